From an optimization exercise on the open Yosys and OpenROAD flow, aimed at small area; shortcuts taken in it are not production practice.
RTL that was checked went through simulation tests only; none was proved equivalent to the original.
The runs stand in the order in which they began. Some may have run side by side, so a run need not build on the results above it, and the first need not be the original design.
Some runs may be left out. An edit can pass the tests and still lose a function that they never use.
The RTL of runs 1 to 4 was laid out without a check of its function.
Power figures rest on the tool's default switching activity, not on a simulated workload.

File: flow/config.mk
export PLATFORM = sky130hd
export DESIGN_NAME = rxm_v23_sender
export DESIGN_NICKNAME = rxm_v23_sender
export VERILOG_FILES = /design/flow/design.v
export SDC_FILE = /design/flow/constraint.sdc
export NUM_CORES = 4
export LEC_CHECK = 0
export CAP_MARGIN = 20
export CORE_MARGIN = 2
export CORE_UTILIZATION = 40
export SLEW_MARGIN = 20
File: flow/constraint.sdc
create_clock -name core_clock -period 8.0 [get_ports {gmiiClk}]
set_input_delay 1.6000 -clock core_clock [delete_from_list [all_inputs] [get_ports {gmiiClk}]]
set_output_delay 1.6000 -clock core_clock [all_outputs]
set_load 0.01 [all_outputs]
File: flow/design.v
module CRC_gen (
input           Reset,
input           Clk,
input           Init,
input [7:0]     Frame_data,
input           Data_en,
input           CRC_rd,
output          CRC_end,
output reg [7:0] CRC_out
);
reg [31:0]  CRC_reg;
reg [31:0]  crc_next;
reg [3:0]   Counter;
integer     i;
always @(*) begin
    crc_next = CRC_reg;
    for (i = 0; i < 8; i = i + 1)
        crc_next = {crc_next[30:0], 1'b0} ^ ((crc_next[31] ^ Frame_data[i]) ? 32'h04c11db7 : 32'h0);
end
always @(posedge Clk or posedge Reset)
    if (Reset)          CRC_reg <= 32'hffffffff;
    else if (Init)      CRC_reg <= 32'hffffffff;
    else if (Data_en)   CRC_reg <= crc_next;
    else if (CRC_rd)    CRC_reg <= {CRC_reg[23:0], 8'hff};
always @(*)
    if (CRC_rd) CRC_out = ~{CRC_reg[24], CRC_reg[25], CRC_reg[26], CRC_reg[27],
                            CRC_reg[28], CRC_reg[29], CRC_reg[30], CRC_reg[31]};
    else        CRC_out = 8'h0;
always @(posedge Clk or posedge Reset)
    if (Reset)          Counter <= 4'h0;
    else if (!CRC_rd)   Counter <= 4'h0;
    else                Counter <= Counter + 1'b1;
assign CRC_end = (Counter == 4'd3);
endmodule
module CRC_chk (
input           Reset,
input           Clk,
input [7:0]     CRC_data,
input           CRC_init,
input           CRC_en,
input           CRC_chk_en,
output          CRC_err,
output reg      CRC_err_l
);
reg [31:0]  CRC_reg;
reg [31:0]  crc_next;
integer     i;
always @(*) begin
    crc_next = CRC_reg;
    for (i = 0; i < 8; i = i + 1)
        crc_next = {crc_next[30:0], 1'b0} ^ ((crc_next[31] ^ CRC_data[i]) ? 32'h04c11db7 : 32'h0);
end
always @(posedge Clk or posedge Reset)
    if (Reset)          CRC_reg <= 32'hffffffff;
    else if (CRC_init)  CRC_reg <= 32'hffffffff;
    else if (CRC_en)    CRC_reg <= crc_next;
assign CRC_err = CRC_chk_en & (CRC_reg != 32'hc704dd7b);
always @(posedge Clk or posedge Reset)
    if (Reset)  CRC_err_l <= 1'b0;
    else        CRC_err_l <= CRC_err;
endmodule
module rxm_v23_sender (
input           nrst,         
input           enLatch,		 
input			rst_latch,		 
input			rst_p,			 
input			one_second_l,	 
input			gmiiClk,
input           gmiiRxDv,                                       
input  [7:0]   	gmiiRxD,                                       
input           gmiiRxErr, 
output			gmiiTxEn,	 
output [7:0]	gmiiTxDa,	 
output [7:0]	rx_data,		 
output			rx_end,			 
output			rx_da_en,		 
output			rxCrcErr,		 
output          findReset_l,
output          findDevice_l,		 
output          findDeviceEnd_l,
output			findInit_l,			 
output			findActive_l,
output			findSync_l,			 
output          findCtrl_l,
output          findEctrl_l,
output          findEdata_l,
output          findData_l,
output          findStstus_l,
output			findUnknow_l,
output			chk_pkt_cnt_l,
output [15:0]	pkt_cnt,
output [15:0]	sv_cnt,
input [15:0]	dropDaAddr,			 
output			dropDaEn,			 
output [7:0]	dropDa,				 
input [15:0]	addDaAddr,			 
output			addDaEn,			 
input [7:0]		addDa,				 
input [15:0]	dropStAddr,		 
output			dropStEn,			 
output [7:0]	dropStDa,			 
input [15:0]	addStAddr,			 
output			addStEn,			 
input [7:0]		addStDa,			 
output [15:0]	rxHostMac,		 
output [7:0]	rxLocalMac,		 
output [23:0]	rxDelayTime,	 
output [31:0]	rxCfgValue,		 
output [7:0]	rxLastCmd,		 
output [1:0]	mfc,			 
output [39:0]	rxRev,			 
output [7:0]	star_chNo,		 
input [7:0]		localMac,		 
output [15:0]	rxPacketNum,
output [15:0]	rxPacketCrcErrNum,
output [7:0]	rxDnmNum,			 
output 			localIndexAviable,	 
output [1:0]	mib_da2,
output			led_crc,			 
output			rxSfd
, output		lts					 
);
parameter       State_idle          =4'd00;
parameter       State_preamble      =4'd01;
parameter       State_SFD           =4'd02;
parameter       State_data          =4'd03;
parameter       State_checkCRC      =4'd04;
parameter       State_OkEnd         =4'd05;
parameter       State_drop          =4'd06;
parameter       State_IFG           =4'd07;
reg [2:0]       Current_state  ;                                                   
reg [3:0]       ifgCnt;   
reg             RxDv_reg;      
reg [7:0]       RxD_reg;
reg             RxErr_reg;
reg             Too_short;
reg             rx_data_en;	 
reg [7:0]		local_mac_reg;
reg [23:0]		delay_reg;
reg [31:0]		conf_reg;
reg [39:0]		rev_reg;
reg [15:0]		host_mac_reg;
reg [7:0]		last_cmd_reg;
reg				rx_end_reg;
reg [7:0]		dly_reg3;
reg [7:0]		dly_reg2;
reg [7:0]		dly_reg1;
reg [7:0]		dly_reg0;
reg				dly_en_reg2;
reg				dly_en_reg1;
reg				dly_en_reg0;
reg				tx_en_reg3;
reg				tx_en_reg2;
reg				tx_en_reg1;
reg				tx_en_reg0;
reg				rx_sfd_reg;
wire [7:0]		crc_gen_daout;
wire			crc_gen_enable;
reg				crc_chk_err_level_reg;
reg 			crc_chk_eof;
reg [6:0]		genCnt;
reg				insert_device_cnt;		 
wire			crc_chk_err_l;
 assign rxCrcErr 	= crc_chk_err_level_reg;
 assign rxSfd		= rx_sfd_reg;
 wire   Clk			= gmiiClk;
always @ (negedge nrst or posedge Clk)                 
    if (~nrst) 
        begin  
            RxDv_reg      <=0;
            RxD_reg       <=0;                                                            
            RxErr_reg     <=0; 
        end
    else
        begin  
            RxDv_reg	<=gmiiRxDv;
            RxD_reg		<=gmiiRxD;                                                            
            RxErr_reg	<=gmiiRxErr; 
        end
always @ (negedge nrst or posedge Clk)                 
    if (~nrst) crc_chk_eof <= 0;
    else crc_chk_eof <= tx_en_reg0 & ~RxDv_reg; 
always @ (negedge nrst or posedge Clk)                 
    if (~nrst) Current_state   <=State_idle;                   
    else  begin              
        case (Current_state)                            
            State_idle:		if (RxDv_reg&&RxD_reg==8'h55)	Current_state <=State_preamble;  	 
            State_preamble:	if (!RxDv_reg | RxErr_reg)		Current_state <=State_drop;   	
							else if (RxD_reg==8'hd5)	Current_state <=State_SFD;                 
							else if (RxD_reg!=8'h55)	Current_state <=State_drop;   
            State_SFD:		if (!RxDv_reg | RxErr_reg)		Current_state <=State_drop;      
							else				Current_state <=State_data;    
            State_data:		if (!RxDv_reg&&!Too_short) 		Current_state <=State_checkCRC;   
							else if (!RxDv_reg&&Too_short || RxErr_reg)	Current_state <=State_drop;		 
            State_checkCRC:	if (crc_chk_err_level_reg)Current_state <=State_IFG;
							else         			Current_state <=State_OkEnd; 
            State_drop:		if (!RxDv_reg)  		Current_state <=State_IFG;     
            State_OkEnd:  	Current_state <=State_IFG;         						 
            State_IFG: 		if (ifgCnt==4'd8)	Current_state <=State_idle;   		 
            default:		Current_state <=State_idle;        
        endcase                                         
		end
always @ (negedge nrst or posedge Clk)                 
    if (~nrst)   						ifgCnt     <=0;   
    else if (Current_state==State_IFG) 	ifgCnt     <=ifgCnt + 1;                               
    else  								ifgCnt     <=0; 
always @ (posedge Clk or negedge nrst)
    if (~nrst)          					genCnt        <=0;   
    else if (Current_state==State_SFD ) 	genCnt        <=0;
    else if (Current_state==State_data && ~(&genCnt)) 	genCnt  <=genCnt+ 1'b1;
always @ (negedge nrst or posedge Clk)                 
    if (~nrst) rx_data_en <= 1'b0;   
    else if ((Current_state==State_data||Current_state==State_SFD ||rx_sfd_reg ) && gmiiRxDv ) 	rx_data_en <= 1'b1;                              
    else rx_data_en <= 1'b0;
always @ (negedge nrst or posedge Clk)                 
    if (~nrst) rx_sfd_reg <= 1'b0;   
    else if (Current_state==State_preamble && gmiiRxD==8'hd5 ) 	rx_sfd_reg <= 1'b1;                              
    else rx_sfd_reg <= 1'b0;
always @ (negedge nrst or posedge Clk)                 
    if (~nrst) Too_short <= 1'b0;   
    else if (genCnt < 7'd63)  Too_short   <=1'b1;                            
    else  Too_short   <=1'b0;
reg			posi_dmac_l;
reg			posi_type;
reg			posi_pkt_cnt;
reg			posi_sv_cnt;
reg [23:0]	gmacdata;
reg [7:0]	rx_tmp_da;
always @ (posedge Clk or negedge nrst)
    if (~nrst) 	begin 
    			posi_dmac_l <= 1'b0;
    			posi_type 	<= 1'b0;
    			posi_pkt_cnt<= 0;
    			posi_sv_cnt<= 0;
    			end
	else if(rx_data_en) begin
			posi_dmac_l 	<= (genCnt == 7'd4);		 
			posi_type 		<= (genCnt == 7'd12);		 
			posi_pkt_cnt 	<=  (genCnt == 7'd23);		 
			posi_sv_cnt 	<=  (genCnt == 7'd66);		 
			end
	else posi_dmac_l <= 1'b0;
always @ (posedge Clk or negedge nrst)
    if (~nrst) begin gmacdata <= 0;rx_tmp_da <= 0; end
	else begin 
			gmacdata[7:0] 	<= RxD_reg;
			gmacdata[15:8] 	<= gmacdata[7:0];
			gmacdata[23:16] <= gmacdata[15:8];
			rx_tmp_da		<= gmacdata[23:16];
		end
	reg		init_l_reg;
	reg		active_l_reg;
	reg		sync_l_reg;
	reg		reset_l_reg;
	reg		device_reg;
	reg		device_end_reg;
	reg		ctrl_l_reg;
	reg		ectrl_l_reg;
	reg		edata_l_reg;
	reg		data_l_reg;
	reg		status_l_reg;
	reg		unknow_l;
	wire [15:0]		source_da = {gmacdata[23:16],gmacdata[7:0]};
	always @ (posedge Clk or negedge nrst)
    if (~nrst) begin
				init_l_reg 		<= 1'b0;
				active_l_reg 	<= 1'b0;
				sync_l_reg 		<= 1'b0;
				reset_l_reg 	<= 1'b0;
				device_reg		<= 1'b0;
				device_end_reg	<= 1'b0;
				ctrl_l_reg 		<= 1'b0;
				ectrl_l_reg 	<= 1'b0;
				edata_l_reg 	<= 1'b0;
				data_l_reg 		<= 1'b0;
				status_l_reg 	<= 1'b0;
				unknow_l		<= 1'b0;
		end
	else if(~dly_en_reg2)begin
				init_l_reg 		<= 1'b0;
				active_l_reg 	<= 1'b0;
				sync_l_reg 		<= 1'b0;
				reset_l_reg 	<= 1'b0;
				device_reg		<= 1'b0;
				device_end_reg	<= 1'b0;			
				ctrl_l_reg 		<= 1'b0;
				ectrl_l_reg 	<= 1'b0;
				edata_l_reg 	<= 1'b0;
				data_l_reg 		<= 1'b0;
				status_l_reg 	<= 1'b0;
				unknow_l		<= 1'b0;
		end
	else if( posi_dmac_l) begin
				if(source_da == 16'h70_00) init_l_reg 		<= 1'b1;	
		   else if(source_da == 16'h70_01) device_reg 		<= 1'b1;
		   else if(source_da == 16'h70_02) device_end_reg	<= 1'b1;
		   else if(source_da == 16'h73_00) sync_l_reg 		<= 1'b1;
		   else if(source_da == 16'h72_00) reset_l_reg 		<= 1'b1;
		   else if(source_da == 16'h00_00) data_l_reg 		<= 1'b1;
		   else if(source_da == 16'h01_00) status_l_reg 	<= 1'b1;
		   else if(source_da == {8'h71,localMac}) 	active_l_reg 	<= 1'b1;
		   else if(source_da == {8'h61,localMac}) 	ctrl_l_reg 		<= 1'b1;
		   else if(source_da == {8'h62,localMac}) 	ectrl_l_reg 	<= 1'b1;
		   else if(source_da == {8'h63,localMac}) 	edata_l_reg 	<= 1'b1;
		   else   unknow_l <= 1'b1;
				end	
	assign findCtrl_l 	= ctrl_l_reg;
	assign findEctrl_l 	= ectrl_l_reg;
	assign findEdata_l 	= edata_l_reg;
	assign findData_l 	= data_l_reg;
	assign findStstus_l = status_l_reg;
	assign findUnknow_l	= unknow_l;
reg [2:0]	init_w1_reg;
reg [2:0]	active_w1_reg;
reg [2:0]	reset_w1_reg;
reg [2:0]	sync_w1_reg;
reg [2:0]	device_w1_reg;
reg [2:0]	device_end_w1_reg;
reg 		crc_err_reg;
always @ (posedge Clk or negedge nrst) 
    if (~nrst)  crc_err_reg <= 0; 
	else crc_err_reg 	<= rx_end_reg & ~crc_chk_err_level_reg;  
always @ (posedge Clk or negedge nrst)
    if (~nrst) begin
				init_w1_reg 	<= 0;
				active_w1_reg 	<= 0;
				reset_w1_reg 	<= 0;
				sync_w1_reg 	<= 0;
				device_w1_reg 	<= 0;
				device_end_w1_reg 	<= 0;
		end
	else begin
				init_w1_reg 	<= {init_w1_reg[1:0],	init_l_reg 		& crc_err_reg};
				active_w1_reg 	<= {active_w1_reg[1:0],	active_l_reg 	& crc_err_reg};
				reset_w1_reg 	<= {reset_w1_reg[1:0],	reset_l_reg 	& crc_err_reg};
				sync_w1_reg 	<= {sync_w1_reg[1:0],	sync_l_reg 		& crc_err_reg};
				device_w1_reg 	<= {device_w1_reg[1:0],	device_reg 		& crc_err_reg};
		device_end_w1_reg 	<= {device_end_w1_reg[1:0],device_end_reg 	& crc_err_reg};
		end
assign findInit_l 		= |init_w1_reg;
assign findActive_l 	= |active_w1_reg;
assign findDevice_l 	= |device_w1_reg;
assign findDeviceEnd_l 	= |device_end_w1_reg;
assign findSync_l 		= |sync_w1_reg;
assign findReset_l 		= |reset_w1_reg;
reg				type_reg;
reg [15:0]		pkt_cnt_reg;
reg [15:0]		pkt_sv_reg;
reg				chk_pkt_cnt;
always @ (posedge Clk or negedge nrst)
    if (~nrst) type_reg <= 0;
    else if(rx_sfd_reg) type_reg <= 0;
    else if(posi_type) type_reg <= gmacdata[15:0] == 16'hc000;		 
always @ (posedge Clk or negedge nrst)
    if (~nrst) pkt_cnt_reg <= 0;
    else if(rx_sfd_reg) pkt_cnt_reg <= 0;
    else if(posi_pkt_cnt) pkt_cnt_reg <= gmacdata[15:0] ;	
always @ (posedge Clk or negedge nrst)
    if (~nrst) pkt_sv_reg <= 0;
    else if(rx_sfd_reg) pkt_sv_reg <= 0;
    else if(posi_sv_cnt) pkt_sv_reg <= gmacdata[15:0] ;
always @ (posedge Clk or negedge nrst)
    if (~nrst) chk_pkt_cnt <= 0;
    else if (rx_sfd_reg) chk_pkt_cnt <= 0;
    else if (rx_end_reg) chk_pkt_cnt <= ~crc_chk_err_l & type_reg;		
assign chk_pkt_cnt_l 	= chk_pkt_cnt;
assign pkt_cnt			= pkt_cnt_reg;
assign sv_cnt			= pkt_sv_reg;
reg [5:0]   insert_cnt;			 
reg 		drop_status_en;
reg 		add_status_en;
reg 		drop_data_en;
reg 		add_data_en;
reg [7:0]	ch_cnt_64B;
reg [7:0]	ch_cnt_16B;
reg			rx_da_en_reg;
reg			avaib_status_drop;
reg			avaib_status_add;
reg			avaib_data_drop;
reg			avaib_data_add;
reg		dly_add_data_en;
reg		dly_add_status_en;
always @ (posedge Clk or negedge nrst)
    if (~nrst)          					insert_cnt        <= 0; 
    else if (Current_state==State_SFD ) 	insert_cnt        <= 0;
    else if (Current_state==State_data) 	insert_cnt        <= insert_cnt+ 1'b1;
always @ (posedge Clk or negedge nrst)
    if (~nrst)   ch_cnt_64B <= 0;
    else if(data_l_reg )   begin 
    			if (insert_cnt == 6'ha) ch_cnt_64B <= ch_cnt_64B + 1'b1;
    			end
    else ch_cnt_64B <= 0;
always @ (posedge Clk or negedge nrst)
    if (~nrst)   ch_cnt_16B <= 0;
    else if(status_l_reg)   begin 
    			if (insert_cnt[3:0] == 4'hb)ch_cnt_16B <= ch_cnt_16B + 1'b1;
    			end
    else ch_cnt_16B <= 0;
always @ (posedge Clk or negedge nrst)
    if (~nrst)    begin avaib_status_drop <= 0;avaib_status_add <= 0; avaib_data_drop <= 0;  avaib_data_add <= 0; end
    else begin 
    		avaib_status_drop 	<= (dropStAddr[15:8] != 0) && (dropStAddr[7:0]> dropStAddr[15:8]) && (dropStAddr[7:0] <= 8'd65);
    		avaib_status_add 	<= (addStAddr[15:8]  != 0) && (addStAddr[7:0] > addStAddr[15:8])  && (addStAddr[7:0] 	<= 8'd65);
    		avaib_data_drop 	<= (dropDaAddr[15:8] != 0) && (dropDaAddr[7:0]> dropDaAddr[15:8]) && (dropDaAddr[7:0] <= 8'd129);
    		avaib_data_add 		<= (addDaAddr[15:8]  != 0) && (addDaAddr[7:0] > addDaAddr[15:8])  && (addDaAddr[7:0]  <= 8'd129);
    	end	
always @ (posedge Clk or negedge nrst)
    if (~nrst)   drop_status_en <= 1'b0;
    else if((ch_cnt_16B == dropStAddr[15:8]) && avaib_status_drop && status_l_reg)   drop_status_en <= 1'b1;
		 else  if(ch_cnt_16B == dropStAddr[7:0])drop_status_en <= 1'b0;			 			 
always @ (posedge Clk or negedge nrst)
    if (~nrst)   add_status_en <= 1'b0;
    else if((ch_cnt_16B == addStAddr[15:8]) && avaib_status_add && status_l_reg)   add_status_en <= 1'b1;
		 else  if(ch_cnt_16B == addStAddr[7:0]) add_status_en <= 1'b0;
always @ (posedge Clk or negedge nrst)
    if (~nrst)   drop_data_en <= 1'b0;
    else if((ch_cnt_64B == dropDaAddr[15:8]) && avaib_data_drop && data_l_reg)   drop_data_en <= 1'b1;
		 else  if(ch_cnt_64B == dropDaAddr[7:0]) drop_data_en <= 1'b0;	
always @ (posedge Clk or negedge nrst)
    if (~nrst)   add_data_en <= 1'b0;
    else if((ch_cnt_64B == addDaAddr[15:8]) && avaib_data_add && data_l_reg)   add_data_en <= 1'b1;
		 else  if(ch_cnt_64B == addDaAddr[7:0]) add_data_en <= 1'b0;	
assign dropDaEn 	= drop_data_en;						 
assign dropDa	 	= gmiiRxD; 
assign addDaEn 		= add_data_en;						 
assign dropStEn		= drop_status_en;
assign dropStDa	 	= RxD_reg; 
assign addStEn		= add_status_en;
always @ (posedge Clk or negedge nrst)
    if (~nrst)    begin 
    				dly_add_data_en 	<= 1'b0; 
    				dly_add_status_en 	<= 1'b0; 
    				end
    else 		 begin 
    				dly_add_data_en 	<= add_data_en;
    				dly_add_status_en 	<= add_status_en;
    			end
always @ (posedge Clk or negedge nrst)
    if (~nrst) begin
				dly_reg0 	<= 8'h0;
				dly_reg1 	<= 8'h0;
				dly_reg2 	<= 8'h0;
				dly_reg3 	<= 8'h0;
				dly_en_reg0 <= 1'b0;
				dly_en_reg1 <= 1'b0;
				dly_en_reg2 <= 1'b0;
				tx_en_reg0	<= 1'b0;
				tx_en_reg1	<= 1'b0;
				tx_en_reg2	<= 1'b0;
				tx_en_reg3	<= 1'b0;	
		end
	else begin
				dly_reg0 	<= dly_add_data_en   ? addDa   : RxD_reg;
				dly_reg1 	<= dly_add_status_en ? addStDa : dly_reg0;			
				dly_reg2 	<= insert_device_cnt ? (rev_reg[7:0] + 1'b1) : dly_reg1;		 
				dly_reg3 	<= crc_gen_enable ? crc_gen_daout : dly_reg2;					 
				dly_en_reg0 <= rx_data_en;    
				dly_en_reg1 <= dly_en_reg0;
				dly_en_reg2 <= dly_en_reg1;
				tx_en_reg0	<= RxDv_reg;
				tx_en_reg1	<= tx_en_reg0;
				tx_en_reg2	<= tx_en_reg1;
				tx_en_reg3	<= tx_en_reg2;
		end
always @ (posedge Clk or negedge nrst)
    if (~nrst) rx_end_reg <= 1'b0;
	else  rx_end_reg <= crc_chk_eof;
always @ (posedge Clk or negedge nrst)
    if (~nrst) rx_da_en_reg <= 1'b0;
	else  if(genCnt == 7'h10) rx_da_en_reg <= 1'b1;
		  else if(Current_state==State_IFG) rx_da_en_reg <= 1'b0;
assign rx_data 	= rx_tmp_da; 
assign rx_da_en	= RxDv_reg & rx_da_en_reg;	 
assign rx_end	= rx_end_reg;
assign gmiiTxEn		= tx_en_reg3;
assign gmiiTxDa 	= dly_reg3;
always @ (posedge Clk or negedge nrst)
    if (~nrst)   begin local_mac_reg <=0; host_mac_reg <= 0; end
	else if(rst_p) begin local_mac_reg <=0; host_mac_reg <= 0; end
    else if(init_l_reg && rst_latch && genCnt == 7'hd)begin
			 local_mac_reg 	<= gmiiRxD;
			 host_mac_reg 	<= {rx_tmp_da,gmacdata[23:16]};
			end
always @ (posedge Clk or negedge nrst)
    if (~nrst)   last_cmd_reg <=0; 
    else if(rst_p) last_cmd_reg <=0;
    else if(ctrl_l_reg|ectrl_l_reg|edata_l_reg)begin
			 if(genCnt == 7'h6) last_cmd_reg <= rx_tmp_da;
			end
reg		lts_reg;
always @ (posedge Clk or negedge nrst)
    if (~nrst)  delay_reg <=0;
    else if(genCnt == 7'h10) delay_reg 		<= gmacdata[23:0];
always @ (posedge Clk or negedge nrst)
    if (~nrst)   lts_reg <= 0;
    else if(~RxDv_reg) lts_reg <= 0;
    else if (genCnt == 7'h12) lts_reg <= 1'b1;
reg [1:0]	conf_cnt_reg;		 
reg [31:0]	conf_q;
always @ (posedge Clk or negedge nrst)
    if (~nrst)  begin 	
    			conf_reg 	<=32'h0; 
    			conf_cnt_reg <= 0;
    			conf_q		<=	0;
    			end
	else if(rst_p)   begin 	
    			conf_reg 	<=32'h0;
    			conf_cnt_reg <= 0;
    			conf_q		<=	0;
    			end
    else if(sync_l_reg & (genCnt == 7'h14))begin
							conf_reg	<= {gmacdata,RxD_reg};
							conf_cnt_reg <= {conf_cnt_reg[0],(conf_reg == {gmacdata,RxD_reg})};
							if(&conf_cnt_reg) conf_q <= conf_reg;
			end	
always @ (posedge Clk or negedge nrst)
    if (~nrst) rev_reg <= 40'h0;
    else if(sync_l_reg & (genCnt == 7'h19)) rev_reg <= {dly_reg3,dly_reg2,dly_reg1,dly_reg0,RxD_reg};
always @ (posedge Clk or negedge nrst)
    if (~nrst) insert_device_cnt <= 0;
    else insert_device_cnt <= sync_l_reg & (genCnt == 7'h1a);
reg [7:0]		dnm_num_reg;
reg [1:0]		dnm_cnt;
reg [7:0]		dnm_q;
always @ (posedge Clk or negedge nrst)
    if (~nrst) begin 
    			dnm_num_reg <= 0;
    			dnm_cnt 	<= 0;
    			dnm_q		<= 0;
    		   end
    else if(rst_p) begin 
    			dnm_num_reg <= 0;
    			dnm_cnt 	<= 0;
    			dnm_q		<= 0;
    		   end
 	 else if(status_l_reg & (genCnt == 7'hc))begin
							dnm_num_reg	<= RxD_reg;
							dnm_cnt 	<= {dnm_cnt[0],(dnm_num_reg == RxD_reg)};
							if(&dnm_cnt) dnm_q <= dnm_num_reg;
			end	
 reg mfCntl_reg ;
 reg mfCnth_reg ;
always @ (posedge Clk or negedge nrst)
    if (~nrst) begin mfCntl_reg <= 0; mfCnth_reg <= 0; end
    else if(sync_l_reg & (genCnt == 7'd14)) begin mfCntl_reg <= &gmacdata[15:8];mfCnth_reg <= &gmacdata[7:0]; end 		
assign rxLocalMac	= local_mac_reg;
assign rxHostMac	= host_mac_reg;
assign rxLastCmd 	= last_cmd_reg;
assign rxDelayTime	= delay_reg;	
assign rxCfgValue 	= conf_q;
assign rxRev 		= rev_reg;
assign mfc 			= {mfCnth_reg,mfCntl_reg};
assign star_chNo	= 0; 
assign rxDnmNum		= dnm_q;
assign localIndexAviable = dnm_q == local_mac_reg;
 reg [2:0]	crc_en_cnt;
 wire		crc_gen_en;
always @ (posedge Clk or negedge nrst)
    if (~nrst) crc_en_cnt <= 3'h7;
	else  if(crc_gen_en) crc_en_cnt <= 3'h0;
		  else if(!crc_en_cnt[2]) crc_en_cnt <= crc_en_cnt + 1'b1;
assign  crc_gen_enable 	= ~crc_en_cnt[2] & ~crc_gen_en;		 
assign 	crc_gen_en 		= dly_en_reg2 & gmiiRxDv;			 
CRC_gen rxm_crc_gen(
.Reset                    (~nrst),
.Clk                      (Clk),
.Init                     (rx_sfd_reg),	 
.Frame_data               (dly_reg2),   		 
.Data_en                  (crc_gen_en), 
.CRC_rd                   (crc_gen_enable),
.CRC_out                  (crc_gen_daout),		 
.CRC_end                  ()					 
);
wire			crc_chk_err;
CRC_chk rxm_crc_chk(
.Reset                      (~nrst), 
.Clk                        (Clk),
.CRC_init                   (rx_sfd_reg),	 
.CRC_data                   (RxD_reg),			 
.CRC_en                     (rx_data_en),		 
.CRC_chk_en                 (crc_chk_eof),		 
.CRC_err                    (crc_chk_err),		 
.CRC_err_l					(crc_chk_err_l)		 
);   
always @ (posedge Clk or negedge nrst)
    if (~nrst) crc_chk_err_level_reg <= 0;
	else if(crc_chk_err_l) crc_chk_err_level_reg <= 1'b1;
	     else if(Current_state==State_idle) crc_chk_err_level_reg <= 1'b0;
reg [15:0]		packet_all_cnt_reg;
reg [15:0]		latch_packet_all_cnt;
reg	[1:0]		one_second_edge;
always @ (posedge Clk or negedge nrst)
    if (!nrst) one_second_edge <= 0;
    else one_second_edge <= {one_second_edge[0],one_second_l};
reg 	one_second_e;
always @ (posedge Clk or negedge nrst)
    if (!nrst) one_second_e <= 0;
    else one_second_e <=  ~one_second_edge[0] & one_second_edge[1];	
always @ (posedge Clk or negedge nrst)
    if (~nrst) packet_all_cnt_reg <= 0;
    else if(one_second_e) packet_all_cnt_reg <= 0;
    else if(Current_state==State_SFD) packet_all_cnt_reg <= packet_all_cnt_reg + 1'b1;
always @ (posedge Clk or negedge nrst)
    if (~nrst) latch_packet_all_cnt <= 0;
    else if(one_second_e) latch_packet_all_cnt <= packet_all_cnt_reg;
reg [15:0]		packet_all_crc_err_cnt_reg;
reg [15:0]		latch_packet_all_crc_err_cnt;
reg				led_crc_reg;
always @ (posedge Clk or negedge nrst)
    if (~nrst) packet_all_crc_err_cnt_reg <= 0;
    else if(one_second_e) packet_all_crc_err_cnt_reg <= 0;
    else if(crc_chk_err_l) packet_all_crc_err_cnt_reg <= packet_all_crc_err_cnt_reg + 1'b1;
always @ (posedge Clk or negedge nrst)
    if (~nrst) begin latch_packet_all_crc_err_cnt <= 0; led_crc_reg <= 0; end
    else if(one_second_e) begin 
    							latch_packet_all_crc_err_cnt <= packet_all_crc_err_cnt_reg;  
    							led_crc_reg <=  |packet_all_crc_err_cnt_reg; 
    						end
assign rxPacketNum			= latch_packet_all_cnt;	
assign rxPacketCrcErrNum	= latch_packet_all_crc_err_cnt;
assign led_crc 				= led_crc_reg;
reg		pkt_ok_reg;
always @ (posedge Clk or negedge nrst)
    if (~nrst) pkt_ok_reg <= 1'b0;
    else if(Current_state==State_SFD)  pkt_ok_reg <= 1'b0;
	else if(rx_end_reg)  pkt_ok_reg <= ~crc_chk_err_l;
assign mib_da2 = {pkt_ok_reg,RxDv_reg};
assign lts = lts_reg;
endmodule            
File: flow/run.sh
#!/bin/bash
# synth_recipe.tcl (not shown) runs the flow's synth.tcl, then flattens the netlist and writes it again
# the make line also repeats each setting of config.mk as NAME=value (left out here)
make -C /OpenROAD-flow-scripts/flow DESIGN_CONFIG=/design/flow/config.mk WORK_HOME=/design/flow/orfs CLKGATE_MAP_FILE= SYNTH_SCRIPT=/design/flow/synth_recipe.tcl finish
==> results by group, run 1 <==
Status
  • Outcome: complete, no violations

Route
  • Drt via density: between 5 and 6
  • Final wirelength: a little under 70 mm
  • Count of nets left with antenna violations after detail routing: 0
  • Via count: 17.6k
  • Post-detailed-route wirelength per cell: 20.0 µm
  • Number of remaining DRC errors: 0
  • Number of iterations in the first detailed-routing pass: 7
  • Initial DRC count: ~1.1k

Synth
  • Area of the mapped netlist: 24600 µm²
  • Number of synthesized flops with an enable pin: 0
  • Synthesized netlist cell count: about 2.2k
  • Sequential share of the synthesized area: 53.6%
  • Proportion of synthesized flip-flops having asynchronous set or reset: 100%
  • Most used flip-flop cell after synthesis: sky130_fd_sc_hd__dfrtp_1
  • Syn Area/Cell: about 11 µm²
  • Unique masters post-synth: between 60 and 70
  • Number of flip-flops and latches in the synthesized netlist: 524
  • Ys Warns: 3

Critical path
  • Count of cell instances traversed by the critical path: 2
  • Worst r2r src: Current_state[0]
  • Capturing element type of the critical path: primary output
  • CP startpoint kind: primary input
  • Number of cells on the worst reg-to-reg path: 7
  • Number of buffer and inverter instances along the worst setup path: 2
  • Reg-to-reg setup timing slack: 5.10 ns
  • FF-to-FF End: packet_all_cnt_reg[13]
  • Source of the critical timing path: gmiiRxD[6]
  • Required time worst endpoint: roughly 6.4 ns
  • Type of the worst setup path: in -> out
  • Worst stage delay on the critical path: roughly 0.57 ns
  • Arrival time at the worst endpoint: 2.74 ns
  • Ordered cell list for the critical path: clkdlybuf4s50_1 > clkdlybuf4s50_1
  • CP max-delay cell: sky130_fd_sc_hd__clkdlybuf4s50_1
  • Largest driver fanout on the critical path: 4
  • CP Capture Point: dropDa[6]
  • Largest delay share family, worst path: buffers and inverters
  • Most Frequent Cell on Critical Path: sky130_fd_sc_hd__clkdlybuf4s50_1

Place
  • Routability congestion estimate: around 0.86
  • Detail Placement HPWL: approximately 46 mm
  • Pre-CTS worst setup slack: roughly 3.7 ns
  • Input/output buffers: roughly 360
  • Post-place instance area: 28800 µm²

Clock tree
  • Clock tree from TritonCTS: built
  • Maximum number of buffers from clock root to sink: 3
  • Number of buffers inserted by hold repair at cts: 0
  • Clock slew seen by the registers of the worst setup and hold paths: approximately 0.060 ns
  • Clk root buf: sky130_fd_sc_hd__clkbuf_16
  • Post-CTS setup buffer count: 0
  • Deepest level of the CTS H-tree: 2
  • Cells resized by post-CTS repair: 0
  • Number of clock buffers inserted by TritonCTS: 56
  • Later-pin clock latency in the skew report: 0.65 ns
  • CTS sink count: ~520

GRT
  • Wire length of the first global-routing pass: about 110 mm
  • Largest net degree at the start of global routing: approximately 180
  • Via count of the first global-routing pass: ~18k
  • Number of antenna violations at the first check in global routing: 3
  • Total track usage: approximately a fifth
  • Total global routing overflow: 0

Power and ir drop
  • Power density relative to cell area: roughly 270 nW/µm²
  • Static Leak: between 10 and 15 nW
  • Worst vdd rail ir drop: 0.185 mV

Cells and area
  • Post-route cell area: 30700 µm²
  • Area grow syn2layout: 24.8%
  • Net count reported at finish: 2686
  • Fraction of final layout cells with drive strength greater than 1: between 10% and 20%
  • Fill cell count: approximately 5.4k
  • Most used cells in the layout excluding fill and tap cells: 455 x sky130_fd_sc_hd__dfrtp_1, 361 x sky130_fd_sc_hd__clkdlybuf4s50_1, 202 x sky130_fd_sc_hd__nand2_1, 199 x sky130_fd_sc_hd__nor2_1, 159 x sky130_fd_sc_hd__xnor2_1
  • Max reg flops: 40
  • Most common library cell in the layout ignoring fill and taps: sky130_fd_sc_hd__dfrtp_1
  • Diode insertion count for antenna repair: 0

Floorplan
  • Initial standard-cell utilization of the core: 40.6%
  • Die outline width: approximately 250 µm
  • Ports placed on the boundary: 373
  • Total number of placement rows: 90
  • Core area: ~61000 µm²
  • Vertical die dimension: around 250 µm
  • Total die area: 63600 µm²

STA
  • Period utilisation layout: between 50% and 60%
  • Slew margin rel.: between 20% and 30%
  • Sum of negative setup slack: 0 ns
  • Tmin final: between 4 and 5 ns
  • Measured slew at the worst slew-check pin: ~1.1 ns
  • Final-report max-slew violation count: 0
  • Finish-stage setup viols: 0
  • Setup repair after global routing missed its margin: no
  • Final Hold Fails: 0
  • Fmax: 230 MHz
  • Worst clock skew: around 0.054 ns
  • Final worst setup slack: between 3 and 4 ns

Min path
  • Worst hold path type: reg -> reg
  • Number of cells on the worst hold path: 0

Flow run
  • Max-cap viol count: 0
## worst min path at each step
stage / from / to / slack, ns
floorplan: dly_en_reg0 / dly_en_reg1 / 0.33
global placement: dly_en_reg0 / dly_en_reg1 / 0.33
detailed placement: tx_en_reg1 / tx_en_reg2 / 0.34
CTS: dly_en_reg1 / dly_en_reg2 / 0.30
global route: dly_en_reg1 / dly_en_reg2 / 0.33
finish: dly_en_reg1 / dly_en_reg2 / 0.30
## Yosys cell counts, types with 51 or more instances
cell                         n  share of area [%]
sky130_fd_sc_hd__mux2_2    112                5.1
sky130_fd_sc_hd__nand2_1   203                3.1
sky130_fd_sc_hd__o21ai_0    53                1.1
sky130_fd_sc_hd__nor2_1    200                3.0
sky130_fd_sc_hd__dfrtp_1   457                 46
sky130_fd_sc_hd__xor2_1    112                4.0
sky130_fd_sc_hd__clkbuf_1  121                1.8
sky130_fd_sc_hd__mux2i_1    66                2.7
sky130_fd_sc_hd__inv_1      51               0.78
sky130_fd_sc_hd__dfstp_2    67                7.1
sky130_fd_sc_hd__a21oi_1   129                2.6
sky130_fd_sc_hd__xnor2_1   159                5.7
## cells by family after synthesis
group	share of synthesized area [%]
buffers and inverters	3.61
adders and majority gates	2.39
and+or+nand+nor	13.3
DFF	53.6
AOI/OAI and AO/OA	7.77
other	0.0152
muxes	7.80
xor gates and xnor gates	11.5
## through the flow
stage	hold slack [ns]	utilization (%)	total power, mW	instances
floorplan	0.331	-	4.94	2251
finish	0.301	50.7	8.23	3362
global placement	0.332	47.5	5.51	3258
global route	0.333	50.7	8.67	3362
detailed placement	0.336	47.5	5.55	3258
CTS	0.301	50.7	8.31	3361
## layout make-up
| cell class | count | area (µm²) | area share [%] |
|---|---|---|---|
| sequential | 524 | 13200 | 42.9 |
| multi-input combinational | 1516 | 10600 | 34.5 |
| timing repair buffer | 384 | 3820 | 12.4 |
| clock buffer | 83 | 1620 | 5.28 |
| tap | 782 | 978 | 3.18 |
| clock inverter | 20 | 327 | 1.06 |
| inverter | 53 | 199 | 0.647 |
## where the power goes
part	internal [mW]	switching, mW
clock network	1.61	1.12
registers	2.99	0.304
logic	1.04	1.16
total	5.64	2.59
## metal layers
layer	part of all wire (%)	GRT usage (%)	up-vias
met1	43	28.8	8860
met4	2.1	5.39	4
met3	6.0	4.75	94
li1	-	-	8178
met5	0.036	0	-
met2	49	34.5	425
==> run 2: changes to the inputs <==
==> flow/flow/run.sh (new file) <==
#!/bin/bash
# Standard ORFS layout, with small port buffers and a leaner clock tree.
set -eo pipefail
export BUFFER_PORTS_ARGS="-buffer_cell sky130_fd_sc_hd__buf_1"
export CTS_ARGS="-sink_clustering_enable -repair_clock_nets -dont_use_dummy_load"
bash standard.sh finish > standard_flow.log 2>&1
==> flow/standard.sh (new file) <==
#!/bin/bash
# synth_recipe.tcl (not shown) runs the flow's synth.tcl, then flattens the netlist and writes it again
# the make line also repeats each setting of config.mk as NAME=value (left out here)
make -C /OpenROAD-flow-scripts/flow DESIGN_CONFIG=/design/flow/config.mk WORK_HOME=/design/flow/orfs CLKGATE_MAP_FILE= SYNTH_SCRIPT=/design/flow/synth_recipe.tcl "${@:-finish}"
removed: flow/run.sh
==> run 2 against run 1 <==
Against the previous run:
- combinational power down 4%
- clock skew is 0.021 ns higher
- first-iteration DRC count is 14% higher
- highest routed layer is now met4
==> results by group, run 2 <==
Status
  • Outcome: complete, no violations

STA
  • Finish-stage setup viols: 0 (unchanged)
  • Tmin final: 3.56 ns (-0.777 ns)
  • Final-report max-slew violation count: 0 (unchanged)
  • Worst clock skew: 0.0741 ns (+0.0206 ns)
  • Fmax: 281 MHz (+22%)
  • Slew margin rel.: 26.4% (-1.9 points)
  • Sum of negative setup slack: 0 ns (unchanged)
  • Measured slew at the worst slew-check pin: 1.10 ns (+0.0278 ns)
  • Period utilisation layout: 44.5% (-9.7 points)
  • Smallest hold slack: 0.346 ns (+0.0453 ns)
  • Setup repair after global routing missed its margin: no
  • Final Hold Fails: 0 (unchanged)

Clock tree
  • Clk root buf: sky130_fd_sc_hd__clkbuf_16
  • Deepest level of the CTS H-tree: 2 (unchanged)
  • CTS sink count: 524 (unchanged)
  • Clock tree from TritonCTS: built
  • Post-CTS setup buffer count: 0 (unchanged)
  • Cells resized by post-CTS repair: 0 (unchanged)
  • Maximum number of buffers from clock root to sink: 3 (unchanged)
  • Later-pin clock latency in the skew report: 0.62 ns (-0.03 ns)
  • Clock slew seen by the registers of the worst setup and hold paths: 0.05 ns (about the same)
  • Number of buffers inserted by hold repair at cts: 0 (unchanged)
  • Number of clock buffers inserted by TritonCTS: 57 (+1.8%)

Synth
  • Number of flip-flops and latches in the synthesized netlist: 524 (unchanged)
  • Unique masters post-synth: 67 (unchanged)
  • Area share of the largest cell type after synthesis: 46.4% (unchanged)
  • Main area contributors after synthesis: sky130_fd_sc_hd__dfrtp_1 46%, sky130_fd_sc_hd__dfstp_2 7.1%, sky130_fd_sc_hd__xnor2_1 5.7%
  • Sequential share of the synthesized area: 53.6% (unchanged)
  • Ys Warns: 3 (unchanged)
  • Syn Area/Cell: 11.0 µm² (unchanged)
  • Dominant cell type by area after synthesis: sky130_fd_sc_hd__dfrtp_1
  • Number of synthesized flops with an enable pin: 0 (unchanged)
  • Most frequently used cell type in the post-synthesis netlist: sky130_fd_sc_hd__dfrtp_1
  • Area of the mapped netlist: 24600 µm² (unchanged)
  • Top cells by count, synth: 457 x sky130_fd_sc_hd__dfrtp_1, 203 x sky130_fd_sc_hd__nand2_1, 200 x sky130_fd_sc_hd__nor2_1
  • Proportion of synthesized flip-flops having asynchronous set or reset: 100% (unchanged)
  • Synthesized netlist cell count: 2244 (unchanged)
  • Most used flip-flop cell after synthesis: sky130_fd_sc_hd__dfrtp_1

Critical path
  • Largest delay share family, worst path: buffers and inverters
  • Worst r2r src: RxD_reg[4]
  • Most Frequent Cell on Critical Path: sky130_fd_sc_hd__buf_1
  • Reg-to-reg setup timing slack: 5.05 ns (-0.05 ns)
  • Number of cells on the worst reg-to-reg path: 7 (unchanged)
  • Ordered cell list for the critical path: buf_1 > buf_1
  • Required time worst endpoint: 6.40 ns (about the same)
  • Arrival time at the worst endpoint: 1.96 ns (-0.78 ns)
  • Number of buffer and inverter instances along the worst setup path: 2 (unchanged)
  • Count of cell instances traversed by the critical path: 2 (unchanged)
  • Type of the worst setup path: in -> out
  • CP max-delay cell: sky130_fd_sc_hd__buf_1
  • CP startpoint kind: primary input
  • Capturing element type of the critical path: primary output
  • Worst stage delay on the critical path: 0.18 ns (-0.39 ns)
  • Largest driver fanout on the critical path: 4 (unchanged)
  • FF-to-FF End: Current_state[2]

Place
  • Detail Placement HPWL: 44.6 mm (-3.3%)
  • Post-place instance area: 26500 µm² (-7.8%)
  • Input/output buffers: 363 (unchanged)
  • Routability congestion estimate: 0.886 (+3.3%)

Cells and area
  • Most common library cell in the layout ignoring fill and taps: sky130_fd_sc_hd__dfrtp_1
  • Fraction of final layout cells with drive strength greater than 1: 11.8% (-0.92 points)
  • Diode insertion count for antenna repair: 0 (unchanged)
  • Most used cells in the layout excluding fill and tap cells: 455 x sky130_fd_sc_hd__dfrtp_1, 361 x sky130_fd_sc_hd__buf_1, 202 x sky130_fd_sc_hd__nand2_1, 199 x sky130_fd_sc_hd__nor2_1, 159 x sky130_fd_sc_hd__xnor2_1
  • Net count reported at finish: 2689 (+0.11%)
  • Area grow syn2layout: 13.6%
  • Max reg flops: 40 (unchanged)
  • Post-route cell area: 28000 µm² (-9.0%)
  • Final core utilization: 46.2% (-4.6 points)
  • Fill cell count: 5569 (+3.5%)

Power and ir drop
  • Power density relative to cell area: 273 nW/µm² (+2.0%)
  • Static Leak: 12.3 nW (-8.3%)
  • Worst vdd rail ir drop: 0.174 mV (-6.2%)
  • Total power after layout: 7.63 mW (-7.2%)

GRT
  • Via count of the first global-routing pass: 17.5k (-1.2%)
  • Wire length of the first global-routing pass: 102 mm (-3.7%)
  • Total track usage: 20.2% (-0.98 points)
  • Number of antenna violations at the first check in global routing: 3 (unchanged)
  • Total global routing overflow: 0 (unchanged)
  • Largest net degree at the start of global routing: 163 (-10%)

Floorplan
  • Total die area: 63600 µm² (unchanged)
  • Initial standard-cell utilization of the core: 40.6% (unchanged)
  • Core area: 60600 µm² (unchanged)
  • Die outline width: 252 µm (unchanged)
  • Ports placed on the boundary: 373 (unchanged)
  • Vertical die dimension: 252 µm (unchanged)
  • Total number of placement rows: 90 (unchanged)

Route
  • Via count: 17.5k (-0.35%)
  • Number of remaining DRC errors: 0 (unchanged)
  • Number of iterations in the first detailed-routing pass: 5 (-2)
  • Initial DRC count: 1245 (+14%)
  • Top layer in use: met4
  • Met2 wire length: 30.6 mm (-6.3%)
  • Met3 routed WL: 3.85 mm (-4.4%)
  • WL met1: 28.3 mm (-3.2%)
  • Count of nets left with antenna violations after detail routing: 0 (unchanged)
  • Post-detailed-route wirelength per cell: 19.4 µm (-3.0%)
  • Final wirelength: 64.5 mm (-4.3%)
  • Drt via density: 5.27 (+0.97%)

Flow run
  • Max-cap viol count: 0 (unchanged)

Min path
  • Hold EP: tx_en_reg3
  • Worst Hold Launch: tx_en_reg2
  • Number of cells on the worst hold path: 0 (unchanged)
  • Worst hold path type: reg -> reg
[run 2: layer usage]
layer,global-route usage (%),up-vias
met1,27.7,8797
met2,32.4,477
li1,-,8120
met5,0,-
met4,5.87,0
met3,4.28,105
[run 2: worst max path at each step]
stage | start | end | slack (ns)
3_3_place_gp | gmiiRxD[7] | dropDa[7] | 4.44
5_1_grt | gmiiRxD[3] | dropDa[3] | 4.41
6_report | gmiiRxD[6] | dropDa[6] | 4.44
3_5_place_dp | gmiiRxD[7] | dropDa[7] | 4.45
2_1_floorplan | gmiiRxD[0] | dropDa[0] | 4.68
4_1_cts | gmiiRxD[6] | dropDa[6] | 4.44
[run 2: layout make-up]
type | count | area [µm²] | area share [%]
clock buffer | 57 | 1430 | 5.10
inverter | 53 | 199 | 0.711
multi-input combinational | 1516 | 10600 | 37.9
sequential | 524 | 13200 | 47.2
tap | 782 | 978 | 3.50
timing repair buffer | 386 | 1580 | 5.65
[run 2: cells by family (layout without fill, tap and decap cells)]
group,after synthesis,in the layout,share of synthesized area (%)
muxes,178,178,7.80
adders and majority gates,47,47,2.39
AOI/OAI and AO/OA,306,306,7.77
DFF,524,524,53.6
xor gates and xnor gates,292,292,11.5
other,1,8,0.0152
buffers and inverters,211,496,3.61
and+or+nand+nor,685,685,13.3
[run 2: per-stage QoR]
| stage | cells | setup slack [ns] |
|---|---|---|
| after floorplan | 2251 | 4.68 |
| after global placement | 3259 | 4.44 |
| after detailed placement | 3259 | 4.45 |
| after CTS | 3316 | 4.44 |
| after global routing | 3318 | 4.41 |
| final | 3318 | 4.44 |
[run 2: report_power, final]
group | internal [mW] | total [mW] | switching [mW] | leakage, nW
Clock | 1.24 | 2.21 | 0.973 | 0.702
Sequential | 2.99 | 3.29 | 0.300 | 6.85
Combinational | 0.971 | 2.13 | 1.16 | 4.75
==> run 3: changes to the inputs <==
==> flow/flow/run.sh (replaced) <==
#!/bin/bash
# Standard ORFS layout, with small port buffers and a leaner clock tree.
set -eo pipefail
export BUFFER_PORTS_ARGS="-buffer_cell sky130_fd_sc_hd__buf_1"
export CTS_ARGS="-sink_clustering_enable -repair_clock_nets -dont_use_dummy_load -buf_list {sky130_fd_sc_hd__clkbuf_4} -sink_clustering_size 12 -sink_clustering_max_diameter 40"
bash standard.sh finish > standard_flow.log 2>&1
--- a/flow/config.mk
+++ b/flow/config.mk
@@ -7,5 +7,6 @@
 export LEC_CHECK = 0
 export CAP_MARGIN = 20
 export CORE_MARGIN = 2
-export CORE_UTILIZATION = 40
+export CORE_UTILIZATION = 65
+export PLACE_DENSITY = 0.75
 export SLEW_MARGIN = 20
==> run 3 against run 2 <==
Against the previous run:
- register-to-register slack better by 0.15 ns
- cell count fell by 7.7%
- total power is 13% lower
- highest routed layer unchanged
==> results by group, run 3 <==
Synth
  • Syn Area/Cell: 11.0 µm² (unchanged)
  • Number of flip-flops and latches in the synthesized netlist: 524 (unchanged)
  • Main area contributors after synthesis: sky130_fd_sc_hd__dfrtp_1 46%, sky130_fd_sc_hd__dfstp_2 7.1%, sky130_fd_sc_hd__xnor2_1 5.7%
  • Ys Warns: 3 (unchanged)
  • Synthesized netlist cell count: 2244 (unchanged)
  • Sequential share of the synthesized area: 53.6% (unchanged)
  • Area of the mapped netlist: 24600 µm² (unchanged)
  • Unique masters post-synth: 67 (unchanged)
  • Area share of the largest cell type after synthesis: 46.4% (unchanged)
  • Top cells by count, synth: 457 x sky130_fd_sc_hd__dfrtp_1, 203 x sky130_fd_sc_hd__nand2_1, 200 x sky130_fd_sc_hd__nor2_1
  • Most frequently used cell type in the post-synthesis netlist: sky130_fd_sc_hd__dfrtp_1
  • Number of synthesized flops with an enable pin: 0 (unchanged)
  • Proportion of synthesized flip-flops having asynchronous set or reset: 100% (unchanged)
  • Dominant cell type by area after synthesis: sky130_fd_sc_hd__dfrtp_1
  • Most used flip-flop cell after synthesis: sky130_fd_sc_hd__dfrtp_1

Route
  • Post-detailed-route wirelength per cell: 20.1 µm (+3.4%)
  • Via count: 18.0k (+2.6%)
  • Drt via density: 5.87 (+11%)
  • Final wirelength: 61.5 mm (-4.6%)
  • Number of remaining DRC errors: 0 (unchanged)
  • Initial DRC count: 1276 (+2.5%)
  • Count of nets left with antenna violations after detail routing: 0 (unchanged)
  • Number of iterations in the first detailed-routing pass: 5 (unchanged)

Power and ir drop
  • Internal Power: 4.36 mW (-16%)
  • Share of power burned in registers: 49.3% (+6.2 points)
  • Switching power: 2.31 mW (-5.2%)
  • Power density relative to cell area: 249 nW/µm² (-8.7%)
  • Switching portion of total power: 34.6% (+2.7 points)
  • Static Leak: 11.9 nW (-3.1%)
  • Combinational Power Share: 32.0% (+4.1 points)
  • Worst vdd rail ir drop: 0.169 mV (-2.8%)
  • Proportion of power drawn by the clock network: 18.7% (-10 points)

Clock tree
  • Clock slew seen by the registers of the worst setup and hold paths: 0.11 ns (+0.06 ns)
  • Maximum number of buffers from clock root to sink: 3 (unchanged)
  • Clk root buf: sky130_fd_sc_hd__clkbuf_4
  • Clock tree from TritonCTS: built
  • Number of clock buffers inserted by TritonCTS: 70 (+23%)
  • Post-CTS setup buffer count: 0 (unchanged)
  • Deepest level of the CTS H-tree: 3 (+1)
  • Cells resized by post-CTS repair: 0 (unchanged)
  • CTS sink count: 524 (unchanged)
  • Number of buffers inserted by hold repair at cts: 0 (unchanged)
  • Later-pin clock latency in the skew report: 0.79 ns (+0.17 ns)

STA
  • Slew margin rel.: 31.5% (+5.1 points)
  • Worst clock skew: 0.0717 ns (-0.00237 ns)
  • Final Hold Fails: 0 (unchanged)
  • Period utilisation layout: 46.7% (+2.1 points)
  • Measured slew at the worst slew-check pin: 1.03 ns (-0.0758 ns)
  • Tmin final: 3.73 ns (+0.171 ns)
  • Final worst setup slack: 4.27 ns (-0.171 ns)
  • Finish-stage setup viols: 0 (unchanged)
  • Sum of negative setup slack: 0 ns (unchanged)
  • Fmax: 268 MHz (-4.6%)
  • Setup repair after global routing missed its margin: no
  • Final-report max-slew violation count: 0 (unchanged)

Critical path
  • CP startpoint kind: flip-flop
  • Number of cells on the worst reg-to-reg path: 7 (unchanged)
  • Arrival time at the worst endpoint: 2.13 ns (+0.17 ns)
  • Required time worst endpoint: 6.40 ns (about the same)
  • Type of the worst setup path: reg -> out
  • Worst r2r src: Current_state[0]
  • Capturing element type of the critical path: primary output
  • FF-to-FF End: packet_all_cnt_reg[15]
  • Largest driver fanout on the critical path: 100 (+96)
  • Reg-to-reg setup timing slack: 5.20 ns (+0.15 ns)

Place
  • Pre-CTS worst setup slack: 4.29 ns (-0.158 ns)
  • Detail Placement HPWL: 42.8 mm (-4.0%)
  • Routability congestion estimate: 0.974 (+9.9%)
  • Input/output buffers: 363 (unchanged)

GRT
  • Number of antenna violations at the first check in global routing: 1 (-2)
  • Total track usage: 32.1% (+12 points)
  • Largest net degree at the start of global routing: 168 (+3.1%)
  • Total global routing overflow: 0 (unchanged)
  • Wire length of the first global-routing pass: 98.3 mm (-3.3%)
  • Via count of the first global-routing pass: 18.1k (+3.2%)

Min path
  • Hold EP: tx_en_reg3
  • Worst Hold Launch: tx_en_reg2
  • Number of cells on the worst hold path: 0 (unchanged)
  • Worst hold path type: reg -> reg

Cells and area
  • Most used cells in the layout excluding fill and tap cells: 455 x sky130_fd_sc_hd__dfrtp_1, 361 x sky130_fd_sc_hd__buf_1, 202 x sky130_fd_sc_hd__nand2_1, 199 x sky130_fd_sc_hd__nor2_1, 159 x sky130_fd_sc_hd__xnor2_1
  • Max reg flops: 40 (unchanged)
  • Area grow syn2layout: 8.59%
  • Final core utilization: 71.3% (+25 points)
  • Fraction of final layout cells with drive strength greater than 1: 12.2% (+0.48 points)
  • Most common library cell in the layout ignoring fill and taps: sky130_fd_sc_hd__dfrtp_1
  • Fill cell count: 2879 (-48%)
  • Net count reported at finish: 2703 (+0.52%)

Floorplan
  • Die outline width: 199 µm (-21%)
  • Core area: 37500 µm² (-38%)
  • Vertical die dimension: 199 µm (-21%)
  • Total number of placement rows: 71 (-21%)
  • Ports placed on the boundary: 373 (unchanged)
  • Total die area: 39500 µm² (-38%)
  • Initial standard-cell utilization of the core: 65.7% (+25 points)

Status
  • Outcome: complete, no violations

Flow run
  • Max-cap viol count: 0 (unchanged)
-- run 3: final cells by class --
type | count | area (µm²) | area share, %
sequential | 524 | 13200 | 49.4
clock buffer | 70 | 526 | 1.97
multi-input combinational | 1516 | 10600 | 39.6
inverter | 53 | 199 | 0.744
antenna | 1 | 2.50 | 0.00936
timing repair buffer | 387 | 1590 | 5.94
tap | 511 | 639 | 2.39
-- run 3: metrics by stage --
step	cell area [µm²]	power, mW	hold WS [ns]	std cells
3_5_place_dp	26200	5.46	0.335	2989
6_report	26700	6.67	0.324	3062
5_1_grt	26700	7.06	0.347	3062
4_1_cts	26700	6.70	0.330	3059
2_1_floorplan	24700	4.94	0.331	2251
3_3_place_gp	26200	5.39	0.333	2989
-- run 3: logic make-up after synthesis --
kind of cell / Yosys count / synth area share (%)
AOI/OAI and AO/OA: 306 / 7.77
buffers and inverters: 211 / 3.61
other: 1 / 0.0152
xor gates and xnor gates: 292 / 11.5
and+or+nand+nor: 685 / 13.3
DFF: 524 / 53.6
muxes: 178 / 7.80
adders and majority gates: 47 / 2.39
-- run 3: worst max path at each step --
stage	depth (start not counted)	slack [ns]	from	end
floorplan	1	4.68	gmiiRxD[0]	dropDa[0]
global placement	6	4.33	gmiiRxDv	rxm_crc_gen.CRC_reg[24]
detailed placement	6	4.29	gmiiRxDv	rxm_crc_gen.CRC_reg[30]
CTS	2	4.20	rx_sfd_reg	rxSfd
global route	2	4.09	rx_sfd_reg	rxSfd
finish	2	4.27	rx_sfd_reg	rxSfd
-- run 3: critical path, cell delays in order (launching register included) --
cell                      delay [ns]
sky130_fd_sc_hd__dfrtp_2        0.35
sky130_fd_sc_hd__buf_4          0.76
sky130_fd_sc_hd__buf_1          0.23
-- run 3: metal layers --
metal | track usage (%) | part of all wire, % | routed length [µm] | vias up
met5 | 0 | 0 | 0 | -
met4 | 12.2 | 3.6 | 2240 | 0
met3 | 7.46 | 7.4 | 4560 | 148
met2 | 50.6 | 48 | 29200 | 657
met1 | 43.5 | 41 | 25500 | 8999
li1 | - | - | - | 8157
-- run 3: power groups by stage --
stage	combinational (mW)	sequential [mW]	clock, mW
floorplan	1.73	3.21	0
global placement	2.07	3.32	0
detailed placement	2.13	3.33	0
CTS	2.14	3.28	1.28
global route	2.36	3.32	1.38
finish	2.14	3.29	1.24
==> run 4: changes to the inputs <==
==> flow/flow/run.sh (replaced) <==
#!/bin/bash
# Standard ORFS layout, with small port buffers and a leaner clock tree.
set -eo pipefail
export BUFFER_PORTS_ARGS="-buffer_cell sky130_fd_sc_hd__buf_1"
export CTS_ARGS="-sink_clustering_enable -repair_clock_nets -dont_use_dummy_load -buf_list {sky130_fd_sc_hd__clkbuf_8} -sink_clustering_size 20 -sink_clustering_max_diameter 60"
bash standard.sh finish > standard_flow.log 2>&1
==> run 4 against run 3 <==
Against the previous run:
- setup slack gained 0.097 ns
- core utilization shrank 0.060 points
- sequential power barely moved
- synthesized cell count stayed put
- worst hold slack better by 0.023 ns
- combinational power hardly changed
- maximum frequency increased by 2.7%
- non-clock buffer count down 1
- cell count shrank 1.1%
- critical path type is now in -> out
==> results by group, run 4 <==
Critical path
  • Capturing element type of the critical path: primary output
  • CP max-delay cell: sky130_fd_sc_hd__buf_1
  • Most Frequent Cell on Critical Path: sky130_fd_sc_hd__buf_1
  • Ordered cell list for the critical path: buf_1 > buf_1
  • FF-to-FF End: packet_all_cnt_reg[15]
  • CP startpoint kind: primary input
  • Largest driver fanout on the critical path: 4 (-96%)
  • Worst stage delay on the critical path: 0.25 ns (-0.51 ns)
  • Type of the worst setup path: in -> out
  • Largest delay share family, worst path: buffers and inverters
  • Required time worst endpoint: 6.40 ns (about the same)
  • Reg-to-reg setup timing slack: 5.17 ns (-0.03 ns)
  • Number of buffer and inverter instances along the worst setup path: 2 (unchanged)
  • Number of cells on the worst reg-to-reg path: 7 (unchanged)
  • Worst r2r src: Current_state[0]
  • Arrival time at the worst endpoint: 2.04 ns (-0.09 ns)

Min path
  • Hold EP: tx_en_reg2
  • Number of cells on the worst hold path: 0 (unchanged)
  • Worst Hold Launch: tx_en_reg1
  • Worst hold path type: reg -> reg

GRT
  • Total track usage: 31.8% (-0.30 points)
  • Wire length of the first global-routing pass: 97.5 mm (-0.77%)
  • Total global routing overflow: 0 (unchanged)
  • Largest net degree at the start of global routing: 168 (unchanged)
  • Number of antenna violations at the first check in global routing: 0 (-1)
  • Via count of the first global-routing pass: 17.8k (-1.4%)

Place
  • Post-place instance area: 26200 µm² (unchanged)
  • Detail Placement HPWL: 42.8 mm (unchanged)
  • Routability congestion estimate: 0.974 (unchanged)
  • Input/output buffers: 363 (unchanged)
  • Placed cell count: 2989 (unchanged)

Floorplan
  • Total die area: 39500 µm² (unchanged)
  • Total number of placement rows: 71 (unchanged)
  • Initial standard-cell utilization of the core: 65.7% (unchanged)
  • Core area: 37500 µm² (unchanged)
  • Die outline width: 199 µm (unchanged)
  • Ports placed on the boundary: 373 (unchanged)
  • Vertical die dimension: 199 µm (unchanged)

Power and ir drop
  • Switching power: 2.28 mW (-1.3%)
  • Static Leak: 11.9 nW (-0.50%)
  • Proportion of power drawn by the clock network: 18.6% (about the same)
  • Worst vdd rail ir drop: 0.176 mV (+4.2%)
  • Internal Power: 4.38 mW (+0.59%)
  • Switching portion of total power: 34.2% (-0.43 points)
  • Share of power burned in registers: 49.3% (about the same)
  • Power density relative to cell area: 249 nW/µm² (about the same)
  • Combinational Power Share: 32.1% (about the same)

Synth
  • Proportion of synthesized flip-flops having asynchronous set or reset: 100% (unchanged)
  • Most frequently used cell type in the post-synthesis netlist: sky130_fd_sc_hd__dfrtp_1
  • Number of flip-flops and latches in the synthesized netlist: 524 (unchanged)
  • Area share of the largest cell type after synthesis: 46.4% (unchanged)
  • Most used flip-flop cell after synthesis: sky130_fd_sc_hd__dfrtp_1
  • Number of synthesized flops with an enable pin: 0 (unchanged)
  • Synthesized netlist cell count: 2244 (unchanged)
  • Unique masters post-synth: 67 (unchanged)
  • Syn Area/Cell: 11.0 µm² (unchanged)
  • Dominant cell type by area after synthesis: sky130_fd_sc_hd__dfrtp_1
  • Main area contributors after synthesis: sky130_fd_sc_hd__dfrtp_1 46%, sky130_fd_sc_hd__dfstp_2 7.1%, sky130_fd_sc_hd__xnor2_1 5.7%
  • Top cells by count, synth: 457 x sky130_fd_sc_hd__dfrtp_1, 203 x sky130_fd_sc_hd__nand2_1, 200 x sky130_fd_sc_hd__nor2_1
  • Ys Warns: 3 (unchanged)
  • Area of the mapped netlist: 24600 µm² (unchanged)
  • Sequential share of the synthesized area: 53.6% (unchanged)

Route
  • Number of remaining DRC errors: 0 (unchanged)
  • Post-detailed-route wirelength per cell: 20.2 µm (+0.48%)
  • Number of iterations in the first detailed-routing pass: 6 (+1)
  • Final wirelength: 61.1 mm (-0.60%)
  • Initial DRC count: 1237 (-3.1%)
  • Via count: 17.7k (-1.6%)
  • Drt via density: 5.83 (-0.56%)
  • Count of nets left with antenna violations after detail routing: 0 (unchanged)

STA
  • Sum of negative setup slack: 0 ns (unchanged)
  • Slew margin rel.: 28.4% (-3.1 points)
  • Worst clock skew: 0.0875 ns (+0.0157 ns)
  • Fmax: 275 MHz (+2.7%)
  • Tmin final: 3.64 ns (-0.0965 ns)
  • Setup repair after global routing missed its margin: no
  • Measured slew at the worst slew-check pin: 1.07 ns (+0.0421 ns)
  • Final Hold Fails: 0 (unchanged)
  • Finish-stage setup viols: 0 (unchanged)
  • Period utilisation layout: 45.5% (-1.2 points)
  • Final-report max-slew violation count: 0 (unchanged)

Flow run
  • Max-cap viol count: 0 (unchanged)

Clock tree
  • Clock slew seen by the registers of the worst setup and hold paths: 0.11 ns (about the same)
  • Clk root buf: sky130_fd_sc_hd__clkbuf_8
  • Later-pin clock latency in the skew report: 0.64 ns (-0.15 ns)
  • Number of buffers inserted by hold repair at cts: 0 (unchanged)
  • Number of clock buffers inserted by TritonCTS: 38 (-46%)
  • Maximum number of buffers from clock root to sink: 3 (unchanged)
  • Deepest level of the CTS H-tree: 2 (-1)
  • Post-CTS setup buffer count: 0 (unchanged)
  • CTS sink count: 524 (unchanged)
  • Clock tree from TritonCTS: built
  • Cells resized by post-CTS repair: 0 (unchanged)

Cells and area
  • Fraction of final layout cells with drive strength greater than 1: 11.1% (-1.2 points)
  • Most common library cell in the layout ignoring fill and taps: sky130_fd_sc_hd__dfrtp_1
  • Post-route cell area: 26700 µm² (about the same)
  • Max reg flops: 40 (unchanged)
  • Number of cells in the finished layout apart from fillers: 3029 (-1.1%)
  • Most used cells in the layout excluding fill and tap cells: 455 x sky130_fd_sc_hd__dfrtp_1, 361 x sky130_fd_sc_hd__buf_1, 202 x sky130_fd_sc_hd__nand2_1, 199 x sky130_fd_sc_hd__nor2_1, 159 x sky130_fd_sc_hd__xnor2_1
  • Fill cell count: 2886 (+0.24%)
  • Final core utilization: 71.3% (about the same)
  • Area grow syn2layout: 8.50% (about the same)
  • Net count reported at finish: 2670 (-1.2%)

Status
  • Outcome: complete, no violations
[run 4: changes by cell type in the layout (fill, tap and decap cells not counted), sizes merged]
cell	change
buf	-1
clkbuf	-32
[run 4: worst max path at each step]
stage,to,depth (start not counted),startpoint,slack (ns)
after floorplan,dropDa[0],1,gmiiRxD[0],4.68
after CTS,dropDa[0],2,gmiiRxD[0],4.35
after global placement,rxm_crc_gen.CRC_reg[24],6,gmiiRxDv,4.33
final,dropDa[0],2,gmiiRxD[0],4.36
after global routing,rxSfd,2,rx_sfd_reg,4.30
after detailed placement,rxm_crc_gen.CRC_reg[30],6,gmiiRxDv,4.29
[run 4: area by class of cell]
type                            count  area (µm²)  area share, %
Antenna cell                        1        2.50        0.00937
Multi-Input combinational cell   1516       10600           39.6
Sequential cell                   524       13200           49.4
Timing Repair Buffer              386        1570           5.87
Tap cell                          511         639           2.39
Clock buffer                       38         523           1.96
Inverter                           53         199          0.745
[run 4: cells by family after synthesis]
logic type,after synthesis,synth area share [%]
buffers and inverters,211,3.61
AOI/OAI and AO/OA,306,7.77
adders and majority gates,47,2.39
other,1,0.0152
xor gates and xnor gates,292,11.5
muxes,178,7.80
DFF,524,53.6
and+or+nand+nor,685,13.3
[run 4: metrics by stage]
step | power [mW] | hold slack (ns) | setup WS, ns
floorplan | 4.94 | 0.331 | 4.68
global placement | 5.39 | 0.333 | 4.33
detailed placement | 5.46 | 0.335 | 4.29
CTS | 6.68 | 0.351 | 4.35
global route | 7.05 | 0.367 | 4.30
finish | 6.66 | 0.347 | 4.36
[run 4: per-layer routing]
layer | global-route usage, % | vias up | routed length [µm]
li1 | - | 8072 | -
met1 | 43.3 | 8917 | 25600
met2 | 51.0 | 556 | 29400
met3 | 6.49 | 123 | 4100
met4 | 11.4 | 0 | 2000
met5 | 0 | - | 0
[run 4: power by group through the flow]
stage          Clock (mW)  Sequential [mW]  Combinational, mW
6_report             1.24             3.29               2.14
5_1_grt              1.36             3.32               2.36
4_1_cts              1.26             3.28               2.14
3_5_place_dp            0             3.33               2.13
3_3_place_gp            0             3.32               2.07
2_1_floorplan           0             3.21               1.73
==> run 5: changes to the inputs <==
==> flow/design.v (replaced) <==
module rxm_v23_sender (
input           nrst,
input           enLatch,
input			rst_latch,
input			rst_p,
input			one_second_l,
input			gmiiClk,
input           gmiiRxDv,
input  [7:0]   	gmiiRxD,
input           gmiiRxErr,
output			gmiiTxEn,
output [7:0]	gmiiTxDa,
output [7:0]	rx_data,
output			rx_end,
output			rx_da_en,
output			rxCrcErr,
output          findReset_l,
output          findDevice_l,
output          findDeviceEnd_l,
output			findInit_l,
output			findActive_l,
output			findSync_l,
output          findCtrl_l,
output          findEctrl_l,
output          findEdata_l,
output          findData_l,
output          findStstus_l,
output			findUnknow_l,
output			chk_pkt_cnt_l,
output [15:0]	pkt_cnt,
output [15:0]	sv_cnt,
input [15:0]	dropDaAddr,
output			dropDaEn,
output [7:0]	dropDa,
input [15:0]	addDaAddr,
output			addDaEn,
input [7:0]		addDa,
input [15:0]	dropStAddr,
output			dropStEn,
output [7:0]	dropStDa,
input [15:0]	addStAddr,
output			addStEn,
input [7:0]		addStDa,
output [15:0]	rxHostMac,
output [7:0]	rxLocalMac,
output [23:0]	rxDelayTime,
output [31:0]	rxCfgValue,
output [7:0]	rxLastCmd,
output [1:0]	mfc,
output [39:0]	rxRev,
output [7:0]	star_chNo,
input [7:0]		localMac,
output [15:0]	rxPacketNum,
output [15:0]	rxPacketCrcErrNum,
output [7:0]	rxDnmNum,
output 			localIndexAviable,
output [1:0]	mib_da2,
output			led_crc,
output			rxSfd
, output		lts
);
localparam [2:0] S_IDLE = 3'd0, S_PRE = 3'd1, S_SFD = 3'd2, S_DATA = 3'd3,
                 S_CHK = 3'd4, S_OK = 3'd5, S_DROP = 3'd6, S_IFG = 3'd7;
wire Clk = gmiiClk;
function [31:0] crc8;
    input [31:0] c;
    input [7:0]  d;
    integer j;
    begin
        crc8 = c;
        for (j = 0; j < 8; j = j + 1)
            crc8 = {crc8[30:0], 1'b0} ^ ((crc8[31] ^ d[j]) ? 32'h04c11db7 : 32'h0);
    end
endfunction
reg       RxDv_reg, RxErr_reg;
reg [7:0] RxD_reg;
always @(posedge Clk or negedge nrst)
    if (~nrst) begin RxDv_reg <= 1'b0; RxD_reg <= 8'h0; RxErr_reg <= 1'b0; end
    else       begin RxDv_reg <= gmiiRxDv; RxD_reg <= gmiiRxD; RxErr_reg <= gmiiRxErr; end
reg tx_en_reg0, tx_en_reg1, tx_en_reg2, tx_en_reg3;
always @(posedge Clk or negedge nrst)
    if (~nrst) begin tx_en_reg0 <= 1'b0; tx_en_reg1 <= 1'b0; tx_en_reg2 <= 1'b0; tx_en_reg3 <= 1'b0; end
    else begin tx_en_reg0 <= RxDv_reg; tx_en_reg1 <= tx_en_reg0; tx_en_reg2 <= tx_en_reg1; tx_en_reg3 <= tx_en_reg2; end
wire crc_chk_eof = tx_en_reg1 & ~tx_en_reg0;
wire rx_end_reg  = tx_en_reg2 & ~tx_en_reg1;
reg [2:0] Current_state;
reg [3:0] ifgCnt;
reg       Too_short;
reg       crc_chk_err_level_reg;
always @(posedge Clk or negedge nrst)
    if (~nrst) Current_state <= S_IDLE;
    else case (Current_state)
        S_IDLE: if (RxDv_reg && RxD_reg == 8'h55) Current_state <= S_PRE;
        S_PRE:  if (!RxDv_reg | RxErr_reg) Current_state <= S_DROP;
                else if (RxD_reg == 8'hd5) Current_state <= S_SFD;
                else if (RxD_reg != 8'h55) Current_state <= S_DROP;
        S_SFD:  if (!RxDv_reg | RxErr_reg) Current_state <= S_DROP;
                else Current_state <= S_DATA;
        S_DATA: if (!RxDv_reg && !Too_short) Current_state <= S_CHK;
                else if (!RxDv_reg && Too_short || RxErr_reg) Current_state <= S_DROP;
        S_CHK:  if (crc_chk_err_level_reg) Current_state <= S_IFG;
                else Current_state <= S_OK;
        S_DROP: if (!RxDv_reg) Current_state <= S_IFG;
        S_OK:   Current_state <= S_IFG;
        S_IFG:  if (ifgCnt == 4'd8) Current_state <= S_IDLE;
        default: Current_state <= S_IDLE;
    endcase
wire st_sfd  = (Current_state == S_SFD);
wire st_data = (Current_state == S_DATA);
wire st_ifg  = (Current_state == S_IFG);
always @(posedge Clk or negedge nrst)
    if (~nrst)       ifgCnt <= 4'd0;
    else if (st_ifg) ifgCnt <= ifgCnt + 1'b1;
    else             ifgCnt <= 4'd0;
reg [6:0] cnt;
reg       sat;
always @(posedge Clk or negedge nrst)
    if (~nrst)        begin cnt <= 7'd0; sat <= 1'b0; end
    else if (st_sfd)  begin cnt <= 7'd0; sat <= 1'b0; end
    else if (st_data) begin cnt <= cnt + 1'b1; if (&cnt) sat <= 1'b1; end
wire [6:0] genCnt     = sat ? 7'h7f : cnt;
wire [5:0] insert_cnt = cnt[5:0];
reg rx_data_en, rx_sfd_reg;
always @(posedge Clk or negedge nrst)
    if (~nrst) begin rx_data_en <= 1'b0; rx_sfd_reg <= 1'b0; Too_short <= 1'b0; end
    else begin
        rx_data_en <= (st_data | st_sfd | rx_sfd_reg) & gmiiRxDv;
        rx_sfd_reg <= (Current_state == S_PRE) & (gmiiRxD == 8'hd5);
        Too_short  <= (genCnt < 7'd63);
    end
reg posi_dmac_l, posi_type, posi_pkt_cnt, posi_sv_cnt;
always @(posedge Clk or negedge nrst)
    if (~nrst) begin posi_dmac_l <= 1'b0; posi_type <= 1'b0; posi_pkt_cnt <= 1'b0; posi_sv_cnt <= 1'b0; end
    else if (rx_data_en) begin
        posi_dmac_l  <= (genCnt == 7'd4);
        posi_type    <= (genCnt == 7'd12);
        posi_pkt_cnt <= (genCnt == 7'd23);
        posi_sv_cnt  <= (genCnt == 7'd66);
    end
    else posi_dmac_l <= 1'b0;
reg [23:0] gmacdata;
reg [7:0]  rx_tmp_da;
always @(posedge Clk or negedge nrst)
    if (~nrst) begin gmacdata <= 24'h0; rx_tmp_da <= 8'h0; end
    else begin gmacdata <= {gmacdata[15:0], RxD_reg}; rx_tmp_da <= gmacdata[23:16]; end
reg dly_en_reg0, dly_en_reg1, dly_en_reg2;
reg init_l_reg, active_l_reg, sync_l_reg, reset_l_reg, device_reg, device_end_reg;
reg ctrl_l_reg, ectrl_l_reg, edata_l_reg, data_l_reg, status_l_reg, unknow_l;
wire [15:0] source_da = {gmacdata[23:16], gmacdata[7:0]};
always @(posedge Clk or negedge nrst)
    if (~nrst) begin
        {init_l_reg, active_l_reg, sync_l_reg, reset_l_reg, device_reg, device_end_reg} <= 6'b0;
        {ctrl_l_reg, ectrl_l_reg, edata_l_reg, data_l_reg, status_l_reg, unknow_l} <= 6'b0;
    end
    else if (~dly_en_reg2) begin
        {init_l_reg, active_l_reg, sync_l_reg, reset_l_reg, device_reg, device_end_reg} <= 6'b0;
        {ctrl_l_reg, ectrl_l_reg, edata_l_reg, data_l_reg, status_l_reg, unknow_l} <= 6'b0;
    end
    else if (posi_dmac_l) begin
        if      (source_da == 16'h7000) init_l_reg     <= 1'b1;
        else if (source_da == 16'h7001) device_reg     <= 1'b1;
        else if (source_da == 16'h7002) device_end_reg <= 1'b1;
        else if (source_da == 16'h7300) sync_l_reg     <= 1'b1;
        else if (source_da == 16'h7200) reset_l_reg    <= 1'b1;
        else if (source_da == 16'h0000) data_l_reg     <= 1'b1;
        else if (source_da == 16'h0100) status_l_reg   <= 1'b1;
        else if (source_da == {8'h71, localMac}) active_l_reg <= 1'b1;
        else if (source_da == {8'h61, localMac}) ctrl_l_reg   <= 1'b1;
        else if (source_da == {8'h62, localMac}) ectrl_l_reg  <= 1'b1;
        else if (source_da == {8'h63, localMac}) edata_l_reg  <= 1'b1;
        else unknow_l <= 1'b1;
    end
assign findCtrl_l   = ctrl_l_reg;
assign findEctrl_l  = ectrl_l_reg;
assign findEdata_l  = edata_l_reg;
assign findData_l   = data_l_reg;
assign findStstus_l = status_l_reg;
assign findUnknow_l = unknow_l;
reg       crc_err_reg;
reg [2:0] init_w1_reg, active_w1_reg, reset_w1_reg, sync_w1_reg, device_w1_reg, device_end_w1_reg;
always @(posedge Clk or negedge nrst)
    if (~nrst) crc_err_reg <= 1'b0;
    else       crc_err_reg <= rx_end_reg & ~crc_chk_err_level_reg;
always @(posedge Clk or negedge nrst)
    if (~nrst) begin
        init_w1_reg <= 3'b0; active_w1_reg <= 3'b0; reset_w1_reg <= 3'b0;
        sync_w1_reg <= 3'b0; device_w1_reg <= 3'b0; device_end_w1_reg <= 3'b0;
    end
    else begin
        init_w1_reg       <= {init_w1_reg[1:0],       init_l_reg     & crc_err_reg};
        active_w1_reg     <= {active_w1_reg[1:0],     active_l_reg   & crc_err_reg};
        reset_w1_reg      <= {reset_w1_reg[1:0],      reset_l_reg    & crc_err_reg};
        sync_w1_reg       <= {sync_w1_reg[1:0],       sync_l_reg     & crc_err_reg};
        device_w1_reg     <= {device_w1_reg[1:0],     device_reg     & crc_err_reg};
        device_end_w1_reg <= {device_end_w1_reg[1:0], device_end_reg & crc_err_reg};
    end
assign findInit_l      = |init_w1_reg;
assign findActive_l    = |active_w1_reg;
assign findDevice_l    = |device_w1_reg;
assign findDeviceEnd_l = |device_end_w1_reg;
assign findSync_l      = |sync_w1_reg;
assign findReset_l     = |reset_w1_reg;
reg [31:0] chk_n;
always @(posedge Clk or negedge nrst)
    if (~nrst)           chk_n <= 32'h0;
    else if (rx_sfd_reg) chk_n <= 32'h0;
    else if (rx_data_en) chk_n <= ~crc8(~chk_n, RxD_reg);
wire chk_bad = crc_chk_eof & (chk_n != ~32'hc704dd7b);
reg  crc_chk_err_l;
always @(posedge Clk or negedge nrst)
    if (~nrst) crc_chk_err_l <= 1'b0;
    else       crc_chk_err_l <= chk_bad;
always @(posedge Clk or negedge nrst)
    if (~nrst)               crc_chk_err_level_reg <= 1'b0;
    else if (crc_chk_err_l)  crc_chk_err_level_reg <= 1'b1;
    else if (Current_state == S_IDLE) crc_chk_err_level_reg <= 1'b0;
assign rxCrcErr = crc_chk_err_level_reg;
assign rxSfd    = rx_sfd_reg;
reg        type_reg, chk_pkt_cnt;
reg [15:0] pkt_cnt_reg, pkt_sv_reg;
always @(posedge Clk or negedge nrst)
    if (~nrst)           type_reg <= 1'b0;
    else if (rx_sfd_reg) type_reg <= 1'b0;
    else if (posi_type)  type_reg <= (gmacdata[15:0] == 16'hc000);
always @(posedge Clk or negedge nrst)
    if (~nrst)             pkt_cnt_reg <= 16'h0;
    else if (rx_sfd_reg)   pkt_cnt_reg <= 16'h0;
    else if (posi_pkt_cnt) pkt_cnt_reg <= gmacdata[15:0];
always @(posedge Clk or negedge nrst)
    if (~nrst)            pkt_sv_reg <= 16'h0;
    else if (rx_sfd_reg)  pkt_sv_reg <= 16'h0;
    else if (posi_sv_cnt) pkt_sv_reg <= gmacdata[15:0];
always @(posedge Clk or negedge nrst)
    if (~nrst)           chk_pkt_cnt <= 1'b0;
    else if (rx_sfd_reg) chk_pkt_cnt <= 1'b0;
    else if (rx_end_reg) chk_pkt_cnt <= ~crc_chk_err_l & type_reg;
assign chk_pkt_cnt_l = chk_pkt_cnt;
assign pkt_cnt       = pkt_cnt_reg;
assign sv_cnt        = pkt_sv_reg;
reg [7:0] ch_cnt_64B, ch_cnt_16B;
reg avaib_status_drop, avaib_status_add, avaib_data_drop, avaib_data_add;
reg drop_status_en, add_status_en, drop_data_en, add_data_en;
reg dly_add_data_en, dly_add_status_en;
always @(posedge Clk or negedge nrst)
    if (~nrst)           ch_cnt_64B <= 8'h0;
    else if (data_l_reg) begin if (insert_cnt == 6'ha) ch_cnt_64B <= ch_cnt_64B + 1'b1; end
    else                 ch_cnt_64B <= 8'h0;
always @(posedge Clk or negedge nrst)
    if (~nrst)             ch_cnt_16B <= 8'h0;
    else if (status_l_reg) begin if (insert_cnt[3:0] == 4'hb) ch_cnt_16B <= ch_cnt_16B + 1'b1; end
    else                   ch_cnt_16B <= 8'h0;
always @(posedge Clk or negedge nrst)
    if (~nrst) begin avaib_status_drop <= 1'b0; avaib_status_add <= 1'b0; avaib_data_drop <= 1'b0; avaib_data_add <= 1'b0; end
    else begin
        avaib_status_drop <= (dropStAddr[15:8] != 0) && (dropStAddr[7:0] > dropStAddr[15:8]) && (dropStAddr[7:0] <= 8'd65);
        avaib_status_add  <= (addStAddr[15:8]  != 0) && (addStAddr[7:0]  > addStAddr[15:8])  && (addStAddr[7:0]  <= 8'd65);
        avaib_data_drop   <= (dropDaAddr[15:8] != 0) && (dropDaAddr[7:0] > dropDaAddr[15:8]) && (dropDaAddr[7:0] <= 8'd129);
        avaib_data_add    <= (addDaAddr[15:8]  != 0) && (addDaAddr[7:0]  > addDaAddr[15:8])  && (addDaAddr[7:0]  <= 8'd129);
    end
always @(posedge Clk or negedge nrst)
    if (~nrst) drop_status_en <= 1'b0;
    else if ((ch_cnt_16B == dropStAddr[15:8]) && avaib_status_drop && status_l_reg) drop_status_en <= 1'b1;
    else if (ch_cnt_16B == dropStAddr[7:0]) drop_status_en <= 1'b0;
always @(posedge Clk or negedge nrst)
    if (~nrst) add_status_en <= 1'b0;
    else if ((ch_cnt_16B == addStAddr[15:8]) && avaib_status_add && status_l_reg) add_status_en <= 1'b1;
    else if (ch_cnt_16B == addStAddr[7:0]) add_status_en <= 1'b0;
always @(posedge Clk or negedge nrst)
    if (~nrst) drop_data_en <= 1'b0;
    else if ((ch_cnt_64B == dropDaAddr[15:8]) && avaib_data_drop && data_l_reg) drop_data_en <= 1'b1;
    else if (ch_cnt_64B == dropDaAddr[7:0]) drop_data_en <= 1'b0;
always @(posedge Clk or negedge nrst)
    if (~nrst) add_data_en <= 1'b0;
    else if ((ch_cnt_64B == addDaAddr[15:8]) && avaib_data_add && data_l_reg) add_data_en <= 1'b1;
    else if (ch_cnt_64B == addDaAddr[7:0]) add_data_en <= 1'b0;
assign dropDaEn = drop_data_en;
assign dropDa   = gmiiRxD;
assign addDaEn  = add_data_en;
assign dropStEn = drop_status_en;
assign dropStDa = RxD_reg;
assign addStEn  = add_status_en;
always @(posedge Clk or negedge nrst)
    if (~nrst) begin dly_add_data_en <= 1'b0; dly_add_status_en <= 1'b0; end
    else begin dly_add_data_en <= add_data_en; dly_add_status_en <= add_status_en; end
reg [7:0]  dly_reg0, dly_reg1, dly_reg2, dly_reg3;
reg [39:0] rev_reg;
reg        insert_device_cnt;
wire       crc_gen_enable;
wire [7:0] gen_out;
always @(posedge Clk or negedge nrst)
    if (~nrst) begin
        dly_reg0 <= 8'h0; dly_reg1 <= 8'h0; dly_reg2 <= 8'h0; dly_reg3 <= 8'h0;
        dly_en_reg0 <= 1'b0; dly_en_reg1 <= 1'b0; dly_en_reg2 <= 1'b0;
    end
    else begin
        dly_reg0 <= dly_add_data_en   ? addDa   : RxD_reg;
        dly_reg1 <= dly_add_status_en ? addStDa : dly_reg0;
        dly_reg2 <= insert_device_cnt ? (rev_reg[7:0] + 1'b1) : dly_reg1;
        dly_reg3 <= crc_gen_enable ? gen_out : dly_reg2;
        dly_en_reg0 <= rx_data_en;
        dly_en_reg1 <= dly_en_reg0;
        dly_en_reg2 <= dly_en_reg1;
    end
reg rx_da_en_reg;
always @(posedge Clk or negedge nrst)
    if (~nrst)                rx_da_en_reg <= 1'b0;
    else if (genCnt == 7'h10) rx_da_en_reg <= 1'b1;
    else if (st_ifg)          rx_da_en_reg <= 1'b0;
assign rx_data  = rx_tmp_da;
assign rx_da_en = RxDv_reg & rx_da_en_reg;
assign rx_end   = rx_end_reg;
assign gmiiTxEn = tx_en_reg3;
assign gmiiTxDa = dly_reg3;
reg [7:0]  local_mac_reg, last_cmd_reg;
reg [15:0] host_mac_reg;
reg [23:0] delay_reg;
reg        lts_reg;
always @(posedge Clk or negedge nrst)
    if (~nrst)      begin local_mac_reg <= 8'h0; host_mac_reg <= 16'h0; end
    else if (rst_p) begin local_mac_reg <= 8'h0; host_mac_reg <= 16'h0; end
    else if (init_l_reg && rst_latch && genCnt == 7'hd) begin
        local_mac_reg <= gmiiRxD;
        host_mac_reg  <= {rx_tmp_da, gmacdata[23:16]};
    end
always @(posedge Clk or negedge nrst)
    if (~nrst)      last_cmd_reg <= 8'h0;
    else if (rst_p) last_cmd_reg <= 8'h0;
    else if ((ctrl_l_reg | ectrl_l_reg | edata_l_reg) && genCnt == 7'h6) last_cmd_reg <= rx_tmp_da;
always @(posedge Clk or negedge nrst)
    if (~nrst)                delay_reg <= 24'h0;
    else if (genCnt == 7'h10) delay_reg <= gmacdata;
always @(posedge Clk or negedge nrst)
    if (~nrst)                lts_reg <= 1'b0;
    else if (~RxDv_reg)       lts_reg <= 1'b0;
    else if (genCnt == 7'h12) lts_reg <= 1'b1;
reg [1:0]  conf_cnt_reg;
reg [31:0] conf_reg, conf_q;
always @(posedge Clk or negedge nrst)
    if (~nrst)      begin conf_reg <= 32'h0; conf_cnt_reg <= 2'b0; conf_q <= 32'h0; end
    else if (rst_p) begin conf_reg <= 32'h0; conf_cnt_reg <= 2'b0; conf_q <= 32'h0; end
    else if (sync_l_reg & (genCnt == 7'h14)) begin
        conf_reg     <= {gmacdata, RxD_reg};
        conf_cnt_reg <= {conf_cnt_reg[0], (conf_reg == {gmacdata, RxD_reg})};
        if (&conf_cnt_reg) conf_q <= conf_reg;
    end
always @(posedge Clk or negedge nrst)
    if (~nrst) rev_reg <= 40'h0;
    else if (sync_l_reg & (genCnt == 7'h19)) rev_reg <= {dly_reg3, dly_reg2, dly_reg1, dly_reg0, RxD_reg};
always @(posedge Clk or negedge nrst)
    if (~nrst) insert_device_cnt <= 1'b0;
    else       insert_device_cnt <= sync_l_reg & (genCnt == 7'h1a);
reg [7:0] dnm_num_reg, dnm_q;
reg [1:0] dnm_cnt;
always @(posedge Clk or negedge nrst)
    if (~nrst)      begin dnm_num_reg <= 8'h0; dnm_cnt <= 2'b0; dnm_q <= 8'h0; end
    else if (rst_p) begin dnm_num_reg <= 8'h0; dnm_cnt <= 2'b0; dnm_q <= 8'h0; end
    else if (status_l_reg & (genCnt == 7'hc)) begin
        dnm_num_reg <= RxD_reg;
        dnm_cnt     <= {dnm_cnt[0], (dnm_num_reg == RxD_reg)};
        if (&dnm_cnt) dnm_q <= dnm_num_reg;
    end
reg mfCntl_reg, mfCnth_reg;
always @(posedge Clk or negedge nrst)
    if (~nrst) begin mfCntl_reg <= 1'b0; mfCnth_reg <= 1'b0; end
    else if (sync_l_reg & (genCnt == 7'd14)) begin mfCntl_reg <= &gmacdata[15:8]; mfCnth_reg <= &gmacdata[7:0]; end
assign rxLocalMac  = local_mac_reg;
assign rxHostMac   = host_mac_reg;
assign rxLastCmd   = last_cmd_reg;
assign rxDelayTime = delay_reg;
assign rxCfgValue  = conf_q;
assign rxRev       = rev_reg;
assign mfc         = {mfCnth_reg, mfCntl_reg};
assign star_chNo   = 8'h0;
assign rxDnmNum    = dnm_q;
assign localIndexAviable = (dnm_q == local_mac_reg);
reg [2:0]  crc_en_cnt;
reg [31:0] gen_n;
wire       crc_gen_en = dly_en_reg2 & gmiiRxDv;
always @(posedge Clk or negedge nrst)
    if (~nrst)               crc_en_cnt <= 3'h7;
    else if (crc_gen_en)     crc_en_cnt <= 3'h0;
    else if (!crc_en_cnt[2]) crc_en_cnt <= crc_en_cnt + 1'b1;
assign crc_gen_enable = ~crc_en_cnt[2] & ~crc_gen_en;
always @(posedge Clk or negedge nrst)
    if (~nrst)               gen_n <= 32'h0;
    else if (rx_sfd_reg)     gen_n <= 32'h0;
    else if (crc_gen_en)     gen_n <= ~crc8(~gen_n, dly_reg2);
    else if (crc_gen_enable) gen_n <= {gen_n[23:0], 8'h00};
assign gen_out = {gen_n[24], gen_n[25], gen_n[26], gen_n[27],
                        gen_n[28], gen_n[29], gen_n[30], gen_n[31]};
reg [1:0]  one_second_edge;
reg        one_second_e;
reg [15:0] packet_all_cnt_reg, latch_packet_all_cnt;
reg [15:0] packet_all_crc_err_cnt_reg, latch_packet_all_crc_err_cnt;
always @(posedge Clk or negedge nrst)
    if (~nrst) begin one_second_edge <= 2'b0; one_second_e <= 1'b0; end
    else begin
        one_second_edge <= {one_second_edge[0], one_second_l};
        one_second_e    <= ~one_second_edge[0] & one_second_edge[1];
    end
always @(posedge Clk or negedge nrst)
    if (~nrst)             packet_all_cnt_reg <= 16'h0;
    else if (one_second_e) packet_all_cnt_reg <= 16'h0;
    else if (st_sfd)       packet_all_cnt_reg <= packet_all_cnt_reg + 1'b1;
always @(posedge Clk or negedge nrst)
    if (~nrst)              packet_all_crc_err_cnt_reg <= 16'h0;
    else if (one_second_e)  packet_all_crc_err_cnt_reg <= 16'h0;
    else if (crc_chk_err_l) packet_all_crc_err_cnt_reg <= packet_all_crc_err_cnt_reg + 1'b1;
always @(posedge Clk or negedge nrst)
    if (~nrst) begin latch_packet_all_cnt <= 16'h0; latch_packet_all_crc_err_cnt <= 16'h0; end
    else if (one_second_e) begin
        latch_packet_all_cnt         <= packet_all_cnt_reg;
        latch_packet_all_crc_err_cnt <= packet_all_crc_err_cnt_reg;
    end
assign rxPacketNum       = latch_packet_all_cnt;
assign rxPacketCrcErrNum = latch_packet_all_crc_err_cnt;
assign led_crc           = |latch_packet_all_crc_err_cnt;
reg pkt_ok_reg;
always @(posedge Clk or negedge nrst)
    if (~nrst)           pkt_ok_reg <= 1'b0;
    else if (st_sfd)     pkt_ok_reg <= 1'b0;
    else if (rx_end_reg) pkt_ok_reg <= ~crc_chk_err_l;
assign mib_da2 = {pkt_ok_reg, RxDv_reg};
assign lts     = lts_reg;
endmodule
==> flow/flow/run.sh (replaced) <==
#!/bin/bash
# Layout: the standard ORFS flow (standard.sh) with three changes:
#  1. synthesis maps the logic with a stronger ABC script (flow/abc.script, used in
#     place of ORFS's abc_speed.script); everything else in synthesis is unchanged,
#     so the registers are the standard synthesis's.
#  2. ports are buffered with buf_1 cells.
#  3. a leaner clock tree: clkbuf_8 buffers, smaller clusters, no dummy loads.
# Each step's output goes to its own log in the work folder.
set -eo pipefail
W=$(pwd)
rm -rf "$W/scripts_abc"
cp -r "$FLOW_HOME/scripts" "$W/scripts_abc"
cp "$W/flow/abc.script" "$W/scripts_abc/abc_speed.script"
export BUFFER_PORTS_ARGS="-buffer_cell sky130_fd_sc_hd__buf_1"
export CTS_ARGS="-sink_clustering_enable -repair_clock_nets -dont_use_dummy_load -buf_list {sky130_fd_sc_hd__clkbuf_8} -sink_clustering_size 16 -sink_clustering_max_diameter 50"
SCRIPTS_DIR="$W/scripts_abc" bash standard.sh synth > "$W/synth_flow.log" 2>&1
bash standard.sh finish > "$W/layout_flow.log" 2>&1
==> flow/flow/abc.script (new file) <==
strash
&get -n
&fraig -x
&put
scorr
dc2
dretime
strash
&get -n
&deepsyn -T 60
&dch -f
&nf
&put
==> run 5 against run 4 <==
Against the previous run:
- total power fell by 11%
- highest routed layer is now met5
- clock power grew 4%
- critical path depth is the same
- maximum frequency grew 0.96%
- routed wire length shrank 3.4%
- still clean on timing, DRC and antenna
- register-to-register slack worse by 0.10 ns
- first-iteration DRC count grew 13%
- non-clock buffer count down 3
- die area fell by 9.4%
- core utilization grew 2.9 points
- clock skew down 0.020 ns
- cell area fell by 6.7%
==> results by group, run 5 <==
STA
  • Sum of negative setup slack: 0 ns (unchanged)
  • Measured slew at the worst slew-check pin: 0.967 ns (-0.104 ns)
  • Final Hold Fails: 0 (unchanged)
  • Slew margin rel.: 35.1% (+6.7 points)
  • Finish-stage setup viols: 0 (unchanged)
  • Worst clock skew: 0.0670 ns (-0.0205 ns)
  • Final-report max-slew violation count: 0 (unchanged)
  • Setup repair after global routing missed its margin: no
  • Fmax: 278 MHz (+0.96%)
  • Tmin final: 3.60 ns (-0.0347 ns)
  • Period utilisation layout: 45.0% (-0.43 points)

Place
  • Routability congestion estimate: 0.945 (-3.0%)
  • Detail Placement HPWL: 41.8 mm (-2.3%)
  • Input/output buffers: 363 (unchanged)

Cells and area
  • Area grow syn2layout: 11.9%
  • Final core utilization: 74.2% (+2.9 points)
  • Most common library cell in the layout ignoring fill and taps: sky130_fd_sc_hd__dfrtp_1
  • Fill cell count: 2350 (-19%)
  • Multi-input logic area: 8930 µm² (-16%)
  • Most used cells in the layout excluding fill and tap cells: 512 x sky130_fd_sc_hd__dfrtp_1, 362 x sky130_fd_sc_hd__buf_1, 155 x sky130_fd_sc_hd__a22o_1, 104 x sky130_fd_sc_hd__mux2_1, 101 x sky130_fd_sc_hd__nand2_1
  • Max reg flops: 40 (unchanged)
  • Register area: 12900 µm² (-2.1%)
  • Fraction of final layout cells with drive strength greater than 1: 3.56% (-7.5 points)
  • Net count reported at finish: 2426 (-9.1%)

Synth
  • Area share of the largest cell type after synthesis: 57.6% (+11 points)
  • Most used flip-flop cell after synthesis: sky130_fd_sc_hd__dfrtp_1
  • Syn Area/Cell: 12.0 µm² (+8.9%)
  • Number of synthesized flops with an enable pin: 0 (unchanged)
  • Synthesized netlist cell count: 1864 (-17%)
  • Number of flip-flops and latches in the synthesized netlist: 516 (-1.5%)
  • Main area contributors after synthesis: sky130_fd_sc_hd__dfrtp_1 58%, sky130_fd_sc_hd__a22o_1 6.1%, sky130_fd_sc_hd__mux2_1 5.3%
  • Dominant cell type by area after synthesis: sky130_fd_sc_hd__dfrtp_1
  • Top cells by count, synth: 513 x sky130_fd_sc_hd__dfrtp_1, 155 x sky130_fd_sc_hd__a22o_1, 104 x sky130_fd_sc_hd__mux2_1
  • Unique masters post-synth: 61 (-9.0%)
  • Proportion of synthesized flip-flops having asynchronous set or reset: 100% (unchanged)
  • Most frequently used cell type in the post-synthesis netlist: sky130_fd_sc_hd__dfrtp_1
  • Area of the mapped netlist: 22300 µm² (-9.5%)
  • Sequential share of the synthesized area: 58.0% (+4.4 points)
  • Ys Warns: 1 (-2)

Min path
  • Worst hold path type: reg -> reg

Route
  • Drt via density: 6.33 (+8.5%)
  • Final wirelength: 59.0 mm (-3.4%)
  • Via count: 17.3k (-2.2%)
  • Initial DRC count: 1398 (+13%)
  • Count of nets left with antenna violations after detail routing: 0 (unchanged)
  • Post-detailed-route wirelength per cell: 21.6 µm (+7.2%)
  • Number of remaining DRC errors: 0 (unchanged)
  • Number of iterations in the first detailed-routing pass: 5 (-1)

Power and ir drop
  • Proportion of power drawn by the clock network: 21.6% (+3.0 points)
  • Switching power: 2.01 mW (-12%)
  • Worst vdd rail ir drop: 0.288 mV (+63%)
  • Static Leak: 11.3 nW (-4.8%)
  • Power density relative to cell area: 239 nW/µm² (-4.1%)
  • Combinational Power Share: 26.1% (-6.0 points)
  • Switching portion of total power: 33.7% (-0.53 points)
  • Internal Power: 3.95 mW (-9.8%)
  • Share of power burned in registers: 52.3% (+3.0 points)

Clock tree
  • Post-CTS setup buffer count: 0 (unchanged)
  • Clk root buf: sky130_fd_sc_hd__clkbuf_8
  • Number of clock buffers inserted by TritonCTS: 44 (+16%)
  • Clock slew seen by the registers of the worst setup and hold paths: 0.10 ns (about the same)
  • Clock tree from TritonCTS: built
  • CTS sink count: 516 (-1.5%)
  • Maximum number of buffers from clock root to sink: 3 (unchanged)
  • Deepest level of the CTS H-tree: 2 (unchanged)
  • Later-pin clock latency in the skew report: 0.60 ns (-0.04 ns)
  • Number of buffers inserted by hold repair at cts: 0 (unchanged)
  • Cells resized by post-CTS repair: 0 (unchanged)

Flow run
  • Max-cap viol count: 0 (unchanged)

Critical path
  • Arrival time at the worst endpoint: 2.00 ns (-0.04 ns)
  • CP max-delay cell: sky130_fd_sc_hd__buf_1
  • Required time worst endpoint: 6.40 ns (about the same)
  • Type of the worst setup path: in -> out
  • Capturing element type of the critical path: primary output
  • Most Frequent Cell on Critical Path: sky130_fd_sc_hd__buf_1
  • Largest delay share family, worst path: buffers and inverters
  • CP startpoint kind: primary input
  • Worst stage delay on the critical path: 0.21 ns (-0.04 ns)
  • Ordered cell list for the critical path: buf_1 > buf_1
  • Number of buffer and inverter instances along the worst setup path: 2 (unchanged)
  • Largest driver fanout on the critical path: 4 (unchanged)

Floorplan
  • Core area: 33600 µm² (-10%)
  • Initial standard-cell utilization of the core: 66.3% (+0.58 points)
  • Vertical die dimension: 189 µm (-4.8%)
  • Die outline width: 189 µm (-4.8%)
  • Total die area: 35800 µm² (-9.4%)
  • Total number of placement rows: 67 (-5.6%)
  • Ports placed on the boundary: 373 (unchanged)

GRT
  • Via count of the first global-routing pass: 16.6k (-6.9%)
  • Number of antenna violations at the first check in global routing: 3 (+3)
  • Largest net degree at the start of global routing: 180 (+7.1%)
  • Total track usage: 32.7% (+0.96 points)
  • Wire length of the first global-routing pass: 92.3 mm (-5.3%)
  • Total global routing overflow: 0 (unchanged)

Status
  • Outcome: complete, no violations
## run 5: cell types whose count changed after synthesis, sizes merged, moves of 64 or more
cell / delta
nand2: -102
clkbuf: -121
a22o: +120
xnor2: -92
nor2: -119
dfstp: -64
clkinv: +95
mux2i: -65
## run 5: metal layers
layer / track usage [%] / up-vias / routed length (µm)
met4: 12.0 / 2 / 2080
met1: 46.3 / 8639 / 24600
li1: - / 7732 / -
met5: 0 / - / 9
met2: 51.3 / 763 / 27800
met3: 5.91 / 136 / 4470
## run 5: final cells by class
type	instances	area share, %
Clock buffer	44	2.43
Sequential cell	516	51.8
Timing Repair Buffer	383	6.22
Multi-Input combinational cell	1238	35.8
Tap cell	448	2.25
Inverter	97	1.46
Antenna cell	2	0.0201
## run 5: kinds of logic (layout without fill, tap and decap cells)
kind of cell               count (synthesis)  count (layout)  synth area share [%]
adders and majority gates                 42              42                  2.36
muxes                                    105             105                  5.30
other                                      1              10                0.0168
buffers and inverters                    117             524                  2.31
DFF                                      516             516                  58.0
and+or+nand+nor                          440             440                  10.3
xor gates and xnor gates                 137             137                  5.39
AOI/OAI and AO/OA                        506             506                  16.4
## run 5: worst paths after layout
path | endpoint | start | slack, ns | depth (start not counted)
worst max register to register | unknow_l | gmacdata[0] | 5.07 | 7
worst max-delay path | dropDa[1] | gmiiRxD[1] | 4.40 | 2
worst min register to register | dly_en_reg2 | dly_en_reg1 | 0.35 | 0
min in group asynchronous | rev_reg[0] | nrst | 1.17 | 1
max in group asynchronous | delay_reg[4] | nrst | 5.40 | 2
worst min-delay path | dly_en_reg2 | dly_en_reg1 | 0.35 | 0
## run 5: power groups by stage
stage	Combinational [mW]	Sequential [mW]	Clock [mW]
final	1.55	3.12	1.29
after global routing	1.71	3.15	1.41
after CTS	1.54	3.11	1.31
after detailed placement	1.53	3.16	0
after global placement	1.49	3.15	0
after floorplan	1.10	3.11	0
## run 5: through the flow
stage | setup slack (ns) | hold slack [ns] | total power, mW | area (µm²) | std cells
finish | 4.40 | 0.353 | 5.96 | 24900 | 2728
global placement | 4.14 | 0.333 | 4.63 | 24300 | 2681
CTS | 4.36 | 0.354 | 5.96 | 24900 | 2726
global route | 4.26 | 0.360 | 6.27 | 24900 | 2728
floorplan | 1.67 | 0.331 | 4.21 | 22300 | 1871
detailed placement | 4.10 | 0.336 | 4.69 | 24300 | 2682
==> run 6: changes to the inputs <==
==> flow/flow/run.sh (replaced) <==
#!/bin/bash
# Layout: the standard ORFS flow (standard.sh) with three changes:
#  1. synthesis maps the logic with a stronger ABC script (flow/abc.script, used in
#     place of ORFS's abc_speed.script) and leaves adders to ABC instead of mapping
#     them to the platform's adder cells (ADDER_MAP_FILE empty); everything else in
#     synthesis is unchanged, so the registers are the standard synthesis's.
#  2. ports are buffered with buf_1 cells.
#  3. a leaner clock tree: clkbuf_8 buffers, smaller clusters, no dummy loads.
# Each step's output goes to its own log in the work folder.
set -eo pipefail
W=$(pwd)
rm -rf "$W/scripts_abc"
cp -r "$FLOW_HOME/scripts" "$W/scripts_abc"
cp "$W/flow/abc.script" "$W/scripts_abc/abc_speed.script"
export BUFFER_PORTS_ARGS="-buffer_cell sky130_fd_sc_hd__buf_1"
export CTS_ARGS="-sink_clustering_enable -repair_clock_nets -dont_use_dummy_load -buf_list {sky130_fd_sc_hd__clkbuf_8} -sink_clustering_size 16 -sink_clustering_max_diameter 50"
ADDER_MAP_FILE= SCRIPTS_DIR="$W/scripts_abc" bash standard.sh synth > "$W/synth_flow.log" 2>&1
bash standard.sh finish > "$W/layout_flow.log" 2>&1
==> flow/flow/abc.script (replaced) <==
strash
&get -n
&fraig -x
&put
scorr
dc2
dretime
strash
&get -n
&deepsyn -T 60
&dch -f
&nf -R 1000
&put
==> run 6 against run 5 <==
Against the previous run:
- still clean on timing, DRC and antenna
- register-to-register slack worse by 0.73 ns
- clock skew shrank 0.033 ns
- maximum frequency shrank 3.5%
- global-route usage grew 0.20 points
- highest routed layer unchanged
==> results by group, run 6 <==
Clock tree
  • Clock tree from TritonCTS: built
  • Later-pin clock latency in the skew report: 0.57 ns (-0.03 ns)
  • Number of buffers inserted by hold repair at cts: 0 (unchanged)
  • CTS sink count: 516 (unchanged)
  • Maximum number of buffers from clock root to sink: 3 (unchanged)
  • Clk root buf: sky130_fd_sc_hd__clkbuf_8
  • Deepest level of the CTS H-tree: 2 (unchanged)
  • Post-CTS setup buffer count: 0 (unchanged)
  • Clock slew seen by the registers of the worst setup and hold paths: 0.09 ns (about the same)
  • Cells resized by post-CTS repair: 0 (unchanged)
  • Number of clock buffers inserted by TritonCTS: 43 (-2.3%)

STA
  • Final-report max-slew violation count: 0 (unchanged)
  • Finish-stage setup viols: 0 (unchanged)
  • Final worst setup slack: 4.27 ns (-0.130 ns)
  • Worst clock skew: 0.0342 ns (-0.0327 ns)
  • Slew margin rel.: 26.4% (-8.7 points)
  • Fmax: 268 MHz (-3.5%)
  • Tmin final: 3.73 ns (+0.130 ns)
  • Sum of negative setup slack: 0 ns (unchanged)
  • Setup repair after global routing missed its margin: no
  • Period utilisation layout: 46.7% (+1.6 points)
  • Measured slew at the worst slew-check pin: 1.10 ns (+0.137 ns)
  • Final Hold Fails: 0 (unchanged)

Floorplan
  • Initial standard-cell utilization of the core: 66.1% (-0.12 points)
  • Ports placed on the boundary: 373 (unchanged)
  • Die outline width: 186 µm (-1.7%)
  • Vertical die dimension: 186 µm (-1.7%)
  • Core area: 32500 µm² (-3.2%)
  • Total die area: 34600 µm² (-3.3%)
  • Total number of placement rows: 66 (-1.5%)

Power and ir drop
  • Switching portion of total power: 32.9% (-0.76 points)
  • Proportion of power drawn by the clock network: 22.2% (+0.6 points)
  • Combinational Power Share: 23.8% (-2.3 points)
  • Share of power burned in registers: 54.0% (+1.7 points)
  • Power density relative to cell area: 235 nW/µm² (-1.7%)
  • Worst vdd rail ir drop: 0.201 mV (-30%)
  • Static Leak: 10.9 nW (-3.8%)
  • Switching power: 1.87 mW (-7.0%)
  • Internal Power: 3.80 mW (-3.8%)

Critical path
  • Number of cells on the worst reg-to-reg path: 14 (+7)
  • Most Frequent Cell on Critical Path: sky130_fd_sc_hd__buf_4
  • Worst r2r src: Current_state[2]
  • Reg-to-reg setup timing slack: 4.34 ns (-0.73 ns)
  • FF-to-FF End: packet_all_cnt_reg[15]
  • Arrival time at the worst endpoint: 4.23 ns (+2.23 ns)
  • Worst stage delay on the critical path: 0.55 ns (+0.34 ns)
  • Required time worst endpoint: 8.50 ns (+2.10 ns)
  • Capturing element type of the critical path: flip-flop
  • Type of the worst setup path: in -> reg
  • CP startpoint kind: primary input
  • Ordered cell list for the critical path: buf_1 > nand2b_1 > nor4_2 > buf_4 > and3_1 > buf_4 > nor2_2 > buf_4 > a22o_1
  • Source of the critical timing path: rst_p
  • Largest driver fanout on the critical path: 36 (+32)
  • CP Capture Point: conf_q[16]
  • CP max-delay cell: sky130_fd_sc_hd__buf_1

Cells and area
  • Fill cell count: 2304 (-2.0%)
  • Fraction of final layout cells with drive strength greater than 1: 3.47% (-0.086 points)
  • Area grow syn2layout: 12.1%
  • Most common library cell in the layout ignoring fill and taps: sky130_fd_sc_hd__dfrtp_1
  • Net count reported at finish: 2325 (-4.2%)
  • Max reg flops: 40 (unchanged)
  • Number of cells in the finished layout apart from fillers: 2664 (-2.3%)
  • Most used cells in the layout excluding fill and tap cells: 512 x sky130_fd_sc_hd__dfrtp_1, 362 x sky130_fd_sc_hd__buf_1, 159 x sky130_fd_sc_hd__a22o_1, 111 x sky130_fd_sc_hd__nand2_1, 102 x sky130_fd_sc_hd__nor2_1

GRT
  • Number of antenna violations at the first check in global routing: 5 (+2)
  • Wire length of the first global-routing pass: 87.9 mm (-4.8%)
  • Total track usage: 32.9% (+0.20 points)
  • Largest net degree at the start of global routing: 172 (-4.4%)
  • Via count of the first global-routing pass: 16.0k (-3.7%)
  • Total global routing overflow: 0 (unchanged)

Synth
  • Ys Warns: 1 (unchanged)
  • Sequential share of the synthesized area: 60.0% (+2.0 points)
  • Syn Area/Cell: 11.9 µm² (-0.28%)
  • Most frequently used cell type in the post-synthesis netlist: sky130_fd_sc_hd__dfrtp_1
  • Synthesized netlist cell count: 1806 (-3.1%)
  • Main area contributors after synthesis: sky130_fd_sc_hd__dfrtp_1 60%, sky130_fd_sc_hd__a22o_1 6.5%, sky130_fd_sc_hd__mux2_1 5.0%
  • Area of the mapped netlist: 21500 µm² (-3.4%)
  • Most used flip-flop cell after synthesis: sky130_fd_sc_hd__dfrtp_1
  • Dominant cell type by area after synthesis: sky130_fd_sc_hd__dfrtp_1
  • Unique masters post-synth: 53 (-13%)
  • Proportion of synthesized flip-flops having asynchronous set or reset: 100% (unchanged)
  • Top cells by count, synth: 513 x sky130_fd_sc_hd__dfrtp_1, 159 x sky130_fd_sc_hd__a22o_1, 111 x sky130_fd_sc_hd__nand2_1
  • Area share of the largest cell type after synthesis: 59.6% (+2.0 points)
  • Number of synthesized flops with an enable pin: 0 (unchanged)
  • Number of flip-flops and latches in the synthesized netlist: 516 (unchanged)

Min path
  • Worst hold path type: reg -> reg

Place
  • Routability congestion estimate: 0.920 (-2.6%)
  • Placed cell count: 2618 (-2.4%)
  • Detail Placement HPWL: 40.5 mm (-3.2%)
  • Input/output buffers: 363 (unchanged)
  • Pre-CTS worst setup slack: 3.72 ns (-0.375 ns)

Route
  • Count of nets left with antenna violations after detail routing: 0 (unchanged)
  • Initial DRC count: 1484 (+6.2%)
  • Post-detailed-route wirelength per cell: 21.4 µm (-1.1%)
  • Via count: 16.8k (-2.7%)
  • Drt via density: 6.31 (-0.37%)
  • Number of iterations in the first detailed-routing pass: 7 (+2)
  • Final wirelength: 57.0 mm (-3.5%)
  • Number of remaining DRC errors: 0 (unchanged)

Status
  • Outcome: complete, no violations

Flow run
  • Max-cap viol count: 0 (unchanged)
## run 6: cell types whose count changed after synthesis, sizes merged, moves of 13 or more
cell / previous run / this run
o22ai: 24 / 40
ha: 42 / 0
xnor2: 81 / 68
nand3: 37 / 11
nor2: 82 / 108
and4: 17 / 0
## run 6: kinds of logic after synthesis
logic type	count (synthesis)	synth area share [%]
compound gates	520	17.4
simple gates	427	9.73
buf+inv	110	2.27
xor+xnor	130	5.29
other cells	1	0.0174
mux	96	5.02
fa+ha+maj	6	0.279
flops	516	60.0
## run 6: per-layer routing
metal | vias up | track usage, % | share of wire (%)
li1 | 7509 | - | -
met1 | 8362 | 45.5 | 41
met2 | 782 | 51.5 | 47
met3 | 145 | 7.45 | 9.0
met4 | 6 | 12.5 | 3.6
met5 | - | 0 | 0.084
## run 6: worst max-delay path: cells and delay by family
kind,cells,cell delay [ns]
AND/OR/NAND/NOR,4,1.05
AO/OA/AOI/OAI,1,0.16
buffers and inverters,4,1.39
## run 6: stage by stage
step | util, % | power, mW | area [µm²] | hold WS [ns]
final | 74.1 | 5.67 | 24100 | 0.357
after global routing | 74.1 | 5.98 | 24100 | 0.365
after CTS | 74.1 | 5.68 | 24100 | 0.361
after detailed placement | 72.3 | 4.43 | 23500 | 0.340
after global placement | 72.3 | 4.39 | 23500 | 0.331
after floorplan | - | 4.01 | 21500 | 0.331
## run 6: worst min-delay path by stage
stage | depth (start not counted) | from | slack (ns) | end
final | 0 | dly_en_reg0 | 0.36 | dly_en_reg1
after detailed placement | 0 | dly_en_reg1 | 0.34 | dly_en_reg2
after global placement | 0 | dly_en_reg1 | 0.33 | dly_en_reg2
after global routing | 0 | dly_en_reg1 | 0.37 | dly_en_reg2
after CTS | 0 | dly_en_reg1 | 0.36 | dly_en_reg2
after floorplan | 0 | dly_en_reg0 | 0.33 | dly_en_reg1
## run 6: final cells by class
class | count | area (µm²) | share of cell area, %
antenna | 3 | 7.51 | 0.0311
clock buffer | 43 | 592 | 2.45
inverter | 90 | 338 | 1.40
multi-input combinational | 1187 | 8170 | 33.9
sequential | 516 | 12900 | 53.6
tap | 442 | 553 | 2.29
timing repair buffer | 383 | 1540 | 6.39
## run 6: power groups by stage
stage	registers [mW]	clock network [mW]	logic, mW
floorplan	3.05	0	0.966
global placement	3.10	0	1.29
detailed placement	3.11	0	1.33
CTS	3.06	1.29	1.33
global route	3.09	1.39	1.50
finish	3.06	1.26	1.35
==> run 7: changes to the inputs <==
--- a/flow/design.v
+++ b/flow/design.v
@@ -144,62 +144,66 @@
     if (~nrst) begin gmacdata <= 24'h0; rx_tmp_da <= 8'h0; end
     else begin gmacdata <= {gmacdata[15:0], RxD_reg}; rx_tmp_da <= gmacdata[23:16]; end
 reg dly_en_reg0, dly_en_reg1, dly_en_reg2;
-reg init_l_reg, active_l_reg, sync_l_reg, reset_l_reg, device_reg, device_end_reg;
-reg ctrl_l_reg, ectrl_l_reg, edata_l_reg, data_l_reg, status_l_reg, unknow_l;
+localparam [3:0] F_NONE = 4'd0, F_CTRL = 4'd1, F_ECTRL = 4'd2, F_EDATA = 4'd3,
+                 F_DATA = 4'd4, F_STATUS = 4'd5, F_UNKNOWN = 4'd6,
+                 F_INIT = 4'd8, F_ACTIVE = 4'd9, F_RESET = 4'd10, F_SYNC = 4'd11,
+                 F_DEVICE = 4'd12, F_DEVEND = 4'd13;
+reg  [3:0] ftype;
+reg  [3:0] fcode;
 wire [15:0] source_da = {gmacdata[23:16], gmacdata[7:0]};
-always @(posedge Clk or negedge nrst)
-    if (~nrst) begin
-        {init_l_reg, active_l_reg, sync_l_reg, reset_l_reg, device_reg, device_end_reg} <= 6'b0;
-        {ctrl_l_reg, ectrl_l_reg, edata_l_reg, data_l_reg, status_l_reg, unknow_l} <= 6'b0;
-    end
-    else if (~dly_en_reg2) begin
-        {init_l_reg, active_l_reg, sync_l_reg, reset_l_reg, device_reg, device_end_reg} <= 6'b0;
-        {ctrl_l_reg, ectrl_l_reg, edata_l_reg, data_l_reg, status_l_reg, unknow_l} <= 6'b0;
-    end
-    else if (posi_dmac_l) begin
-        if      (source_da == 16'h7000) init_l_reg     <= 1'b1;
-        else if (source_da == 16'h7001) device_reg     <= 1'b1;
-        else if (source_da == 16'h7002) device_end_reg <= 1'b1;
-        else if (source_da == 16'h7300) sync_l_reg     <= 1'b1;
-        else if (source_da == 16'h7200) reset_l_reg    <= 1'b1;
-        else if (source_da == 16'h0000) data_l_reg     <= 1'b1;
-        else if (source_da == 16'h0100) status_l_reg   <= 1'b1;
-        else if (source_da == {8'h71, localMac}) active_l_reg <= 1'b1;
-        else if (source_da == {8'h61, localMac}) ctrl_l_reg   <= 1'b1;
-        else if (source_da == {8'h62, localMac}) ectrl_l_reg  <= 1'b1;
-        else if (source_da == {8'h63, localMac}) edata_l_reg  <= 1'b1;
-        else unknow_l <= 1'b1;
-    end
-assign findCtrl_l   = ctrl_l_reg;
-assign findEctrl_l  = ectrl_l_reg;
-assign findEdata_l  = edata_l_reg;
+always @(*) begin
+    if      (source_da == 16'h7000) fcode = F_INIT;
+    else if (source_da == 16'h7001) fcode = F_DEVICE;
+    else if (source_da == 16'h7002) fcode = F_DEVEND;
+    else if (source_da == 16'h7300) fcode = F_SYNC;
+    else if (source_da == 16'h7200) fcode = F_RESET;
+    else if (source_da == 16'h0000) fcode = F_DATA;
+    else if (source_da == 16'h0100) fcode = F_STATUS;
+    else if (source_da == {8'h71, localMac}) fcode = F_ACTIVE;
+    else if (source_da == {8'h61, localMac}) fcode = F_CTRL;
+    else if (source_da == {8'h62, localMac}) fcode = F_ECTRL;
+    else if (source_da == {8'h63, localMac}) fcode = F_EDATA;
+    else fcode = F_UNKNOWN;
+end
+always @(posedge Clk or negedge nrst)
+    if (~nrst)             ftype <= F_NONE;
+    else if (~dly_en_reg2) ftype <= F_NONE;
+    else if (posi_dmac_l)  ftype <= fcode;
+wire init_l_reg   = (ftype == F_INIT);
+wire sync_l_reg   = (ftype == F_SYNC);
+wire data_l_reg   = (ftype == F_DATA);
+wire status_l_reg = (ftype == F_STATUS);
+wire cmd_l        = ~ftype[3] & ~ftype[2] & (ftype[1] | ftype[0]);    
+assign findCtrl_l   = (ftype == F_CTRL);
+assign findEctrl_l  = (ftype == F_ECTRL);
+assign findEdata_l  = (ftype == F_EDATA);
 assign findData_l   = data_l_reg;
 assign findStstus_l = status_l_reg;
-assign findUnknow_l = unknow_l;
+assign findUnknow_l = (ftype == F_UNKNOWN);
+localparam [2:0] K_INIT = 3'd0, K_ACTIVE = 3'd1, K_RESET = 3'd2, K_SYNC = 3'd3,
+                 K_DEVICE = 3'd4, K_DEVEND = 3'd5;
 reg       crc_err_reg;
-reg [2:0] init_w1_reg, active_w1_reg, reset_w1_reg, sync_w1_reg, device_w1_reg, device_end_w1_reg;
+reg [2:0] cmd_hist;
+reg [2:0] cmd_kind;
+wire      cmd_any   = ftype[3];
+wire      cmd_pulse = crc_err_reg & cmd_any;
 always @(posedge Clk or negedge nrst)
     if (~nrst) crc_err_reg <= 1'b0;
     else       crc_err_reg <= rx_end_reg & ~crc_chk_err_level_reg;
 always @(posedge Clk or negedge nrst)
-    if (~nrst) begin
-        init_w1_reg <= 3'b0; active_w1_reg <= 3'b0; reset_w1_reg <= 3'b0;
-        sync_w1_reg <= 3'b0; device_w1_reg <= 3'b0; device_end_w1_reg <= 3'b0;
-    end
+    if (~nrst) begin cmd_hist <= 3'b0; cmd_kind <= 3'd0; end
     else begin
-        init_w1_reg       <= {init_w1_reg[1:0],       init_l_reg     & crc_err_reg};
-        active_w1_reg     <= {active_w1_reg[1:0],     active_l_reg   & crc_err_reg};
-        reset_w1_reg      <= {reset_w1_reg[1:0],      reset_l_reg    & crc_err_reg};
-        sync_w1_reg       <= {sync_w1_reg[1:0],       sync_l_reg     & crc_err_reg};
-        device_w1_reg     <= {device_w1_reg[1:0],     device_reg     & crc_err_reg};
-        device_end_w1_reg <= {device_end_w1_reg[1:0], device_end_reg & crc_err_reg};
-    end
-assign findInit_l      = |init_w1_reg;
-assign findActive_l    = |active_w1_reg;
-assign findDevice_l    = |device_w1_reg;
-assign findDeviceEnd_l = |device_end_w1_reg;
-assign findSync_l      = |sync_w1_reg;
-assign findReset_l     = |reset_w1_reg;
+        cmd_hist <= {cmd_hist[1:0], cmd_pulse};
+        if (cmd_pulse)
+            cmd_kind <= ftype[2:0];
+    end
+wire cmd_on = |cmd_hist;
+assign findInit_l      = cmd_on & (cmd_kind == K_INIT);
+assign findActive_l    = cmd_on & (cmd_kind == K_ACTIVE);
+assign findReset_l     = cmd_on & (cmd_kind == K_RESET);
+assign findSync_l      = cmd_on & (cmd_kind == K_SYNC);
+assign findDevice_l    = cmd_on & (cmd_kind == K_DEVICE);
+assign findDeviceEnd_l = cmd_on & (cmd_kind == K_DEVEND);
 reg [31:0] chk_n;
 always @(posedge Clk or negedge nrst)
     if (~nrst)           chk_n <= 32'h0;
@@ -325,7 +329,7 @@
 always @(posedge Clk or negedge nrst)
     if (~nrst)      last_cmd_reg <= 8'h0;
     else if (rst_p) last_cmd_reg <= 8'h0;
-    else if ((ctrl_l_reg | ectrl_l_reg | edata_l_reg) && genCnt == 7'h6) last_cmd_reg <= rx_tmp_da;
+    else if (cmd_l && genCnt == 7'h6) last_cmd_reg <= rx_tmp_da;
 always @(posedge Clk or negedge nrst)
     if (~nrst)                delay_reg <= 24'h0;
     else if (genCnt == 7'h10) delay_reg <= gmacdata;
==> run 7 against run 6 <==
Against the previous run:
- still clean on timing, DRC and antenna
- clock-buffer cell count decreased by 1
- setup slack got worse by 0.32 ns
- clock power about the same
- combinational power increased by 29%
- routed wire length decreased by 1.8%
- critical path type unchanged
- highest routed layer is now met4
==> results by group, run 7 <==
Floorplan
  • Core area: 31800 µm² (-2.3%)
  • Vertical die dimension: 184 µm (-0.95%)
  • Die outline width: 184 µm (-0.95%)
  • Ports placed on the boundary: 373 (unchanged)
  • Total die area: 33900 µm² (-1.9%)
  • Initial standard-cell utilization of the core: 66.4% (+0.23 points)
  • Total number of placement rows: 65 (-1.5%)

Cells and area
  • Register area: 12400 µm² (-3.9%)
  • Most used cells in the layout excluding fill and tap cells: 492 x sky130_fd_sc_hd__dfrtp_1, 362 x sky130_fd_sc_hd__buf_1, 147 x sky130_fd_sc_hd__a22o_1, 107 x sky130_fd_sc_hd__mux2_1, 103 x sky130_fd_sc_hd__nand2_1
  • Multi-input logic area: 8220 µm² (+0.61%)
  • Fraction of final layout cells with drive strength greater than 1: 3.52% (+0.051 points)
  • Number of cells in the finished layout apart from fillers: 2652 (-0.45%)
  • Net count reported at finish: 2321 (-0.17%)
  • Most common library cell in the layout ignoring fill and taps: sky130_fd_sc_hd__dfrtp_1
  • Max reg flops: 40 (unchanged)
  • Area grow syn2layout: 12.4%
  • Fill cell count: 2284 (-0.87%)

Synth
  • Most frequently used cell type in the post-synthesis netlist: sky130_fd_sc_hd__dfrtp_1
  • Syn Area/Cell: 11.7 µm² (-1.5%)
  • Number of synthesized flops with an enable pin: 0 (unchanged)
  • Synthesized netlist cell count: 1798 (-0.44%)
  • Top cells by count, synth: 493 x sky130_fd_sc_hd__dfrtp_1, 147 x sky130_fd_sc_hd__a22o_1, 107 x sky130_fd_sc_hd__mux2_1
  • Dominant cell type by area after synthesis: sky130_fd_sc_hd__dfrtp_1
  • Proportion of synthesized flip-flops having asynchronous set or reset: 100% (unchanged)
  • Most used flip-flop cell after synthesis: sky130_fd_sc_hd__dfrtp_1
  • Area of the mapped netlist: 21100 µm² (-1.9%)
  • Number of flip-flops and latches in the synthesized netlist: 496 (-3.9%)
  • Ys Warns: 1 (unchanged)
  • Sequential share of the synthesized area: 58.8% (-1.2 points)
  • Main area contributors after synthesis: sky130_fd_sc_hd__dfrtp_1 58%, sky130_fd_sc_hd__a22o_1 6.1%, sky130_fd_sc_hd__mux2_1 5.7%
  • Unique masters post-synth: 57 (+7.5%)
  • Area share of the largest cell type after synthesis: 58.5% (-1.2 points)

STA
  • Finish-stage setup viols: 0 (unchanged)
  • Period utilisation layout: 50.6% (+4.0 points)
  • Final worst setup slack: 3.95 ns (-0.318 ns)
  • Final-report max-slew violation count: 0 (unchanged)
  • Slew margin rel.: 31.0% (+4.5 points)
  • Worst clock skew: 0.0800 ns (+0.0457 ns)
  • Final Hold Fails: 0 (unchanged)
  • Measured slew at the worst slew-check pin: 1.04 ns (-0.0680 ns)
  • Tmin final: 4.05 ns (+0.318 ns)
  • Fmax: 247 MHz (-7.8%)
  • Setup repair after global routing missed its margin: no
  • Sum of negative setup slack: 0 ns (unchanged)

Clock tree
  • Number of clock buffers inserted by TritonCTS: 42 (-2.3%)
  • CTS sink count: 496 (-3.9%)
  • Later-pin clock latency in the skew report: 0.59 ns (+0.02 ns)
  • Deepest level of the CTS H-tree: 2 (unchanged)
  • Number of buffers inserted by hold repair at cts: 0 (unchanged)
  • Post-CTS setup buffer count: 0 (unchanged)
  • Clk root buf: sky130_fd_sc_hd__clkbuf_8
  • Maximum number of buffers from clock root to sink: 3 (unchanged)
  • Clock tree from TritonCTS: built
  • Cells resized by post-CTS repair: 0 (unchanged)
  • Clock slew seen by the registers of the worst setup and hold paths: 0.10 ns (about the same)

Route
  • Final wirelength: 56.0 mm (-1.8%)
  • Number of iterations in the first detailed-routing pass: 6 (-1)
  • Drt via density: 6.26 (-0.70%)
  • Count of nets left with antenna violations after detail routing: 0 (unchanged)
  • Number of remaining DRC errors: 0 (unchanged)
  • Post-detailed-route wirelength per cell: 21.1 µm (-1.4%)
  • Via count: 16.6k (-1.1%)
  • Initial DRC count: 1643 (+11%)

GRT
  • Via count of the first global-routing pass: 16.1k (+0.51%)
  • Number of antenna violations at the first check in global routing: 3 (-2)
  • Wire length of the first global-routing pass: 87.5 mm (-0.41%)
  • Largest net degree at the start of global routing: 183 (+6.4%)
  • Total global routing overflow: 0 (unchanged)
  • Total track usage: 33.0% (+0.11 points)

Critical path
  • Required time worst endpoint: 8.47 ns (-0.03 ns)
  • Largest driver fanout on the critical path: 36 (unchanged)
  • Most Frequent Cell on Critical Path: sky130_fd_sc_hd__buf_4
  • Capturing element type of the critical path: flip-flop
  • Number of buffer and inverter instances along the worst setup path: 4 (unchanged)
  • Ordered cell list for the critical path: buf_1 > or3_1 > nor3_2 > buf_4 > and3_1 > buf_4 > nor2_2 > buf_4 > a22o_1
  • CP max-delay cell: sky130_fd_sc_hd__and3_1
  • CP startpoint kind: primary input
  • Worst stage delay on the critical path: 0.58 ns (+0.03 ns)
  • Type of the worst setup path: in -> reg
  • Largest delay share family, worst path: buffers and inverters
  • Arrival time at the worst endpoint: 4.52 ns (+0.29 ns)

Place
  • Placed cell count: 2608 (-0.38%)
  • Detail Placement HPWL: 40.0 mm (-1.2%)
  • Routability congestion estimate: 0.931 (+1.1%)
  • Input/output buffers: 363 (unchanged)
  • Pre-CTS worst setup slack: 3.45 ns (-0.277 ns)

Power and ir drop
  • Switching power: 2.13 mW (+14%)
  • Worst vdd rail ir drop: 0.187 mV (-7.0%)
  • Power density relative to cell area: 257 nW/µm² (+9.4%)
  • Static Leak: 10.6 nW (-2.8%)
  • Internal Power: 3.96 mW (+4.2%)
  • Switching portion of total power: 35.0% (+2.1 points)
  • Proportion of power drawn by the clock network: 20.2% (-2.0 points)
  • Share of power burned in registers: 51.2% (-2.8 points)
  • Combinational Power Share: 28.5% (+4.7 points)

Flow run
  • Max-cap viol count: 0 (unchanged)

Status
  • Outcome: complete, no violations

Min path
  • Worst hold path type: reg -> reg
## run 7: cell count changes in the layout (fill, tap and decap cells not counted), moves of 9 or more
cell	change
sky130_fd_sc_hd__dfrtp_1	-20
sky130_fd_sc_hd__a21oi_1	+18
sky130_fd_sc_hd__nor3_1	+16
sky130_fd_sc_hd__xnor2_1	+13
sky130_fd_sc_hd__a22o_1	-12
sky130_fd_sc_hd__nand3_1	+12
sky130_fd_sc_hd__o21ai_0	-12
sky130_fd_sc_hd__mux2_1	+11
sky130_fd_sc_hd__nor2_1	-10
sky130_fd_sc_hd__clkinv_1	+9
sky130_fd_sc_hd__o211ai_1	+9
sky130_fd_sc_hd__o22ai_1	-9
## run 7: cell type report
type                    instances  area share, %
repair buffers                388           6.66
multi-input cells            1190           34.7
well taps                     435           2.30
inverters                      99           1.57
diodes                          2         0.0211
clock buffers                  42           2.44
flip-flops and latches        496           52.4
## run 7: power groups by stage
stage                     Combinational (mW)  Clock (mW)  Sequential, mW
after detailed placement                1.71           0            3.16
final                                   1.74        1.23            3.13
after global placement                  1.65           0            3.14
after floorplan                         1.15           0            3.13
after CTS                               1.72        1.25            3.12
after global routing                    1.91        1.36            3.16
## run 7: cell families (layout without fill, tap and decap cells)
| group | Yosys count | in the layout | share of synthesized area (%) |
|---|---|---|---|
| AND/OR/NAND/NOR | 430 | 430 | 10.0 |
| buffers and inverters | 119 | 529 | 2.47 |
| AO/OA/AOI/OAI | 501 | 501 | 16.9 |
| XOR/XNOR | 137 | 137 | 5.68 |
| adder cells (fa/ha/maj) | 6 | 6 | 0.285 |
| multiplexers | 108 | 108 | 5.76 |
| other | 1 | 10 | 0.0178 |
| flip-flops | 496 | 496 | 58.8 |
## run 7: worst reg2reg max path: cells and delay by family, from the launching register on
family           cells  cell delay [ns]
AND/OR/NAND/NOR     13             3.11
flip-flops           1             0.50
## run 7: path summary, 6_finish.rpt
path / startpoint / to / slack (ns) / cells after the start
setup / recovery: rst_p / conf_q[15] / 3.95 / 9
hold / removal: tx_en_reg2 / tx_en_reg3 / 0.35 / 0
setup reg to reg: Current_state[2] / packet_all_cnt_reg[15] / 4.27 / 13
hold reg to reg: tx_en_reg2 / tx_en_reg3 / 0.35 / 0
max in group asynchronous: nrst / chk_n[27] / 5.25 / 2
min in group asynchronous: nrst / rev_reg[36] / 1.18 / 1
## run 7: layer usage
layer	GRT usage, %	part of all wire (%)	vias up
li1	-	-	7455
met1	46.5	42	8317
met2	53.2	47	731
met3	6.24	8.0	109
met4	9.34	2.8	0
met5	0	0	-
## run 7: through the flow
stage	util (%)	cell area (µm²)	hold WS [ns]	power, mW
finish	74.6	23700	0.350	6.10
global route	74.6	23700	0.356	6.43
CTS	74.5	23700	0.344	6.09
detailed placement	72.7	23100	0.335	4.87
global placement	72.7	23100	0.335	4.80
floorplan	-	21100	0.331	4.28
==> run 8: changes to the inputs <==
--- a/flow/design.v
+++ b/flow/design.v
@@ -241,18 +241,19 @@
 assign chk_pkt_cnt_l = chk_pkt_cnt;
 assign pkt_cnt       = pkt_cnt_reg;
 assign sv_cnt        = pkt_sv_reg;
-reg [7:0] ch_cnt_64B, ch_cnt_16B;
+reg [7:0] ch_cnt;
+reg       ch_data;
 reg avaib_status_drop, avaib_status_add, avaib_data_drop, avaib_data_add;
 reg drop_status_en, add_status_en, drop_data_en, add_data_en;
 reg dly_add_data_en, dly_add_status_en;
 always @(posedge Clk or negedge nrst)
-    if (~nrst)           ch_cnt_64B <= 8'h0;
-    else if (data_l_reg) begin if (insert_cnt == 6'ha) ch_cnt_64B <= ch_cnt_64B + 1'b1; end
-    else                 ch_cnt_64B <= 8'h0;
-always @(posedge Clk or negedge nrst)
-    if (~nrst)             ch_cnt_16B <= 8'h0;
-    else if (status_l_reg) begin if (insert_cnt[3:0] == 4'hb) ch_cnt_16B <= ch_cnt_16B + 1'b1; end
-    else                   ch_cnt_16B <= 8'h0;
+    if (~nrst) begin ch_cnt <= 8'h0; ch_data <= 1'b0; end
+    else begin
+        ch_data <= data_l_reg;
+        if (data_l_reg)        begin if (insert_cnt == 6'ha)      ch_cnt <= ch_cnt + 1'b1; end
+        else if (status_l_reg) begin if (insert_cnt[3:0] == 4'hb) ch_cnt <= ch_cnt + 1'b1; end
+        else                   ch_cnt <= 8'h0;
+    end
 always @(posedge Clk or negedge nrst)
     if (~nrst) begin avaib_status_drop <= 1'b0; avaib_status_add <= 1'b0; avaib_data_drop <= 1'b0; avaib_data_add <= 1'b0; end
     else begin
@@ -263,20 +264,20 @@
     end
 always @(posedge Clk or negedge nrst)
     if (~nrst) drop_status_en <= 1'b0;
-    else if ((ch_cnt_16B == dropStAddr[15:8]) && avaib_status_drop && status_l_reg) drop_status_en <= 1'b1;
-    else if (ch_cnt_16B == dropStAddr[7:0]) drop_status_en <= 1'b0;
+    else if ((ch_cnt == dropStAddr[15:8]) && avaib_status_drop && status_l_reg) drop_status_en <= 1'b1;
+    else if (ch_data ? (dropStAddr[7:0] == 8'h0) : (ch_cnt == dropStAddr[7:0])) drop_status_en <= 1'b0;
 always @(posedge Clk or negedge nrst)
     if (~nrst) add_status_en <= 1'b0;
-    else if ((ch_cnt_16B == addStAddr[15:8]) && avaib_status_add && status_l_reg) add_status_en <= 1'b1;
-    else if (ch_cnt_16B == addStAddr[7:0]) add_status_en <= 1'b0;
+    else if ((ch_cnt == addStAddr[15:8]) && avaib_status_add && status_l_reg) add_status_en <= 1'b1;
+    else if (ch_data ? (addStAddr[7:0] == 8'h0) : (ch_cnt == addStAddr[7:0])) add_status_en <= 1'b0;
 always @(posedge Clk or negedge nrst)
     if (~nrst) drop_data_en <= 1'b0;
-    else if ((ch_cnt_64B == dropDaAddr[15:8]) && avaib_data_drop && data_l_reg) drop_data_en <= 1'b1;
-    else if (ch_cnt_64B == dropDaAddr[7:0]) drop_data_en <= 1'b0;
+    else if ((ch_cnt == dropDaAddr[15:8]) && avaib_data_drop && data_l_reg) drop_data_en <= 1'b1;
+    else if (ch_data ? (ch_cnt == dropDaAddr[7:0]) : (dropDaAddr[7:0] == 8'h0)) drop_data_en <= 1'b0;
 always @(posedge Clk or negedge nrst)
     if (~nrst) add_data_en <= 1'b0;
-    else if ((ch_cnt_64B == addDaAddr[15:8]) && avaib_data_add && data_l_reg) add_data_en <= 1'b1;
-    else if (ch_cnt_64B == addDaAddr[7:0]) add_data_en <= 1'b0;
+    else if ((ch_cnt == addDaAddr[15:8]) && avaib_data_add && data_l_reg) add_data_en <= 1'b1;
+    else if (ch_data ? (ch_cnt == addDaAddr[7:0]) : (addDaAddr[7:0] == 8'h0)) add_data_en <= 1'b0;
 assign dropDaEn = drop_data_en;
 assign dropDa   = gmiiRxD;
 assign addDaEn  = add_data_en;
==> run 8 against run 7 <==
Against the previous run:
- still clean on timing, DRC and antenna
- register-to-register slack gained 0.03 ns
- maximum frequency is 0.45% higher
- sequential cell count shrank 7
- routed wire length is 0.97% higher
- non-clock buffer count decreased by 7
- via count grew 0.11%
- worst hold slack improved by 0.0080 ns
- first-iteration DRC count fell by 15%
- setup slack better by 0.018 ns
- clock skew is 0.027 ns lower
- clock power about the same
- synthesized cell count shrank 1.8%
==> results by group, run 8 <==
Power and ir drop
  • Power density relative to cell area: 224 nW/µm² (-13%)
  • Worst vdd rail ir drop: 0.268 mV (+43%)
  • Total power after layout: 5.25 mW (-14%)
  • Static Leak: 10.5 nW (-0.20%)

Cells and area
  • Register area: 12200 µm² (-1.4%)
  • Multi-input logic area: 8190 µm² (-0.43%)
  • Fill cell count: 2284 (unchanged)
  • Final core utilization: 74.2% (-0.41 points)
  • Net count reported at finish: 2284 (-1.6%)
  • Area grow syn2layout: 12.3% (about the same)
  • Fraction of final layout cells with drive strength greater than 1: 3.67% (+0.15 points)
  • Most common library cell in the layout ignoring fill and taps: sky130_fd_sc_hd__dfrtp_1
  • Max reg flops: 40 (unchanged)
  • Post-route cell area: 23400 µm² (-1.3%)
  • Most used cells in the layout excluding fill and tap cells: 485 x sky130_fd_sc_hd__dfrtp_1, 362 x sky130_fd_sc_hd__buf_1, 155 x sky130_fd_sc_hd__a22o_1, 125 x sky130_fd_sc_hd__nand2_1, 108 x sky130_fd_sc_hd__mux2_1

Floorplan
  • Die outline width: 183 µm (-0.64%)
  • Initial standard-cell utilization of the core: 66.0% (-0.35 points)
  • Total number of placement rows: 65 (unchanged)
  • Ports placed on the boundary: 373 (unchanged)
  • Total die area: 33500 µm² (-1.3%)
  • Vertical die dimension: 183 µm (-0.64%)
  • Core area: 31600 µm² (-0.77%)

STA
  • Finish-stage setup viols: 0 (unchanged)
  • Final Hold Fails: 0 (unchanged)
  • Setup repair after global routing missed its margin: no
  • Fmax: 248 MHz (+0.45%)
  • Final worst setup slack: 3.97 ns (+0.0180 ns)
  • Final-report max-slew violation count: 0 (unchanged)
  • Sum of negative setup slack: 0 ns (unchanged)
  • Worst clock skew: 0.0532 ns (-0.0268 ns)
  • Tmin final: 4.03 ns (-0.0180 ns)
  • Period utilisation layout: 50.4% (-0.22 points)
  • Slew margin rel.: 29.0% (-2.0 points)
  • Measured slew at the worst slew-check pin: 1.07 ns (+0.0297 ns)

Synth
  • Area of the mapped netlist: 20800 µm² (-1.3%)
  • Ys Warns: 1 (unchanged)
  • Number of flip-flops and latches in the synthesized netlist: 489 (-1.4%)
  • Number of synthesized flops with an enable pin: 0 (unchanged)
  • Proportion of synthesized flip-flops having asynchronous set or reset: 100% (unchanged)
  • Syn Area/Cell: 11.8 µm² (+0.55%)
  • Area share of the largest cell type after synthesis: 58.4% (-0.076 points)
  • Dominant cell type by area after synthesis: sky130_fd_sc_hd__dfrtp_1
  • Unique masters post-synth: 54 (-5.3%)
  • Synthesized netlist cell count: 1765 (-1.8%)
  • Sequential share of the synthesized area: 58.8% (-0.071 points)
  • Most frequently used cell type in the post-synthesis netlist: sky130_fd_sc_hd__dfrtp_1
  • Main area contributors after synthesis: sky130_fd_sc_hd__dfrtp_1 58%, sky130_fd_sc_hd__a22o_1 6.5%, sky130_fd_sc_hd__mux2_1 5.8%
  • Top cells by count, synth: 486 x sky130_fd_sc_hd__dfrtp_1, 155 x sky130_fd_sc_hd__a22o_1, 125 x sky130_fd_sc_hd__nand2_1
  • Most used flip-flop cell after synthesis: sky130_fd_sc_hd__dfrtp_1

Critical path
  • Worst stage delay on the critical path: 0.70 ns (+0.12 ns)
  • Required time worst endpoint: 8.44 ns (-0.03 ns)
  • CP max-delay cell: sky130_fd_sc_hd__and3_1
  • Largest delay share family, worst path: simple AND/OR/NAND/NOR gates
  • Ordered cell list for the critical path: buf_1 > buf_4 > or4_1 > nor2_2 > buf_4 > and3_1 > buf_4 > nor2_2 > buf_4 > a22o_1
  • Count of cell instances traversed by the critical path: 10 (+1)
  • FF-to-FF End: packet_all_cnt_reg[15]
  • Capturing element type of the critical path: flip-flop
  • Arrival time at the worst endpoint: 4.47 ns (-0.05 ns)
  • Largest driver fanout on the critical path: 36 (unchanged)
  • Reg-to-reg setup timing slack: 4.30 ns (+0.03 ns)
  • Worst r2r src: Current_state[1]
  • Number of buffer and inverter instances along the worst setup path: 5 (+1)
  • Number of cells on the worst reg-to-reg path: 13 (unchanged)
  • Most Frequent Cell on Critical Path: sky130_fd_sc_hd__buf_4
  • CP startpoint kind: primary input
  • Type of the worst setup path: in -> reg

GRT
  • Largest net degree at the start of global routing: 180 (-1.6%)
  • Number of antenna violations at the first check in global routing: 2 (-1)
  • Total global routing overflow: 0 (unchanged)
  • Wire length of the first global-routing pass: 88.9 mm (+1.6%)
  • Total track usage: 33.7% (+0.66 points)
  • Via count of the first global-routing pass: 16.0k (-0.60%)

Min path
  • Worst Hold Launch: dly_en_reg0
  • Number of cells on the worst hold path: 0 (unchanged)
  • Worst hold path type: reg -> reg
  • Hold EP: dly_en_reg1

Route
  • Initial DRC count: 1389 (-15%)
  • Post-detailed-route wirelength per cell: 21.9 µm (+3.7%)
  • Final wirelength: 56.5 mm (+0.97%)
  • Via count: 16.6k (+0.11%)
  • Number of iterations in the first detailed-routing pass: 5 (-1)
  • Drt via density: 6.44 (+2.9%)
  • Count of nets left with antenna violations after detail routing: 0 (unchanged)
  • Number of remaining DRC errors: 0 (unchanged)

Clock tree
  • Deepest level of the CTS H-tree: 2 (unchanged)
  • Maximum number of buffers from clock root to sink: 3 (unchanged)
  • Post-CTS setup buffer count: 0 (unchanged)
  • Clock slew seen by the registers of the worst setup and hold paths: 0.09 ns (about the same)
  • Cells resized by post-CTS repair: 0 (unchanged)
  • Number of buffers inserted by hold repair at cts: 0 (unchanged)
  • CTS sink count: 489 (-1.4%)
  • Later-pin clock latency in the skew report: 0.58 ns (about the same)
  • Clk root buf: sky130_fd_sc_hd__clkbuf_8
  • Clock tree from TritonCTS: built
  • Number of clock buffers inserted by TritonCTS: 45 (+7.1%)

Place
  • Detail Placement HPWL: 40.3 mm (+0.73%)
  • Routability congestion estimate: 0.929 (-0.19%)
  • Input/output buffers: 363 (unchanged)
  • Pre-CTS worst setup slack: 3.43 ns (-0.0133 ns)
  • Post-place instance area: 22800 µm² (-1.6%)

Status
  • Outcome: complete, no violations

Flow run
  • Max-cap viol count: 0 (unchanged)
## run 8: cell count changes in the layout (fill, tap and decap cells not counted), moves of 8 or more
cell	before	now
sky130_fd_sc_hd__a222oi_1	16	7
sky130_fd_sc_hd__a22o_1	147	155
sky130_fd_sc_hd__clkinv_1	99	87
sky130_fd_sc_hd__nand2_1	103	125
sky130_fd_sc_hd__nor2_1	92	62
## run 8: worst max path at each step
stage | from | end | slack, ns
floorplan | rst_p | conf_q[0] | 2.97
global placement | rst_p | conf_q[12] | 3.48
detailed placement | rst_p | conf_q[27] | 3.43
CTS | rst_p | conf_q[27] | 4.04
global route | rst_p | conf_q[28] | 3.87
finish | rst_p | conf_q[12] | 3.97
## run 8: power breakdown
group | leakage (nW) | internal, mW | switching (mW)
sequential | 6.57 | 2.64 | 0.197
combinational | 3.65 | 0.445 | 0.695
clock | 0.324 | 0.502 | 0.761
total | 10.5 | 3.59 | 1.65
## run 8: final cells by class
class | instances | share of cell area, %
flip-flops and latches | 489 | 52.3
multi-input cells | 1176 | 35.0
diodes | 1 | 0.0107
inverters | 87 | 1.40
well taps | 402 | 2.15
repair buffers | 381 | 6.52
clock buffers | 45 | 2.65
## run 8: kinds of logic after synthesis
group,share of synthesized area [%]
other,0.0180
buffers and inverters,2.29
DFF,58.8
muxes,5.84
and+or+nand+nor,9.75
AOI/OAI and AO/OA,17.5
adders and majority gates,0.0961
xor gates and xnor gates,5.72
## run 8: routing by layer
layer | part of all wire (%) | vias up | wire length, µm | GRT usage [%]
li1 | - | 7373 | - | -
met1 | 41 | 8326 | 23100 | 47.2
met2 | 48 | 800 | 27000 | 54.4
met3 | 7.9 | 130 | 4470 | 5.76
met4 | 3.4 | 2 | 1930 | 11.2
met5 | 0.021 | - | 12 | 0
## run 8: per-stage QoR
step,cells,hold slack [ns]
floorplan,1772,0.331
global placement,2534,0.334
detailed placement,2535,0.339
CTS,2580,0.358
global route,2581,0.361
finish,2581,0.358
==> run 9: changes to the inputs <==
==> flow/flow/run.sh (replaced) <==
#!/bin/bash
# Layout: the standard ORFS flow (standard.sh) with three changes:
#  1. synthesis maps the logic with a stronger ABC script (flow/abc.script, used in
#     place of ORFS's abc_speed.script) and leaves adders to ABC instead of mapping
#     them to the platform's adder cells (ADDER_MAP_FILE empty); everything else in
#     synthesis is unchanged, so the registers are the standard synthesis's.
#  2. ports are buffered with buf_1 cells.
#  3. a leaner clock tree: clkbuf_16 buffers, smaller clusters, no dummy loads.
# Each step's output goes to its own log in the work folder.
set -eo pipefail
W=$(pwd)
rm -rf "$W/scripts_abc"
cp -r "$FLOW_HOME/scripts" "$W/scripts_abc"
cp "$W/flow/abc.script" "$W/scripts_abc/abc_speed.script"
export BUFFER_PORTS_ARGS="-buffer_cell sky130_fd_sc_hd__buf_1"
export CTS_ARGS="-sink_clustering_enable -repair_clock_nets -dont_use_dummy_load -buf_list {sky130_fd_sc_hd__clkbuf_16} -sink_clustering_size 28 -sink_clustering_max_diameter 50"
ADDER_MAP_FILE= SCRIPTS_DIR="$W/scripts_abc" bash standard.sh synth > "$W/synth_flow.log" 2>&1
bash standard.sh finish > "$W/layout_flow.log" 2>&1
==> run 9 against run 8 <==
Against the previous run:
- critical path type unchanged
- sequential cell count unchanged
- total power increased by 8.3%
- core utilization increased by 1.2 points
- setup slack got worse by 0.058 ns
- still clean on timing, DRC and antenna
- clock skew decreased by 0.0032 ns
- sequential power about the same
- die area unchanged
- non-clock buffer count increased by 1
==> results by group, run 9 <==
Route
  • Final wirelength: 57.3 mm (+1.4%)
  • Number of iterations in the first detailed-routing pass: 6 (+1)
  • Number of remaining DRC errors: 0 (unchanged)
  • Count of nets left with antenna violations after detail routing: 0 (unchanged)
  • Initial DRC count: 1385 (-0.29%)
  • Post-detailed-route wirelength per cell: 22.2 µm (+1.6%)
  • Via count: 16.6k (-0.030%)
  • Drt via density: 6.45 (+0.13%)

Cells and area
  • Register area: 12200 µm² (unchanged)
  • Area grow syn2layout: 14.2%
  • Most common library cell in the layout ignoring fill and taps: sky130_fd_sc_hd__dfrtp_1
  • Net count reported at finish: 2280 (-0.18%)
  • Multi-input logic area: 8180 µm² (about the same)
  • Fill cell count: 2223 (-2.7%)
  • Max reg flops: 40 (unchanged)
  • Fraction of final layout cells with drive strength greater than 1: 3.45% (-0.22 points)
  • Most used cells in the layout excluding fill and tap cells: 485 x sky130_fd_sc_hd__dfrtp_1, 362 x sky130_fd_sc_hd__buf_1, 155 x sky130_fd_sc_hd__a22o_1, 125 x sky130_fd_sc_hd__nand2_1, 108 x sky130_fd_sc_hd__mux2_1

Synth
  • Unique masters post-synth: 54 (unchanged)
  • Main area contributors after synthesis: sky130_fd_sc_hd__dfrtp_1 58%, sky130_fd_sc_hd__a22o_1 6.5%, sky130_fd_sc_hd__mux2_1 5.8%
  • Most frequently used cell type in the post-synthesis netlist: sky130_fd_sc_hd__dfrtp_1
  • Sequential share of the synthesized area: 58.8% (unchanged)
  • Proportion of synthesized flip-flops having asynchronous set or reset: 100% (unchanged)
  • Syn Area/Cell: 11.8 µm² (unchanged)
  • Fraction of the mapped netlist area in compound gates: 17.5% (unchanged)
  • Post-Synth XOR/XNOR Area: 5.72% (unchanged)
  • Synthesized-area fraction occupied by adder cells: 0.0961% (unchanged)
  • Most used flip-flop cell after synthesis: sky130_fd_sc_hd__dfrtp_1
  • Synthesized netlist cell count: 1765 (unchanged)
  • Dominant cell type by area after synthesis: sky130_fd_sc_hd__dfrtp_1
  • Area share of the largest cell type after synthesis: 58.4% (unchanged)
  • Top cells by count, synth: 486 x sky130_fd_sc_hd__dfrtp_1, 155 x sky130_fd_sc_hd__a22o_1, 125 x sky130_fd_sc_hd__nand2_1
  • Number of flip-flops and latches in the synthesized netlist: 489 (unchanged)
  • Portion of netlist area occupied by mux cells: 5.84% (unchanged)
  • Number of synthesized flops with an enable pin: 0 (unchanged)
  • Ys Warns: 1 (unchanged)
  • Main combinational cell family by area after synthesis: compound AO/OA/AOI/OAI gates
  • Area of the mapped netlist: 20800 µm² (unchanged)
  • Fraction of the mapped netlist area in simple logic gates: 9.75% (unchanged)

Critical path
  • Worst stage delay on the critical path: 0.71 ns (about the same)
  • Number of buffer and inverter instances along the worst setup path: 5 (unchanged)
  • CP startpoint kind: primary input
  • CP max-delay cell: sky130_fd_sc_hd__and3_1
  • FF-to-FF End: packet_all_cnt_reg[15]
  • Required time worst endpoint: 8.41 ns (-0.03 ns)
  • Largest driver fanout on the critical path: 36 (unchanged)
  • Ordered cell list for the critical path: buf_1 > buf_4 > or4_1 > nor2_2 > buf_4 > and3_1 > buf_4 > nor2_2 > buf_4 > a22o_1
  • Largest delay share family, worst path: simple AND/OR/NAND/NOR gates
  • Type of the worst setup path: in -> reg
  • Reg-to-reg setup timing slack: 4.35 ns (+0.05 ns)
  • Number of cells on the worst reg-to-reg path: 13 (unchanged)
  • Arrival time at the worst endpoint: 4.51 ns (+0.04 ns)
  • Capturing element type of the critical path: flip-flop
  • Worst r2r src: Current_state[1]
  • Most Frequent Cell on Critical Path: sky130_fd_sc_hd__buf_4

Power and ir drop
  • Worst vdd rail ir drop: 0.270 mV (+0.72%)
  • Proportion of power drawn by the clock network: 29.7% (+5.6 points)
  • Share of power burned in registers: 50.1% (-4.1 points)
  • Total power after layout: 5.68 mW (+8.3%)
  • Internal Power: 3.97 mW (+11%)
  • Power density relative to cell area: 239 nW/µm² (+6.5%)
  • Switching portion of total power: 30.0% (-1.5 points)
  • Static Leak: 10.7 nW (+1.7%)
  • Combinational Power Share: 20.2% (-1.5 points)
  • Switching power: 1.71 mW (+3.2%)

STA
  • Setup repair after global routing missed its margin: no
  • Finish-stage setup viols: 0 (unchanged)
  • Slew margin rel.: 30.1% (+1.1 points)
  • Sum of negative setup slack: 0 ns (unchanged)
  • Fmax: 244 MHz (-1.4%)
  • Final-report max-slew violation count: 0 (unchanged)
  • Period utilisation layout: 51.1% (+0.72 points)
  • Worst clock skew: 0.0499 ns (-0.00321 ns)
  • Measured slew at the worst slew-check pin: 1.05 ns (-0.0164 ns)
  • Final Hold Fails: 0 (unchanged)
  • Tmin final: 4.09 ns (+0.0577 ns)

Min path
  • Worst Hold Launch: dly_en_reg0
  • Worst hold path type: reg -> reg
  • Hold EP: dly_en_reg1
  • Number of cells on the worst hold path: 0 (unchanged)

Status
  • Outcome: complete, no violations

GRT
  • Total global routing overflow: 0 (unchanged)
  • Via count of the first global-routing pass: 16.1k (+0.66%)
  • Number of antenna violations at the first check in global routing: 2 (unchanged)
  • Largest net degree at the start of global routing: 180 (unchanged)
  • Total track usage: 34.1% (+0.45 points)
  • Wire length of the first global-routing pass: 90.0 mm (+1.2%)

Flow run
  • Max-cap viol count: 0 (unchanged)

Clock tree
  • Post-CTS setup buffer count: 0 (unchanged)
  • CTS sink count: 489 (unchanged)
  • Number of clock buffers inserted by TritonCTS: 40 (-11%)
  • Cells resized by post-CTS repair: 0 (unchanged)
  • Clock tree from TritonCTS: built
  • Clk root buf: sky130_fd_sc_hd__clkbuf_16
  • Deepest level of the CTS H-tree: 2 (unchanged)
  • Maximum number of buffers from clock root to sink: 3 (unchanged)
  • Clock slew seen by the registers of the worst setup and hold paths: 0.06 ns (-0.03 ns)
  • Later-pin clock latency in the skew report: 0.54 ns (-0.04 ns)
  • Number of buffers inserted by hold repair at cts: 0 (unchanged)

Place
  • Detail Placement HPWL: 40.3 mm (unchanged)
  • Input/output buffers: 363 (unchanged)
  • Routability congestion estimate: 0.929 (unchanged)

Floorplan
  • Vertical die dimension: 183 µm (unchanged)
  • Die outline width: 183 µm (unchanged)
  • Core area: 31600 µm² (unchanged)
  • Total number of placement rows: 65 (unchanged)
  • Total die area: 33500 µm² (unchanged)
  • Ports placed on the boundary: 373 (unchanged)
  • Initial standard-cell utilization of the core: 66.0% (unchanged)
run 9: cell count changes in the layout (fill, tap and decap cells not counted):
cell / previous run / this run
sky130_fd_sc_hd__nand2b_2: 1 / 0
sky130_fd_sc_hd__clkbuf_16: 0 / 40
sky130_fd_sc_hd__clkbuf_8: 45 / 0
sky130_fd_sc_hd__buf_6: 0 / 1
sky130_fd_sc_hd__nand2b_1: 9 / 10
run 9: layout make-up:
class | instances | share of cell area (%)
multi-input combinational | 1176 | 34.4
inverter | 87 | 1.37
antenna | 1 | 0.0105
sequential | 489 | 51.4
clock buffer | 40 | 4.21
timing repair buffer | 382 | 6.46
tap | 402 | 2.11
run 9: power by group through the flow:
stage               combinational (mW)  clock (mW)  sequential [mW]
detailed placement                1.12           0             2.88
CTS                               1.14        1.71             2.84
global route                      1.28        1.80             2.87
finish                            1.15        1.69             2.84
floorplan                        0.834           0             2.83
global placement                  1.10           0             2.88
run 9: stage by stage:
step / hold WS [ns] / utilization [%] / cells / setup WS [ns] / cell area (µm²)
global route: 0.352 / 75.4 / 2577 / 3.80 / 23800
CTS: 0.352 / 75.3 / 2575 / 4.00 / 23800
floorplan: 0.331 / - / 1772 / 2.97 / 20900
detailed placement: 0.339 / 72.1 / 2535 / 3.43 / 22800
finish: 0.349 / 75.4 / 2577 / 3.91 / 23800
global placement: 0.334 / 72.1 / 2534 / 3.48 / 22700
run 9: kinds of logic after synthesis:
kind of cell | count (synthesis)
AOI/OAI and AO/OA | 510
DFF | 489
and+or+nand+nor | 412
xor gates and xnor gates | 136
muxes | 108
buffers and inverters | 107
adders and majority gates | 2
other | 1
run 9: routing by layer:
layer | part of all wire (%) | track usage, %
met1 | 41 | 47.6
met2 | 48 | 55.3
met3 | 7.8 | 5.32
met4 | 3.5 | 12.2
met5 | 0.021 | 0
run 9: worst max path at each step:
stage	slack (ns)	startpoint	end	cells past startpoint
after global placement	3.48	rst_p	conf_q[12]	10
after global routing	3.80	rst_p	conf_q[23]	10
after detailed placement	3.43	rst_p	conf_q[27]	10
after CTS	4.00	rst_p	conf_q[12]	10
after floorplan	2.97	rst_p	conf_q[0]	5
final	3.91	rst_p	conf_q[12]	10
==> run 10: changes to the inputs <==
==> flow/flow/run.sh (replaced) <==
#!/bin/bash
# Layout: the standard ORFS flow (standard.sh) with three changes:
#  1. synthesis maps the logic with a stronger ABC script (flow/abc.script, used in
#     place of ORFS's abc_speed.script) and leaves adders to ABC instead of mapping
#     them to the platform's adder cells (ADDER_MAP_FILE empty); everything else in
#     synthesis is unchanged, so the registers are the standard synthesis's.
#  2. ports are buffered with buf_1 cells.
#  3. a leaner clock tree: clkbuf_8 buffers, smaller clusters, no dummy loads.
# Each step's output goes to its own log in the work folder.
set -eo pipefail
W=$(pwd)
rm -rf "$W/scripts_abc"
cp -r "$FLOW_HOME/scripts" "$W/scripts_abc"
cp "$W/flow/abc.script" "$W/scripts_abc/abc_speed.script"
export BUFFER_PORTS_ARGS="-buffer_cell sky130_fd_sc_hd__buf_1"
export CTS_ARGS="-sink_clustering_enable -repair_clock_nets -dont_use_dummy_load -buf_list {sky130_fd_sc_hd__clkbuf_8} -sink_clustering_size 16 -sink_clustering_max_diameter 50"
ADDER_MAP_FILE= SCRIPTS_DIR="$W/scripts_abc" bash standard.sh synth > "$W/synth_flow.log" 2>&1
bash standard.sh finish > "$W/layout_flow.log" 2>&1
--- a/flow/config.mk
+++ b/flow/config.mk
@@ -5,8 +5,8 @@
 export SDC_FILE = /design/flow/constraint.sdc
 export NUM_CORES = 4
 export LEC_CHECK = 0
-export CAP_MARGIN = 20
+export CAP_MARGIN = 5
 export CORE_MARGIN = 2
 export CORE_UTILIZATION = 65
 export PLACE_DENSITY = 0.75
-export SLEW_MARGIN = 20
+export SLEW_MARGIN = 5
==> run 10 against run 9 <==
Against the previous run:
- still clean on timing, DRC and antenna
- critical path type unchanged
- core utilization is 1.4 points lower
- worst hold slack better by 0.0069 ns
- die area stayed put
- combinational power hardly changed
- clock skew is 0.031 ns higher
- synthesized area stayed put
- critical endpoint unchanged
- register-to-register slack worse by 0.04 ns
- sequential share of layout area is 1.0 points higher
- clock-buffer cell count is 3 higher
- non-clock buffer count is 2 lower
- global-route usage is 0.56 points lower
- sequential cell count stayed put
==> results by group, run 10 <==
Floorplan
  • Initial standard-cell utilization of the core: 66.0% (unchanged)
  • Total number of placement rows: 65 (unchanged)
  • Vertical die dimension: 183 µm (unchanged)
  • Core area: 31600 µm² (unchanged)
  • Total die area: 33500 µm² (unchanged)
  • Ports placed on the boundary: 373 (unchanged)
  • Die outline width: 183 µm (unchanged)

Synth
  • Main area contributors after synthesis: sky130_fd_sc_hd__dfrtp_1 58%, sky130_fd_sc_hd__a22o_1 6.5%, sky130_fd_sc_hd__mux2_1 5.8%
  • Top cells by count, synth: 486 x sky130_fd_sc_hd__dfrtp_1, 155 x sky130_fd_sc_hd__a22o_1, 125 x sky130_fd_sc_hd__nand2_1
  • Synthesized netlist cell count: 1765 (unchanged)
  • Area share of the largest cell type after synthesis: 58.4% (unchanged)
  • Ys Warns: 1 (unchanged)
  • Portion of netlist area occupied by mux cells: 5.84% (unchanged)
  • Area of the mapped netlist: 20800 µm² (unchanged)
  • Dominant cell type by area after synthesis: sky130_fd_sc_hd__dfrtp_1
  • Unique masters post-synth: 54 (unchanged)
  • Post-Synth XOR/XNOR Area: 5.72% (unchanged)
  • Most used flip-flop cell after synthesis: sky130_fd_sc_hd__dfrtp_1
  • Synthesized-area fraction occupied by adder cells: 0.0961% (unchanged)
  • Most frequently used cell type in the post-synthesis netlist: sky130_fd_sc_hd__dfrtp_1
  • Fraction of the mapped netlist area in simple logic gates: 9.75% (unchanged)
  • Syn Area/Cell: 11.8 µm² (unchanged)
  • Main combinational cell family by area after synthesis: compound AO/OA/AOI/OAI gates
  • Fraction of the mapped netlist area in compound gates: 17.5% (unchanged)
  • Number of flip-flops and latches in the synthesized netlist: 489 (unchanged)
  • Sequential share of the synthesized area: 58.8% (unchanged)
  • Number of synthesized flops with an enable pin: 0 (unchanged)
  • Proportion of synthesized flip-flops having asynchronous set or reset: 100% (unchanged)

Critical path
  • Source of the critical timing path: rst_p
  • Largest driver fanout on the critical path: 36 (unchanged)
  • CP Capture Point: conf_q[12]
  • Arrival time at the worst endpoint: 4.48 ns (-0.03 ns)
  • FF-to-FF End: packet_all_cnt_reg[15]
  • Required time worst endpoint: 8.45 ns (+0.04 ns)
  • Worst stage delay on the critical path: 0.69 ns (-0.02 ns)
  • Worst r2r src: Current_state[1]
  • Number of cells on the worst reg-to-reg path: 13 (unchanged)
  • Reg-to-reg setup timing slack: 4.31 ns (-0.04 ns)
  • Count of cell instances traversed by the critical path: 10 (unchanged)
  • Capturing element type of the critical path: flip-flop
  • Type of the worst setup path: in -> reg
  • CP max-delay cell: sky130_fd_sc_hd__and3_1
  • Largest delay share family, worst path: simple AND/OR/NAND/NOR gates
  • Number of buffer and inverter instances along the worst setup path: 5 (unchanged)
  • Ordered cell list for the critical path: buf_1 > buf_4 > or4_1 > nor2_2 > buf_4 > and3_1 > buf_4 > nor2_2 > buf_4 > a22o_1
  • Most Frequent Cell on Critical Path: sky130_fd_sc_hd__buf_4
  • CP startpoint kind: primary input

Clock tree
  • Deepest level of the CTS H-tree: 2 (unchanged)
  • Clk root buf: sky130_fd_sc_hd__clkbuf_8
  • Post-CTS setup buffer count: 0 (unchanged)
  • Number of clock buffers inserted by TritonCTS: 43 (+7.5%)
  • Maximum number of buffers from clock root to sink: 3 (unchanged)
  • Clock tree from TritonCTS: built
  • Clock slew seen by the registers of the worst setup and hold paths: 0.08 ns (+0.02 ns)
  • CTS sink count: 489 (unchanged)
  • Number of buffers inserted by hold repair at cts: 0 (unchanged)
  • Later-pin clock latency in the skew report: 0.58 ns (+0.04 ns)
  • Cells resized by post-CTS repair: 0 (unchanged)

Cells and area
  • Max reg flops: 40 (unchanged)
  • Fraction of final layout cells with drive strength greater than 1: 3.26% (-0.19 points)
  • Number of cells in the finished layout apart from fillers: 2579 (+0.078%)
  • Most used cells in the layout excluding fill and tap cells: 485 x sky130_fd_sc_hd__dfrtp_1, 362 x sky130_fd_sc_hd__buf_1, 155 x sky130_fd_sc_hd__a22o_1, 125 x sky130_fd_sc_hd__nand2_1, 108 x sky130_fd_sc_hd__mux2_1
  • Net count reported at finish: 2281 (+0.044%)
  • Most common library cell in the layout ignoring fill and taps: sky130_fd_sc_hd__dfrtp_1
  • Area grow syn2layout: 12.0%

GRT
  • Total track usage: 33.6% (-0.56 points)
  • Total global routing overflow: 0 (unchanged)
  • Largest net degree at the start of global routing: 180 (unchanged)
  • Wire length of the first global-routing pass: 88.6 mm (-1.5%)
  • Number of antenna violations at the first check in global routing: 2 (unchanged)
  • Via count of the first global-routing pass: 16.0k (-0.94%)

Power and ir drop
  • Power density relative to cell area: 224 nW/µm² (-6.2%)
  • Worst vdd rail ir drop: 0.301 mV (+11%)
  • Total power after layout: 5.23 mW (-8.0%)
  • Switching power: 1.65 mW (-3.0%)
  • Static Leak: 10.5 nW (-1.9%)
  • Share of power burned in registers: 54.4% (+4.3 points)
  • Internal Power: 3.57 mW (-10%)
  • Proportion of power drawn by the clock network: 23.8% (-5.9 points)
  • Combinational Power Share: 21.9% (+1.7 points)
  • Switching portion of total power: 31.7% (+1.6 points)

STA
  • Finish-stage setup viols: 0 (unchanged)
  • Tmin final: 4.02 ns (-0.0671 ns)
  • Slew margin rel.: 10.9% (-19 points)
  • Measured slew at the worst slew-check pin: 1.33 ns (+0.283 ns)
  • Period utilisation layout: 50.3% (-0.84 points)
  • Fmax: 249 MHz (+1.7%)
  • Worst clock skew: 0.0813 ns (+0.0314 ns)
  • Final Hold Fails: 0 (unchanged)
  • Final-report max-slew violation count: 0 (unchanged)
  • Sum of negative setup slack: 0 ns (unchanged)
  • Setup repair after global routing missed its margin: no

Route
  • Number of remaining DRC errors: 0 (unchanged)
  • Post-detailed-route wirelength per cell: 21.8 µm (-1.9%)
  • Final wirelength: 56.3 mm (-1.8%)
  • Initial DRC count: 1306 (-5.7%)
  • Count of nets left with antenna violations after detail routing: 0 (unchanged)
  • Drt via density: 6.44 (-0.23%)
  • Via count: 16.6k (-0.15%)
  • Number of iterations in the first detailed-routing pass: 6 (unchanged)

Status
  • Outcome: complete, no violations

Place
  • Detail Placement HPWL: 40.2 mm (-0.24%)
  • Input/output buffers: 363 (unchanged)
  • Placed cell count: 2534 (-0.039%)
  • Routability congestion estimate: 0.929 (unchanged)

Flow run
  • Max-cap viol count: 0 (unchanged)

Min path
  • Worst hold path type: reg -> reg
[run 10: how the worst min path moves through the flow]
| stage | from | endpoint | slack (ns) | cells after the start |
|---|---|---|---|---|
| after CTS | dly_en_reg0 | dly_en_reg1 | 0.36 | 0 |
| after global placement | dly_en_reg1 | dly_en_reg2 | 0.33 | 0 |
| after detailed placement | dly_en_reg0 | dly_en_reg1 | 0.34 | 0 |
| after floorplan | dly_en_reg0 | dly_en_reg1 | 0.33 | 0 |
| final | dly_en_reg0 | dly_en_reg1 | 0.36 | 0 |
| after global routing | dly_en_reg0 | dly_en_reg1 | 0.36 | 0 |
[run 10: cell families after synthesis]
group | after synthesis
adder cells (fa/ha/maj) | 2
AO/OA/AOI/OAI | 510
other | 1
multiplexers | 108
XOR/XNOR | 136
AND/OR/NAND/NOR | 412
buffers and inverters | 107
flip-flops | 489
[run 10: final cells by class]
type	count	area (µm²)
flip-flops and latches	489	12200
inverters	87	327
fillers	2342	8210
diodes	2	5.00
well taps	402	503
clock buffers	43	592
multi-input cells	1176	8160
repair buffers	380	1520
[run 10: per-layer routing]
| layer | GRT usage (%) | share of wire, % |
|---|---|---|
| met4 | 11.6 | 3.5 |
| met2 | 53.4 | 47 |
| met1 | 47.6 | 41 |
| met5 | 0 | 0 |
| met3 | 5.68 | 8.4 |
[run 10: power by group through the flow]
| stage | clock (mW) | sequential, mW | combinational (mW) |
|---|---|---|---|
| 2_1_floorplan | 0 | 2.83 | 0.834 |
| 3_3_place_gp | 0 | 2.88 | 1.10 |
| 3_5_place_dp | 0 | 2.88 | 1.13 |
| 4_1_cts | 1.26 | 2.84 | 1.13 |
| 5_1_grt | 1.35 | 2.87 | 1.27 |
| 6_report | 1.24 | 2.84 | 1.14 |
[run 10: metrics by stage]
step	area, µm²	setup WS, ns	utilization [%]	hold slack, ns
finish	23300	3.98	74.0	0.356
global route	23300	3.87	74.0	0.362
CTS	23300	4.03	74.0	0.358
detailed placement	22700	3.43	72.1	0.339
global placement	22700	3.48	72.1	0.334
floorplan	20900	2.97	-	0.331
==> run 11: changes to the inputs <==
==> flow/config.mk (replaced) <==
export PLATFORM = sky130hd
export DESIGN_NAME = rxm_v23_sender
export DESIGN_NICKNAME = rxm_v23_sender
export VERILOG_FILES = /design/flow/design.v
export SDC_FILE = /design/flow/constraint.sdc
export NUM_CORES = 4
export LEC_CHECK = 0
export CAP_MARGIN = 20
export CORE_MARGIN = 2
export CORE_UTILIZATION = 80
export PLACE_DENSITY = 0.88
export SLEW_MARGIN = 20
==> run 11 against run 10 <==
Against the previous run:
- combinational power is 8% higher
- sequential cell count is the same
- setup slack better by 0.11 ns
- routed wire length rose by 13%
- worst hold slack is essentially flat
- sequential power hardly changed
- cell area decreased by 0.57%
- largest power group unchanged
- highest routed layer unchanged
==> results by group, run 11 <==
Synth
  • Fraction of the mapped netlist area in compound gates: 17.5% (unchanged)
  • Post-Synth XOR/XNOR Area: 5.72% (unchanged)
  • Area of the mapped netlist: 20800 µm² (unchanged)
  • Sequential share of the synthesized area: 58.8% (unchanged)
  • Unique masters post-synth: 54 (unchanged)
  • Number of synthesized flops with an enable pin: 0 (unchanged)
  • Fraction of the mapped netlist area in simple logic gates: 9.75% (unchanged)
  • Syn Area/Cell: 11.8 µm² (unchanged)
  • Top cells by count, synth: 486 x sky130_fd_sc_hd__dfrtp_1, 155 x sky130_fd_sc_hd__a22o_1, 125 x sky130_fd_sc_hd__nand2_1
  • Main combinational cell family by area after synthesis: compound AO/OA/AOI/OAI gates
  • Ys Warns: 1 (unchanged)
  • Area share of the largest cell type after synthesis: 58.4% (unchanged)
  • Synthesized netlist cell count: 1765 (unchanged)
  • Synthesized-area fraction occupied by adder cells: 0.0961% (unchanged)
  • Most frequently used cell type in the post-synthesis netlist: sky130_fd_sc_hd__dfrtp_1
  • Dominant cell type by area after synthesis: sky130_fd_sc_hd__dfrtp_1
  • Most used flip-flop cell after synthesis: sky130_fd_sc_hd__dfrtp_1
  • Main area contributors after synthesis: sky130_fd_sc_hd__dfrtp_1 58%, sky130_fd_sc_hd__a22o_1 6.5%, sky130_fd_sc_hd__mux2_1 5.8%
  • Number of flip-flops and latches in the synthesized netlist: 489 (unchanged)
  • Portion of netlist area occupied by mux cells: 5.84% (unchanged)
  • Proportion of synthesized flip-flops having asynchronous set or reset: 100% (unchanged)

Floorplan
  • Vertical die dimension: 165 µm (-9.6%)
  • Initial standard-cell utilization of the core: 80.6% (+15 points)
  • Die outline width: 165 µm (-9.6%)
  • Core area: 25800 µm² (-18%)
  • Total die area: 27300 µm² (-18%)
  • Ports placed on the boundary: 373 (unchanged)
  • Total number of placement rows: 59 (-9.2%)

GRT
  • Via count of the first global-routing pass: 17.4k (+9.2%)
  • Number of antenna violations at the first check in global routing: 0 (-2)
  • Total global routing overflow: 0 (unchanged)
  • Largest net degree at the start of global routing: 184 (+2.2%)
  • Wire length of the first global-routing pass: 96.5 mm (+8.9%)
  • Total track usage: 46.3% (+13 points)

Clock tree
  • Number of clock buffers inserted by TritonCTS: 39 (-9.3%)
  • Later-pin clock latency in the skew report: 0.58 ns (about the same)
  • Clk root buf: sky130_fd_sc_hd__clkbuf_8
  • Clock slew seen by the registers of the worst setup and hold paths: 0.10 ns (+0.02 ns)
  • CTS sink count: 489 (unchanged)
  • Post-CTS setup buffer count: 0 (unchanged)
  • Maximum number of buffers from clock root to sink: 3 (unchanged)
  • Clock tree from TritonCTS: built
  • Deepest level of the CTS H-tree: 2 (unchanged)
  • Cells resized by post-CTS repair: 0 (unchanged)
  • Number of buffers inserted by hold repair at cts: 0 (unchanged)

Min path
  • Worst Hold Launch: dly_en_reg1
  • Number of cells on the worst hold path: 0 (unchanged)
  • Worst hold path type: reg -> reg
  • Hold EP: dly_en_reg2

Power and ir drop
  • Worst vdd rail ir drop: 0.284 mV (-5.4%)
  • Static Leak: 10.5 nW (-0.35%)
  • Power density relative to cell area: 228 nW/µm² (+2.1%)

Cells and area
  • Area grow syn2layout: 11.4%
  • Final core utilization: 89.8% (+16 points)
  • Diode insertion count for antenna repair: 0 (-2)
  • Net count reported at finish: 2274 (-0.31%)
  • Fraction of final layout cells with drive strength greater than 1: 3.23% (-0.036 points)
  • Most common library cell in the layout ignoring fill and taps: sky130_fd_sc_hd__dfrtp_1
  • Number of cells in the finished layout apart from fillers: 2503 (-2.9%)
  • Max reg flops: 40 (unchanged)
  • Most used cells in the layout excluding fill and tap cells: 485 x sky130_fd_sc_hd__dfrtp_1, 362 x sky130_fd_sc_hd__buf_1, 155 x sky130_fd_sc_hd__a22o_1, 125 x sky130_fd_sc_hd__nand2_1, 108 x sky130_fd_sc_hd__mux2_1

Critical path
  • Worst stage delay on the critical path: 0.56 ns (-0.13 ns)
  • Capturing element type of the critical path: flip-flop
  • Number of buffer and inverter instances along the worst setup path: 2 (-3)
  • Reg-to-reg setup timing slack: 4.08 ns (-0.23 ns)
  • Number of cells on the worst reg-to-reg path: 14 (+1)
  • Arrival time at the worst endpoint: 4.32 ns (-0.16 ns)
  • Ordered cell list for the critical path: clkinv_1 > nor3_1 > buf_4 > and3_1 > and2_0 > and3_1 > and2_0 > and3_1 > and2_0 > and3_1 > and2_0 > and3_1 > and3_1 > nor3_1
  • Most Frequent Cell on Critical Path: sky130_fd_sc_hd__and3_1
  • Worst r2r src: Current_state[1]
  • Largest delay share family, worst path: simple AND/OR/NAND/NOR gates
  • Type of the worst setup path: reg -> reg
  • CP startpoint kind: flip-flop
  • Required time worst endpoint: 8.40 ns (-0.05 ns)
  • CP max-delay cell: sky130_fd_sc_hd__dfrtp_1
  • Largest driver fanout on the critical path: 11 (-69%)
  • FF-to-FF End: packet_all_cnt_reg[15]

Route
  • Number of remaining DRC errors: 0 (unchanged)
  • Drt via density: 7.19 (+12%)
  • Initial DRC count: 2664 (+100%)
  • Number of iterations in the first detailed-routing pass: 9 (+3)
  • Via count: 18.0k (+8.4%)
  • Post-detailed-route wirelength per cell: 25.3 µm (+16%)
  • Final wirelength: 63.4 mm (+13%)
  • Count of nets left with antenna violations after detail routing: 0 (unchanged)

STA
  • Sum of negative setup slack: 0 ns (unchanged)
  • Final Hold Fails: 0 (unchanged)
  • Measured slew at the worst slew-check pin: 1.11 ns (-0.222 ns)
  • Slew margin rel.: 26.0% (+15 points)
  • Fmax: 255 MHz (+2.7%)
  • Worst clock skew: 0.0758 ns (-0.00554 ns)
  • Period utilisation layout: 49.0% (-1.3 points)
  • Final-report max-slew violation count: 0 (unchanged)
  • Tmin final: 3.92 ns (-0.105 ns)
  • Setup repair after global routing missed its margin: no
  • Finish-stage setup viols: 0 (unchanged)

Place
  • Detail Placement HPWL: 41.1 mm (+2.2%)
  • Input/output buffers: 363 (unchanged)
  • Placed cell count: 2464 (-2.8%)
  • Routability congestion estimate: 0.960 (+3.3%)

Status
  • Outcome: complete, no violations

Flow run
  • Max-cap viol count: 0 (unchanged)
==> run 11: cell counts after synthesis <==
No cell type changed its count.
==> run 11: metal layers <==
layer	GRT usage, %	routed length, µm	vias up
li1	-	-	7336
met1	60.1	22000	8617
met2	71.8	29400	1612
met3	12.3	7540	425
met4	26.3	4440	0
met5	0	0	-
==> run 11: worst max path at each step <==
stage	startpoint	end	slack (ns)	depth (start not counted)
after floorplan	rst_p	conf_q[0]	2.97	5
after global placement	rst_p	conf_q[2]	4.16	8
after detailed placement	gmiiRxDv	gen_n[11]	4.10	7
after CTS	Current_state[1]	packet_all_cnt_reg[15]	4.16	14
after global routing	Current_state[1]	packet_all_cnt_reg[15]	3.74	14
final	Current_state[1]	packet_all_cnt_reg[15]	4.08	14
==> run 11: cell type report <==
class	count	area [µm²]
flip-flops and latches	489	12200
multi-input cells	1176	8190
fillers	1096	2630
repair buffers	377	1500
clock buffers	39	537
well taps	335	419
inverters	87	327
==> run 11: cell families after synthesis <==
family / count (synthesis)
AOI/OAI and AO/OA: 510
DFF: 489
and+or+nand+nor: 412
xor gates and xnor gates: 136
muxes: 108
buffers and inverters: 107
adders and majority gates: 2
other: 1
==> run 11: where the power goes <==
part	switching, mW	internal, mW	leakage [nW]	total [mW]
clock network	0.765	0.439	0.280	1.20
logic	0.788	0.443	3.63	1.23
registers	0.222	2.64	6.57	2.87
total	1.78	3.53	10.5	5.30
==> run 11: metrics by stage <==
stage	power, mW	hold WS [ns]	worst slack (ns)	cell area, µm²
CTS	5.23	0.357	4.16	23200
floorplan	3.66	0.331	2.97	20900
detailed placement	4.04	0.345	4.10	22600
global route	5.49	0.373	3.74	23200
finish	5.30	0.356	4.08	23200
global placement	3.95	0.333	4.16	22600
==> run 12: changes to the inputs <==
--- a/flow/config.mk
+++ b/flow/config.mk
@@ -5,8 +5,8 @@
 export SDC_FILE = /design/flow/constraint.sdc
 export NUM_CORES = 4
 export LEC_CHECK = 0
-export CAP_MARGIN = 20
+export CAP_MARGIN = 5
 export CORE_MARGIN = 2
 export CORE_UTILIZATION = 80
 export PLACE_DENSITY = 0.88
-export SLEW_MARGIN = 20
+export SLEW_MARGIN = 5
==> run 12 against run 11 <==
Against the previous run:
- the layout now fails its checks (capacitance limit, slew limit)
- sequential power about the same
- largest cell class unchanged
- sequential cell count is the same
- routed wire length grew 1.9%
- sequential share of layout area barely moved
- clock-buffer cell count did not move
==> results by group, run 12 <==
Floorplan
  • Ports placed on the boundary: 373 (unchanged)
  • Core area: 25800 µm² (unchanged)
  • Initial standard-cell utilization of the core: 80.6% (unchanged)
  • Total die area: 27300 µm² (unchanged)
  • Total number of placement rows: 59 (unchanged)
  • Die outline width: 165 µm (unchanged)
  • Vertical die dimension: 165 µm (unchanged)

Status
  • Violated checks: capacitance limit, slew limit
  • Outcome: finished with violations

Power and ir drop
  • Static Leak: 10.5 nW (about the same)
  • Worst vdd rail ir drop: 0.276 mV (-2.9%)
  • Power density relative to cell area: 230 nW/µm² (+0.65%)

GRT
  • Number of antenna violations at the first check in global routing: 1 (+1)
  • Total track usage: 46.1% (-0.25 points)
  • Via count of the first global-routing pass: 17.5k (+0.44%)
  • Total global routing overflow: 0 (unchanged)
  • Largest net degree at the start of global routing: 184 (unchanged)
  • Wire length of the first global-routing pass: 95.7 mm (-0.83%)

STA
  • Worst clock skew: 0.0714 ns (-0.00446 ns)
  • Final-report max-slew violation count: 16 (+16)
  • Slew margin rel.: -3.72% (-30 points)
  • Setup repair after global routing missed its margin: no
  • Period utilisation layout: 50.7% (+1.7 points)
  • Final Hold Fails: 0 (unchanged)
  • Fmax: 247 MHz (-3.3%)
  • Sum of negative setup slack: 0 ns (unchanged)
  • Smallest hold slack: 0.366 ns (+0.00963 ns)
  • Tmin final: 4.05 ns (+0.135 ns)
  • Finish-stage setup viols: 0 (unchanged)
  • Measured slew at the worst slew-check pin: 1.56 ns (+0.446 ns)

Min path
  • Worst hold path type: reg -> reg

Clock tree
  • Deepest level of the CTS H-tree: 2 (unchanged)
  • Clock tree from TritonCTS: built
  • Later-pin clock latency in the skew report: 0.59 ns (about the same)
  • Cells resized by post-CTS repair: 0 (unchanged)
  • Clock slew seen by the registers of the worst setup and hold paths: 0.10 ns (about the same)
  • Clk root buf: sky130_fd_sc_hd__clkbuf_8
  • Maximum number of buffers from clock root to sink: 3 (unchanged)
  • Number of buffers inserted by hold repair at cts: 0 (unchanged)
  • CTS sink count: 489 (unchanged)
  • Number of clock buffers inserted by TritonCTS: 39 (unchanged)
  • Post-CTS setup buffer count: 0 (unchanged)

Place
  • Post-place instance area: 22600 µm² (about the same)
  • Input/output buffers: 363 (unchanged)
  • Routability congestion estimate: 0.960 (unchanged)
  • Detail Placement HPWL: 41.9 mm (+2.1%)

Synth
  • Most frequently used cell type in the post-synthesis netlist: sky130_fd_sc_hd__dfrtp_1
  • Area of the mapped netlist: 20800 µm² (unchanged)
  • Number of flip-flops and latches in the synthesized netlist: 489 (unchanged)
  • Dominant cell type by area after synthesis: sky130_fd_sc_hd__dfrtp_1
  • Sequential share of the synthesized area: 58.8% (unchanged)
  • Number of synthesized flops with an enable pin: 0 (unchanged)
  • Area share of the largest cell type after synthesis: 58.4% (unchanged)
  • Top cells by count, synth: 486 x sky130_fd_sc_hd__dfrtp_1, 155 x sky130_fd_sc_hd__a22o_1, 125 x sky130_fd_sc_hd__nand2_1
  • Main area contributors after synthesis: sky130_fd_sc_hd__dfrtp_1 58%, sky130_fd_sc_hd__a22o_1 6.5%, sky130_fd_sc_hd__mux2_1 5.8%
  • Synthesized netlist cell count: 1765 (unchanged)
  • Proportion of synthesized flip-flops having asynchronous set or reset: 100% (unchanged)
  • Unique masters post-synth: 54 (unchanged)
  • Ys Warns: 1 (unchanged)
  • Syn Area/Cell: 11.8 µm² (unchanged)
  • Most used flip-flop cell after synthesis: sky130_fd_sc_hd__dfrtp_1

Route
  • Initial DRC count: 2687 (+0.86%)
  • Count of nets left with antenna violations after detail routing: 0 (unchanged)
  • Final wirelength: 64.6 mm (+1.9%)
  • Via count: 18.1k (+0.78%)
  • Number of remaining DRC errors: 0 (unchanged)
  • Drt via density: 7.24 (+0.78%)
  • Post-detailed-route wirelength per cell: 25.8 µm (+1.9%)
  • Number of iterations in the first detailed-routing pass: 9 (unchanged)

Critical path
  • Arrival time at the worst endpoint: 4.45 ns (+0.13 ns)
  • Ordered cell list for the critical path: clkinv_1 > nor3_1 > buf_4 > and3_1 > and2_0 > and3_1 > and2_0 > and3_1 > and2_0 > and3_1 > and2_0 > and3_1 > and3_1 > nor3_1
  • Required time worst endpoint: 8.40 ns (about the same)
  • Most Frequent Cell on Critical Path: sky130_fd_sc_hd__and3_1
  • Worst stage delay on the critical path: 0.56 ns (about the same)
  • CP startpoint kind: flip-flop
  • CP max-delay cell: sky130_fd_sc_hd__dfrtp_1
  • Type of the worst setup path: reg -> reg
  • Capturing element type of the critical path: flip-flop
  • Largest driver fanout on the critical path: 11 (unchanged)

Cells and area
  • Net count reported at finish: 2274 (unchanged)
  • Most common library cell in the layout ignoring fill and taps: sky130_fd_sc_hd__dfrtp_1
  • Diode insertion count for antenna repair: 0 (unchanged)
  • Most used cells in the layout excluding fill and tap cells: 485 x sky130_fd_sc_hd__dfrtp_1, 362 x sky130_fd_sc_hd__buf_1, 155 x sky130_fd_sc_hd__a22o_1, 125 x sky130_fd_sc_hd__nand2_1, 108 x sky130_fd_sc_hd__mux2_1
  • Fraction of final layout cells with drive strength greater than 1: 3.00% (-0.23 points)
  • Max reg flops: 40 (unchanged)
  • Post-route cell area: 23200 µm² (-0.11%)
  • Area grow syn2layout: 11.3%

Flow run
  • Max-cap viol count: 1 (+1)
-- run 12: path summary, 6_finish.rpt --
| check | startpoint | endpoint | slack, ns | depth (start not counted) |
|---|---|---|---|---|
| setup / recovery | Current_state[1] | packet_all_cnt_reg[15] | 3.95 | 14 |
| min in group asynchronous | nrst | latch_packet_all_crc_err_cnt[15] | 1.12 | 1 |
| max in group asynchronous | nrst | drop_data_en | 5.31 | 2 |
| hold reg to reg | cmd_hist[1] | cmd_hist[2] | 0.37 | 0 |
| setup reg to reg | Current_state[1] | packet_all_cnt_reg[15] | 3.95 | 14 |
| hold / removal | cmd_hist[1] | cmd_hist[2] | 0.37 | 0 |
-- run 12: kinds of logic (layout without fill, tap and decap cells) --
group	count (synthesis)	after routing	share of synthesized area, %
fa+ha+maj	2	2	0.0961
other cells	1	8	0.0180
buf+inv	107	503	2.29
flops	489	489	58.8
compound gates	510	510	17.5
xor+xnor	136	136	5.72
mux	108	108	5.84
simple gates	412	412	9.75
-- run 12: layer usage --
layer / vias up / share of wire (%) / GRT usage, %
li1: 7345 / - / -
met1: 8731 / 34 / 59.3
met2: 1653 / 47 / 72.7
met3: 400 / 12 / 11.0
met4: 2 / 6.9 / 26.3
met5: - / 0.020 / 0
-- run 12: area by class of cell --
class | instances | area [µm²]
Multi-Input combinational cell | 1176 | 8160
Clock buffer | 39 | 537
Tap cell | 335 | 419
Fill cell | 1135 | 2650
Sequential cell | 489 | 12200
Timing Repair Buffer | 377 | 1500
Inverter | 87 | 327
-- run 12: worst max-delay path, delay by kind of cell, from the launching register on --
family	cells	cell delay (ns)
buffers and inverters	2	0.40
and+or+nand+nor	12	2.92
DFF	1	0.56
-- run 12: report_power, final --
part / leakage [nW] / switching, mW / total (mW) / internal [mW]
Combinational: 3.62 / 0.801 / 1.24 / 0.443
Clock: 0.280 / 0.772 / 1.21 / 0.439
Sequential: 6.57 / 0.230 / 2.87 / 2.64
Total: 10.5 / 1.80 / 5.33 / 3.53
-- run 12: stage by stage --
stage                     setup WS [ns]  util [%]  std cells  total power [mW]
after detailed placement           4.05      87.6       2463              4.06
after CTS                          4.06      89.7       2502              5.24
final                              3.95      89.7       2503              5.33
after global routing               3.69      89.7       2503              5.51
after global placement             4.16      87.6       2463              3.95
after floorplan                    2.97         -       1772              3.66

-- separate check: timing with driven ports --
No port has a modelled driver above. Below, the same layouts with a new extraction and two added sets of constraints. Step 1 (the two cells are an assumption about what drives the block):
set clk [get_ports {gmiiClk}]
set_driving_cell -lib_cell sky130_fd_sc_hd__clkbuf_16 $clk
set_driving_cell -lib_cell sky130_fd_sc_hd__buf_2 [delete_from_list [all_inputs] $clk]
Step 2, shift: input delay + t, output delay - t, t = (earliest + latest rising clock arrival at the registers) / 2. This alone moves slack from input paths to output paths. Three values: no drivers, after step 1, after step 2; two values: the first two.
run | t (ns) | slack for setup (ns) | clock arrival spread, ns | slew at the worst register clock pin (ns) | worst slew at a driven data input, ns
run 1 | 0.687 | 3.660 / 3.630 / 3.630 | 0.054 / 0.054 | 0.07 / 0.07 | 0.06
run 2 | 0.649 | 4.437 / 4.415 / 4.415 | 0.077 / 0.077 | 0.06 / 0.06 | 0.08
run 3 | 0.807 | 4.266 / 4.211 / 4.231 | 0.088 / 0.088 | 0.12 / 0.12 | 0.06
run 4 | 0.657 | 4.362 / 4.340 / 4.240 | 0.094 / 0.095 | 0.12 / 0.12 | 0.06
run 5 | 0.619 | 4.397 / 4.348 / 4.028 | 0.067 / 0.067 | 0.10 / 0.10 | 0.08
run 6 | 0.607 | 4.267 / 4.291 / 3.684 | 0.040 / 0.040 | 0.10 / 0.10 | 0.09
run 7 | 0.602 | 3.950 / 3.977 / 3.376 | 0.084 / 0.085 | 0.10 / 0.10 | 0.10
run 8 | 0.601 | 3.968 / 3.950 / 3.389 | 0.053 / 0.053 | 0.10 / 0.10 | 0.09
run 9 | 0.571 | 3.910 / 3.937 / 3.367 | 0.070 / 0.071 | 0.08 / 0.08 | 0.09
run 10 | 0.586 | 3.977 / 3.989 / 3.411 | 0.086 / 0.086 | 0.10 / 0.10 | 0.11
run 11 | 0.598 | 4.082 / 4.082 / 3.728 | 0.085 / 0.085 | 0.11 / 0.11 | 0.07
run 12 | 0.603 | 3.947 / 3.947 / 3.696 | 0.077 / 0.077 | 0.11 / 0.11 | 0.06
The setup slack of run 6, which loses most, moves by +0.024 ns with the drivers and by -0.583 ns with both steps.
